From an optimization exercise on the open Yosys and OpenROAD flow, aimed at small area; shortcuts taken in it are not production practice. Only simulation tests tie the RTL to the original design; equivalence was not proved. Runs are listed by start time; runs that overlapped did not see each other's results, and the first one shown may already differ from the original design. Some runs may be left out. An edit can pass the tests and still lose a function that they never use. The flow treats the clock pin as an ideal source, which a real chip does not have. Power and IR drop assume default switching activity.

### flow/design.v
module drawing_mem_ctrl (
                  input  wire        clk,		 
                  input  wire        reset,		
		  input  wire        iq_req,		 
		  output reg         iq_ack,
                  input  wire [17:0] iq_address,
		  input  wire  [3:0] iq_nbyte,
		  input  wire        iq_rnw,
		  input  wire [31:0] data_from_iq,
		  input  wire        vdu_req,		 
		  output  reg        vdu_ack,
		  input  wire [17:0] vdu_address,
		  output wire [31:0] vdu_data,
		  input  wire        de_req,		 
		  output reg         de_ack,
		  input  wire [17:0] de_address,
		  input  wire  [3:0] de_nbyte,
		  input  wire        de_rnw,
		  input  wire [31:0] de_wdata,
		  output reg  [17:0] fs_address,	 
		  output reg   [1:0] fs_ncs,
		  output reg         fs_noe,
		  output reg         fs_nwe,
		  output reg   [3:0] fs_nbyte_sel,
		  input  wire [31:0] fs_rdata,
		  output reg  [31:0] fs_wdata
		  );
reg        mem_state;		 
reg [1:0]  granted;		 
reg        pre_nwe;		 
always @ (posedge clk)
if (reset)
  begin						 
  mem_state <= 0;
  vdu_ack   <= 0;
  de_ack    <= 0;
  iq_ack    <= 0;
  fs_ncs    <= 2'b00;
  fs_noe    <= 1;
  pre_nwe   <= 1;
  end
else
  if (mem_state == 0)
    begin
    mem_state <= 1;				 
    vdu_ack   <= 0;
    de_ack    <= 0;
    iq_ack    <= 0;
    pre_nwe   <= 1;
    end
  else
    begin
    mem_state <= 0;				 
    if (vdu_req)				 
      begin
      granted  <= 1;				 
      vdu_ack  <= 1;			 
      fs_noe   <= 0;			 
      pre_nwe  <= 1;				 
      fs_ncs   <= 2'b00;			 
      fs_nbyte_sel <= 4'b0000;		 
      fs_address   <= vdu_address;
      end
    else
      if (iq_req)				 
        begin
        granted  <= 3;				 
        iq_ack   <= 1;			 
        fs_noe   <= !iq_rnw;		 
        pre_nwe  <= iq_rnw;			 
        fs_ncs   <= 2'b00;		 
        fs_nbyte_sel <= iq_nbyte;		 
        fs_address   <= iq_address;
        fs_wdata     <= data_from_iq;	 
        end
      else
        if (de_req)
          begin
          granted  <= 2;			 
          de_ack   <= 1;			 
          fs_noe   <= !de_rnw;		 
          pre_nwe  <= de_rnw;		 
          fs_ncs   <= 2'b00;		 
          fs_nbyte_sel <= de_nbyte;	 
          fs_address   <= de_address;
          fs_wdata     <= de_wdata;	 
          end
        else
          begin					 
          granted  <= 0;			 
          fs_noe   <= 1;			 
          pre_nwe  <= 1;			 
          fs_ncs   <= 2'b11;		 
          fs_nbyte_sel <= 4'b1111;	 
          end
    end
always @ (negedge clk) fs_nwe <= pre_nwe;	 
assign vdu_data   = fs_rdata;		 
endmodule
module drawing_vduc (
            input  wire        clk,
            input  wire        reset,
            output reg         frame_over,	 
	    output reg  [17:0] vdu_address,
	    input  wire [31:0] vdu_data,
	    output reg         vdu_req,
	    input  wire        vdu_ack,
	    output reg         v_sync_out,
	    output reg         h_sync_out,
	    output reg   [7:0] pixel_out,
	    output reg         v_blank,		 
	    output reg         h_blank		 
            );
reg   [1:0] vduc_state;			 
reg   [9:0] h_count;			 
reg   [1:0] h_state;			 
reg   [9:0] v_count;			 
reg   [1:0] v_state;			 
reg  [31:0] pixels;
wire        blank;
reg  [17:0] line_address;		 
reg         sync_start;			 
reg         sync_start_L;		 
reg         v_blank0;
reg         h_blank0;
always @ (posedge clk)
  if (reset)
    begin
    vdu_req    <= 1'b1;
    vduc_state <= 0;
    pixels     <= 32'h0000_0000;
    v_blank0   <= 1'b1;
    h_blank0   <= 1'b1;
    end
  else if (vdu_ack)                
    begin
    vdu_req <= 1'b0;
    vduc_state <= 3;
    end
  else
    begin
    if (blank)			 
      begin
      if (vduc_state == 3) pixels <= 32'h0000_0000;
      end
    else
      case (vduc_state)
        0: vdu_req <= 1'b1;
        2: if (vdu_ack) vdu_req <= 1'b0;
        3: pixels  <= vdu_data;
      endcase
    if (vduc_state == 3)
      begin
      v_blank0 <= (v_state != 1);	 
      h_blank0 <= (h_state != 1);
      end
    vduc_state <= vduc_state + 1;
    end
always @ (posedge clk)
  if (reset)
    begin
    h_count    <= 0;
    h_state    <= 0;
    h_sync_out <= 1'b0;
    sync_start <= 1'b0;
    end
  else if ((vduc_state == 3) && !vdu_ack)    
    begin
    if (h_count == 0)
      case (h_state)
        0:     begin
	         h_state <= 1;
	         h_count <= 640/4 - 1;
	         end
        1: begin
	         h_state <= 2;
	         h_count <= 16/4 - 1;
	         end
        2:     begin
	         h_state <= 3;
	         h_count <= 96/4 - 1;
	         h_sync_out <= 1'b1;
		 sync_start <= 1'b1;
		 end
        3:   begin
	         h_state <= 0;
	         h_count <= 48/4 - 1;
	         h_sync_out <= 1'b0;
	         end
      endcase
    else
      h_count <= h_count - 1;
    end
  else
    sync_start <= 1'b0;			 
always @ (posedge clk)
  if (reset)
    begin
    v_count    <= 3;
    v_state    <= 2;
    v_sync_out <= 1'b0;
    frame_over <= 1'b0;
    end
  else if (sync_start)
    begin
    if (v_count == 0)
      case (v_state)
        0:     begin
	         v_state <= 1;
	         v_count <= 480 - 1;
	         end
        1: begin
	         v_state <= 2;
	         v_count <= 10 - 1;
		 frame_over <= 1'b1;
	         end
        2:     begin
	         v_state <= 3;
	         v_count <= 2 - 1;
	         v_sync_out <= 1'b1;
	         end
        3:   begin
	         v_state <= 0;
	         v_count <= 33 - 1;
	         v_sync_out <= 1'b0;
	         end
      endcase
    else
      v_count <= v_count - 1;
    end
  else
    frame_over <= 1'b0;
assign blank = ((v_state != 1) || (h_state != 1));
always @ (posedge clk)
  if (reset) sync_start_L <= 1'b0;
  else       sync_start_L <= sync_start;
always @ (posedge clk)
  if (reset)
    begin
    line_address <= 18'h0;
    vdu_address  <= 18'h0;
    end
  else
  if (v_state == 3)			 
    line_address <= 18'h0;
  else
    if (sync_start_L)
      begin
      vdu_address <= line_address;
      if (v_state == 1)
        begin
	  line_address <= line_address + (640 / 4);
	end
      end
    else
      if ((v_state==1) && (h_state==1) && (vduc_state==3) && !vdu_ack)
        vdu_address <= vdu_address + 1;
always @ (posedge clk)		  
  if (reset)
    pixel_out <= 8'h00;
  else
  begin
  case (vduc_state)
    0: pixel_out <= pixels[ 7: 0];
    1: pixel_out <= pixels[15: 8];
    2: pixel_out <= pixels[23:16];
    3: pixel_out <= pixels[31:24];
  endcase
  end
always @ (posedge clk)		 
  if (reset)
    begin
    v_blank <= 1'b1;
    h_blank <= 1'b1;
    end
  else
  begin
  v_blank <= v_blank0;
  h_blank <= h_blank0; 
  end
endmodule
module framestore (
            input  wire        clk,
            input  wire        reset,
            input  wire        iq_req,
            output wire        iq_ack,
            input  wire [17:0] iq_address,
            input  wire  [3:0] iq_nbyte,
            input  wire        iq_rnw,
            input  wire [31:0] data_from_iq,
            input  wire        de_req,
            output wire        de_ack,
            input  wire [17:0] de_address,
            input  wire  [3:0] de_nbyte,
            input  wire        de_rnw,
            input  wire [31:0] de_wdata,
            output wire [17:0] fs_address,
            output wire  [1:0] fs_ncs,
            output wire        fs_noe,
            output wire        fs_nwe,
            output wire  [3:0] fs_nbyte_sel,
            input  wire [31:0] fs_rdata,
            output wire [31:0] fs_wdata,
            output wire        frame_over,
            output wire        v_sync_out,
            output wire        h_sync_out,
            output wire  [7:0] pixel_out,
            output wire        v_blank,
            output wire        h_blank
            );
wire        vdu_req, vdu_ack;
wire [17:0] vdu_address;
wire [31:0] vdu_data;
drawing_mem_ctrl mem_ctrl (
            .clk(clk), .reset(reset),
            .iq_req(iq_req), .iq_ack(iq_ack), .iq_address(iq_address),
            .iq_nbyte(iq_nbyte), .iq_rnw(iq_rnw), .data_from_iq(data_from_iq),
            .vdu_req(vdu_req), .vdu_ack(vdu_ack), .vdu_address(vdu_address),
            .vdu_data(vdu_data),
            .de_req(de_req), .de_ack(de_ack), .de_address(de_address),
            .de_nbyte(de_nbyte), .de_rnw(de_rnw), .de_wdata(de_wdata),
            .fs_address(fs_address), .fs_ncs(fs_ncs), .fs_noe(fs_noe),
            .fs_nwe(fs_nwe), .fs_nbyte_sel(fs_nbyte_sel),
            .fs_rdata(fs_rdata), .fs_wdata(fs_wdata));
drawing_vduc vduc (
            .clk(clk), .reset(reset),
            .frame_over(frame_over), .vdu_address(vdu_address),
            .vdu_data(vdu_data), .vdu_req(vdu_req), .vdu_ack(vdu_ack),
            .v_sync_out(v_sync_out), .h_sync_out(h_sync_out),
            .pixel_out(pixel_out), .v_blank(v_blank), .h_blank(h_blank));
endmodule
### flow/run.sh
#!/bin/bash
# synth_recipe.tcl (not shown) runs the flow's synth.tcl, then flattens the netlist and writes it again
# the make line also repeats each setting of config.mk as NAME=value (left out here)
make -C /OpenROAD-flow-scripts/flow DESIGN_CONFIG=/design/flow/config.mk WORK_HOME=/design/flow/orfs CLKGATE_MAP_FILE= SYNTH_SCRIPT=/design/flow/synth_recipe.tcl finish
### flow/config.mk
export PLATFORM = sky130hd
export DESIGN_NAME = framestore
export DESIGN_NICKNAME = framestore
export VERILOG_FILES = /design/flow/design.v
export SDC_FILE = /design/flow/constraint.sdc
export NUM_CORES = 4
export LEC_CHECK = 0
export CAP_MARGIN = 20
export CORE_MARGIN = 2
export CORE_UTILIZATION = 40
export PLACE_DENSITY = 0.6
export SLEW_MARGIN = 20
### flow/constraint.sdc
create_clock -name core_clock -period 5.0 [get_ports {clk}]
set_input_delay 1.0000 -clock core_clock [delete_from_list [all_inputs] [get_ports {clk}]]
set_output_delay 1.0000 -clock core_clock [all_outputs]
set_load 0.01 [all_outputs]
==> out/results.ini, run 1 <==
[global_routing]
antenna_found_initial=0
grt_overflow=0
grt_use_total_pct=21.25
grt_first_pass_wirelength_mm=33.32
grt_pass1_vias=6134
grt_max_degree=47

[pwr]
p_leak_nw=3.671
p_total_mw=3.083
peakVddDrop_uv=231.3
power.density_nw_per_um2=294.6

[worst_setup_path]
crit_chain=clkdlybuf4s50_1
path_delay_family=buffers and inverters
crit_path_start_kind=register
reg2reg_to=mem_ctrl.fs_nwe
critPathMaxStageDelay_ns=0.53
critPathSlowestCell=clkdlybuf4s50_1
rr_startpoint=mem_ctrl.pre_nwe
worst-setup-path-type=register to output port
cp_max_fo=1
endpoint_kind=output port
crit_buf_inv=1
r2r_setup_slack_ns=2.12
crit_arrival_ns=3.77
worstPathRequired_ns=4.00
reg2reg_depth=0

[place]
portBuffers=218
finalWeightedCongestion=0.8124
place_area_um2=9879
dp_hpwl_mm=16.06

[logic_synthesis]
yosysSeqAreaShare_pct=52.14
yosys_warnings=2
ys.flop_type=dfxtp_1
synth_nets=911
syn_area_um2=7525
async_reset_ff_share_pct=0
synth-edff-count=54
ys_ff_latch=169
synthCells=748
syn_area_per_cell_um2=10.06
ys_types=62

[sta]
finalClockSkew_ns=0.02335
rsz0062_at_grt=no
setup_viol=0
relSlewSlack_pct=37.96
tns_ns=0
hold_viol=0
worst_pin_slew_ns=0.9293
slew_viol_final=0

[finish]
multiInputGateArea_um2=3333
nets=1111
syn2layout_area_growth_pct=39.06
seq_area_um2=3924
final_area_um2=10460
drive_above_1_share_pct=8.741
final_util_pct=56.32
antenna_cells=0
fill_cells=1580

[clocking]
postCtsHoldBufs=0
clock_latency_ns=0.44
cts.path.max_buffers=2
post_cts_resized=0
cts_sinks=169
clk_pin_slew_worst_paths_ns=0.06
tritoncts=built
cts_setup_buffers=0
root_buffer=clkbuf_16
htreeDepth=4
cts_made_buffers=17

[floorplanning]
die_area_um2=19920
start_util_pct=40.50
die_h_um=141.2
core.rowCount=50
fp.dieW_um=141.2
core-area_um2=18580
io_pins=219

[hold_path]
min_to=vduc.h_blank
whs_path_depth=1
hold_class=register to register
hold_start=vduc.h_blank0

[detailed_routing]
drt_iter0_drc=429
vias=6455
viasPerCell=5.402
drtAntennaViolNets=0
routed_wl_mm=21.64
route.detailed.drc=0
wl_per_cell_um=18.10
drt_pre_antenna_iters=6

[status]
status=timing/DRC/antenna clean

[flow_run]
max_cap_viol_count=0

==> cell usage after synthesis, types with 9 or more instances <==
| cell | n | share of area (%) |
|---|---|---|
| mux2i_1 | 25 | 3.3 |
| mux2_2 | 33 | 4.9 |
| ha_1 | 17 | 2.8 |
| dfxtp_1 | 115 | 31 |
| o21ai_0 | 40 | 2.7 |
| a22oi_1 | 35 | 3.5 |
| inv_1 | 25 | 1.2 |
| nand3_1 | 17 | 1.1 |
| nor2_1 | 100 | 5.0 |
| a31oi_1 | 9 | 0.75 |
| nand2_1 | 44 | 2.2 |
| a21oi_1 | 32 | 2.1 |
| nor3_1 | 21 | 1.4 |
| nor4_1 | 9 | 0.75 |
| clkbuf_1 | 35 | 1.7 |
| xnor2_1 | 11 | 1.3 |
| a211oi_1 | 10 | 1.0 |
| edfxtp_1 | 54 | 22 |
==> cell type report <==
type                       instances  area share (%)
clock buffer                      19           4.233
clock inverter                    14           1.387
inverter                          25          0.8968
multi-input combinational        508           31.85
sequential                       169           37.50
tap                              234           2.798
timing repair buffer             226           21.33
==> power by group <==
group	total [mW]	internal (mW)	switching, mW
Clock	1.30	0.755	0.548
Sequential	1.46	1.44	0.0183
Combinational	0.319	0.178	0.141
Total	3.08	2.38	0.707
==> state kept, by name, summed over array words and instances (netlist names), 2 cells and up <==
register / flops
vduc.v_state: 2
mem_ctrl.fs_nbyte_sel: 4
vduc.pixels: 32
vduc.line_address: 13
mem_ctrl.fs_wdata: 32
vduc.vduc_state: 2
vduc.v_count: 10
vduc.h_state: 2
mem_ctrl.fs_address: 18
vduc.pixel_out: 8
vduc.vdu_address: 18
vduc.h_count: 10
==> kinds of logic after synthesis <==
logic type / Yosys count / synth area share (%)
compound gates: 175 / 15.61
simple gates: 241 / 15.55
buf+inv: 71 / 3.625
flops: 169 / 52.15
xor+xnor: 17 / 1.979
fa+ha+maj: 17 / 2.827
mux: 58 / 8.264
==> stage by stage <==
| stage | hold slack, ns | std cells | setup WS [ns] |
|---|---|---|---|
| 2_1_floorplan | 0.4174 | 748 | 0.5157 |
| 3_3_place_gp | 0.4277 | 1163 | 0.6776 |
| 3_5_place_dp | 0.4248 | 1163 | 0.6841 |
| 4_1_cts | 0.4450 | 1195 | 0.2209 |
| 5_1_grt | 0.4592 | 1195 | 0.2162 |
| 6_report | 0.4422 | 1195 | 0.2290 |
==> cells in the final DEF (no fill, tap or decap), types with 8 or more instances in the layout <==
cell type and count:
nor2_1 100, dfxtp_1 115, ha_1 17, clkbuf_16 17
a21oi_1 32, buf_4 8, xnor2_1 11, nand2_1 44
edfxtp_1 54, o21ai_0 40, a211oi_1 10, a222oi_1 8
clkdlybuf4s50_1 216, mux2i_1 25, nor4_1 9, a22oi_1 35
mux2_2 33, nand3_1 17, a31oi_1 9, inv_1 25
nor3_1 20
==> how the worst max path moves through the flow <==
stage | from | end | depth (start not counted)
6_report | mem_ctrl.fs_nwe | fs_nwe | 1
5_1_grt | mem_ctrl.fs_nwe | fs_nwe | 1
4_1_cts | mem_ctrl.fs_nwe | fs_nwe | 1
3_5_place_dp | mem_ctrl.fs_nwe | fs_nwe | 1
3_3_place_gp | mem_ctrl.fs_nwe | fs_nwe | 1
2_1_floorplan | iq_req | mem_ctrl.fs_wdata[0] | 4
==> metal layers <==
metal | up-vias | GRT usage, % | part of all wire [%]
li1 | 3174 | - | -
met3 | 34 | 4.857 | 7.1
met5 | - | 0 | 0
met2 | 223 | 35.79 | 48
met1 | 3024 | 26.69 | 42
met4 | 0 | 7.895 | 2.6
==> run 2, diff against run 1 <==
==> flow/design.v (replaced) <==
module drawing_mem_ctrl (
                  input  wire        clk,
                  input  wire        reset,
                  input  wire        phase,
                  input  wire        iq_req,
                  output reg         iq_ack,
                  input  wire [17:0] iq_address,
                  input  wire  [3:0] iq_nbyte,
                  input  wire        iq_rnw,
                  input  wire [31:0] data_from_iq,
                  input  wire        vdu_req,
                  input  wire        vdu_take,
                  input  wire [16:0] vdu_address,
                  input  wire        de_req,
                  output reg         de_ack,
                  input  wire [17:0] de_address,
                  input  wire  [3:0] de_nbyte,
                  input  wire        de_rnw,
                  input  wire [31:0] de_wdata,
                  output reg  [17:0] fs_address,
                  output wire  [1:0] fs_ncs,
                  output reg         fs_noe,
                  output reg         fs_nwe,
                  output reg   [3:0] fs_nbyte_sel,
                  output reg  [31:0] fs_wdata
                  );
reg  ncs;
wire iq_grant = phase & !vdu_req & iq_req;
wire de_grant = phase & !vdu_req & !iq_req & de_req;
wire iq_sel   = phase ? iq_grant : iq_ack;
wire de_sel   = phase ? de_grant : de_ack;
wire pre_nwe  = !((iq_ack | de_ack) & fs_noe);
assign fs_ncs = {ncs, ncs};
always @ (posedge clk)
  if (reset)
    begin
    iq_ack <= 1'b0;
    de_ack <= 1'b0;
    ncs    <= 1'b0;
    fs_noe <= 1'b1;
    end
  else
    begin
    iq_ack <= iq_grant;
    de_ack <= de_grant;
    if (phase)
      begin
      ncs    <= !(vdu_req | iq_req | de_req);
      fs_noe <= !(vdu_req | (iq_req ? iq_rnw : (de_req & de_rnw)));
      end
    end
always @ (posedge clk)
  begin
  fs_address   <= ({18{vdu_take}} & {1'b0, vdu_address})
                | ({18{iq_sel}}   & iq_address)
                | ({18{de_sel}}   & de_address);
  fs_nbyte_sel <= ({4{iq_sel}} & iq_nbyte) | ({4{de_sel}} & de_nbyte);
  fs_wdata     <= iq_sel ? data_from_iq : de_wdata;
  end
always @ (negedge clk) fs_nwe <= pre_nwe;
endmodule
module drawing_vduc (
            input  wire        clk,
            input  wire        reset,
            output wire        frame_over,
            output wire        vdu_req,      
            output wire        vdu_take,     
            output wire [16:0] vdu_address,
            output wire        phase,        
            input  wire [31:0] vdu_data,
            output wire        v_sync_out,
            output wire        h_sync_out,
            output reg   [7:0] pixel_out,
            output reg         v_blank,
            output wire        h_blank
            );
reg  [9:0] p;
reg  [9:0] v;
reg [31:0] pixels;
wire [7:0] hw     = p[9:2];
wire       first  = p[9] & p[8] & p[7];              
wire       p_wrap = p[9] & p[8] & (&p[4:0]);         
wire       v_wrap = v[9] & v[3] & v[2];              
wire       h_act  = !p[9] | (!p[8] & !p[7]);         
wire       v_act  = !(v[9] | (&v[8:5]));             
wire       p656   = (p == 10'd656);
wire       show   = h_act & v_act;
assign phase       = p[0];
assign vdu_req     = (first | show) & !p[1] & p[0];
assign vdu_take    = show & (p[1] ^ p[0]);
wire [11:0] line5  = {3'd0, v[8:0]} + {1'b0, v[8:0], 2'b00};    
assign vdu_address = {line5 + {9'd0, hw[7:5]}, hw[4:0]};
assign h_sync_out  = (p >= 10'd656) & (p <= 10'd751);
assign h_blank     = !((p >= 10'd5) & (p <= 10'd644));
assign v_sync_out  = (v[8:1] == 8'b1111_0101);
assign frame_over  = (p == 10'd657) & (v == 10'd480);
always @ (posedge clk)
  if (reset)       p <= 10'd1020;
  else if (p_wrap) p <= 10'd0;
  else             p <= p + 10'd1;
always @ (posedge clk)
  if (reset)        v <= 10'd486;
  else if (p656)
    if (v_wrap)     v <= 10'd0;
    else            v <= v + 10'd1;
always @ (posedge clk)
  begin
  pixels[31:24] <= vdu_data[31:24];
  if (p[1:0] == 2'd3) pixels[23:0] <= vdu_data[23:0];
  else                pixels[23:0] <= pixels[31:8];
  end
wire prev_show = (p >= 10'd4) & (p <= 10'd643) & v_act;
always @ (posedge clk)
  if (reset) pixel_out <= 8'h00;
  else       pixel_out <= prev_show ? pixels[7:0] : 8'h00;
always @ (posedge clk)
  if (reset)              v_blank <= 1'b1;
  else if (hw != 8'd164)  v_blank <= !v_act;
endmodule
module framestore (
            input  wire        clk,
            input  wire        reset,
            input  wire        iq_req,
            output wire        iq_ack,
            input  wire [17:0] iq_address,
            input  wire  [3:0] iq_nbyte,
            input  wire        iq_rnw,
            input  wire [31:0] data_from_iq,
            input  wire        de_req,
            output wire        de_ack,
            input  wire [17:0] de_address,
            input  wire  [3:0] de_nbyte,
            input  wire        de_rnw,
            input  wire [31:0] de_wdata,
            output wire [17:0] fs_address,
            output wire  [1:0] fs_ncs,
            output wire        fs_noe,
            output wire        fs_nwe,
            output wire  [3:0] fs_nbyte_sel,
            input  wire [31:0] fs_rdata,
            output wire [31:0] fs_wdata,
            output wire        frame_over,
            output wire        v_sync_out,
            output wire        h_sync_out,
            output wire  [7:0] pixel_out,
            output wire        v_blank,
            output wire        h_blank
            );
wire        phase, vdu_req, vdu_take;
wire [16:0] vdu_address;
drawing_mem_ctrl mem_ctrl (
            .clk(clk), .reset(reset), .phase(phase),
            .iq_req(iq_req), .iq_ack(iq_ack), .iq_address(iq_address),
            .iq_nbyte(iq_nbyte), .iq_rnw(iq_rnw), .data_from_iq(data_from_iq),
            .vdu_req(vdu_req), .vdu_take(vdu_take), .vdu_address(vdu_address),
            .de_req(de_req), .de_ack(de_ack), .de_address(de_address),
            .de_nbyte(de_nbyte), .de_rnw(de_rnw), .de_wdata(de_wdata),
            .fs_address(fs_address), .fs_ncs(fs_ncs), .fs_noe(fs_noe),
            .fs_nwe(fs_nwe), .fs_nbyte_sel(fs_nbyte_sel),
            .fs_wdata(fs_wdata));
drawing_vduc vduc (
            .clk(clk), .reset(reset),
            .frame_over(frame_over), .vdu_req(vdu_req), .vdu_take(vdu_take),
            .vdu_address(vdu_address), .phase(phase), .vdu_data(fs_rdata),
            .v_sync_out(v_sync_out), .h_sync_out(h_sync_out),
            .pixel_out(pixel_out), .v_blank(v_blank), .h_blank(h_blank));
endmodule
==> out/results.ini, run 2 <==
[logic_synthesis]
yosys_warnings=2  ; unchanged
async_reset_ff_share_pct=0  ; unchanged
syn_area_per_cell_um2=9.288  ; -7.7%
synthTopCellsByArea=dfxtp_1 48%, nand2_1 9.0%, ha_1 5.8%
ys_ff_latch=120  ; -29%
synth-edff-count=0  ; -100%
synth_commonest_cells=120 x dfxtp_1, 119 x nand2_1, 24 x mux2_2
syn_area_um2=4960  ; -34%
ys.flop_type=dfxtp_1
ys_types=55  ; -11%
synthCells=534  ; -29%
synth_top_area_cell=dfxtp_1
yosysSeqAreaShare_pct=48.44  ; -3.7 points
synthMostInstantiatedCell=dfxtp_1
synth_top_cell_area_share_pct=48.44  ; +18 points
synth_nets=705  ; -23%

[sta]
setup_viol=0  ; unchanged
hold_viol=0  ; unchanged
slew_viol_final=0  ; unchanged
rsz0062_at_grt=no
finalClockSkew_ns=0.02871  ; +0.005363 ns
relSlewSlack_pct=34.20  ; -3.8 points
tns_ns=0  ; unchanged
worst_pin_slew_ns=0.9842  ; +0.05484 ns

[global_routing]
grt_max_degree=55  ; +17%
grt_overflow=0  ; unchanged
grt_first_pass_wirelength_mm=22.68  ; -32%
antenna_found_initial=0  ; unchanged
grt_pass1_vias=4373  ; -29%
grt_use_total_pct=22.29  ; +1.0 points

[place]
portBuffers=218  ; unchanged
dp_hpwl_mm=11.26  ; -30%
place_area_um2=7263  ; -26%
finalWeightedCongestion=0.8312  ; +2.3%

[flow_run]
max_cap_viol_count=0  ; unchanged

[hold_path]
whs_path_depth=1  ; unchanged
hold_start=vduc.pixels[3]
min_to=vduc.pixel_out[3]
hold_class=register to register

[detailed_routing]
routed_wl_mm=15.15  ; -30%
met3WireLength_mm=1.262  ; -18%
wl_per_cell_um=16.35  ; -9.7%
drt_pre_antenna_iters=5  ; -1
drt_iter0_drc=301  ; -30%
vias=4641  ; -28%
route.detailed.drc=0  ; unchanged
wl_met1_mm=6.120  ; -33%
route.met2.wl_mm=7.525  ; -28%
drtAntennaViolNets=0  ; unchanged
viasPerCell=5.006  ; -7.3%
routed.top_layer=met4

[clocking]
cts_sinks=120  ; -29%
tritoncts=built
cts_made_buffers=17  ; unchanged
clk_pin_slew_worst_paths_ns=0.05  ; about the same
cts.path.max_buffers=2  ; unchanged
clock_latency_ns=0.45  ; about the same
root_buffer=clkbuf_16
postCtsHoldBufs=0  ; unchanged
htreeDepth=4  ; unchanged
post_cts_resized=0  ; unchanged
cts_setup_buffers=0  ; unchanged

[worst_setup_path]
worstPathRequired_ns=4.00  ; about the same
endpoint_kind=output port
path_delay_family=buffers and inverters
crit_buf_inv=1  ; unchanged
critPathSlowestCell=clkdlybuf4s50_1
reg2reg_depth=1  ; +1
crit_path_start_kind=register
cp_max_fo=1  ; unchanged
crit_chain=clkdlybuf4s50_1
crit_arrival_ns=3.77  ; about the same
worst-setup-path-type=register to output port
critPathMaxStageDelay_ns=0.53  ; about the same
rr_startpoint=mem_ctrl.iq_ack
r2r_setup_slack_ns=1.84  ; -0.28 ns
cp-startpoint=mem_ctrl.fs_nwe
reg2reg_to=mem_ctrl.fs_nwe

[pwr]
peakVddDrop_uv=335.3  ; +45%
power.density_nw_per_um2=376.6  ; +28%
p_leak_nw=3.285  ; -11%
p_total_mw=2.977  ; -3.4%

[finish]
nets=917  ; -17%
final_area_um2=7904  ; -24%
final_util_pct=65.53  ; +9.2 points
drive_above_1_share_pct=8.432  ; -0.31 points
syn2layout_area_growth_pct=59.36
antenna_cells=0  ; unchanged
fill_cells=1024  ; -35%
final_cell_mix=218 x clkdlybuf4s50_1, 120 x dfxtp_1, 119 x nand2_1
largestRegisters=mem_ctrl.fs_wdata: 32 flops, vduc.pixels: 32 flops, mem_ctrl.fs_address: 18 flops
final_common_cell=clkdlybuf4s50_1

[floorplanning]
core.rowCount=40  ; -20%
start_util_pct=41.12  ; +0.62 points
die_area_um2=13310  ; -33%
core-area_um2=12060  ; -35%
io_pins=219  ; unchanged
die_h_um=115.4  ; -18%
fp.dieW_um=115.4  ; -18%

[status]
status=timing/DRC/antenna clean

-- run 2: cell types whose count changed in the layout (fill, tap and decap cells not counted), sizes merged, moves of 19 or more --
cell,delta
mux2i,-23
a21oi,-19
edfxtp,-54
a22oi,-22
nand2,+75
nor2,-83
-- run 2: report_power, final --
part / leakage, nW / total, mW / switching, mW / internal (mW)
clock network: 0.312 / 1.31 / 0.437 / 0.873
logic: 1.98 / 0.543 / 0.225 / 0.319
registers: 0.995 / 1.12 / 0.0575 / 1.07
-- run 2: logic make-up (layout without fill, tap and decap cells) --
group | Yosys count | in the layout | share of synthesized area (%)
mux | 26 | 26 | 5.853
flops | 120 | 120 | 48.44
buf+inv | 47 | 272 | 3.935
fa+ha+maj | 25 | 25 | 6.610
xor+xnor | 11 | 11 | 1.942
simple gates | 212 | 212 | 20.01
compound gates | 93 | 93 | 13.22
-- run 2: how the worst max path moves through the flow --
stage / slack [ns] / endpoint / cells past startpoint
floorplan: 1.17 / fs_nwe / 0
global placement: 0.68 / fs_nwe / 1
detailed placement: 0.69 / fs_nwe / 1
CTS: 0.23 / fs_nwe / 1
global route: 0.21 / fs_nwe / 1
finish: 0.23 / fs_nwe / 1
-- run 2: cell type report --
cell class	instances	area, µm²	share of cell area, %
flip-flops and latches	120	2402	30.39
multi-input cells	367	2375	30.05
repair buffers	221	2205	27.89
clock buffers	21	470.5	5.952
well taps	168	210.2	2.659
clock inverters	12	173.9	2.200
inverters	18	67.56	0.8548
-- run 2: per-stage QoR --
stage	std cells	hold WS, ns	worst slack [ns]
2_1_floorplan	534	0.4057	1.169
3_3_place_gp	895	0.4075	0.6767
3_5_place_dp	895	0.4114	0.6866
4_1_cts	927	0.4242	0.2265
5_1_grt	927	0.4330	0.2146
6_report	927	0.4219	0.2304
-- run 2: routing by layer --
layer | track usage [%] | up-vias
li1 | - | 2278
met1 | 25.63 | 2127
met2 | 38.48 | 219
met3 | 6.906 | 17
met4 | 8.996 | 0
met5 | 0 | -
==> run 3, diff against run 2 <==
==> flow/flow/run.sh (new file) <==
#!/bin/bash
# Standard ORFS layout, with the smallest buffer on the ports and no CTS
# dummy loads. Each tool's full output stays in orfs/logs; make's output
# goes to standard.log.
set -euo pipefail
export BUFFER_PORTS_ARGS="-buffer_cell sky130_fd_sc_hd__buf_1"
export CTS_ARGS="-sink_clustering_enable -repair_clock_nets -dont_use_dummy_load"
bash standard.sh finish > standard.log 2>&1
==> flow/standard.sh (new file) <==
#!/bin/bash
# synth_recipe.tcl (not shown) runs the flow's synth.tcl, then flattens the netlist and writes it again
# the make line also repeats each setting of config.mk as NAME=value (left out here)
make -C /OpenROAD-flow-scripts/flow DESIGN_CONFIG=/design/flow/config.mk WORK_HOME=/design/flow/orfs CLKGATE_MAP_FILE= SYNTH_SCRIPT=/design/flow/synth_recipe.tcl "${@:-finish}"
removed: flow/run.sh
==> out/results.ini, run 3 <==
[status]
status=timing/DRC/antenna clean

[global_routing]
antenna_found_initial=0  ; unchanged
grt_first_pass_wirelength_mm=20.06  ; -12%
grt_max_degree=55  ; unchanged
grt_pass1_vias=4199  ; -4.0%
grt_overflow=0  ; unchanged
grt_use_met3_pct=7.011  ; +0.11 points
grtUsageMet1_pct=22.17  ; -3.5 points
grt_use_total_pct=19.70  ; -2.6 points
top_usage_layer=met2
met2_usage_pct=33.80  ; -4.7 points

[clocking]
post_cts_resized=0  ; unchanged
tritoncts=built
cts_setup_buffers=0  ; unchanged
htreeDepth=4  ; unchanged
clock_latency_ns=0.41  ; -0.04 ns
postCtsHoldBufs=0  ; unchanged
cts_made_buffers=17  ; unchanged
cts.path.max_buffers=2  ; unchanged
clk_pin_slew_worst_paths_ns=0.04  ; about the same
cts_sinks=120  ; unchanged
root_buffer=clkbuf_16

[worst_setup_path]
worstPathRequired_ns=4.00  ; about the same
cp_max_fo=1  ; unchanged
critPathMaxStageDelay_ns=0.30  ; -0.23 ns
path_delay_family=flip-flops
crit_buf_inv=1  ; unchanged
endpoint_kind=output port
crit_path_start_kind=register
crit_arrival_ns=3.38  ; -0.39 ns
crit_chain=buf_1
critPathSlowestCell=dfxtp_1
worst-setup-path-type=register to output port

[logic_synthesis]
yosys_warnings=2  ; unchanged
synthMostInstantiatedCell=dfxtp_1
ys_ff_latch=120  ; unchanged
yosysSeqAreaShare_pct=48.44  ; unchanged
ys.flop_type=dfxtp_1
synth-edff-count=0  ; unchanged
synth_nets=705  ; unchanged
synth_top_area_cell=dfxtp_1
synth_top_cell_area_share_pct=48.44  ; unchanged
async_reset_ff_share_pct=0  ; unchanged
syn_area_per_cell_um2=9.288  ; unchanged
synth_commonest_cells=120 x dfxtp_1, 119 x nand2_1, 24 x mux2_2
synthCells=534  ; unchanged
synthTopCellsByArea=dfxtp_1 48%, nand2_1 9.0%, ha_1 5.8%
syn_area_um2=4960  ; unchanged
ys_types=55  ; unchanged

[sta]
rsz0062_at_grt=no
relSlewSlack_pct=34.45  ; +0.24 points
tns_ns=0  ; unchanged
worst_pin_slew_ns=0.9805  ; -0.003655 ns
worst_slack_ns=0.6187  ; +0.3883 ns
finalClockSkew_ns=0.02548  ; -0.003226 ns
setup_viol=0  ; unchanged
hold_viol=0  ; unchanged
slew_viol_final=0  ; unchanged

[floorplanning]
io_pins=219  ; unchanged
die_area_um2=13310  ; unchanged
die_h_um=115.4  ; unchanged
core-area_um2=12060  ; unchanged
fp.dieW_um=115.4  ; unchanged
start_util_pct=41.12  ; unchanged
core.rowCount=40  ; unchanged

[hold_path]
hold_class=register to register

[detailed_routing]
drt_iter0_drc=202  ; -33%
routed_wl_mm=13.28  ; -12%
viasPerCell=4.968  ; -0.76%
drt_pre_antenna_iters=4  ; -1
vias=4536  ; -2.3%
route.detailed.drc=0  ; unchanged
wl_per_cell_um=14.54  ; -11%
drtAntennaViolNets=0  ; unchanged

[place]
dp_hpwl_mm=10.13  ; -10%
dp_slack_ns=1.060  ; +0.3735 ns
dp_cells=895  ; unchanged
portBuffers=218  ; unchanged
finalWeightedCongestion=0.8529  ; +2.6%
place_area_um2=5898  ; -19%

[finish]
antenna_cells=0  ; unchanged
largestRegisters=mem_ctrl.fs_wdata: 32 flops, vduc.pixels: 32 flops, mem_ctrl.fs_address: 18 flops
final_common_cell=buf_1
fill_cells=1159  ; +13%
final_area_um2=6351  ; -20%
multiInputGateArea_um2=2374  ; about the same
drive_above_1_share_pct=6.846  ; -1.6 points
seq_area_um2=2402  ; unchanged
final_cells=913  ; -1.5%
final_cell_mix=218 x buf_1, 120 x dfxtp_1, 119 x nand2_1
nets=918  ; +0.11%
syn2layout_area_growth_pct=28.05

[flow_run]
max_cap_viol_count=0  ; unchanged

[pwr]
power.density_nw_per_um2=385.8  ; +2.4%
peakVddDrop_uv=249.9  ; -25%
p_leak_nw=2.622  ; -20%

## run 3: changes by cell type in the layout (fill, tap and decap cells not counted), sizes merged
cell and delta:
buf +219, clkdlybuf4s50 -218, clkinv -5, bufinv -4, clkbuf -4, clkinvlp -2
## run 3: worst paths after layout
check	start	end	slack, ns	depth (start not counted)
max reg2reg	mem_ctrl.iq_ack	mem_ctrl.fs_nwe	1.89	1
max	mem_ctrl.fs_nwe	fs_nwe	0.62	1
min reg2reg	vduc.pixels[0]	vduc.pixel_out[0]	0.42	1
min	vduc.pixels[0]	vduc.pixel_out[0]	0.42	1
## run 3: layout make-up
| class | count | area share [%] |
|---|---|---|
| Sequential cell | 120 | 37.83 |
| Multi-Input combinational cell | 367 | 37.37 |
| Clock inverter | 1 | 0.05910 |
| Clock buffer | 17 | 6.698 |
| Timing Repair Buffer | 222 | 13.67 |
| Tap cell | 168 | 3.310 |
| Inverter | 18 | 1.064 |
## run 3: stage by stage
stage          hold WS, ns  power [mW]  util [%]
3_3_place_gp        0.4081       1.515     48.90
2_1_floorplan       0.4057       1.377         -
5_1_grt             0.4401       2.586     52.66
6_report            0.4221       2.450     52.66
4_1_cts             0.4275       2.476     52.43
3_5_place_dp        0.4143       1.528     48.90
## run 3: kinds of logic (layout without fill, tap and decap cells)
group	after synthesis	after routing	synth area share (%)
AO/OA/AOI/OAI	93	93	13.22
multiplexers	26	26	5.853
flip-flops	120	120	48.44
AND/OR/NAND/NOR	212	212	20.01
adder cells (fa/ha/maj)	25	25	6.610
XOR/XNOR	11	11	1.942
buffers and inverters	47	258	3.935
## run 3: power by group
group / switching [mW] / total [mW] / internal [mW] / leakage (nW)
Combinational: 0.219 / 0.386 / 0.167 / 1.41
Clock: 0.356 / 0.940 / 0.584 / 0.215
Sequential: 0.0558 / 1.12 / 1.07 / 0.995
## run 3: layer usage
metal / wire, µm / vias to the layer above / part of all wire, %
li1: - / 2270 / -
met1: 5462 / 2064 / 41
met2: 6507 / 186 / 49
met3: 1111 / 16 / 8.4
met4: 194 / 0 / 1.5
met5: 0 / - / 0
==> run 4, diff against run 3 <==
--- a/flow/flow/run.sh
+++ b/flow/flow/run.sh
@@ -4,5 +4,5 @@
 # goes to standard.log.
 set -euo pipefail
 export BUFFER_PORTS_ARGS="-buffer_cell sky130_fd_sc_hd__buf_1"
-export CTS_ARGS="-sink_clustering_enable -repair_clock_nets -dont_use_dummy_load"
+export CTS_ARGS="-sink_clustering_enable -repair_clock_nets -dont_use_dummy_load -buf_list sky130_fd_sc_hd__clkbuf_8 -root_buf sky130_fd_sc_hd__clkbuf_8 -sink_clustering_size 40 -sink_clustering_max_diameter 120"
 bash standard.sh finish > standard.log 2>&1
==> out/results.ini, run 4 <==
[global_routing]
grt_max_degree=55  ; unchanged
grt_use_total_pct=19.77  ; +0.069 points
antenna_found_initial=0  ; unchanged
grt_pass1_vias=4195  ; -0.095%
grt_overflow=0  ; unchanged
grt_first_pass_wirelength_mm=20.02  ; -0.21%

[clocking]
postCtsHoldBufs=0  ; unchanged
htreeDepth=4  ; unchanged
tritoncts=built
cts_sinks=120  ; unchanged
root_buffer=clkbuf_8
clk_pin_slew_worst_paths_ns=0.05  ; about the same
cts_setup_buffers=0  ; unchanged
post_cts_resized=0  ; unchanged
cts_made_buffers=17  ; unchanged
clock_latency_ns=0.43  ; +0.02 ns
cts.path.max_buffers=2  ; unchanged

[floorplanning]
die_area_um2=13310  ; unchanged
fp.dieW_um=115.4  ; unchanged
core-area_um2=12060  ; unchanged
die_h_um=115.4  ; unchanged
core.rowCount=40  ; unchanged
io_pins=219  ; unchanged
start_util_pct=41.12  ; unchanged

[place]
portBuffers=218  ; unchanged
finalWeightedCongestion=0.8529  ; unchanged
dp_cells=895  ; unchanged
dp_hpwl_mm=10.13  ; unchanged
dp_slack_ns=1.060  ; unchanged

[sta]
worst_pin_slew_ns=0.9591  ; -0.02142 ns
rsz0062_at_grt=no
worst_slack_ns=0.6148  ; -0.003925 ns
tns_ns=0  ; unchanged
relSlewSlack_pct=35.88  ; +1.4 points
finalClockSkew_ns=0.03060  ; +0.005117 ns
whs_ns=0.4177  ; -0.004437 ns
setup_viol=0  ; unchanged
hold_viol=0  ; unchanged
slew_viol_final=0  ; unchanged

[logic_synthesis]
synth_nets=705  ; unchanged
syn_area_per_cell_um2=9.288  ; unchanged
ys_types=55  ; unchanged
ys.flop_type=dfxtp_1
synth_top_cell_area_share_pct=48.44  ; unchanged
synthMostInstantiatedCell=dfxtp_1
async_reset_ff_share_pct=0  ; unchanged
synth-edff-count=0  ; unchanged
synthCells=534  ; unchanged
syn_area_um2=4960  ; unchanged
yosysSeqAreaShare_pct=48.44  ; unchanged
yosys_warnings=2  ; unchanged
synth_top_area_cell=dfxtp_1
synthTopCellsByArea=dfxtp_1 48%, nand2_1 9.0%, ha_1 5.8%
ys_ff_latch=120  ; unchanged
synth_commonest_cells=120 x dfxtp_1, 119 x nand2_1, 24 x mux2_2

[worst_setup_path]
crit_chain=buf_1
worst-setup-path-type=register to output port
critPathSlowestCell=dfxtp_1
crit_path_start_kind=register
worstPathRequired_ns=4.00  ; about the same
crit_buf_inv=1  ; unchanged
crit_arrival_ns=3.39  ; about the same
critPathMaxStageDelay_ns=0.30  ; about the same
endpoint_kind=output port
cp_max_fo=1  ; unchanged
path_delay_family=flip-flops

[pwr]
peakVddDrop_uv=256.4  ; +2.6%
power.density_nw_per_um2=343.8  ; -11%
p_leak_nw=2.535  ; -3.3%

[detailed_routing]
drt_pre_antenna_iters=4  ; unchanged
vias=4492  ; -0.97%
route.detailed.drc=0  ; unchanged
drtAntennaViolNets=0  ; unchanged
routed_wl_mm=13.27  ; about the same
viasPerCell=4.920  ; -0.97%
drt_iter0_drc=193  ; -4.5%
wl_per_cell_um=14.53  ; about the same

[finish]
final_cell_mix=218 x buf_1, 120 x dfxtp_1, 119 x nand2_1
nets=918  ; unchanged
syn2layout_area_growth_pct=24.19
drive_above_1_share_pct=6.846  ; unchanged
largestRegisters=mem_ctrl.fs_wdata: 32 flops, vduc.pixels: 32 flops, mem_ctrl.fs_address: 18 flops
final_util_pct=51.07  ; -1.6 points
antenna_cells=0  ; unchanged
final_cells=913  ; unchanged
final_common_cell=buf_1

[status]
status=timing/DRC/antenna clean

[hold_path]
hold_class=register to register

[flow_run]
max_cap_viol_count=0  ; unchanged

## run 4: cell counts after synthesis
Identical to the previous run, type by type.
## run 4: power breakdown
| group | switching [mW] | internal (mW) |
|---|---|---|
| Clock | 0.313 | 0.298 |
| Sequential | 0.0557 | 1.07 |
| Combinational | 0.218 | 0.167 |
| Total | 0.587 | 1.53 |
## run 4: logic make-up (layout without fill, tap and decap cells)
kind of cell / count (synthesis) / count (layout) / synth area share, %
AO/OA/AOI/OAI: 93 / 93 / 13.22
XOR/XNOR: 11 / 11 / 1.942
adder cells (fa/ha/maj): 25 / 25 / 6.610
buffers and inverters: 47 / 258 / 3.935
flip-flops: 120 / 120 / 48.44
multiplexers: 26 / 26 / 5.853
AND/OR/NAND/NOR: 212 / 212 / 20.01
## run 4: layer usage
layer  up-vias  track usage [%]  routed length, µm
li1       2265                -                  -
met5         -                0                  0
met2       164            33.76               6644
met4         0            8.514                 82
met3         6            7.380               1053
met1      2057            22.05               5487
## run 4: worst paths after layout
check / to / depth (start not counted) / slack (ns) / from
max reg2reg: mem_ctrl.fs_nwe / 1 / 1.87 / mem_ctrl.iq_ack
max: fs_nwe / 1 / 0.61 / mem_ctrl.fs_nwe
min reg2reg: vduc.pixel_out[0] / 1 / 0.42 / vduc.pixels[0]
min: vduc.pixel_out[0] / 1 / 0.42 / vduc.pixels[0]
## run 4: final cells by class
| cell class | instances | area, µm² |
|---|---|---|
| clock inverter | 1 | 3.754 |
| clock buffer | 17 | 234.0 |
| inverter | 18 | 67.56 |
| fill | 1183 | 5902 |
| timing repair buffer | 222 | 868.3 |
| tap | 168 | 210.2 |
| multi-input combinational | 367 | 2374 |
| sequential | 120 | 2402 |
## run 4: per-stage QoR
step	area, µm²	total power, mW
after floorplan	4960	1.377
after global placement	5898	1.515
after detailed placement	5898	1.528
after CTS	6132	2.146
after global routing	6160	2.254
final	6160	2.118
==> run 5, diff against run 4 <==
==> flow/flow/run.sh (replaced) <==
#!/bin/bash
# Standard ORFS layout, with the smallest buffer on the ports and no CTS
# dummy loads. Each tool's full output stays in orfs/logs; make's output
# goes to standard.log.
set -euo pipefail
export BUFFER_PORTS_ARGS="-buffer_cell sky130_fd_sc_hd__buf_1"
export CTS_ARGS="-sink_clustering_enable -repair_clock_nets -dont_use_dummy_load -buf_list sky130_fd_sc_hd__clkbuf_4 -root_buf sky130_fd_sc_hd__clkbuf_4"
bash standard.sh finish > standard.log 2>&1
==> out/results.ini, run 5 <==
[status]
status=timing/DRC/antenna clean

[sta]
tns_ns=0  ; unchanged
hold_viol=0  ; unchanged
rsz0062_at_grt=no
relSlewSlack_pct=35.10  ; -0.78 points
worst_slack_ns=0.5258  ; -0.08900 ns
slew_viol_final=0  ; unchanged
finalClockSkew_ns=0.05009  ; +0.01949 ns
setup_viol=0  ; unchanged
whs_ns=0.4161  ; -0.001649 ns
worst_pin_slew_ns=0.9708  ; +0.01165 ns

[place]
finalWeightedCongestion=0.8529  ; unchanged
portBuffers=218  ; unchanged
dp_cells=895  ; unchanged
dp_hpwl_mm=10.13  ; unchanged
place_area_um2=5898  ; unchanged
dp_slack_ns=1.060  ; unchanged

[finish]
final_common_cell=buf_1
final_area_um2=6053  ; -1.7%
final_cell_mix=218 x buf_1, 120 x dfxtp_1, 119 x nand2_1
final_util_pct=50.19  ; -0.88 points
nets=918  ; unchanged
antenna_cells=0  ; unchanged
drive_above_1_share_pct=6.846  ; unchanged
syn2layout_area_growth_pct=22.05
final_cells=913  ; unchanged
largestRegisters=mem_ctrl.fs_wdata: 32 flops, vduc.pixels: 32 flops, mem_ctrl.fs_address: 18 flops

[logic_synthesis]
synthMostInstantiatedCell=dfxtp_1
ys_ff_latch=120  ; unchanged
async_reset_ff_share_pct=0  ; unchanged
synth_nets=705  ; unchanged
synthCells=534  ; unchanged
syn_area_um2=4960  ; unchanged
synth-edff-count=0  ; unchanged
synthTopCellsByArea=dfxtp_1 48%, nand2_1 9.0%, ha_1 5.8%
synth_commonest_cells=120 x dfxtp_1, 119 x nand2_1, 24 x mux2_2
synth_top_cell_area_share_pct=48.44  ; unchanged
synth_top_area_cell=dfxtp_1
syn_area_per_cell_um2=9.288  ; unchanged
ys.flop_type=dfxtp_1
yosys_warnings=2  ; unchanged
ys_types=55  ; unchanged
yosysSeqAreaShare_pct=48.44  ; unchanged

[global_routing]
grt_use_total_pct=19.58  ; -0.19 points
grt_max_degree=55  ; unchanged
grt_pass1_vias=4185  ; -0.24%
antenna_found_initial=0  ; unchanged
grt_first_pass_wirelength_mm=19.85  ; -0.82%
grt_overflow=0  ; unchanged

[detailed_routing]
drt_pre_antenna_iters=4  ; unchanged
drt_iter0_drc=210  ; +8.8%
wl_per_cell_um=14.53  ; about the same
routed_wl_mm=13.26  ; about the same
vias=4494  ; +0.045%
viasPerCell=4.922  ; about the same
drtAntennaViolNets=0  ; unchanged
route.detailed.drc=0  ; unchanged

[worst_setup_path]
endpoint_kind=output port
crit_path_start_kind=register
worstPathRequired_ns=4.00  ; about the same
critPathMaxStageDelay_ns=0.30  ; about the same
crit_arrival_ns=3.47  ; +0.08 ns
critPathSlowestCell=dfxtp_1
cp_max_fo=1  ; unchanged
path_delay_family=flip-flops
crit_buf_inv=1  ; unchanged
worst-setup-path-type=register to output port
crit_chain=buf_1

[hold_path]
hold_class=register to register

[pwr]
peakVddDrop_uv=212.6  ; -17%
p_total_mw=1.956  ; -7.6%
power.density_nw_per_um2=323.2  ; -6.0%
p_leak_nw=2.491  ; -1.7%

[clocking]
postCtsHoldBufs=0  ; unchanged
cts_setup_buffers=0  ; unchanged
htreeDepth=4  ; unchanged
cts_sinks=120  ; unchanged
root_buffer=clkbuf_4
clock_latency_ns=0.53  ; +0.10 ns
post_cts_resized=0  ; unchanged
clk_pin_slew_worst_paths_ns=0.07  ; +0.02 ns
tritoncts=built
cts.path.max_buffers=2  ; unchanged
cts_made_buffers=17  ; unchanged

[floorplanning]
start_util_pct=41.12  ; unchanged
die_h_um=115.4  ; unchanged
io_pins=219  ; unchanged
die_area_um2=13310  ; unchanged
core-area_um2=12060  ; unchanged
fp.dieW_um=115.4  ; unchanged
core.rowCount=40  ; unchanged

[flow_run]
max_cap_viol_count=0  ; unchanged

## run 5: changes by cell type in the layout (fill, tap and decap cells not counted)
cell	change
clkbuf_4	+17
clkbuf_8	-17
## run 5: cell type report
type	count	area [µm²]
Fill cell	1194	6008
Sequential cell	120	2402
Multi-Input combinational cell	367	2374
Timing Repair Buffer	222	868.3
Tap cell	168	210.2
Clock buffer	17	127.6
Inverter	18	67.56
Clock inverter	1	3.754
## run 5: cells by family (layout without fill, tap and decap cells)
group                    Yosys count  count (layout)  synth area share, %
AND/OR/NAND/NOR                  212             212                20.01
flip-flops                       120             120                48.44
AO/OA/AOI/OAI                     93              93                13.22
buffers and inverters             47             258                3.935
multiplexers                      26              26                5.853
adder cells (fa/ha/maj)           25              25                6.610
XOR/XNOR                          11              11                1.942
## run 5: metal layers
metal	wire length [µm]	global-route usage [%]
met1	5447	22.12
met2	6517	33.53
met3	1106	6.589
met4	191	8.675
met5	0	0
## run 5: final timing paths
check | slack [ns] | startpoint | depth (start not counted) | end
hold reg to reg | 0.42 | vduc.pixels[0] | 1 | vduc.pixel_out[0]
hold / removal | 0.42 | vduc.pixels[0] | 1 | vduc.pixel_out[0]
setup / recovery | 0.53 | mem_ctrl.fs_nwe | 1 | fs_nwe
setup reg to reg | 1.87 | mem_ctrl.iq_ack | 1 | mem_ctrl.fs_nwe
## run 5: power breakdown
group	leakage (nW)	internal, mW	total, mW	switching [mW]
registers	0.995	1.06	1.12	0.0556
clock network	0.0835	0.156	0.452	0.296
logic	1.41	0.167	0.385	0.218
==> run 6, diff against run 5 <==
--- a/flow/design.v
+++ b/flow/design.v
@@ -55,7 +55,7 @@
                 | ({18{iq_sel}}   & iq_address)
                 | ({18{de_sel}}   & de_address);
   fs_nbyte_sel <= ({4{iq_sel}} & iq_nbyte) | ({4{de_sel}} & de_nbyte);
-  fs_wdata     <= iq_sel ? data_from_iq : de_wdata;
+  fs_wdata     <= ({32{iq_sel}} & data_from_iq) | ({32{de_sel}} & de_wdata);
   end
 always @ (negedge clk) fs_nwe <= pre_nwe;
 endmodule
@@ -75,34 +75,34 @@
             output wire        h_blank
             );
 reg  [9:0] p;
-reg  [9:0] v;
+reg [11:0] b;                     
 reg [31:0] pixels;
 wire [7:0] hw     = p[9:2];
 wire       first  = p[9] & p[8] & p[7];              
 wire       p_wrap = p[9] & p[8] & (&p[4:0]);         
-wire       v_wrap = v[9] & v[3] & v[2];              
+wire       b_wrap = b[11] & b[9] & b[6];             
 wire       h_act  = !p[9] | (!p[8] & !p[7]);         
-wire       v_act  = !(v[9] | (&v[8:5]));             
+wire       v_act  = (b < 12'd2400);                  
 wire       p656   = (p == 10'd656);
+wire       b_inc  = p656 | (!p[9] & (&p[6:0]));      
 wire       show   = h_act & v_act;
 assign phase       = p[0];
 assign vdu_req     = (first | show) & !p[1] & p[0];
 assign vdu_take    = show & (p[1] ^ p[0]);
-wire [11:0] line5  = {3'd0, v[8:0]} + {1'b0, v[8:0], 2'b00};    
-assign vdu_address = {line5 + {9'd0, hw[7:5]}, hw[4:0]};
+assign vdu_address = {b, hw[4:0]};
 assign h_sync_out  = (p >= 10'd656) & (p <= 10'd751);
 assign h_blank     = !((p >= 10'd5) & (p <= 10'd644));
-assign v_sync_out  = (v[8:1] == 8'b1111_0101);
-assign frame_over  = (p == 10'd657) & (v == 10'd480);
+assign v_sync_out  = (b >= 12'd2450) & (b <= 12'd2459);
+assign frame_over  = (p == 10'd657) & (b == 12'd2400);
 always @ (posedge clk)
   if (reset)       p <= 10'd1020;
   else if (p_wrap) p <= 10'd0;
   else             p <= p + 10'd1;
 always @ (posedge clk)
-  if (reset)        v <= 10'd486;
-  else if (p656)
-    if (v_wrap)     v <= 10'd0;
-    else            v <= v + 10'd1;
+  if (reset)        b <= 12'd2430;
+  else if (b_inc)
+    if (b_wrap)     b <= 12'd0;
+    else            b <= b + 12'd1;
 always @ (posedge clk)
   begin
   pixels[31:24] <= vdu_data[31:24];
==> out/results.ini, run 6 <==
[status]
status=timing/DRC/antenna clean

[logic_synthesis]
synth_nets=580  ; -18%
synthCells=428  ; -20%
syn_area_um2=4533  ; -8.6%
synthMostInstantiatedCell=dfxtp_1
ys_ff_latch=122  ; +1.7%
synth_top_cell_area_share_pct=53.88  ; +5.4 points
yosysSeqAreaShare_pct=53.88  ; +5.4 points
yosys_warnings=2  ; unchanged
syn_area_per_cell_um2=10.59  ; +14%
synthTopCellsByArea=dfxtp_1 54%, a22o_1 7.5%, mux2_2 6.0%
async_reset_ff_share_pct=0  ; unchanged
ys.flop_type=dfxtp_1
synth_commonest_cells=122 x dfxtp_1, 39 x a22o_1, 27 x nor2_1
synth_top_area_cell=dfxtp_1
synth-edff-count=0  ; unchanged
ys_types=48  ; -13%

[pwr]
combPwrFrac_pct=17.8  ; -1.9 points
p_seq_share_pct=58.6  ; +1.4 points
clockPowerShare_pct=23.6  ; +0.5 points
p_int_mw=1.383  ; -0.27%
peakVddDrop_uv=202.8  ; -4.6%
p_leak_nw=2.138  ; -14%
power.density_nw_per_um2=342.5  ; +6.0%
swShare_pct=27.67  ; -1.5 points
p_switching_mw=0.5290  ; -7.2%

[sta]
setup_viol=0  ; unchanged
finalClockSkew_ns=0.03979  ; -0.01030 ns
tns_ns=0  ; unchanged
worst_pin_slew_ns=0.8993  ; -0.07142 ns
relSlewSlack_pct=39.98  ; +4.9 points
rsz0062_at_grt=no
hold_viol=0  ; unchanged
slew_viol_final=0  ; unchanged

[worst_setup_path]
path_delay_family=flip-flops
cp_max_fo=1  ; unchanged
cp-startpoint=mem_ctrl.fs_nwe
reg2reg_depth=1  ; unchanged
worstPathRequired_ns=4.00  ; about the same
critPathMaxStageDelay_ns=0.30  ; about the same
path_depth=1  ; unchanged
worst-setup-path-type=register to output port
crit_buf_inv=1  ; unchanged
rr_startpoint=mem_ctrl.iq_ack
crit_arrival_ns=3.45  ; -0.02 ns
critPathSlowestCell=dfxtp_1
crit_chain=buf_1
endpoint_kind=output port
crit_path_start_kind=register

[clocking]
cts_made_buffers=17  ; unchanged
htreeDepth=4  ; unchanged
clk_pin_slew_worst_paths_ns=0.10  ; +0.03 ns
postCtsHoldBufs=0  ; unchanged
tritoncts=built
root_buffer=clkbuf_4
post_cts_resized=0  ; unchanged
cts_sinks=122  ; +1.7%
clock_latency_ns=0.51  ; -0.02 ns
cts_setup_buffers=0  ; unchanged
cts.path.max_buffers=2  ; unchanged

[detailed_routing]
route.detailed.drc=0  ; unchanged
drt_pre_antenna_iters=7  ; +3
wl_per_cell_um=16.47  ; +13%
drtAntennaViolNets=0  ; unchanged
routed_wl_mm=12.77  ; -3.7%
viasPerCell=5.283  ; +7.3%
drt_iter0_drc=260  ; +24%
vias=4094  ; -8.9%

[global_routing]
grt_pass1_vias=3970  ; -5.1%
grt_first_pass_wirelength_mm=19.76  ; -0.45%
grt_use_total_pct=20.29  ; +0.71 points
antenna_found_initial=0  ; unchanged
grt_max_degree=38  ; -31%
grt_overflow=0  ; unchanged

[finish]
nets=789  ; -14%
largestRegisters=mem_ctrl.fs_wdata: 32 flops, vduc.pixels: 32 flops, mem_ctrl.fs_address: 18 flops
final_area_um2=5582  ; -7.8%
seq_area_um2=2442  ; +1.7%
fill_cells=1086  ; -9.0%
multiInputGateArea_um2=1917  ; -19%
final_common_cell=buf_1
drive_above_1_share_pct=8.031  ; +1.2 points
antenna_cells=0  ; unchanged
final_cell_mix=218 x buf_1, 122 x dfxtp_1, 39 x a22o_1
syn2layout_area_growth_pct=23.13

[hold_path]
hold_start=vduc.pixels[26]
hold_class=register to register
whs_path_depth=1  ; unchanged

[floorplanning]
start_util_pct=41.45  ; +0.33 points
die_h_um=110.5  ; -4.2%
fp.dieW_um=110.5  ; -4.2%
io_pins=219  ; unchanged
core-area_um2=10940  ; -9.3%
die_area_um2=12200  ; -8.3%
core.rowCount=38  ; -5.0%

[place]
finalWeightedCongestion=0.9027  ; +5.8%
dp_hpwl_mm=9.508  ; -6.1%
place_area_um2=5449  ; -7.6%
portBuffers=218  ; unchanged

[flow_run]
max_cap_viol_count=0  ; unchanged

-- run 6: cell type report --
cell class	count	area share (%)
clock inverter	1	0.06725
tap	140	3.138
timing repair buffer	222	15.20
inverter	18	1.210
clock buffer	17	2.286
multi-input combinational	255	34.34
sequential	122	43.76
-- run 6: layer usage --
metal / part of all wire [%] / GRT usage [%] / up-vias
met5: 0 / 0 / -
met4: 1.7 / 7.917 / 0
met3: 7.3 / 6.312 / 17
met2: 50 / 34.64 / 183
met1: 41 / 23.78 / 1898
li1: - / - / 1996
-- run 6: logic make-up (layout without fill, tap and decap cells) --
family                   after synthesis  after routing  share of synthesized area (%)
AO/OA/AOI/OAI                        112            112                          20.12
XOR/XNOR                               5              5                         0.9660
adder cells (fa/ha/maj)                6              6                          1.656
buffers and inverters                 51            258                          4.444
flip-flops                           122            122                          53.88
multiplexers                          24             24                          5.962
AND/OR/NAND/NOR                      108            108                          12.97
-- run 6: metrics by stage --
step	total power [mW]	setup WS (ns)	instances	hold WS, ns	util, %
CTS	1.934	0.5162	775	0.4544	51.00
global placement	1.479	1.065	758	0.4380	49.83
floorplan	1.347	1.169	428	0.4340	-
global route	2.012	0.4879	775	0.4634	51.04
finish	1.911	0.5547	775	0.4558	51.04
detailed placement	1.484	1.067	758	0.4404	49.83
-- run 6: final timing paths --
check | to | slack, ns
worst min register to register | vduc.pixels[18] | 0.46
worst max-delay path | fs_nwe | 0.55
worst max register to register | mem_ctrl.fs_nwe | 1.86
worst min-delay path | vduc.pixels[18] | 0.46
-- run 6: power groups by stage --
| stage | combinational [mW] | sequential [mW] | clock (mW) |
|---|---|---|---|
| 5_1_grt | 0.374 | 1.13 | 0.507 |
| 6_report | 0.340 | 1.12 | 0.452 |
| 3_5_place_dp | 0.339 | 1.14 | 0.00250 |
| 3_3_place_gp | 0.335 | 1.14 | 0.00250 |
| 4_1_cts | 0.343 | 1.12 | 0.472 |
| 2_1_floorplan | 0.192 | 1.15 | 0.00250 |
==> run 7, diff against run 6 <==
==> flow/flow/run.sh (replaced) <==
#!/bin/bash
# Layout flow: the standard synthesis, then the combinational logic of
# its netlist re-mapped for area by Yosys/ABC (registers and their names
# untouched), then the standard ORFS layout with the smallest buffer on the
# ports and a clock tree of clkbuf_4 without dummy loads.
# Logs: synth.log, remap.log, remap_check.log, standard.log here, and each
# ORFS step's own log under orfs/logs.
set -euo pipefail
top=${FLOW_TOP:-framestore}
lib=$FLOW_HOME/platforms/sky130hd/lib/sky130_fd_sc_hd__tt_025C_1v80.lib
yosys=$FLOW_HOME/../tools/install/yosys/bin/yosys
res=orfs/results/sky130hd/framestore/base

export BUFFER_PORTS_ARGS="-buffer_cell sky130_fd_sc_hd__buf_1"
export CTS_ARGS="-sink_clustering_enable -repair_clock_nets -dont_use_dummy_load -buf_list sky130_fd_sc_hd__clkbuf_4 -root_buf sky130_fd_sc_hd__clkbuf_4"

bash standard.sh synth > synth.log 2>&1

cp $res/1_2_yosys.v $res/1_2_yosys.standard.v
sed -e "s#@LIB@#$lib#g; s#@IN@#$res/1_2_yosys.standard.v#; s#@TOP@#$top#; s#@OUT@#$PWD/remapped.v#g; s#@ABC@#$PWD/flow/remap.abc#" \
  flow/remap.ys > remap_run.ys
$yosys -l remap.log -s remap_run.ys > /dev/null
$yosys -l remap_check.log -p "read_liberty -lib $lib; read_verilog remapped.v; hierarchy -top $top; check -assert -mapped" > /dev/null
cp remapped.v $res/1_2_yosys.v
rm -f $res/1_synth.odb $res/1_synth.sdc

bash standard.sh finish > standard.log 2>&1
==> flow/flow/remap.abc (new file) <==
strash; &get -n; &fraig -x; &put; scorr; dc2; strash; dc2; strash; &get -n; &syn2; &dch -f; &nf -R 1000; &put
==> flow/flow/remap.ys (new file) <==
# Re-map the combinational logic of the standard synthesis netlist for
# area. Registers (and tie cells) are kept as they are, by name and type.
read_liberty -ignore_miss_func @LIB@
read_verilog @IN@
hierarchy -top @TOP@
blackbox sky130_fd_sc_hd__df* sky130_fd_sc_hd__ed* sky130_fd_sc_hd__sdf* sky130_fd_sc_hd__sed* sky130_fd_sc_hd__dl* sky130_fd_sc_hd__conb*
flatten
opt_clean -purge
tee -o @OUT@.before.txt stat -liberty @LIB@
abc -script @ABC@ -liberty @LIB@ -dont_use *lpflow* -dont_use *probe*
splitnets
opt_clean -purge
hilomap -singleton -hicell sky130_fd_sc_hd__conb_1 HI -locell sky130_fd_sc_hd__conb_1 LO
insbuf -buf sky130_fd_sc_hd__buf_4 A X
rename -enumerate -pattern _rm%_
opt_clean -purge
tee -o @OUT@.after.txt stat -liberty @LIB@
write_verilog -noattr -noexpr -nohex -nodec @OUT@
==> out/results.ini, run 7 <==
[flow_run]
max_cap_viol_count=0  ; unchanged

[finish]
final_cells=738  ; -4.8%
final_cell_mix=218 x buf_1, 122 x dfxtp_1, 37 x a22o_1
final_area_um2=5245  ; -6.0%
final_common_cell=buf_1
drive_above_1_share_pct=4.132  ; -3.9 points
largestRegisters=mem_ctrl.fs_wdata: 32 flops, vduc.pixels: 32 flops, mem_ctrl.fs_address: 18 flops
syn2layout_area_growth_pct=28.71
antenna_cells=0  ; unchanged
nets=753  ; -4.6%
final_util_pct=53.41  ; +2.4 points

[floorplanning]
die_area_um2=11010  ; -9.7%
fp.dieW_um=104.9  ; -5.0%
io_pins=219  ; unchanged
die_h_um=104.9  ; -5.0%
core.rowCount=36  ; -5.3%
start_util_pct=41.50  ; +0.048 points
core-area_um2=9819  ; -10%

[place]
finalWeightedCongestion=0.8318  ; -7.9%
dp_hpwl_mm=8.683  ; -8.7%
place_area_um2=5117  ; -6.1%
dp_cells=721  ; -4.9%
portBuffers=218  ; unchanged

[detailed_routing]
route.detailed.drc=0  ; unchanged
drtAntennaViolNets=0  ; unchanged
routed_wl_mm=11.66  ; -8.7%
wl_per_cell_um=15.80  ; -4.1%
drt_pre_antenna_iters=6  ; -1
viasPerCell=5.081  ; -3.8%
drt_iter0_drc=300  ; +15%
vias=3750  ; -8.4%

[worst_setup_path]
cp_max_fo=1  ; unchanged
crit_buf_inv=1  ; unchanged
rr_startpoint=mem_ctrl.de_ack
crit_arrival_ns=3.44  ; about the same
worstPathRequired_ns=4.00  ; about the same
cp-startpoint=mem_ctrl.fs_nwe
critPathSlowestCell=dfxtp_1
endpoint_kind=output port
crit_path_start_kind=register
crit_chain=buf_1
critPathMaxStageDelay_ns=0.30  ; about the same
path_delay_family=flip-flops
worst-setup-path-type=register to output port

[pwr]
power.density_nw_per_um2=323.7  ; -5.5%
peakVddDrop_uv=174.7  ; -14%
p_leak_nw=1.926  ; -9.9%

[clocking]
cts_sinks=122  ; unchanged
cts_setup_buffers=0  ; unchanged
post_cts_resized=0  ; unchanged
root_buffer=clkbuf_4
postCtsHoldBufs=0  ; unchanged
clk_pin_slew_worst_paths_ns=0.09  ; about the same
clock_latency_ns=0.51  ; about the same
cts.path.max_buffers=2  ; unchanged
htreeDepth=4  ; unchanged
tritoncts=built
cts_made_buffers=17  ; unchanged

[status]
status=timing/DRC/antenna clean

[sta]
finalClockSkew_ns=0.02954  ; -0.01025 ns
slew_viol_final=0  ; unchanged
hold_viol=0  ; unchanged
worst_pin_slew_ns=0.8254  ; -0.07394 ns
relSlewSlack_pct=44.97  ; +5.0 points
setup_viol=0  ; unchanged
whs_ns=0.4292  ; -0.02658 ns
tns_ns=0  ; unchanged
rsz0062_at_grt=no

[logic_synthesis]
synthCells=367  ; -14%
syn_area_per_cell_um2=11.10  ; +4.8%
synth_nets=513  ; -12%
yosys_warnings=2  ; unchanged
syn_area_um2=4075  ; -10%

[global_routing]
grt_first_pass_wirelength_mm=18.22  ; -7.8%
grt_max_degree=30  ; -21%
antenna_found_initial=0  ; unchanged
grt_pass1_vias=3607  ; -9.1%
grt_overflow=0  ; unchanged
grt_use_total_pct=21.33  ; +1.0 points

[hold_path]
hold_class=register to register
hold_start=vduc.pixels[1]

run 7: power breakdown:
part | internal, mW | total (mW) | switching [mW]
logic | 0.0876 | 0.195 | 0.107
registers | 1.03 | 1.06 | 0.0242
clock network | 0.156 | 0.446 | 0.290
total | 1.28 | 1.70 | 0.421
run 7: layer usage:
metal	routed length, µm	track usage, %	vias up	share of wire (%)
met2	6078	38.50	153	52
met5	0	0	-	0
met3	800	6.737	18	6.9
met1	4604	23.35	1743	39
met4	179	7.714	0	1.5
li1	-	-	1836	-
run 7: path summary, 6_finish.rpt:
check	cells past startpoint	slack, ns	to
worst max-delay path	1	0.56	fs_nwe
worst min-delay path	1	0.43	vduc.pixel_out[1]
worst max register to register	1	1.84	mem_ctrl.fs_nwe
worst min register to register	1	0.43	vduc.pixel_out[1]
run 7: cell type report:
type,count,area [µm²]
Fill cell,988,4574
Sequential cell,122,2442
Multi-Input combinational cell,219,1563
Timing Repair Buffer,223,855.8
Tap cell,133,166.4
Clock buffer,17,127.6
Inverter,23,86.33
Clock inverter,1,3.754
run 7: per-stage QoR:
| stage | total power, mW | setup WS, ns |
|---|---|---|
| 2_1_floorplan | 1.179 | 1.010 |
| 3_3_place_gp | 1.273 | 1.059 |
| 3_5_place_dp | 1.278 | 1.052 |
| 4_1_cts | 1.724 | 0.5176 |
| 5_1_grt | 1.794 | 0.4868 |
| 6_report | 1.698 | 0.5609 |
==> run 8, diff against run 7 <==
==> flow/flow/remap.abc (replaced) <==
strash; &get -n; &fraig -x; &put; scorr; dc2; strash; dc2; strash; &get -n; &deepsyn -T 60; &dch -f; &nf -R 1000; &put; strash; dch -f; amap
==> out/results.ini, run 8 <==
[status]
status=timing/DRC/antenna clean

[pwr]
peakVddDrop_uv=157.7  ; -9.8%
p_leak_nw=1.941  ; +0.79%
power.density_nw_per_um2=332.9  ; +2.8%
p_total_mw=1.695  ; -0.14%

[sta]
worst_pin_slew_ns=0.8291  ; +0.003722 ns
slew_viol_final=0  ; unchanged
whs_ns=0.4207  ; -0.008444 ns
setup_viol=0  ; unchanged
hold_viol=0  ; unchanged
tns_ns=0  ; unchanged
rsz0062_at_grt=no
relSlewSlack_pct=43.95  ; -1.0 points
finalClockSkew_ns=0.04935  ; +0.01981 ns

[floorplanning]
fp.dieW_um=103.2  ; -1.7%
core.rowCount=36  ; unchanged
io_pins=219  ; unchanged
core-area_um2=9639  ; -1.8%
start_util_pct=40.80  ; -0.70 points
die_area_um2=10640  ; -3.4%
die_h_um=103.2  ; -1.7%

[finish]
final_cell_mix=218 x buf_1, 122 x dfxtp_1, 61 x a22o_1
fill_cells=958  ; -3.0%
final_cells=733  ; -0.68%
drive_above_1_share_pct=4.000  ; -0.13 points
syn2layout_area_growth_pct=29.53
antenna_cells=0  ; unchanged
nets=748  ; -0.66%
final_common_cell=buf_1
largestRegisters=mem_ctrl.fs_wdata: 32 flops, vduc.pixels: 32 flops, mem_ctrl.fs_address: 18 flops

[detailed_routing]
wl_per_cell_um=14.02  ; -11%
drtAntennaViolNets=0  ; unchanged
route.detailed.drc=0  ; unchanged
vias=3533  ; -5.8%
drt_iter0_drc=152  ; -49%
viasPerCell=4.820  ; -5.1%
drt_pre_antenna_iters=5  ; -1
routed_wl_mm=10.27  ; -12%

[clocking]
post_cts_resized=0  ; unchanged
cts_sinks=122  ; unchanged
cts.path.max_buffers=2  ; unchanged
cts_made_buffers=17  ; unchanged
postCtsHoldBufs=0  ; unchanged
cts_setup_buffers=0  ; unchanged
clk_pin_slew_worst_paths_ns=0.09  ; about the same
clock_latency_ns=0.50  ; about the same
htreeDepth=4  ; unchanged
tritoncts=built
root_buffer=clkbuf_4

[place]
dp_cells=716  ; -0.69%
finalWeightedCongestion=0.8732  ; +5.0%
portBuffers=218  ; unchanged
dp_hpwl_mm=7.643  ; -12%

[global_routing]
grt_overflow=0  ; unchanged
grt_pass1_vias=3145  ; -13%
antenna_found_initial=0  ; unchanged
grt_use_total_pct=18.33  ; -3.0 points
grt_first_pass_wirelength_mm=14.68  ; -19%
grt_max_degree=49  ; +63%

[logic_synthesis]
syn_area_um2=3933  ; -3.5%
synth_nets=509  ; -0.78%
yosys_warnings=2  ; unchanged
syn_area_per_cell_um2=10.83  ; -2.4%
synthCells=363  ; -1.1%

[worst_setup_path]
crit_path_start_kind=register
critPathSlowestCell=dfxtp_1
path_delay_family=flip-flops
cp_max_fo=1  ; unchanged
worst-setup-path-type=register to output port
critPathMaxStageDelay_ns=0.30  ; about the same
crit_chain=buf_1
crit_buf_inv=1  ; unchanged
worstPathRequired_ns=4.00  ; about the same
crit_arrival_ns=3.42  ; -0.02 ns
endpoint_kind=output port

[hold_path]
hold_class=register to register

[flow_run]
max_cap_viol_count=0  ; unchanged

## run 8: final cells by class
| type | count | area [µm²] | share of cell area [%] |
|---|---|---|---|
| Sequential cell | 122 | 2442 | 47.95 |
| Tap cell | 133 | 166.4 | 3.267 |
| Multi-Input combinational cell | 200 | 1363 | 26.75 |
| Inverter | 38 | 142.6 | 2.800 |
| Timing Repair Buffer | 222 | 848.3 | 16.65 |
| Clock inverter | 1 | 3.754 | 0.07369 |
| Clock buffer | 17 | 127.6 | 2.506 |
## run 8: path summary, 6_finish.rpt
check / startpoint / to / slack [ns] / cells after the start
worst max-delay path: mem_ctrl.fs_nwe / fs_nwe / 0.58 / 1
worst min-delay path: vduc.pixels[13] / vduc.pixels[5] / 0.42 / 1
worst min register to register: vduc.pixels[13] / vduc.pixels[5] / 0.42 / 1
worst max register to register: vduc.p[9] / vduc.b[11] / 0.96 / 16
## run 8: report_power, final
group | leakage, nW | total [mW] | internal [mW] | switching [mW]
Combinational | 0.859 | 0.198 | 0.0918 | 0.106
Clock | 0.0798 | 0.440 | 0.156 | 0.284
Sequential | 1.00 | 1.06 | 1.04 | 0.0217
Total | 1.94 | 1.70 | 1.28 | 0.412
## run 8: through the flow
stage	instance area (µm²)	utilization (%)	setup WS, ns
after floorplan	3933	-	0.9772
after global placement	4960	51.45	1.062
after detailed placement	4966	51.52	1.049
after CTS	5094	52.84	0.5513
after global routing	5094	52.84	0.5000
final	5094	52.84	0.5848
## run 8: routing by layer
metal	up-vias	share of wire, %	track usage, %
li1	1811	-	-
met1	1580	42	20.35
met2	130	49	31.92
met3	12	7.6	6.169
met4	0	1.5	7.996
met5	-	0	0
==> run 9, diff against run 8 <==
--- a/flow/config.mk
+++ b/flow/config.mk
@@ -5,8 +5,8 @@
 export SDC_FILE = /design/flow/constraint.sdc
 export NUM_CORES = 4
 export LEC_CHECK = 0
-export CAP_MARGIN = 20
+export CAP_MARGIN = 0
 export CORE_MARGIN = 2
 export CORE_UTILIZATION = 40
 export PLACE_DENSITY = 0.6
-export SLEW_MARGIN = 20
+export SLEW_MARGIN = 0
==> out/results.ini, run 9 <==
[worst_setup_path]
cp_max_fo=1  ; unchanged
crit_arrival_ns=3.40  ; -0.02 ns
crit_buf_inv=1  ; unchanged
crit_path_start_kind=register
crit_chain=buf_1
endpoint_kind=output port
path_delay_family=flip-flops
critPathSlowestCell=dfxtp_1
critPathMaxStageDelay_ns=0.30  ; about the same
worst-setup-path-type=register to output port
worstPathRequired_ns=4.00  ; about the same

[place]
portBuffers=218  ; unchanged
dp_hpwl_mm=7.589  ; -0.70%
finalWeightedCongestion=0.8732  ; unchanged

[clocking]
post_cts_resized=0  ; unchanged
root_buffer=clkbuf_4
cts_setup_buffers=0  ; unchanged
clk_pin_slew_worst_paths_ns=0.09  ; about the same
cts.path.max_buffers=2  ; unchanged
postCtsHoldBufs=0  ; unchanged
tritoncts=built
cts_made_buffers=17  ; unchanged
cts_sinks=122  ; unchanged
clock_latency_ns=0.48  ; -0.02 ns
htreeDepth=4  ; unchanged

[global_routing]
grt_use_total_pct=18.52  ; +0.19 points
met2_usage_pct=31.62  ; -0.30 points
antenna_found_initial=0  ; unchanged
grt_first_pass_wirelength_mm=14.77  ; +0.57%
grt_max_degree=49  ; unchanged
grt_use_met3_pct=6.508  ; +0.34 points
grt_overflow=0  ; unchanged
grt_pass1_vias=3071  ; -2.4%
top_usage_layer=met2
grtUsageMet1_pct=21.03  ; +0.68 points

[detailed_routing]
viasPerCell=4.774  ; -0.96%
routed_wl_mm=10.24  ; -0.29%
drt_iter0_drc=159  ; +4.6%
route.detailed.drc=0  ; unchanged
vias=3499  ; -0.96%
wl_per_cell_um=13.98  ; -0.29%
drtAntennaViolNets=0  ; unchanged
drt_pre_antenna_iters=4  ; -1

[pwr]
peakVddDrop_uv=137.5  ; -13%
power.density_nw_per_um2=333.3  ; +0.14%
p_total_mw=1.696  ; about the same
p_leak_nw=1.943  ; about the same

[sta]
tns_ns=0  ; unchanged
relSlewSlack_pct=23.78  ; -20 points
rsz0062_at_grt=no
finalClockSkew_ns=0.05059  ; +0.001248 ns
slew_viol_final=0  ; unchanged
hold_viol=0  ; unchanged
setup_viol=0  ; unchanged
worst_pin_slew_ns=1.137  ; +0.3080 ns

[logic_synthesis]
syn_area_um2=3933  ; unchanged
synthCells=363  ; unchanged
synth_nets=509  ; unchanged
syn_area_per_cell_um2=10.83  ; unchanged
yosys_warnings=2  ; unchanged

[floorplanning]
die_h_um=103.2  ; unchanged
core-area_um2=9639  ; unchanged
start_util_pct=40.80  ; unchanged
fp.dieW_um=103.2  ; unchanged
die_area_um2=10640  ; unchanged
core.rowCount=36  ; unchanged
io_pins=219  ; unchanged

[finish]
syn2layout_area_growth_pct=29.37
fill_cells=952  ; -0.63%
largestRegisters=mem_ctrl.fs_wdata: 32 flops, vduc.pixels: 32 flops, mem_ctrl.fs_address: 18 flops
nets=748  ; unchanged
final_util_pct=52.78  ; -0.065 points
drive_above_1_share_pct=4.000  ; unchanged
final_common_cell=buf_1
antenna_cells=0  ; unchanged
final_cell_mix=218 x buf_1, 122 x dfxtp_1, 61 x a22o_1

[status]
status=timing/DRC/antenna clean

[hold_path]
hold_class=register to register

[flow_run]
max_cap_viol_count=0  ; unchanged

[run 9: power breakdown]
| part | total (mW) | switching, mW | internal, mW |
|---|---|---|---|
| Combinational | 0.197 | 0.106 | 0.0918 |
| Sequential | 1.06 | 0.0217 | 1.04 |
| Clock | 0.441 | 0.284 | 0.157 |
| Total | 1.70 | 0.411 | 1.28 |
[run 9: final cells by class]
type                       instances  area, µm²  share of cell area (%)
sequential                       122       2442                   48.01
multi-input combinational        200       1356                   26.66
timing repair buffer             222      848.3                   16.67
tap                              133      166.4                   3.271
inverter                          38      142.6                   2.804
clock buffer                      17      127.6                   2.509
clock inverter                     1      3.754                 0.07378
[run 9: worst paths after layout]
| kind | start | endpoint | slack (ns) | depth (start not counted) |
|---|---|---|---|---|
| worst max-delay path | mem_ctrl.fs_nwe | fs_nwe | 0.60 | 1 |
| worst min-delay path | vduc.pixels[12] | vduc.pixels[4] | 0.42 | 1 |
| worst min register to register | vduc.pixels[12] | vduc.pixels[4] | 0.42 | 1 |
| worst max register to register | vduc.p[0] | vduc.b[11] | 1.11 | 18 |
[run 9: through the flow]
stage / cells / hold WS, ns / cell area, µm² / setup WS [ns]
after detailed placement: 716 / 0.4248 / 4960 / 1.067
after global placement: 716 / 0.4228 / 4960 / 1.062
after CTS: 733 / 0.4266 / 5087 / 0.5486
final: 733 / 0.4206 / 5087 / 0.5981
after floorplan: 363 / 0.4138 / 3933 / 0.9772
after global routing: 733 / 0.4329 / 5087 / 0.4926
[run 9: layer usage]
| layer | part of all wire, % | vias up |
|---|---|---|
| met2 | 50 | 130 |
| met3 | 7.1 | 8 |
| met4 | 0.91 | 0 |
| met5 | 0 | - |
| met1 | 42 | 1552 |
| li1 | - | 1809 |
==> run 10, diff against run 9 <==
--- a/flow/design.v
+++ b/flow/design.v
@@ -90,10 +90,10 @@
 assign vdu_req     = (first | show) & !p[1] & p[0];
 assign vdu_take    = show & (p[1] ^ p[0]);
 assign vdu_address = {b, hw[4:0]};
-assign h_sync_out  = (p >= 10'd656) & (p <= 10'd751);
+assign h_sync_out  = p[9] & !p[8] & p[7] & (p[6] | p[5] | p[4]) & !(p[6] & p[5] & p[4]);   
 assign h_blank     = !((p >= 10'd5) & (p <= 10'd644));
 assign v_sync_out  = (b >= 12'd2450) & (b <= 12'd2459);
-assign frame_over  = (p == 10'd657) & (b == 12'd2400);
+assign frame_over  = (p == 10'd657) & !v_blank & !v_act;    
 always @ (posedge clk)
   if (reset)       p <= 10'd1020;
   else if (p_wrap) p <= 10'd0;
--- a/flow/config.mk
+++ b/flow/config.mk
@@ -7,6 +7,6 @@
 export LEC_CHECK = 0
 export CAP_MARGIN = 0
 export CORE_MARGIN = 2
-export CORE_UTILIZATION = 40
-export PLACE_DENSITY = 0.6
+export CORE_UTILIZATION = 55
+export PLACE_DENSITY = 0.75
 export SLEW_MARGIN = 0
==> out/results.ini, run 10 <==
[global_routing]
grt_max_degree=55  ; +12%
grt_pass1_vias=3401  ; +11%
grt_use_total_pct=26.60  ; +8.1 points
grt_overflow=0  ; unchanged
grt_first_pass_wirelength_mm=15.78  ; +6.9%
antenna_found_initial=0  ; unchanged

[detailed_routing]
routed_wl_mm=10.71  ; +4.5%
vias=3706  ; +5.9%
wl_per_cell_um=15.21  ; +8.9%
route.detailed.drc=0  ; unchanged
drtAntennaViolNets=0  ; unchanged
drt_iter0_drc=223  ; +40%
drt_pre_antenna_iters=7  ; +3
viasPerCell=5.264  ; +10%

[floorplanning]
start_util_pct=57.40  ; +17 points
io_pins=219  ; unchanged
core-area_um2=6869  ; -29%
core.rowCount=30  ; -17%
fp.dieW_um=88.67  ; -14%
die_area_um2=7861  ; -26%
die_h_um=88.67  ; -14%

[finish]
largestRegisters=mem_ctrl.fs_wdata: 32 flops, vduc.pixels: 32 flops, mem_ctrl.fs_address: 18 flops
drive_above_1_share_pct=3.783  ; -0.22 points
final_common_cell=buf_1
antenna_cells=0  ; unchanged
final_cell_mix=218 x buf_1, 122 x dfxtp_1, 45 x clkinv_1
fill_cells=551  ; -42%
nets=756  ; +1.1%
syn2layout_area_growth_pct=27.77

[pwr]
power.density_nw_per_um2=337.6  ; +1.3%
p_leak_nw=1.865  ; -4.0%
peakVddDrop_uv=205.9  ; +50%
p_total_mw=1.701  ; +0.29%

[logic_synthesis]
yosys_warnings=2  ; unchanged
syn_area_per_cell_um2=10.63  ; -1.9%
syn_area_um2=3943  ; +0.25%
synthCells=371  ; +2.2%
synth_nets=517  ; +1.6%

[hold_path]
hold_class=register to register

[sta]
slew_viol_final=0  ; unchanged
worst_slack_ns=0.5879  ; -0.01014 ns
finalClockSkew_ns=0.02879  ; -0.02180 ns
relSlewSlack_pct=32.32  ; +8.5 points
worst_pin_slew_ns=1.012  ; -0.1254 ns
setup_viol=0  ; unchanged
hold_viol=0  ; unchanged
rsz0062_at_grt=no
tns_ns=0  ; unchanged

[place]
portBuffers=218  ; unchanged
dp_slack_ns=1.064  ; -0.002460 ns
finalWeightedCongestion=0.8423  ; -3.5%
dp_hpwl_mm=8.069  ; +6.3%

[worst_setup_path]
critPathSlowestCell=dfxtp_1
cp_max_fo=1  ; unchanged
worstPathRequired_ns=4.00  ; about the same
crit_chain=buf_1
crit_arrival_ns=3.41  ; about the same
worst-setup-path-type=register to output port
critPathMaxStageDelay_ns=0.29  ; about the same
crit_buf_inv=1  ; unchanged
path_delay_family=flip-flops
endpoint_kind=output port
crit_path_start_kind=register

[clocking]
cts_sinks=122  ; unchanged
cts.path.max_buffers=2  ; unchanged
postCtsHoldBufs=0  ; unchanged
root_buffer=clkbuf_4
clock_latency_ns=0.49  ; about the same
clk_pin_slew_worst_paths_ns=0.09  ; about the same
tritoncts=built
cts_setup_buffers=0  ; unchanged
post_cts_resized=0  ; unchanged
htreeDepth=4  ; unchanged
cts_made_buffers=17  ; unchanged

[status]
status=timing/DRC/antenna clean

[flow_run]
max_cap_viol_count=0  ; unchanged

==> run 10: changes by cell type in the layout (fill, tap and decap cells not counted), moves of 4 or more <==
cell,before,now
a22o_1,61,37
clkinv_1,39,45
nand2_1,23,30
nor2_1,29,25
nor3_1,5,9
o22a_1,0,24
==> run 10: path summary, 6_finish.rpt <==
path	start	to	slack, ns	cells after the start
worst max register to register	vduc.b[6]	mem_ctrl.fs_address[7]	1.42	12
worst min register to register	vduc.pixels[5]	vduc.pixel_out[5]	0.42	1
worst max-delay path	mem_ctrl.fs_nwe	fs_nwe	0.59	1
worst min-delay path	vduc.pixels[5]	vduc.pixel_out[5]	0.42	1
==> run 10: layout make-up <==
| cell class | count | area (µm²) | share of cell area, % |
|---|---|---|---|
| Clock buffer | 17 | 127.6 | 2.534 |
| Clock inverter | 1 | 3.754 | 0.07452 |
| Inverter | 44 | 165.2 | 3.279 |
| Multi-Input combinational cell | 202 | 1330 | 26.40 |
| Sequential cell | 122 | 2442 | 48.48 |
| Tap cell | 96 | 120.1 | 2.384 |
| Timing Repair Buffer | 222 | 848.3 | 16.84 |
==> run 10: power breakdown <==
part | leakage (nW) | switching (mW) | internal [mW]
combinational | 0.783 | 0.110 | 0.0940
sequential | 1.00 | 0.0217 | 1.04
clock | 0.0798 | 0.283 | 0.156
==> run 10: through the flow <==
step                std cells  util [%]  cell area, µm²  hold WS, ns
floorplan                 371         -            3943       0.4138
detailed placement        687     71.48            4910       0.4231
finish                    704     73.33            5037       0.4208
global placement          687     71.48            4910       0.4158
global route              704     73.33            5037       0.4209
CTS                       704     73.33            5037       0.4230
==> run 10: metal layers <==
layer  vias up  wire [µm]  GRT usage (%)  part of all wire (%)
met5         -          0              0                     0
met4         0        304          13.36                   2.8
met3        26        849          8.489                   7.9
met2       157       5470          45.18                    51
met1      1694       4086          30.01                    38
li1       1829          -              -                     -
==> run 11, diff against run 10 <==
--- a/flow/config.mk
+++ b/flow/config.mk
@@ -7,6 +7,6 @@
 export LEC_CHECK = 0
 export CAP_MARGIN = 0
 export CORE_MARGIN = 2
-export CORE_UTILIZATION = 55
-export PLACE_DENSITY = 0.75
+export CORE_UTILIZATION = 40
+export PLACE_DENSITY = 0.85
 export SLEW_MARGIN = 0
==> out/results.ini, run 11 <==
[logic_synthesis]
syn_area_per_cell_um2=10.63  ; unchanged
synthCells=371  ; unchanged
syn_area_um2=3943  ; unchanged
synth_nets=517  ; unchanged
yosys_warnings=2  ; unchanged

[worst_setup_path]
endpoint_kind=output port
crit_path_start_kind=register
r2r_setup_slack_ns=1.22  ; -0.20 ns
critPathMaxStageDelay_ns=0.30  ; about the same
crit_arrival_ns=3.43  ; +0.02 ns
critPathSlowestCell=dfxtp_1
path_delay_family=flip-flops
crit_chain=buf_1
reg2reg_depth=19  ; +7
cp_max_fo=1  ; unchanged
reg2reg_to=vduc.b[11]
worst-setup-path-type=register to output port
crit_buf_inv=1  ; unchanged
worstPathRequired_ns=4.00  ; about the same
rr_startpoint=vduc.p[0]

[detailed_routing]
vias=3678  ; -0.76%
viasPerCell=4.970  ; -5.6%
met3WireLength_um=801  ; -5.7%
drt_iter0_drc=175  ; -22%
route.met2.wl_mm=5.503  ; +0.60%
route.detailed.drc=0  ; unchanged
routed_wl_mm=10.60  ; -1.1%
routed.top_layer=met4
wl_met1_mm=4.141  ; +1.3%
drtAntennaViolNets=0  ; unchanged
drt_pre_antenna_iters=5  ; -2
wl_per_cell_um=14.32  ; -5.9%

[finish]
final_area_um2=5076  ; +0.77%
largestRegisters=mem_ctrl.fs_wdata: 32 flops, vduc.pixels: 32 flops, mem_ctrl.fs_address: 18 flops
final_common_cell=buf_1
fill_cells=897  ; +63%
final_cell_mix=218 x buf_1, 122 x dfxtp_1, 45 x clkinv_1
syn2layout_area_growth_pct=28.75
drive_above_1_share_pct=3.624  ; -0.16 points
nets=755  ; -0.13%
antenna_cells=0  ; unchanged

[place]
dp_hpwl_mm=7.959  ; -1.4%
finalWeightedCongestion=0.8341  ; -0.97%
portBuffers=218  ; unchanged
place_area_um2=4949  ; +0.79%

[floorplanning]
core-area_um2=9684  ; +41%
die_h_um=103.3  ; +16%
die_area_um2=10670  ; +36%
fp.dieW_um=103.3  ; +16%
io_pins=219  ; unchanged
core.rowCount=36  ; +20%
start_util_pct=40.71  ; -17 points

[clocking]
cts_setup_buffers=0  ; unchanged
clock_latency_ns=0.50  ; about the same
postCtsHoldBufs=0  ; unchanged
clk_pin_slew_worst_paths_ns=0.10  ; about the same
cts_made_buffers=17  ; unchanged
tritoncts=built
cts_sinks=122  ; unchanged
htreeDepth=4  ; unchanged
root_buffer=clkbuf_4
post_cts_resized=0  ; unchanged
cts.path.max_buffers=2  ; unchanged

[global_routing]
grt_first_pass_wirelength_mm=14.91  ; -5.5%
grt_overflow=0  ; unchanged
grt_max_degree=55  ; unchanged
antenna_found_initial=0  ; unchanged
grt_use_total_pct=18.53  ; -8.1 points
grt_pass1_vias=3335  ; -1.9%

[flow_run]
max_cap_viol_count=0  ; unchanged

[sta]
finalClockSkew_ns=0.02754  ; -0.001256 ns
whs_ns=0.4452  ; +0.02433 ns
slew_viol_final=0  ; unchanged
hold_viol=0  ; unchanged
rsz0062_at_grt=no
worst_pin_slew_ns=1.011  ; -0.0009532 ns
setup_viol=0  ; unchanged
tns_ns=0  ; unchanged
relSlewSlack_pct=32.38  ; +0.064 points

[hold_path]
min_to=vduc.pixels[23]
whs_path_depth=1  ; unchanged
hold_class=register to register
hold_start=vduc.pixels[31]

[pwr]
power.density_nw_per_um2=335.6  ; -0.61%
p_leak_nw=1.859  ; -0.29%
peakVddDrop_uv=139.8  ; -32%

[status]
status=timing/DRC/antenna clean

-- run 11: routing by layer --
layer	vias up	GRT usage, %
met4	0	7.186
met1	1684	19.18
met3	15	6.452
met2	150	34.27
li1	1829	-
met5	-	0
-- run 11: report_power, final --
part	switching [mW]	internal (mW)	leakage [nW]	total, mW
clock network	0.287	0.156	0.0798	0.444
logic	0.108	0.0935	0.778	0.202
registers	0.0226	1.04	1.00	1.06
total	0.418	1.29	1.86	1.70
-- run 11: worst reg2reg max path, delay by kind of cell, from the launching register on --
kind                   cells  cell delay (ns)
buffers and inverters      3             0.45
flip-flops                 1             0.43
AO/OA/AOI/OAI              2             0.45
AND/OR/NAND/NOR           14             2.35
-- run 11: through the flow --
| step | util (%) | setup WS, ns | total power, mW | cells |
|---|---|---|---|---|
| 2_1_floorplan | - | 0.3140 | 1.191 | 371 |
| 3_3_place_gp | 51.10 | 1.057 | 1.277 | 723 |
| 4_1_cts | 52.42 | 0.5366 | 1.721 | 740 |
| 5_1_grt | 52.42 | 0.5142 | 1.791 | 740 |
| 6_report | 52.42 | 0.5710 | 1.703 | 740 |
| 3_5_place_dp | 51.10 | 1.065 | 1.285 | 723 |
-- run 11: layout make-up --
| class | count | area (µm²) | area share [%] |
|---|---|---|---|
| clock buffers | 17 | 127.6 | 2.514 |
| inverters | 44 | 165.2 | 3.254 |
| well taps | 133 | 166.4 | 3.278 |
| repair buffers | 221 | 840.8 | 16.56 |
| flip-flops and latches | 122 | 2442 | 48.11 |
| multi-input cells | 202 | 1330 | 26.20 |
| clock inverters | 1 | 3.754 | 0.07395 |
-- run 11: worst max-delay path by stage --
stage	slack (ns)	end	depth (start not counted)	from
floorplan	0.31	mem_ctrl.fs_address[0]	6	vduc.p[0]
global placement	1.06	fs_nwe	1	mem_ctrl.fs_nwe
detailed placement	1.07	fs_nwe	1	mem_ctrl.fs_nwe
CTS	0.54	fs_nwe	1	mem_ctrl.fs_nwe
global route	0.51	fs_nwe	1	mem_ctrl.fs_nwe
finish	0.57	fs_nwe	1	mem_ctrl.fs_nwe
==> run 12, diff against run 11 <==
--- a/flow/flow/run.sh
+++ b/flow/flow/run.sh
@@ -1,10 +1,4 @@
 #!/bin/bash
-# Layout flow: the standard synthesis, then the combinational logic of
-# its netlist re-mapped for area by Yosys/ABC (registers and their names
-# untouched), then the standard ORFS layout with the smallest buffer on the
-# ports and a clock tree of clkbuf_4 without dummy loads.
-# Logs: synth.log, remap.log, remap_check.log, standard.log here, and each
-# ORFS step's own log under orfs/logs.
 set -euo pipefail
 top=${FLOW_TOP:-framestore}
 lib=$FLOW_HOME/platforms/sky130hd/lib/sky130_fd_sc_hd__tt_025C_1v80.lib
@@ -12,6 +6,9 @@
 res=orfs/results/sky130hd/framestore/base
 
 export BUFFER_PORTS_ARGS="-buffer_cell sky130_fd_sc_hd__buf_1"
+# After CTS, any clock buffer whose flip-flops still see a slow edge (by the
+# placement estimate) is upsized, for margin on the clock-pin slew limit.
+export POST_CTS_TCL=$PWD/flow/post_cts.tcl CTS_ROOT_BUF=sky130_fd_sc_hd__clkbuf_8 CTS_ROOT_SLEW=100 CTS_LEAF_SLEW=0.110
 export CTS_ARGS="-sink_clustering_enable -repair_clock_nets -dont_use_dummy_load -buf_list sky130_fd_sc_hd__clkbuf_4 -root_buf sky130_fd_sc_hd__clkbuf_4"
 
 bash standard.sh synth > synth.log 2>&1
==> flow/flow/post_cts.tcl (new file) <==
# Resize the clock tree buffers so every flip-flop clock pin stays well
# inside the slew limit after routing: the root first, then any leaf buffer
# whose flip-flops still see a slow edge.
proc sink_slew {inst} {
  set worst 0
  foreach opin [get_pins -of_objects $inst -filter "direction == output"] {
    foreach p [get_pins -of_objects [get_nets -of_objects $opin] -filter "direction == input"] {
      set s [get_property $p slew_max]
      if {$s > $worst} { set worst $s }
    }
  }
  return $worst
}
proc clock_buffers {} {
  set l {}
  foreach inst [get_cells *] {
    if {[string match "sky130_fd_sc_hd__clkbuf_*" [get_property $inst ref_name]]} { lappend l $inst }
  }
  return $l
}
estimate_parasitics -placement
set resized 0
foreach inst [clock_buffers] {
  if {[sink_slew $inst] > $::env(CTS_ROOT_SLEW)} {
    puts "clock buffer [get_full_name $inst]: sink slew [format %.3f [sink_slew $inst]] ns, resized to $::env(CTS_ROOT_BUF)"
    replace_cell $inst $::env(CTS_ROOT_BUF)
    incr resized
  }
}
estimate_parasitics -placement
foreach inst [clock_buffers] {
  if {[get_property $inst ref_name] ne "sky130_fd_sc_hd__clkbuf_4"} { continue }
  if {[sink_slew $inst] > $::env(CTS_LEAF_SLEW)} {
    puts "clock buffer [get_full_name $inst]: sink slew [format %.3f [sink_slew $inst]] ns, resized to clkbuf_8"
    replace_cell $inst sky130_fd_sc_hd__clkbuf_8
    incr resized
  }
}
if {$resized > 0} {
  detailed_placement
  check_placement -verbose
}
==> out/results.ini, run 12 <==
[pwr]
p_switching_mw=0.4173  ; -0.16%
power.density_nw_per_um2=337.3  ; +0.51%
p_leak_nw=1.862  ; +0.14%
p_int_mw=1.297  ; +0.89%
combPwrFrac_pct=11.8  ; about the same
peakVddDrop_uv=140.5  ; +0.50%
clockPowerShare_pct=26.5  ; +0.5 points
p_seq_share_pct=61.7  ; -0.4 points
swShare_pct=24.34  ; -0.19 points

[place]
portBuffers=218  ; unchanged
finalWeightedCongestion=0.8341  ; unchanged
dp_hpwl_mm=7.959  ; unchanged
place_area_um2=4949  ; unchanged
dp_cells=723  ; unchanged

[global_routing]
grt_pass1_vias=3340  ; +0.15%
grt_overflow=0  ; unchanged
antenna_found_initial=0  ; unchanged
grt_max_degree=55  ; unchanged
grt_first_pass_wirelength_mm=14.90  ; about the same
grt_use_total_pct=18.53  ; unchanged

[detailed_routing]
drt_iter0_drc=218  ; +25%
vias=3666  ; -0.33%
routed_wl_mm=10.61  ; +0.11%
wl_per_cell_um=14.34  ; +0.11%
drtAntennaViolNets=0  ; unchanged
route.detailed.drc=0  ; unchanged
drt_pre_antenna_iters=5  ; unchanged
viasPerCell=4.954  ; -0.33%

[finish]
syn2layout_area_growth_pct=28.91
final_cell_mix=218 x buf_1, 122 x dfxtp_1, 45 x clkinv_1
final_area_um2=5082  ; +0.12%
final_common_cell=buf_1
largestRegisters=mem_ctrl.fs_wdata: 32 flops, vduc.pixels: 32 flops, mem_ctrl.fs_address: 18 flops
antenna_cells=0  ; unchanged
final_util_pct=52.48  ; +0.065 points
nets=755  ; unchanged
drive_above_1_share_pct=3.624  ; unchanged
fill_cells=896  ; -0.11%
final_cells=740  ; unchanged

[logic_synthesis]
syn_area_per_cell_um2=10.63  ; unchanged
syn_area_um2=3943  ; unchanged
synthCells=371  ; unchanged
synth_nets=517  ; unchanged
yosys_warnings=2  ; unchanged

[floorplanning]
core-area_um2=9684  ; unchanged
start_util_pct=40.71  ; unchanged
fp.dieW_um=103.3  ; unchanged
die_area_um2=10670  ; unchanged
die_h_um=103.3  ; unchanged
core.rowCount=36  ; unchanged
io_pins=219  ; unchanged

[sta]
hold_viol=0  ; unchanged
slew_viol_final=0  ; unchanged
setup_viol=0  ; unchanged
tns_ns=0  ; unchanged
relSlewSlack_pct=31.71  ; -0.67 points
worst_pin_slew_ns=1.021  ; +0.01007 ns
rsz0062_at_grt=no
finalClockSkew_ns=0.02876  ; +0.001227 ns

[worst_setup_path]
reg2reg_to=vduc.b[11]
crit_chain=buf_1
path_delay_family=flip-flops
worst-setup-path-type=register to output port
critPathMaxStageDelay_ns=0.30  ; about the same
worstPathRequired_ns=4.00  ; about the same
reg2reg_depth=19  ; unchanged
crit_path_start_kind=register
r2r_setup_slack_ns=1.23  ; about the same
crit_arrival_ns=3.35  ; -0.08 ns
crit_buf_inv=1  ; unchanged
rr_startpoint=vduc.p[0]
path_depth=1  ; unchanged
critPathSlowestCell=dfxtp_1
endpoint_kind=output port
cp_max_fo=1  ; unchanged

[hold_path]
min_to=vduc.pixels[23]
whs_path_depth=1  ; unchanged
hold_start=vduc.pixels[31]
hold_class=register to register

[clocking]
clock_latency_ns=0.40  ; -0.10 ns
clk_pin_slew_worst_paths_ns=0.10  ; about the same
cts_sinks=122  ; unchanged
tritoncts=built

[status]
status=timing/DRC/antenna clean

[flow_run]
max_cap_viol_count=0  ; unchanged

run 12: cell count changes in the layout (fill, tap and decap cells not counted):
cell / delta
clkbuf_4: -1
clkbuf_8: +1
run 12: power by group through the flow:
stage	Sequential, mW	Combinational, mW	Clock [mW]
floorplan	1.09	0.0942	0.00272
global placement	1.08	0.197	0.00272
detailed placement	1.08	0.202	0.00272
global route	1.06	0.225	0.512
finish	1.06	0.202	0.454
run 12: per-stage QoR:
stage	hold slack, ns	setup WS (ns)	total power [mW]
3_3_place_gp	0.4182	1.057	1.277
2_1_floorplan	0.4138	0.3140	1.191
6_report	0.4440	0.6475	1.714
5_1_grt	0.4582	0.6086	1.802
3_5_place_dp	0.4220	1.065	1.285
run 12: worst max-delay path by stage:
| stage | start | endpoint | slack (ns) |
|---|---|---|---|
| finish | mem_ctrl.fs_nwe | fs_nwe | 0.65 |
| global placement | mem_ctrl.fs_nwe | fs_nwe | 1.06 |
| detailed placement | mem_ctrl.fs_nwe | fs_nwe | 1.07 |
| floorplan | vduc.p[0] | mem_ctrl.fs_address[0] | 0.31 |
| global route | mem_ctrl.fs_nwe | fs_nwe | 0.61 |
run 12: area by class of cell:
type                       instances  area [µm²]  area share, %
clock buffer                      17       133.9          2.634
clock inverter                     1       3.754        0.07386
inverter                          44       165.2          3.250
multi-input combinational        202        1330          26.17
sequential                       122        2442          48.06
tap                              133       166.4          3.274
timing repair buffer             221       840.8          16.54
run 12: per-layer routing:
metal | global-route usage, % | share of wire, % | up-vias
met5 | 0 | 0 | -
met3 | 5.847 | 7.2 | 13
met1 | 19.27 | 40 | 1676
met2 | 34.32 | 52 | 150
met4 | 7.794 | 1.4 | 0
li1 | - | - | 1827
==> run 13, diff against run 12 <==
--- a/flow/design.v
+++ b/flow/design.v
@@ -72,7 +72,7 @@
             output wire        h_sync_out,
             output reg   [7:0] pixel_out,
             output reg         v_blank,
-            output wire        h_blank
+            output reg         h_blank
             );
 reg  [9:0] p;
 reg [11:0] b;                     
@@ -85,13 +85,12 @@
 wire       v_act  = (b < 12'd2400);                  
 wire       p656   = (p == 10'd656);
 wire       b_inc  = p656 | (!p[9] & (&p[6:0]));      
-wire       show   = h_act & v_act;
+wire       show   = h_act & !v_blank;                
 assign phase       = p[0];
 assign vdu_req     = (first | show) & !p[1] & p[0];
 assign vdu_take    = show & (p[1] ^ p[0]);
 assign vdu_address = {b, hw[4:0]};
 assign h_sync_out  = p[9] & !p[8] & p[7] & (p[6] | p[5] | p[4]) & !(p[6] & p[5] & p[4]);   
-assign h_blank     = !((p >= 10'd5) & (p <= 10'd644));
 assign v_sync_out  = (b >= 12'd2450) & (b <= 12'd2459);
 assign frame_over  = (p == 10'd657) & !v_blank & !v_act;    
 always @ (posedge clk)
@@ -109,7 +108,10 @@
   if (p[1:0] == 2'd3) pixels[23:0] <= vdu_data[23:0];
   else                pixels[23:0] <= pixels[31:8];
   end
-wire prev_show = (p >= 10'd4) & (p <= 10'd643) & v_act;
+wire prev_word = (p >= 10'd4) & (p <= 10'd643);    
+wire prev_show = prev_word & !v_blank;
+always @ (posedge clk)
+  h_blank <= reset | !prev_word;
 always @ (posedge clk)
   if (reset) pixel_out <= 8'h00;
   else       pixel_out <= prev_show ? pixels[7:0] : 8'h00;
--- a/flow/flow/run.sh
+++ b/flow/flow/run.sh
@@ -14,9 +14,19 @@
 bash standard.sh synth > synth.log 2>&1
 
 cp $res/1_2_yosys.v $res/1_2_yosys.standard.v
-sed -e "s#@LIB@#$lib#g; s#@IN@#$res/1_2_yosys.standard.v#; s#@TOP@#$top#; s#@OUT@#$PWD/remapped.v#g; s#@ABC@#$PWD/flow/remap.abc#" \
-  flow/remap.ys > remap_run.ys
-$yosys -l remap.log -s remap_run.ys > /dev/null
+# Four re-mapping runs with different ABC seeds in parallel; keep the smallest.
+for seed in 0 1 2 3; do
+  sed -e "s#@SEED@#$seed#" flow/remap.abc.in > remap_$seed.abc
+  sed -e "s#@LIB@#$lib#g; s#@IN@#$res/1_2_yosys.standard.v#; s#@TOP@#$top#; s#@OUT@#$PWD/remapped_$seed.v#g; s#@ABC@#$PWD/remap_$seed.abc#" \
+    flow/remap.ys > remap_run_$seed.ys
+  $yosys -l remap_$seed.log -s remap_run_$seed.ys > /dev/null &
+done
+wait
+best=$(for seed in 0 1 2 3; do
+  echo "$(awk '/Chip area/ {print $NF}' remapped_$seed.v.after.txt) $seed"
+done | sort -g | head -1 | awk '{print $2}')
+echo "remap: areas $(cat remapped_?.v.after.txt | awk '/Chip area/ {print $NF}' | tr '\n' ' '), using seed $best" > remap_choice.log
+cp remapped_$best.v remapped.v
 $yosys -l remap_check.log -p "read_liberty -lib $lib; read_verilog remapped.v; hierarchy -top $top; check -assert -mapped" > /dev/null
 cp remapped.v $res/1_2_yosys.v
 rm -f $res/1_synth.odb $res/1_synth.sdc
==> flow/flow/remap.abc.in (new file) <==
strash; &get -n; &fraig -x; &put; scorr; dc2; strash; dc2; strash; &get -n; &deepsyn -T 60 -S @SEED@; &dch -f; &nf -R 1000; &put; strash; dch -f; amap
removed: flow/flow/remap.abc
==> out/results.ini, run 13 <==
[clocking]
clk_pin_slew_worst_paths_ns=0.09  ; about the same
tritoncts=built
clock_latency_ns=0.41  ; about the same
cts_sinks=123  ; +0.82%

[finish]
syn2layout_area_growth_pct=28.87  ; about the same
nets=741  ; -1.9%
fill_cells=872  ; -2.7%
final_cells=726  ; -1.9%
final_cell_mix=218 x buf_1, 123 x dfxtp_1, 38 x clkinv_1
final_common_cell=buf_1
drive_above_1_share_pct=3.710  ; +0.086 points
antenna_cells=0  ; unchanged
largestRegisters=mem_ctrl.fs_wdata: 32 flops, vduc.pixels: 32 flops, mem_ctrl.fs_address: 18 flops

[sta]
relSlewSlack_pct=27.05  ; -4.7 points
finalClockSkew_ns=0.03266  ; +0.003899 ns
hold_viol=0  ; unchanged
setup_viol=0  ; unchanged
slew_viol_final=0  ; unchanged
tns_ns=0  ; unchanged
rsz0062_at_grt=no
worst_pin_slew_ns=1.090  ; +0.06966 ns
worst_slack_ns=0.6422  ; -0.005252 ns
whs_ns=0.4311  ; -0.01286 ns

[global_routing]
grt_overflow=0  ; unchanged
grt_first_pass_wirelength_mm=15.55  ; +4.4%
grt_max_degree=55  ; unchanged
grt_use_total_pct=19.73  ; +1.2 points
antenna_found_initial=0  ; unchanged
grt_pass1_vias=3256  ; -2.5%

[worst_setup_path]
crit_path_start_kind=register
crit_buf_inv=1  ; unchanged
endpoint_kind=output port
critPathSlowestCell=dfxtp_1
reg2reg_depth=13  ; -6
cp_max_fo=1  ; unchanged
crit_arrival_ns=3.36  ; about the same
worstPathRequired_ns=4.00  ; about the same
critPathMaxStageDelay_ns=0.29  ; about the same
path_depth=1  ; unchanged
crit_chain=buf_1
worst-setup-path-type=register to output port
path_delay_family=flip-flops

[logic_synthesis]
syn_area_per_cell_um2=10.98  ; +3.3%
synthCells=358  ; -3.5%
syn_area_um2=3931  ; -0.29%
yosys_warnings=2  ; unchanged
synth_nets=504  ; -2.5%

[pwr]
peakVddDrop_uv=164.6  ; +17%
p_leak_nw=1.871  ; +0.50%
power.density_nw_per_um2=341.8  ; +1.3%

[place]
dp_cells=709  ; -1.9%
portBuffers=218  ; unchanged
finalWeightedCongestion=0.8898  ; +6.7%
dp_slack_ns=1.066  ; +0.0001800 ns
dp_hpwl_mm=8.185  ; +2.8%

[flow_run]
max_cap_viol_count=0  ; unchanged

[floorplanning]
fp.dieW_um=103.1  ; -0.14%
die_h_um=103.1  ; -0.14%
io_pins=219  ; unchanged
core-area_um2=9639  ; -0.47%
start_util_pct=40.78  ; +0.073 points
die_area_um2=10640  ; -0.28%
core.rowCount=36  ; unchanged

[detailed_routing]
routed_wl_mm=11.00  ; +3.7%
wl_per_cell_um=15.16  ; +5.7%
drt_iter0_drc=225  ; +3.2%
viasPerCell=5.076  ; +2.5%
drtAntennaViolNets=0  ; unchanged
route.detailed.drc=0  ; unchanged
vias=3685  ; +0.52%
drt_pre_antenna_iters=6  ; +1

[status]
status=timing/DRC/antenna clean

[hold_path]
hold_class=register to register
whs_path_depth=1  ; unchanged

[run 13: final cells by class]
type | count | area, µm² | share of cell area [%]
Timing Repair Buffer | 220 | 833.3 | 16.45
Clock buffer | 17 | 140.1 | 2.766
Inverter | 37 | 138.9 | 2.741
Multi-Input combinational cell | 195 | 1321 | 26.08
Clock inverter | 1 | 3.754 | 0.07409
Sequential cell | 123 | 2462 | 48.60
Tap cell | 133 | 166.4 | 3.285
[run 13: through the flow]
stage,utilization [%],total power [mW],area (µm²)
6_report,52.56,1.732,5066
3_5_place_dp,51.10,1.288,4926
5_1_grt,52.56,1.819,5066
2_1_floorplan,-,1.193,3931
3_3_place_gp,51.10,1.279,4926
[run 13: per-layer routing]
metal	global-route usage, %	share of wire (%)	vias up	routed length, µm
met5	0	0	-	0
met4	8.907	2.0	0	215
met3	6.847	7.3	14	806
met2	34.57	53	155	5778
met1	21.46	38	1722	4204
li1	-	-	1794	-
[run 13: final timing paths]
| kind | to | slack [ns] | start |
|---|---|---|---|
| max | fs_nwe | 0.64 | mem_ctrl.fs_nwe |
| min | vduc.pixel_out[5] | 0.43 | vduc.pixels[5] |
| max reg2reg | vduc.b[11] | 1.39 | vduc.p[0] |
| min reg2reg | vduc.pixel_out[5] | 0.43 | vduc.pixels[5] |
[run 13: power by group]
| part | internal, mW | switching, mW |
|---|---|---|
| sequential | 1.04 | 0.0227 |
| combinational | 0.0914 | 0.105 |
| clock | 0.176 | 0.293 |
==> run 14, diff against run 13 <==
==> flow/flow/run.sh (replaced) <==
#!/bin/bash
set -euo pipefail
top=${FLOW_TOP:-framestore}
lib=$FLOW_HOME/platforms/sky130hd/lib/sky130_fd_sc_hd__tt_025C_1v80.lib
yosys=$FLOW_HOME/../tools/install/yosys/bin/yosys
res=orfs/results/sky130hd/framestore/base

export BUFFER_PORTS_ARGS="-buffer_cell sky130_fd_sc_hd__buf_1"
# After CTS, any clock buffer whose flip-flops still see a slow edge (by the
# placement estimate) is upsized, for margin on the clock-pin slew limit.
export POST_CTS_TCL=$PWD/flow/post_cts.tcl CTS_ROOT_BUF=sky130_fd_sc_hd__clkbuf_8 CTS_ROOT_SLEW=100 CTS_LEAF_SLEW=0.110
export CTS_ARGS="-sink_clustering_enable -repair_clock_nets -dont_use_dummy_load -buf_list sky130_fd_sc_hd__clkbuf_4 -root_buf sky130_fd_sc_hd__clkbuf_4"

bash standard.sh synth > synth.log 2>&1

cp $res/1_2_yosys.v $res/1_2_yosys.standard.v
# Two passes of four re-mapping runs with different ABC seeds in parallel;
# each pass starts from the smallest netlist so far and keeps the smallest.
remap_pass() {  # pass input
  local pass=$1 in=$2 seed
  for seed in 0 1 2 3; do
    sed -e "s#@SEED@#$((seed + 4 * pass))#" flow/remap.abc.in > remap_${pass}_$seed.abc
    sed -e "s#@LIB@#$lib#g; s#@IN@#$in#; s#@TOP@#$top#; s#@OUT@#$PWD/remapped_${pass}_$seed.v#g; s#@ABC@#$PWD/remap_${pass}_$seed.abc#" \
      flow/remap.ys > remap_run_${pass}_$seed.ys
    $yosys -l remap_${pass}_$seed.log -s remap_run_${pass}_$seed.ys > /dev/null &
  done
  wait
  for seed in 0 1 2 3; do
    if [[ -f remapped_${pass}_$seed.v.after.txt ]]; then
      echo "$(awk '/Chip area/ {print $NF}' remapped_${pass}_$seed.v.after.txt) remapped_${pass}_$seed.v"
    fi
  done | sort -g > remap_pass_$pass.log
  cp $(head -1 remap_pass_$pass.log | awk '{print $2}') remapped_pass_$pass.v
}
remap_pass 0 $res/1_2_yosys.standard.v
remap_pass 1 $PWD/remapped_pass_0.v
cp $(cat remap_pass_0.log remap_pass_1.log | sort -g | head -1 | awk '{print $2}') remapped.v
$yosys -l remap_check.log -p "read_liberty -lib $lib; read_verilog remapped.v; hierarchy -top $top; check -assert -mapped" > /dev/null
cp remapped.v $res/1_2_yosys.v
rm -f $res/1_synth.odb $res/1_synth.sdc

bash standard.sh finish > standard.log 2>&1
--- a/flow/flow/post_cts.tcl
+++ b/flow/flow/post_cts.tcl
@@ -10,6 +10,14 @@
     }
   }
   return $worst
+}
+proc drives_clock_buffer {inst} {
+  foreach opin [get_pins -of_objects $inst -filter "direction == output"] {
+    foreach p [get_pins -of_objects [get_nets -of_objects $opin] -filter "direction == input"] {
+      if {[string match "sky130_fd_sc_hd__clkbuf_*" [get_property [get_cells -of_objects $p] ref_name]]} { return 1 }
+    }
+  }
+  return 0
 }
 proc clock_buffers {} {
   set l {}
@@ -30,6 +38,7 @@
 estimate_parasitics -placement
 foreach inst [clock_buffers] {
   if {[get_property $inst ref_name] ne "sky130_fd_sc_hd__clkbuf_4"} { continue }
+  if {[drives_clock_buffer $inst]} { continue }
   if {[sink_slew $inst] > $::env(CTS_LEAF_SLEW)} {
     puts "clock buffer [get_full_name $inst]: sink slew [format %.3f [sink_slew $inst]] ns, resized to clkbuf_8"
     replace_cell $inst sky130_fd_sc_hd__clkbuf_8
==> out/results.ini, run 14 <==
[status]
status=timing/DRC/antenna clean

[detailed_routing]
route.detailed.drc=0  ; unchanged
drtAntennaViolNets=0  ; unchanged
drt_pre_antenna_iters=6  ; unchanged
viasPerCell=5.047  ; -0.57%
wl_per_cell_um=14.16  ; -6.6%
routed_wl_mm=10.32  ; -6.2%
vias=3679  ; -0.16%
drt_iter0_drc=214  ; -4.9%

[pwr]
p_seq_share_pct=62.3  ; +0.7 points
p_switching_mw=0.4105  ; -2.4%
power.density_nw_per_um2=337.3  ; -1.3%
combPwrFrac_pct=10.9  ; -0.5 points
clockPowerShare_pct=26.8  ; -0.3 points
p_int_mw=1.292  ; -1.5%
peakVddDrop_uv=139.3  ; -15%
p_leak_nw=1.893  ; +1.1%
swShare_pct=24.11  ; -0.18 points

[worst_setup_path]
cp_max_fo=1  ; unchanged
critPathMaxStageDelay_ns=0.30  ; about the same
crit_arrival_ns=3.41  ; +0.05 ns
crit_chain=buf_1
worst-setup-path-type=register to output port
critPathSlowestCell=dfxtp_1
crit_buf_inv=1  ; unchanged
crit_path_start_kind=register
endpoint_kind=output port
path_delay_family=flip-flops
worstPathRequired_ns=4.00  ; about the same

[sta]
worst_pin_slew_ns=0.9711  ; -0.1194 ns
setup_viol=0  ; unchanged
tns_ns=0  ; unchanged
finalClockSkew_ns=0.03137  ; -0.001292 ns
slew_viol_final=0  ; unchanged
whs_ns=0.4359  ; +0.004785 ns
hold_viol=0  ; unchanged
relSlewSlack_pct=35.26  ; +8.2 points
rsz0062_at_grt=no

[place]
dp_hpwl_mm=7.757  ; -5.2%
finalWeightedCongestion=0.8321  ; -6.5%
portBuffers=218  ; unchanged

[logic_synthesis]
syn_area_um2=3918  ; -0.35%
synth_nets=506  ; +0.40%
syn_area_per_cell_um2=10.88  ; -0.90%
synthCells=360  ; +0.56%
yosys_warnings=2  ; unchanged

[hold_path]
hold_class=register to register

[finish]
largestRegisters=mem_ctrl.fs_wdata: 32 flops, vduc.pixels: 32 flops, mem_ctrl.fs_address: 18 flops
nets=743  ; +0.27%
syn2layout_area_growth_pct=28.84  ; about the same
final_common_cell=buf_1
drive_above_1_share_pct=3.697  ; -0.012 points
final_cell_mix=218 x buf_1, 123 x dfxtp_1, 37 x a22o_1

[global_routing]
grt_first_pass_wirelength_mm=15.17  ; -2.5%
grt_overflow=0  ; unchanged
grt_max_degree=55  ; unchanged
grt_pass1_vias=3340  ; +2.6%
grt_use_total_pct=18.79  ; -0.93 points
antenna_found_initial=1  ; +1

[clocking]
cts_sinks=123  ; unchanged
tritoncts=built
clk_pin_slew_worst_paths_ns=0.08  ; about the same
clock_latency_ns=0.50  ; +0.09 ns

[floorplanning]
start_util_pct=40.64  ; -0.14 points
die_h_um=103.0  ; -0.16%
die_area_um2=10600  ; -0.33%
core-area_um2=9639  ; unchanged
io_pins=219  ; unchanged
fp.dieW_um=103.0  ; -0.16%
core.rowCount=36  ; unchanged

[flow_run]
max_cap_viol_count=0  ; unchanged

-- run 14: stage by stage --
| step | std cells | util [%] | power (mW) | instance area [µm²] | setup WS, ns |
|---|---|---|---|---|---|
| after floorplan | 360 | - | 1.182 | 3918 | 1.169 |
| after global placement | 711 | 50.95 | 1.264 | 4911 | 1.062 |
| after detailed placement | 711 | 50.95 | 1.272 | 4911 | 1.058 |
| after global routing | 729 | 52.36 | 1.799 | 5047 | 0.5043 |
| final | 729 | 52.36 | 1.702 | 5047 | 0.5878 |
-- run 14: cell type report --
| class | count | area, µm² |
|---|---|---|
| fill | 913 | 4592 |
| sequential | 123 | 2462 |
| multi-input combinational | 199 | 1314 |
| timing repair buffer | 220 | 833.3 |
| tap | 133 | 166.4 |
| clock buffer | 17 | 133.9 |
| inverter | 35 | 131.4 |
| clock inverter | 1 | 3.754 |
| antenna | 1 | 2.502 |
-- run 14: power groups by stage --
stage | combinational (mW) | sequential [mW] | clock (mW)
6_report | 0.186 | 1.06 | 0.456
3_5_place_dp | 0.185 | 1.08 | 0.00272
3_3_place_gp | 0.180 | 1.08 | 0.00272
5_1_grt | 0.208 | 1.07 | 0.523
2_1_floorplan | 0.0843 | 1.10 | 0.00272
-- run 14: path summary, 6_finish.rpt --
| check | cells past startpoint | startpoint | to | slack, ns |
|---|---|---|---|---|
| setup / recovery | 1 | mem_ctrl.fs_nwe | fs_nwe | 0.59 |
| hold / removal | 1 | vduc.pixels[6] | vduc.pixel_out[6] | 0.44 |
| setup reg to reg | 14 | vduc.p[0] | vduc.b[11] | 1.34 |
| hold reg to reg | 1 | vduc.pixels[6] | vduc.pixel_out[6] | 0.44 |
-- run 14: routing by layer --
layer | GRT usage [%] | vias to the layer above | routed length, µm
met5 | 0 | - | 0
met4 | 9.312 | 0 | 208
met3 | 6.508 | 17 | 792
met2 | 31.37 | 179 | 5227
met1 | 21.42 | 1684 | 4091
li1 | - | 1799 | -
==> run 15, diff against run 14 <==
--- a/flow/config.mk
+++ b/flow/config.mk
@@ -8,5 +8,6 @@
 export CAP_MARGIN = 0
 export CORE_MARGIN = 2
 export CORE_UTILIZATION = 40
+export GPL_TIMING_DRIVEN = 0
 export PLACE_DENSITY = 0.85
 export SLEW_MARGIN = 0
==> out/results.ini, run 15 <==
[global_routing]
grt_first_pass_wirelength_mm=14.87  ; -2.0%
grt_use_total_pct=18.43  ; -0.36 points
grt_overflow=0  ; unchanged
grt_pass1_vias=3251  ; -2.7%
grt_max_degree=55  ; unchanged
antenna_found_initial=1  ; unchanged

[logic_synthesis]
yosys_warnings=2  ; unchanged
synthCells=360  ; unchanged
synth_nets=506  ; unchanged
syn_area_um2=3918  ; unchanged
syn_area_per_cell_um2=10.88  ; unchanged

[place]
finalWeightedCongestion=0.8808  ; +5.9%
portBuffers=218  ; unchanged
dp_cells=712  ; +0.14%
dp_hpwl_mm=7.718  ; -0.51%

[finish]
final_common_cell=buf_1
fill_cells=912  ; -0.11%
final_cell_mix=218 x buf_1, 123 x dfxtp_1, 37 x a22o_1
largestRegisters=mem_ctrl.fs_wdata: 32 flops, vduc.pixels: 32 flops, mem_ctrl.fs_address: 18 flops
drive_above_1_share_pct=3.859  ; +0.16 points
final_cells=730  ; +0.14%
nets=744  ; +0.13%
syn2layout_area_growth_pct=29.13

[worst_setup_path]
reg2reg_to=vduc.b[10]
worstPathRequired_ns=4.00  ; about the same
rr_startpoint=vduc.p[1]
crit_chain=buf_1
worst-setup-path-type=register to output port
crit_path_start_kind=register
r2r_setup_slack_ns=1.24  ; -0.10 ns
crit_buf_inv=1  ; unchanged
path_delay_family=flip-flops
crit_arrival_ns=3.43  ; +0.02 ns
cp_max_fo=1  ; unchanged
endpoint_kind=output port
critPathMaxStageDelay_ns=0.30  ; about the same
critPathSlowestCell=dfxtp_1
reg2reg_depth=14  ; unchanged

[sta]
hold_viol=0  ; unchanged
slew_viol_final=0  ; unchanged
worst_pin_slew_ns=1.010  ; +0.03858 ns
setup_viol=0  ; unchanged
finalClockSkew_ns=0.02670  ; -0.004672 ns
tns_ns=0  ; unchanged
relSlewSlack_pct=32.45  ; -2.8 points
rsz0062_at_grt=no

[detailed_routing]
routed_wl_mm=10.37  ; +0.49%
route.detailed.drc=0  ; unchanged
vias=3682  ; +0.082%
drtAntennaViolNets=0  ; unchanged
drt_pre_antenna_iters=7  ; +1
drt_iter0_drc=232  ; +8.4%
wl_per_cell_um=14.21  ; +0.36%
viasPerCell=5.044  ; about the same

[hold_path]
hold_class=register to register
hold_start=vduc.pixels[3]
whs_path_depth=1  ; unchanged
min_to=vduc.pixel_out[3]

[floorplanning]
core.rowCount=36  ; unchanged
core-area_um2=9639  ; unchanged
start_util_pct=40.64  ; unchanged
io_pins=219  ; unchanged
die_h_um=103.0  ; unchanged
fp.dieW_um=103.0  ; unchanged
die_area_um2=10600  ; unchanged

[clocking]
clock_latency_ns=0.50  ; about the same
tritoncts=built
cts_sinks=123  ; unchanged
clk_pin_slew_worst_paths_ns=0.09  ; about the same

[pwr]
p_seq_share_pct=62.3  ; about the same
p_int_mw=1.291  ; about the same
swShare_pct=24.19  ; +0.078 points
p_switching_mw=0.4122  ; +0.41%
power.density_nw_per_um2=336.8  ; -0.14%
p_leak_nw=1.899  ; +0.33%
combPwrFrac_pct=10.9  ; about the same
peakVddDrop_uv=135.2  ; -2.9%
p_total_mw=1.704  ; about the same
clockPowerShare_pct=26.8  ; about the same

[status]
status=timing/DRC/antenna clean

[flow_run]
max_cap_viol_count=0  ; unchanged

-- run 15: per-stage QoR --
step	utilization (%)	setup WS [ns]	cell area [µm²]	hold WS, ns
after floorplan	-	1.169	3918	0.4138
after global placement	50.86	-0.3380	4902	0.4179
after detailed placement	51.06	1.065	4922	0.4272
after global routing	52.48	0.4692	5059	0.4522
final	52.48	0.5745	5059	0.4368
-- run 15: worst max-delay path by stage --
| stage | startpoint | end | depth (start not counted) |
|---|---|---|---|
| 2_1_floorplan | mem_ctrl.fs_nwe | fs_nwe | 0 |
| 3_3_place_gp | vduc.p[0] | mem_ctrl.fs_address[13] | 8 |
| 3_5_place_dp | mem_ctrl.fs_nwe | fs_nwe | 1 |
| 5_1_grt | mem_ctrl.fs_nwe | fs_nwe | 1 |
| 6_report | mem_ctrl.fs_nwe | fs_nwe | 1 |
-- run 15: routing by layer --
layer  track usage [%]  share of wire (%)
met4             9.413                1.8
met1             21.24                 40
met3             6.576                8.1
met5                 0                  0
met2             30.22                 50
-- run 15: power groups by stage --
stage	Combinational [mW]	Clock, mW	Sequential, mW
floorplan	0.0843	0.00272	1.10
global placement	0.180	0.00272	1.08
detailed placement	0.184	0.00272	1.08
global route	0.206	0.530	1.07
finish	0.185	0.457	1.06
-- run 15: area by class of cell --
class                           instances  area, µm²  area share [%]
Clock buffer                           17      133.9           2.647
Tap cell                              133      166.4           3.290
Multi-Input combinational cell        199       1314           25.97
Inverter                               35      131.4           2.597
Sequential cell                       123       2462           48.68
Clock inverter                          1      3.754         0.07420
Buffer                                  2      15.01          0.2968
Timing Repair Buffer                  219      829.5           16.40
Antenna cell                            1      2.502         0.04947
==> run 16, diff against run 15 <==
--- a/flow/config.mk
+++ b/flow/config.mk
@@ -7,7 +7,6 @@
 export LEC_CHECK = 0
 export CAP_MARGIN = 0
 export CORE_MARGIN = 2
-export CORE_UTILIZATION = 40
-export GPL_TIMING_DRIVEN = 0
-export PLACE_DENSITY = 0.85
+export CORE_UTILIZATION = 60
+export PLACE_DENSITY = 0.95
 export SLEW_MARGIN = 0
==> out/results.ini, run 16 <==
[pwr]
power.density_nw_per_um2=342.2  ; +1.6%
peakVddDrop_uv=257.5  ; +90%
p_leak_nw=1.887  ; -0.61%
p_total_mw=1.700  ; -0.23%

[floorplanning]
core.rowCount=29  ; -19%
core-area_um2=6350  ; -34%
io_pins=219  ; unchanged
start_util_pct=61.69  ; +21 points
die_area_um2=7192  ; -32%
fp.dieW_um=84.81  ; -18%
die_h_um=84.81  ; -18%

[status]
status=timing/DRC/antenna clean

[worst_setup_path]
crit_path_start_kind=register
worst-setup-path-type=register to output port
rr_startpoint=vduc.p[1]
critPathSlowestCell=dfxtp_1
path_delay_family=flip-flops
endpoint_kind=output port
cp-startpoint=mem_ctrl.fs_nwe
reg2reg_to=vduc.b[10]
crit_buf_inv=1  ; unchanged
reg2reg_depth=14  ; unchanged
cp_max_fo=1  ; unchanged
path_depth=1  ; unchanged
r2r_setup_slack_ns=1.18  ; -0.06 ns
critPathMaxStageDelay_ns=0.30  ; about the same
crit_chain=buf_1
crit_arrival_ns=3.43  ; about the same
crit_end=fs_nwe
worstPathRequired_ns=4.00  ; about the same

[hold_path]
hold_class=register to register

[detailed_routing]
viasPerCell=5.668  ; +12%
drtAntennaViolNets=0  ; unchanged
vias=3803  ; +3.3%
drt_pre_antenna_iters=5  ; -2
wl_per_cell_um=16.00  ; +13%
route.detailed.drc=0  ; unchanged
drt_iter0_drc=240  ; +3.4%
routed_wl_mm=10.73  ; +3.5%

[place]
portBuffers=218  ; unchanged
place_area_um2=4833  ; -1.8%
finalWeightedCongestion=0.8900  ; +1.0%
dp_hpwl_mm=7.961  ; +3.1%

[finish]
final_cell_mix=218 x buf_1, 123 x dfxtp_1, 37 x a22o_1
drive_above_1_share_pct=3.535  ; -0.32 points
fill_cells=437  ; -52%
final_util_pct=78.23  ; +26 points
antenna_cells=0  ; -1
final_area_um2=4967  ; -1.8%
final_common_cell=buf_1
syn2layout_area_growth_pct=26.80
nets=742  ; -0.27%
largestRegisters=mem_ctrl.fs_wdata: 32 flops, vduc.pixels: 32 flops, mem_ctrl.fs_address: 18 flops

[sta]
whs_ns=0.4404  ; +0.003622 ns
setup_viol=0  ; unchanged
relSlewSlack_pct=31.70  ; -0.75 points
hold_viol=0  ; unchanged
worst_pin_slew_ns=1.021  ; +0.01120 ns
slew_viol_final=0  ; unchanged
rsz0062_at_grt=no
tns_ns=0  ; unchanged
finalClockSkew_ns=0.02699  ; +0.0002909 ns

[flow_run]
max_cap_viol_count=0  ; unchanged

[clocking]
clock_latency_ns=0.50  ; about the same
cts_sinks=123  ; unchanged
tritoncts=built
clk_pin_slew_worst_paths_ns=0.07  ; -0.02 ns

[global_routing]
grt_use_total_pct=29.07  ; +11 points
grt_overflow=0  ; unchanged
antenna_found_initial=0  ; -1
grt_max_degree=55  ; unchanged
grt_first_pass_wirelength_mm=16.26  ; +9.4%
grt_pass1_vias=3624  ; +11%

[logic_synthesis]
syn_area_per_cell_um2=10.88  ; unchanged
synth_nets=506  ; unchanged
synthCells=360  ; unchanged
syn_area_um2=3918  ; unchanged
yosys_warnings=2  ; unchanged

## run 16: how the worst min path moves through the flow
stage,from,to,cells after the start,slack (ns)
2_1_floorplan,vduc.pixels[0],vduc.pixel_out[0],1,0.41
5_1_grt,vduc.pixels[11],vduc.pixels[3],1,0.45
6_report,vduc.pixels[6],vduc.pixel_out[6],1,0.44
3_5_place_dp,vduc.pixels[6],vduc.pixel_out[6],1,0.43
3_3_place_gp,vduc.pixels[0],vduc.pixel_out[0],1,0.42
## run 16: worst register-to-register path, stage by stage (launching register included)
cell	delay, ns
dfxtp_1	0.41
nand2_1	0.53
nor2b_1	0.43
nand2_1	0.12
clkinv_1	0.10
nand2_1	0.10
o32ai_1	0.21
and2_0	0.29
nand4_1	0.22
or3_1	0.45
nor2_1	0.24
nand3_1	0.18
nor2_1	0.17
nor2_1	0.06
nor3_1	0.18
## run 16: routing by layer
layer	vias up	global-route usage (%)	wire length [µm]
met5	-	0	0
met4	0	13.56	264
met3	29	9.046	932
met2	218	52.76	5619
met1	1767	30.43	3917
li1	1789	-	-
## run 16: per-stage QoR
stage                     instances  setup slack [ns]
after floorplan                 360             1.169
after global placement          654             1.065
after detailed placement        654             1.067
after global routing            671            0.5153
final                           671            0.5721
## run 16: area by class of cell
type / count / area, µm² / share of cell area [%]
well taps: 77 / 96.34 / 1.940
multi-input cells: 199 / 1314 / 26.45
clock buffers: 17 / 133.9 / 2.695
flip-flops and latches: 123 / 2462 / 49.57
repair buffers: 219 / 825.8 / 16.62
inverters: 35 / 131.4 / 2.645
clock inverters: 1 / 3.754 / 0.07557
## run 16: where the power goes
part           internal (mW)  switching, mW
combinational         0.0866          0.101
sequential              1.04         0.0225
clock                  0.165          0.285
==> run 17, diff against run 16 <==
--- a/flow/config.mk
+++ b/flow/config.mk
@@ -7,6 +7,6 @@
 export LEC_CHECK = 0
 export CAP_MARGIN = 0
 export CORE_MARGIN = 2
-export CORE_UTILIZATION = 60
-export PLACE_DENSITY = 0.95
+export CORE_UTILIZATION = 55
+export PLACE_DENSITY = 0.92
 export SLEW_MARGIN = 0
==> out/results.ini, run 17 <==
[global_routing]
grt_pass1_vias=3279  ; -9.5%
grt_use_met3_pct=8.675  ; -0.37 points
met2_usage_pct=44.02  ; -8.7 points
grt_overflow=0  ; unchanged
antenna_found_initial=0  ; unchanged
grt_first_pass_wirelength_mm=15.62  ; -3.9%
grt_max_degree=55  ; unchanged
grtUsageMet1_pct=32.18  ; +1.7 points
top_usage_layer=met2
grt_use_total_pct=26.78  ; -2.3 points

[finish]
largestRegisters=mem_ctrl.fs_wdata: 32 flops, vduc.pixels: 32 flops, mem_ctrl.fs_address: 18 flops
antenna_cells=0  ; unchanged
final_cell_mix=218 x buf_1, 123 x dfxtp_1, 37 x a22o_1
fill_cells=525  ; +20%
multiInputGateArea_um2=1314  ; unchanged
final_common_cell=buf_1
nets=742  ; unchanged
seq_area_um2=2462  ; unchanged
drive_above_1_share_pct=3.535  ; unchanged
syn2layout_area_growth_pct=27.24

[detailed_routing]
vias=3744  ; -1.6%
viasPerCell=5.426  ; -4.3%
route.detailed.drc=0  ; unchanged
drt_pre_antenna_iters=5  ; unchanged
wl_per_cell_um=16.05  ; +0.32%
routed_wl_mm=11.07  ; +3.2%
drtAntennaViolNets=0  ; unchanged
drt_iter0_drc=286  ; +19%

[pwr]
clockPowerShare_pct=25.8  ; -0.7 points
p_total_mw=1.688  ; -0.71%
p_leak_nw=1.885  ; -0.14%
combPwrFrac_pct=11.3  ; +0.3 points
peakVddDrop_uv=205.4  ; -20%
swShare_pct=23.97  ; -0.063 points
p_int_mw=1.283  ; -0.63%
p_switching_mw=0.4046  ; -0.97%
power.density_nw_per_um2=338.6  ; -1.1%
p_seq_share_pct=62.9  ; +0.4 points

[worst_setup_path]
endpoint_kind=output port
crit_arrival_ns=3.40  ; -0.03 ns
worst-setup-path-type=register to output port
rr_startpoint=vduc.p[1]
crit_buf_inv=1  ; unchanged
reg2reg_depth=14  ; unchanged
cp_max_fo=1  ; unchanged
critPathSlowestCell=dfxtp_1
critPathMaxStageDelay_ns=0.29  ; about the same
reg2reg_to=vduc.b[11]
r2r_setup_slack_ns=1.37  ; +0.19 ns
crit_path_start_kind=register
worstPathRequired_ns=4.00  ; about the same
path_delay_family=flip-flops
crit_chain=buf_1

[floorplanning]
io_pins=219  ; unchanged
start_util_pct=57.34  ; -4.4 points
die_h_um=88.40  ; +4.2%
core-area_um2=6832  ; +7.6%
core.rowCount=30  ; +3.4%
die_area_um2=7814  ; +8.6%
fp.dieW_um=88.40  ; +4.2%

[clocking]
clk_pin_slew_worst_paths_ns=0.08  ; about the same
cts_sinks=123  ; unchanged
clock_latency_ns=0.48  ; -0.02 ns
tritoncts=built

[sta]
relSlewSlack_pct=31.33  ; -0.37 points
whs_ns=0.4337  ; -0.006631 ns
setup_viol=0  ; unchanged
worst_pin_slew_ns=1.026  ; +0.005531 ns
finalClockSkew_ns=0.03091  ; +0.003916 ns
hold_viol=0  ; unchanged
tns_ns=0  ; unchanged
worst_slack_ns=0.5966  ; +0.02453 ns
slew_viol_final=0  ; unchanged
rsz0062_at_grt=no

[place]
finalWeightedCongestion=0.8815  ; -0.96%
portBuffers=218  ; unchanged
dp_slack_ns=1.074  ; +0.006340 ns
dp_hpwl_mm=8.339  ; +4.8%

[status]
status=timing/DRC/antenna clean

[hold_path]
hold_start=vduc.pixels[0]
min_to=vduc.pixel_out[0]
hold_class=register to register
whs_path_depth=1  ; unchanged

[logic_synthesis]
synth_nets=506  ; unchanged
syn_area_per_cell_um2=10.88  ; unchanged
syn_area_um2=3918  ; unchanged
synthCells=360  ; unchanged
yosys_warnings=2  ; unchanged

[flow_run]
max_cap_viol_count=0  ; unchanged

-- run 17: final cells by class --
cell class,instances,share of cell area [%]
well taps,96,2.410
repair buffers,219,16.57
clock buffers,17,2.560
clock inverters,1,0.07530
inverters,35,2.636
multi-input cells,199,26.36
flip-flops and latches,123,49.40
-- run 17: worst max path at each step --
| stage | end | cells past startpoint | start |
|---|---|---|---|
| after global placement | fs_nwe | 1 | mem_ctrl.fs_nwe |
| final | fs_nwe | 1 | mem_ctrl.fs_nwe |
| after global routing | fs_nwe | 1 | mem_ctrl.fs_nwe |
| after detailed placement | fs_nwe | 1 | mem_ctrl.fs_nwe |
| after floorplan | fs_nwe | 0 | mem_ctrl.fs_nwe |
-- run 17: power by group through the flow --
stage                     logic, mW  registers (mW)  clock network, mW
after floorplan              0.0843            1.10            0.00272
after global placement        0.183            1.08            0.00272
after detailed placement      0.189            1.08            0.00272
after global routing          0.210            1.07              0.491
final                         0.191            1.06              0.436
-- run 17: routing by layer --
metal	part of all wire [%]	up-vias
met5	0	-
met3	9.7	28
met4	3.4	0
li1	-	1790
met1	38	1714
met2	49	212
-- run 17: per-stage QoR --
stage               cell area, µm²  instances  utilization [%]
floorplan                     3918        360                -
global placement              4857        673            71.10
detailed placement            4857        673            71.10
global route                  4985        690            72.97
finish                        4985        690            72.97
==> run 18, diff against run 17 <==
--- a/flow/config.mk
+++ b/flow/config.mk
@@ -7,6 +7,6 @@
 export LEC_CHECK = 0
 export CAP_MARGIN = 0
 export CORE_MARGIN = 2
-export CORE_UTILIZATION = 55
+export CORE_UTILIZATION = 50
 export PLACE_DENSITY = 0.92
 export SLEW_MARGIN = 0
==> out/results.ini, run 18 <==
[sta]
slew_viol_final=0  ; unchanged
tns_ns=0  ; unchanged
setup_viol=0  ; unchanged
relSlewSlack_pct=31.68  ; +0.35 points
worst_slack_ns=0.5887  ; -0.007920 ns
worst_pin_slew_ns=1.021  ; -0.005204 ns
hold_viol=0  ; unchanged
rsz0062_at_grt=no
finalClockSkew_ns=0.04465  ; +0.01375 ns
whs_ns=0.4305  ; -0.003270 ns

[detailed_routing]
vias=3701  ; -1.1%
routed_wl_mm=10.56  ; -4.6%
drt_iter0_drc=257  ; -10%
drtAntennaViolNets=0  ; unchanged
route.detailed.drc=0  ; unchanged
drt_pre_antenna_iters=8  ; +3
wl_per_cell_um=15.17  ; -5.4%
viasPerCell=5.318  ; -2.0%

[finish]
seq_area_um2=2462  ; unchanged
nets=742  ; unchanged
drive_above_1_share_pct=3.535  ; unchanged
fill_cells=631  ; +20%
antenna_cells=0  ; unchanged
largestRegisters=mem_ctrl.fs_wdata: 32 flops, vduc.pixels: 32 flops, mem_ctrl.fs_address: 18 flops
final_cells=696  ; +0.87%
final_area_um2=4992  ; +0.15%
syn2layout_area_growth_pct=27.44
multiInputGateArea_um2=1314  ; unchanged
final_cell_mix=218 x buf_1, 123 x dfxtp_1, 37 x a22o_1
final_common_cell=buf_1

[global_routing]
grt_max_degree=55  ; unchanged
grt_use_total_pct=23.84  ; -2.9 points
grt_first_pass_wirelength_mm=15.95  ; +2.1%
top_usage_layer=met2
grt_overflow=0  ; unchanged
grt_use_met3_pct=7.242  ; -1.4 points
met2_usage_pct=41.55  ; -2.5 points
antenna_found_initial=0  ; unchanged
grtUsageMet1_pct=27.65  ; -4.5 points
grt_pass1_vias=3460  ; +5.5%

[worst_setup_path]
crit_arrival_ns=3.41  ; about the same
crit_path_start_kind=register
endpoint_kind=output port
critPathMaxStageDelay_ns=0.30  ; about the same
worstPathRequired_ns=4.00  ; about the same
path_delay_family=flip-flops
cp_max_fo=1  ; unchanged
critPathSlowestCell=dfxtp_1
crit_buf_inv=1  ; unchanged
worst-setup-path-type=register to output port
crit_chain=buf_1

[floorplanning]
fp.dieW_um=92.52  ; +4.7%
start_util_pct=51.23  ; -6.1 points
core-area_um2=7647  ; +12%
core.rowCount=32  ; +6.7%
die_area_um2=8559  ; +9.5%
io_pins=219  ; unchanged
die_h_um=92.52  ; +4.7%

[logic_synthesis]
synth_nets=506  ; unchanged
syn_area_per_cell_um2=10.88  ; unchanged
syn_area_um2=3918  ; unchanged
synthCells=360  ; unchanged
yosys_warnings=2  ; unchanged

[clocking]
tritoncts=built
cts_sinks=123  ; unchanged
clk_pin_slew_worst_paths_ns=0.08  ; about the same
clock_latency_ns=0.47  ; about the same

[pwr]
p_switching_mw=0.3993  ; -1.3%
p_int_mw=1.283  ; about the same
peakVddDrop_uv=201.3  ; -2.0%
power.density_nw_per_um2=337.0  ; -0.45%
swShare_pct=23.73  ; -0.24 points
clockPowerShare_pct=25.9  ; about the same
combPwrFrac_pct=11.1  ; -0.2 points
p_leak_nw=1.885  ; unchanged
p_seq_share_pct=63.1  ; +0.2 points

[hold_path]
hold_class=register to register

[place]
finalWeightedCongestion=0.8476  ; -3.8%
dp_cells=679  ; +0.89%
place_area_um2=4865  ; +0.15%
dp_hpwl_mm=7.962  ; -4.5%
dp_slack_ns=1.054  ; -0.01954 ns
portBuffers=218  ; unchanged

[flow_run]
max_cap_viol_count=0  ; unchanged

[status]
status=timing/DRC/antenna clean

## run 18: routing by layer
| metal | wire length (µm) | vias up | part of all wire, % |
|---|---|---|---|
| li1 | - | 1789 | - |
| met4 | 228 | 0 | 2.2 |
| met1 | 4029 | 1711 | 38 |
| met3 | 870 | 22 | 8.2 |
| met5 | 0 | - | 0 |
| met2 | 5431 | 179 | 51 |
## run 18: per-stage QoR
stage / total power [mW] / utilization, %
floorplan: 1.182 / -
global placement: 1.262 / 63.61
detailed placement: 1.271 / 63.61
global route: 1.772 / 65.28
finish: 1.683 / 65.28
## run 18: layout make-up
cell class,count,share of cell area (%)
inverters,35,2.632
well taps,102,2.556
clock buffers,17,2.556
multi-input cells,199,26.32
repair buffers,219,16.54
clock inverters,1,0.07519
flip-flops and latches,123,49.32
## run 18: worst paths after layout
kind | depth (start not counted) | slack (ns) | end | start
max | 1 | 0.59 | fs_nwe | mem_ctrl.fs_nwe
min | 1 | 0.43 | vduc.pixel_out[3] | vduc.pixels[3]
max reg2reg | 14 | 1.21 | vduc.b[10] | vduc.p[1]
min reg2reg | 1 | 0.43 | vduc.pixel_out[3] | vduc.pixels[3]
## run 18: power by group through the flow
stage	Combinational [mW]	Clock (mW)	Sequential [mW]
after floorplan	0.0843	0.00272	1.10
after global placement	0.179	0.00272	1.08
after detailed placement	0.185	0.00272	1.08
after global routing	0.205	0.499	1.07
final	0.186	0.435	1.06
==> run 19, diff against run 18 <==
--- a/flow/design.v
+++ b/flow/design.v
@@ -83,7 +83,7 @@
 wire       b_wrap = b[11] & b[9] & b[6];             
 wire       h_act  = !p[9] | (!p[8] & !p[7]);         
 wire       v_act  = (b < 12'd2400);                  
-wire       p656   = (p == 10'd656);
+wire       p656   = p[9] & p[7] & (p[6:0] == 7'b001_0000);    
 wire       b_inc  = p656 | (!p[9] & (&p[6:0]));      
 wire       show   = h_act & !v_blank;                
 assign phase       = p[0];
@@ -92,16 +92,19 @@
 assign vdu_address = {b, hw[4:0]};
 assign h_sync_out  = p[9] & !p[8] & p[7] & (p[6] | p[5] | p[4]) & !(p[6] & p[5] & p[4]);   
 assign v_sync_out  = (b >= 12'd2450) & (b <= 12'd2459);
-assign frame_over  = (p == 10'd657) & !v_blank & !v_act;    
+assign frame_over  = p[9] & p[7] & (p[6:0] == 7'b001_0001)    
+                   & !v_blank & !v_act;                        
+wire [9:0]  p_next = p + 10'd1;
+wire [11:0] b_next = b + 12'd1;
 always @ (posedge clk)
   if (reset)       p <= 10'd1020;
-  else if (p_wrap) p <= 10'd0;
-  else             p <= p + 10'd1;
+  else if (p_wrap) p <= p_next & ~10'b11_0010_0000;
+  else             p <= p_next;
 always @ (posedge clk)
   if (reset)        b <= 12'd2430;
   else if (b_inc)
-    if (b_wrap)     b <= 12'd0;
-    else            b <= b + 12'd1;
+    if (b_wrap)     b <= b_next & ~12'b1010_0100_0001;
+    else            b <= b_next;
 always @ (posedge clk)
   begin
   pixels[31:24] <= vdu_data[31:24];
@@ -117,7 +120,8 @@
   else       pixel_out <= prev_show ? pixels[7:0] : 8'h00;
 always @ (posedge clk)
   if (reset)              v_blank <= 1'b1;
-  else if (hw != 8'd164)  v_blank <= !v_act;
+  else if (!(p[9] & p[7] & (p[6:2] == 5'b0_0100)))    
+                          v_blank <= !v_act;
 endmodule
 module framestore (
             input  wire        clk,
==> out/results.ini, run 19 <==
[sta]
hold_viol=0  ; unchanged
worst_pin_slew_ns=1.020  ; -0.0007789 ns
tns_ns=0  ; unchanged
finalClockSkew_ns=0.02879  ; -0.01586 ns
rsz0062_at_grt=no
slew_viol_final=0  ; unchanged
setup_viol=0  ; unchanged
relSlewSlack_pct=31.97  ; +0.29 points

[finish]
final_cell_mix=218 x buf_1, 123 x dfxtp_1, 61 x a22o_1
final_util_pct=65.35  ; +0.065 points
final_common_cell=buf_1
largestRegisters=mem_ctrl.fs_wdata: 32 flops, vduc.pixels: 32 flops, mem_ctrl.fs_address: 18 flops
drive_above_1_share_pct=3.925  ; +0.39 points
syn2layout_area_growth_pct=28.14
antenna_cells=0  ; unchanged
nets=734  ; -1.1%

[global_routing]
grt_max_degree=55  ; unchanged
grt_first_pass_wirelength_mm=15.72  ; -1.5%
grt_overflow=0  ; unchanged
grt_use_total_pct=23.87  ; +0.031 points
antenna_found_initial=0  ; unchanged
grt_pass1_vias=3370  ; -2.6%

[detailed_routing]
vias=3602  ; -2.7%
drt_pre_antenna_iters=5  ; -3
route.detailed.drc=0  ; unchanged
routed_wl_mm=10.31  ; -2.3%
viasPerCell=5.235  ; -1.5%
drt_iter0_drc=243  ; -5.4%
drtAntennaViolNets=0  ; unchanged
wl_per_cell_um=14.99  ; -1.2%

[place]
finalWeightedCongestion=0.9176  ; +8.3%
dp_hpwl_mm=7.820  ; -1.8%
portBuffers=218  ; unchanged

[pwr]
peakVddDrop_uv=221.0  ; +9.8%
power.density_nw_per_um2=334.2  ; -0.84%
p_leak_nw=1.935  ; +2.7%

[logic_synthesis]
yosys_warnings=2  ; unchanged
synth_nets=496  ; -2.0%
synthCells=350  ; -2.8%
syn_area_um2=3900  ; -0.45%
syn_area_per_cell_um2=11.14  ; +2.4%

[floorplanning]
fp.dieW_um=92.32  ; -0.22%
core.rowCount=32  ; unchanged
core-area_um2=7647  ; unchanged
start_util_pct=51.00  ; -0.23 points
die_h_um=92.32  ; -0.22%
io_pins=219  ; unchanged
die_area_um2=8522  ; -0.43%

[clocking]
clock_latency_ns=0.48  ; about the same
clk_pin_slew_worst_paths_ns=0.10  ; +0.02 ns
tritoncts=built
cts_sinks=123  ; unchanged

[worst_setup_path]
reg2reg_depth=19  ; +5
path_delay_family=flip-flops
cp_max_fo=1  ; unchanged
crit_arrival_ns=3.40  ; about the same
crit_path_start_kind=register
path_depth=1  ; unchanged
worst-setup-path-type=register to output port
critPathSlowestCell=dfxtp_1
endpoint_kind=output port
critPathMaxStageDelay_ns=0.29  ; about the same
crit_buf_inv=1  ; unchanged
crit_chain=buf_1
worstPathRequired_ns=4.00  ; about the same

[status]
status=timing/DRC/antenna clean

[hold_path]
whs_path_depth=1  ; unchanged
hold_class=register to register

[flow_run]
max_cap_viol_count=0  ; unchanged

[run 19: changes by cell type in the layout (fill, tap and decap cells not counted), sizes merged, moves of 2 or more]
cell / delta
nand3: -7
and3: +3
o311a: +2
nand2: -16
a22o: +24
nand4: -3
buf: +2
nor2: +11
o22a: -23
clkinv: -3
nor3: -3
o21ai: +3
[run 19: cell type report]
type                            instances  area (µm²)
Clock buffer                           17       133.9
Inverter                               32       120.1
Clock inverter                          1       3.754
Multi-Input combinational cell        192        1309
Fill cell                             621        2650
Timing Repair Buffer                  221       840.8
Tap cell                              102       127.6
Sequential cell                       123        2462
[run 19: stage by stage]
step / worst slack, ns / total power [mW] / std cells / instance area, µm² / hold WS, ns
after floorplan: 0.3954 / 1.170 / 350 / 3901 / 0.4138
after global placement: 1.063 / 1.248 / 671 / 4863 / 0.4193
after global routing: 0.5242 / 1.756 / 688 / 4997 / 0.4547
after detailed placement: 1.064 / 1.259 / 671 / 4863 / 0.4204
final: 0.5979 / 1.670 / 688 / 4997 / 0.4329
[run 19: path summary, 6_finish.rpt]
check                       start               to  slack [ns]
setup / recovery  mem_ctrl.fs_nwe           fs_nwe        0.60
hold / removal    vduc.pixels[21]  vduc.pixels[13]        0.43
setup reg to reg        vduc.p[0]       vduc.b[11]        1.41
hold reg to reg   vduc.pixels[21]  vduc.pixels[13]        0.43
[run 19: power breakdown]
part / internal, mW / total [mW] / switching [mW]
clock network: 0.165 / 0.437 / 0.272
logic: 0.0812 / 0.175 / 0.0943
registers: 1.04 / 1.06 / 0.0204
total: 1.28 / 1.67 / 0.387
[run 19: metal layers]
metal	share of wire, %	routed length, µm	track usage, %
met5	0	0	0
met4	2.4	245	10.95
met3	7.6	788	6.835
met2	52	5353	43.07
met1	38	3926	25.73
==> run 20, diff against run 19 <==
--- a/flow/design.v
+++ b/flow/design.v
@@ -82,7 +82,7 @@
 wire       p_wrap = p[9] & p[8] & (&p[4:0]);         
 wire       b_wrap = b[11] & b[9] & b[6];             
 wire       h_act  = !p[9] | (!p[8] & !p[7]);         
-wire       v_act  = (b < 12'd2400);                  
+wire       v_act  = !b[11] | (!b[9] & !b[8]) | (b[8] & !b[7] & !b[5]) | (!b[9] & !b[7] & !b[6]);
 wire       p656   = p[9] & p[7] & (p[6:0] == 7'b001_0000);    
 wire       b_inc  = p656 | (!p[9] & (&p[6:0]));      
 wire       show   = h_act & !v_blank;                
@@ -90,8 +90,9 @@
 assign vdu_req     = (first | show) & !p[1] & p[0];
 assign vdu_take    = show & (p[1] ^ p[0]);
 assign vdu_address = {b, hw[4:0]};
-assign h_sync_out  = p[9] & !p[8] & p[7] & (p[6] | p[5] | p[4]) & !(p[6] & p[5] & p[4]);   
-assign v_sync_out  = (b >= 12'd2450) & (b <= 12'd2459);
+assign h_sync_out  = p[9] & p[7] & (p[6] | p[5] | p[4]) & !(p[6] & p[5] & p[4]);   
+assign v_sync_out  = b[11] & b[8] & b[7] & !b[6] & !b[5] & b[4]
+                   & ((b[3] ^ b[2]) | (!b[2] & b[1]));
 assign frame_over  = p[9] & p[7] & (p[6:0] == 7'b001_0001)    
                    & !v_blank & !v_act;                        
 wire [9:0]  p_next = p + 10'd1;
==> out/results.ini, run 20 <==
[status]
status=timing/DRC/antenna clean

[sta]
tns_ns=0  ; unchanged
rsz0062_at_grt=no
setup_viol=0  ; unchanged
hold_viol=0  ; unchanged
slew_viol_final=0  ; unchanged
relSlewSlack_pct=30.45  ; -1.5 points
finalClockSkew_ns=0.03851  ; +0.009718 ns
worst_slack_ns=0.5890  ; -0.008883 ns
worst_pin_slew_ns=1.040  ; +0.01924 ns

[worst_setup_path]
cp_max_fo=1  ; unchanged
critPathSlowestCell=dfxtp_1
endpoint_kind=output port
crit_arrival_ns=3.41  ; about the same
cp-startpoint=mem_ctrl.fs_nwe
crit_chain=buf_1
critPathMaxStageDelay_ns=0.30  ; about the same
r2r_setup_slack_ns=1.17  ; -0.24 ns
rr_startpoint=vduc.p[0]
path_depth=1  ; unchanged
reg2reg_to=vduc.b[11]
crit_end=fs_nwe
worstPathRequired_ns=4.00  ; about the same
crit_buf_inv=1  ; unchanged
path_delay_family=flip-flops
reg2reg_depth=21  ; +2
crit_path_start_kind=register
worst-setup-path-type=register to output port

[pwr]
power.density_nw_per_um2=337.2  ; +0.90%
peakVddDrop_uv=181.6  ; -18%
p_leak_nw=1.843  ; -4.7%

[logic_synthesis]
syn_area_um2=3889  ; -0.29%
syn_area_per_cell_um2=11.14  ; about the same
yosys_warnings=2  ; unchanged
synthCells=349  ; -0.29%
synth_nets=495  ; -0.20%

[place]
dp_slack_ns=1.068  ; +0.003730 ns
portBuffers=218  ; unchanged
finalWeightedCongestion=0.8499  ; -7.4%
dp_hpwl_mm=7.776  ; -0.56%

[floorplanning]
core.rowCount=32  ; unchanged
die_area_um2=8499  ; -0.27%
die_h_um=92.19  ; -0.14%
fp.dieW_um=92.19  ; -0.14%
io_pins=219  ; unchanged
core-area_um2=7647  ; unchanged
start_util_pct=50.85  ; -0.15 points

[detailed_routing]
routed_wl_mm=10.55  ; +2.2%
wl_per_cell_um=15.33  ; +2.2%
drt_iter0_drc=246  ; +1.2%
vias=3625  ; +0.64%
drt_pre_antenna_iters=5  ; unchanged
drtAntennaViolNets=0  ; unchanged
route.detailed.drc=0  ; unchanged
viasPerCell=5.269  ; +0.64%

[finish]
final_cell_mix=218 x buf_1, 123 x dfxtp_1, 37 x a22o_1
largestRegisters=mem_ctrl.fs_wdata: 32 flops, vduc.pixels: 32 flops, mem_ctrl.fs_address: 18 flops
syn2layout_area_growth_pct=28.12  ; about the same
final_common_cell=buf_1
drive_above_1_share_pct=3.932  ; +0.0067 points
nets=733  ; -0.14%

[global_routing]
grt_use_total_pct=24.23  ; +0.36 points
grt_overflow=0  ; unchanged
grt_pass1_vias=3409  ; +1.2%
grt_max_degree=55  ; unchanged
grt_first_pass_wirelength_mm=15.80  ; +0.53%
antenna_found_initial=1  ; +1

[flow_run]
max_cap_viol_count=0  ; unchanged

[clocking]
tritoncts=built
clock_latency_ns=0.50  ; +0.02 ns
cts_sinks=123  ; unchanged
clk_pin_slew_worst_paths_ns=0.10  ; about the same

[hold_path]
hold_class=register to register

==> run 20: where the power goes <==
| part | switching, mW | total (mW) | internal, mW |
|---|---|---|---|
| logic | 0.0961 | 0.182 | 0.0858 |
| registers | 0.0206 | 1.06 | 1.04 |
| clock network | 0.284 | 0.440 | 0.156 |
| total | 0.400 | 1.68 | 1.28 |
==> run 20: metal layers <==
metal	GRT usage [%]	share of wire, %	routed length [µm]
met5	0	0	0
met4	11.19	1.9	198
met3	8.299	7.1	745
met2	41.85	52	5447
met1	26.81	39	4154
==> run 20: worst min path at each step <==
stage | cells past startpoint | start | endpoint | slack [ns]
floorplan | 1 | vduc.pixels[0] | vduc.pixel_out[0] | 0.41
global placement | 1 | vduc.pixels[6] | vduc.pixel_out[6] | 0.42
detailed placement | 1 | vduc.pixels[3] | vduc.pixel_out[3] | 0.42
global route | 1 | vduc.pixels[7] | vduc.pixel_out[7] | 0.45
finish | 1 | vduc.pixels[3] | vduc.pixel_out[3] | 0.43
==> run 20: layout make-up <==
class / instances / area (µm²)
fillers: 608 / 2665
flip-flops and latches: 123 / 2462
multi-input cells: 188 / 1286
repair buffers: 221 / 840.8
inverters: 35 / 131.4
clock buffers: 17 / 127.6
well taps: 102 / 127.6
clock inverters: 1 / 3.754
diodes: 1 / 2.502
==> run 20: stage by stage <==
| step | instances | power, mW | cell area, µm² | util, % | hold WS, ns |
|---|---|---|---|---|---|
| after global placement | 670 | 1.257 | 4852 | 63.45 | 0.4203 |
| final | 688 | 1.680 | 4982 | 65.15 | 0.4260 |
| after detailed placement | 670 | 1.265 | 4852 | 63.45 | 0.4235 |
| after floorplan | 349 | 1.175 | 3889 | - | 0.4138 |
| after global routing | 688 | 1.760 | 4982 | 65.15 | 0.4488 |
==> run 21, diff against run 20 <==
--- a/flow/flow/run.sh
+++ b/flow/flow/run.sh
@@ -14,12 +14,13 @@
 bash standard.sh synth > synth.log 2>&1
 
 cp $res/1_2_yosys.v $res/1_2_yosys.standard.v
-# Two passes of four re-mapping runs with different ABC seeds in parallel;
+# Three passes of four re-mapping runs with different ABC seeds in parallel;
 # each pass starts from the smallest netlist so far and keeps the smallest.
 remap_pass() {  # pass input
   local pass=$1 in=$2 seed
   for seed in 0 1 2 3; do
-    sed -e "s#@SEED@#$((seed + 4 * pass))#" flow/remap.abc.in > remap_${pass}_$seed.abc
+    amap_args=""; (( seed % 2 )) && amap_args="-F 4 -A 8"
+    sed -e "s#@SEED@#$((seed + 4 * pass))#; s#@AMAP@#$amap_args#" flow/remap.abc.in > remap_${pass}_$seed.abc
     sed -e "s#@LIB@#$lib#g; s#@IN@#$in#; s#@TOP@#$top#; s#@OUT@#$PWD/remapped_${pass}_$seed.v#g; s#@ABC@#$PWD/remap_${pass}_$seed.abc#" \
       flow/remap.ys > remap_run_${pass}_$seed.ys
     $yosys -l remap_${pass}_$seed.log -s remap_run_${pass}_$seed.ys > /dev/null &
@@ -34,7 +35,9 @@
 }
 remap_pass 0 $res/1_2_yosys.standard.v
 remap_pass 1 $PWD/remapped_pass_0.v
-cp $(cat remap_pass_0.log remap_pass_1.log | sort -g | head -1 | awk '{print $2}') remapped.v
+cp $(cat remap_pass_0.log remap_pass_1.log | sort -g | head -1 | awk '{print $2}') remapped_best_1.v
+remap_pass 2 $PWD/remapped_best_1.v
+cp $(cat remap_pass_0.log remap_pass_1.log remap_pass_2.log | sort -g | head -1 | awk '{print $2}') remapped.v
 $yosys -l remap_check.log -p "read_liberty -lib $lib; read_verilog remapped.v; hierarchy -top $top; check -assert -mapped" > /dev/null
 cp remapped.v $res/1_2_yosys.v
 rm -f $res/1_synth.odb $res/1_synth.sdc
==> flow/flow/remap.abc.in (replaced) <==
strash; &get -n; &fraig -x; &put; scorr; dc2; strash; dc2; strash; &get -n; &deepsyn -T 90 -S @SEED@; &dch -f; &nf -R 1000; &put; strash; dch -f; amap @AMAP@
==> out/results.ini, run 21 <==
[detailed_routing]
route.detailed.drc=0  ; unchanged
routed_wl_mm=10.57  ; +0.20%
viasPerCell=5.341  ; +1.4%
drt_pre_antenna_iters=5  ; unchanged
drt_iter0_drc=212  ; -14%
drtAntennaViolNets=0  ; unchanged
vias=3648  ; +0.63%
wl_per_cell_um=15.47  ; +0.93%

[clocking]
clk_pin_slew_worst_paths_ns=0.10  ; about the same
tritoncts=built
clock_latency_ns=0.47  ; -0.03 ns
cts_sinks=123  ; unchanged

[logic_synthesis]
yosys_warnings=2  ; unchanged
syn_area_per_cell_um2=11.22  ; +0.74%
syn_area_um2=3884  ; -0.13%
synth_nets=492  ; -0.61%
synthCells=346  ; -0.86%

[worst_setup_path]
crit_chain=buf_1
endpoint_kind=output port
cp_max_fo=1  ; unchanged
crit_arrival_ns=3.41  ; about the same
r2r_setup_slack_ns=1.45  ; +0.28 ns
path_delay_family=flip-flops
crit_path_start_kind=register
critPathMaxStageDelay_ns=0.30  ; about the same
reg2reg_depth=15  ; -29%
reg2reg_to=vduc.b[10]
critPathSlowestCell=dfxtp_1
crit_buf_inv=1  ; unchanged
worst-setup-path-type=register to output port
worstPathRequired_ns=4.00  ; about the same
rr_startpoint=vduc.p[1]

[sta]
setup_viol=0  ; unchanged
slew_viol_final=0  ; unchanged
relSlewSlack_pct=32.46  ; +2.0 points
finalClockSkew_ns=0.03609  ; -0.002421 ns
rsz0062_at_grt=no
worst_pin_slew_ns=1.010  ; -0.03009 ns
worst_slack_ns=0.5945  ; +0.005512 ns
hold_viol=0  ; unchanged
tns_ns=0  ; unchanged

[place]
dp_slack_ns=1.066  ; -0.002370 ns
finalWeightedCongestion=0.8577  ; +0.92%
portBuffers=218  ; unchanged
dp_hpwl_mm=7.757  ; -0.25%

[finish]
syn2layout_area_growth_pct=27.90
final_cell_mix=218 x buf_1, 123 x dfxtp_1, 37 x a22o_1
nets=729  ; -0.55%
final_common_cell=buf_1
drive_above_1_share_pct=3.787  ; -0.15 points
largestRegisters=mem_ctrl.fs_wdata: 32 flops, vduc.pixels: 32 flops, mem_ctrl.fs_address: 18 flops
antenna_cells=0  ; -1

[global_routing]
grt_use_total_pct=24.03  ; -0.20 points
grt_use_met3_pct=6.574  ; -1.7 points
grt_max_degree=55  ; unchanged
antenna_found_initial=0  ; -1
met2_usage_pct=42.71  ; +0.86 points
grtUsageMet1_pct=27.37  ; +0.56 points
grt_first_pass_wirelength_mm=15.97  ; +1.1%
grt_pass1_vias=3354  ; -1.6%
grt_overflow=0  ; unchanged
top_usage_layer=met2

[floorplanning]
io_pins=219  ; unchanged
core.rowCount=32  ; unchanged
core-area_um2=7607  ; -0.52%
fp.dieW_um=92.14  ; about the same
die_h_um=92.14  ; about the same
die_area_um2=8489  ; -0.12%
start_util_pct=51.05  ; +0.20 points

[pwr]
p_leak_nw=1.840  ; -0.15%
power.density_nw_per_um2=338.0  ; +0.25%
peakVddDrop_uv=173.8  ; -4.3%

[hold_path]
hold_start=vduc.pixels[5]
whs_path_depth=1  ; unchanged
min_to=vduc.pixel_out[5]
hold_class=register to register

[status]
status=timing/DRC/antenna clean

[flow_run]
max_cap_viol_count=0  ; unchanged

-- run 21: stage by stage --
| step | cell area [µm²] | instances | hold slack (ns) | power [mW] | util [%] |
|---|---|---|---|---|---|
| final | 4967 | 683 | 0.4392 | 1.679 | 65.30 |
| after global routing | 4967 | 683 | 0.4586 | 1.757 | 65.30 |
| after detailed placement | 4840 | 666 | 0.4256 | 1.263 | 63.62 |
| after global placement | 4840 | 666 | 0.4220 | 1.254 | 63.62 |
| after floorplan | 3884 | 346 | 0.4138 | 1.173 | - |
-- run 21: layout make-up --
class / count / area [µm²]
fill: 637 / 2640
sequential: 123 / 2462
multi-input combinational: 188 / 1292
timing repair buffer: 220 / 833.3
clock buffer: 17 / 127.6
tap: 102 / 127.6
inverter: 32 / 120.1
clock inverter: 1 / 3.754
-- run 21: where the power goes --
part	switching, mW	internal (mW)
Clock	0.284	0.157
Sequential	0.0195	1.04
Combinational	0.0977	0.0844
Total	0.401	1.28
-- run 21: worst max-delay path by stage --
stage / startpoint / endpoint / slack, ns / cells after the start
2_1_floorplan: vduc.p[1] / mem_ctrl.fs_address[0] / 0.89 / 8
3_3_place_gp: mem_ctrl.fs_nwe / fs_nwe / 1.06 / 1
3_5_place_dp: mem_ctrl.fs_nwe / fs_nwe / 1.07 / 1
5_1_grt: mem_ctrl.fs_nwe / fs_nwe / 0.53 / 1
6_report: mem_ctrl.fs_nwe / fs_nwe / 0.59 / 1
-- run 21: layer usage --
layer | vias up | wire [µm]
li1 | 1754 | -
met1 | 1710 | 4151
met2 | 168 | 5495
met3 | 16 | 772
met4 | 0 | 147
met5 | - | 0
==> run 22, diff against run 21 <==
--- a/flow/design.v
+++ b/flow/design.v
@@ -109,8 +109,10 @@
 always @ (posedge clk)
   begin
   pixels[31:24] <= vdu_data[31:24];
-  if (p[1:0] == 2'd3) pixels[23:0] <= vdu_data[23:0];
-  else                pixels[23:0] <= pixels[31:8];
+  if (p[1])           pixels[23:8] <= vdu_data[23:8];
+  else                pixels[23:8] <= pixels[31:16];
+  if (p[1:0] == 2'd3) pixels[7:0]  <= vdu_data[7:0];
+  else                pixels[7:0]  <= pixels[15:8];
   end
 wire prev_word = (p >= 10'd4) & (p <= 10'd643);    
 wire prev_show = prev_word & !v_blank;
==> out/results.ini, run 22 <==
[status]
status=timing/DRC/antenna clean

[worst_setup_path]
critPathMaxStageDelay_ns=0.30  ; about the same
path_depth=1  ; unchanged
worstPathRequired_ns=4.00  ; about the same
cp_max_fo=1  ; unchanged
crit_chain=buf_1
crit_path_start_kind=register
crit_buf_inv=1  ; unchanged
crit_arrival_ns=3.41  ; about the same
worst-setup-path-type=register to output port
reg2reg_depth=11  ; -4
path_delay_family=flip-flops
endpoint_kind=output port
critPathSlowestCell=dfxtp_1

[clocking]
cts_sinks=123  ; unchanged
clock_latency_ns=0.48  ; about the same
tritoncts=built
clk_pin_slew_worst_paths_ns=0.08  ; -0.02 ns

[floorplanning]
core-area_um2=7647  ; +0.53%
die_h_um=92.21  ; about the same
core.rowCount=32  ; unchanged
die_area_um2=8502  ; +0.15%
start_util_pct=50.87  ; -0.19 points
fp.dieW_um=92.21  ; about the same
io_pins=219  ; unchanged

[global_routing]
antenna_found_initial=1  ; +1
grt_max_degree=55  ; unchanged
grt_first_pass_wirelength_mm=16.48  ; +3.2%
grt_pass1_vias=3526  ; +5.1%
grt_overflow=0  ; unchanged
grt_use_total_pct=25.15  ; +1.1 points

[place]
dp_hpwl_mm=8.157  ; +5.2%
place_area_um2=4846  ; +0.13%
finalWeightedCongestion=0.9304  ; +8.5%
portBuffers=218  ; unchanged

[pwr]
clockPowerShare_pct=26.0  ; -0.2 points
p_total_mw=1.704  ; +1.5%
swShare_pct=24.33  ; +0.44 points
p_switching_mw=0.4146  ; +3.3%
power.density_nw_per_um2=342.5  ; +1.3%
peakVddDrop_uv=188.9  ; +8.7%
combPwrFrac_pct=11.2  ; +0.4 points
p_int_mw=1.290  ; +0.92%
p_seq_share_pct=62.7  ; -0.2 points
p_leak_nw=1.845  ; +0.25%

[finish]
final_common_cell=buf_1
fill_cells=639  ; +0.31%
drive_above_1_share_pct=3.761  ; -0.026 points
seq_area_um2=2462  ; unchanged
final_cell_mix=218 x buf_1, 123 x dfxtp_1, 39 x clkinv_1
nets=733  ; +0.55%
multiInputGateArea_um2=1276  ; -1.3%
final_util_pct=65.07  ; -0.23 points
syn2layout_area_growth_pct=27.92  ; about the same
final_area_um2=4976  ; +0.18%
largestRegisters=mem_ctrl.fs_wdata: 32 flops, vduc.pixels: 32 flops, mem_ctrl.fs_address: 18 flops

[detailed_routing]
drt_pre_antenna_iters=7  ; +2
drt_iter0_drc=219  ; +3.3%
routed_wl_mm=10.98  ; +3.9%
viasPerCell=5.308  ; -0.62%
vias=3652  ; +0.11%
route.detailed.drc=0  ; unchanged
drtAntennaViolNets=0  ; unchanged
wl_per_cell_um=15.96  ; +3.2%

[hold_path]
hold_class=register to register
whs_path_depth=1  ; unchanged

[sta]
tns_ns=0  ; unchanged
relSlewSlack_pct=30.98  ; -1.5 points
slew_viol_final=0  ; unchanged
rsz0062_at_grt=no
setup_viol=0  ; unchanged
worst_pin_slew_ns=1.032  ; +0.02215 ns
hold_viol=0  ; unchanged
finalClockSkew_ns=0.03042  ; -0.005663 ns

[logic_synthesis]
synthCells=350  ; +1.2%
synth_nets=496  ; +0.81%
syn_area_per_cell_um2=11.11  ; -0.98%
syn_area_um2=3890  ; +0.16%
yosys_warnings=2  ; unchanged

[flow_run]
max_cap_viol_count=0  ; unchanged

## run 22: area by class of cell
cell class                      count  area share, %
Sequential cell                   123          49.48
Timing Repair Buffer              220          16.75
Clock buffer                       17          2.565
Clock inverter                      1        0.07543
Multi-Input combinational cell    186          25.65
Antenna cell                        1        0.05029
Tap cell                          102          2.565
Inverter                           38          2.866
## run 22: worst paths after layout
check,from,endpoint,slack [ns]
setup / recovery,mem_ctrl.fs_nwe,fs_nwe,0.59
hold / removal,vduc.pixels[4],vduc.pixel_out[4],0.44
setup reg to reg,vduc.p[1],mem_ctrl.fs_address[9],0.73
hold reg to reg,vduc.pixels[4],vduc.pixel_out[4],0.44
## run 22: per-layer routing
metal  track usage [%]  share of wire, %
met1             29.69                40
met2             41.54                50
met3             6.409               6.8
met4             14.43               3.2
met5                 0                 0
## run 22: power by group through the flow
stage	sequential (mW)	combinational (mW)	clock, mW
6_report	1.07	0.191	0.444
5_1_grt	1.07	0.209	0.495
3_5_place_dp	1.09	0.189	0.00272
3_3_place_gp	1.09	0.184	0.00272
2_1_floorplan	1.10	0.0864	0.00272
## run 22: stage by stage
step                cells  setup slack, ns  hold slack [ns]
floorplan             350           0.7177           0.4138
global placement      670            1.070           0.4178
detailed placement    670           0.7982           0.4283
global route          688           0.3918           0.4498
finish                688           0.5929           0.4420
